Source: an optimization exercise on an open RTL-to-GDS flow (aim: small area). Production flows keep margins and buffers that such runs may drop. The RTL was checked by simulation tests, not by an equivalence proof against the original design. The runs stand in the order in which they began. Some may have run side by side, so a run need not build on the results above it, and the first need not be the original design. Not every run is shown, and edits may drop behaviour that the tests do not exercise. The clock cells of runs 10, 11 and 13 come from the design's own scripts or RTL, not from TritonCTS. The flow treats the clock pin as an ideal source. Dropping or thinning the clock tree relies on that and would not hold on a real chip.

[flow/run.sh]
#!/bin/bash
# synth_recipe.tcl (not shown) runs the flow's synth.tcl, then flattens the netlist and writes it again
# the make line also repeats each setting of config.mk as NAME=value (left out here)
make -C /OpenROAD-flow-scripts/flow DESIGN_CONFIG=/design/flow/config.mk WORK_HOME=/design/flow/orfs CLKGATE_MAP_FILE= SYNTH_SCRIPT=/design/flow/synth_recipe.tcl finish
[flow/design.v]
`timescale 1ns / 1ps
module SPI(
input wire clk,
input wire reset,
    output reg spi_sck,
    output reg spi_mosi,
    input wire spi_miso,
    output reg spi_cs,
   input wire [7:0] tx0,tx1,tx2,tx3,tx4,tx5,tx6,  
   output reg [7:0] rx0,rx1,rx2,rx3,rx4,rx5,rx6,  
   input wire spi_go,
   input wire [2:0] spi_n,  
   output reg spi_ok,  
   output wire [3:0] ss_state  
       );
    wire reset1;
    assign reset1 = ~reset; 
    reg [3:0] ss;  
    reg [7:0] sc;  
    reg [3:0] sb;  
    reg [3:0] si;  
    reg [7:0] st;  
    assign ss_state =ss;
    always @(posedge clk or negedge reset1) begin
        if(!reset1) begin
            ss<=0; spi_cs<=1; spi_sck<=0; spi_mosi<=0; spi_ok<=0; sc<=0; sb<=0; si<=0;
            rx0<=0; rx1<=0; rx2<=0; rx3<=0; rx4<=0; rx5<=0; rx6<=0; 
        end
        else begin
            spi_ok<=0;
            case(ss)
                0: begin 
                spi_cs<=1; 
                spi_sck<=0; 
                    if(spi_go) begin 
                    si<=0; 
                    ss<=1; 
                    end 
                end
                1: begin 
                spi_cs<=0; 
                sb<=7; 
                    case(si) 
                    0:st<=tx0; 
                    1:st<=tx1; 
                    2:st<=tx2; 
                    3:st<=tx3; 
                    4:st<=tx4; 
                    5:st<=tx5; 
                    6:st<=tx6; 
                    endcase 
                sc<=0; 
                ss<=2; 
                end
                2: begin spi_mosi<=st[sb]; 
                sc<=0; 
                ss<=3; 
                end
                3: begin 
                    if(sc<12) 
                    sc<=sc+1; 
                        else begin 
                        spi_sck<=1; 
                            case(si) 
                            0:rx0<={rx0[6:0],spi_miso}; 
                            1:rx1<={rx1[6:0],spi_miso}; 
                            2:rx2<={rx2[6:0],spi_miso}; 
                            3:rx3<={rx3[6:0],spi_miso}; 
                            4:rx4<={rx4[6:0],spi_miso}; 
                            5:rx5<={rx5[6:0],spi_miso}; 
                            6:rx6<={rx6[6:0],spi_miso}; 
                            endcase 
                            sc<=0; 
                            ss<=4; 
                            end 
                        end
                4: begin 
                    if(sc<12) 
                    sc<=sc+1; 
                        else begin 
                        spi_sck<=0; 
                            if(sb==0) 
                            ss<=5; 
                            else begin 
                            sb<=sb-1; 
                            ss<=2; 
                            end 
                        end 
                end
                5: begin 
                    if(si==spi_n-1) 
                    ss<=6; 
                        else begin 
                        si<=si+1; 
                        ss<=1;
                        end 
                end
                6: begin 
                spi_cs<=1; 
                spi_sck<=0; 
                spi_ok<=1; 
                ss<=0; 
                end
            endcase
        end
    end
    endmodule
`timescale 1ns / 1ps
module Uart_tx(
    input wire clk,
    input wire reset,
    input wire uart_start,         
    input wire [7:0] uart_data,    
    output wire uart_tx,
    output wire [2:0] ust_state  
);
    wire reset1;
    assign reset1 = ~reset;
    reg uart_tx_reg;
    assign uart_tx = uart_tx_reg;
    reg [2:0] ust;       
    reg [15:0] ucnt;     
    reg [3:0] ubit;      
    reg [7:0] ubuf;      
    assign ust_state =ust;  
    always @(posedge clk or negedge reset1) begin
        if (!reset1) begin
            ust <= 0;     
            uart_tx_reg <= 1; 
            ucnt <= 0; 
            ubit <= 0;
        end 
        else case(ust)
            0: begin 
                uart_tx_reg <= 1; 
                if(uart_start) begin 
                    ubuf <= uart_data; 
                    ucnt <= 0; 
                    ust <= 1; 
                end 
            end
            1: begin 
                uart_tx_reg <= 0; 
                if(ucnt < 103) 
                    ucnt <= ucnt + 1; 
                else begin 
                    ucnt <= 0; 
                    ubit <= 0; 
                    ust <= 2; 
                end 
            end
            2: begin 
                uart_tx_reg <= ubuf[ubit]; 
                if(ucnt < 103) 
                    ucnt <= ucnt + 1; 
                else begin 
                    ucnt <= 0; 
                    if(ubit == 7) 
                        ust <= 3; 
                    else 
                        ubit <= ubit + 1; 
                end 
            end
            3: begin 
                uart_tx_reg <= 1; 
                if(ucnt < 103) 
                    ucnt <= ucnt + 1; 
                else 
                    ust <= 0; 
            end
        endcase
    end  
endmodule
`timescale 1ns / 1ps
module FSM_main(
    input wire clk,
    input wire reset,
    output reg [7:0] tx0, tx1, tx2, tx3, tx4, tx5, tx6,
    input wire [7:0] rx0, rx1, rx2, rx3, rx4, rx5, rx6,
    output reg spi_go,
    output reg [2:0] spi_n,
    input wire spi_ok,
    input wire [3:0] ss_state,   
    output reg uart_start,
    output reg [7:0] uart_data,
    input wire [2:0] ust_state,   
    output reg temp_ok
);
    wire reset1;
    assign reset1 = ~reset;
    reg [7:0] ms;
    reg [31:0] dly;
    reg [23:0] temp;
    always @(posedge clk or negedge reset1) begin
        if(!reset1) begin
            ms<=0; 
            dly<=0;
            temp<=0; 
            temp_ok<=0; 
            spi_go<=0; 
            spi_n<=0;
            tx0<=0; tx1<=0; tx2<=0; tx3<=0; tx4<=0; tx5<=0; tx6<=0;
        end else begin
            temp_ok<=0; 
            spi_go<=0;
            case(ms)
                0: begin 
                    dly<=0; 
                    ms<=1; 
                end
                1: if(dly<1200) 
                    dly<=dly+1; 
                   else begin 
                    dly<=0; 
                    ms<=2; 
                   end
                2: if(ss_state==0) begin   
                    tx0<=8'h02;
                    tx1<=8'h02; 
                    tx2<=8'h18;
                    tx3<=8'hE8; 
                    tx4<=8'h17; 
                    tx5<=8'h70; 
                    tx6<=8'h00;
                    spi_n<=7; 
                    spi_go<=1; 
                    ms<=3;
                end
                3: if(spi_ok) 
                    ms<=4;
                4: if(ss_state==0) begin
                    tx0<=8'h02; 
                    tx1<=8'h02; 
                    tx2<=8'h20;
                    tx3<=8'h79; 
                    tx4<=8'hC6; 
                    tx5<=8'h00; 
                    tx6<=8'h00;
                    spi_n<=7; 
                    spi_go<=1; 
                    ms<=5;
                end
                5: if(spi_ok) 
                    ms<=6;
                6: if(ss_state==0) begin
                    tx0<=8'h02; 
                    tx1<=8'h00; 
                    tx2<=8'h00; 
                    tx3<=8'h89;
                    spi_n<=4; 
                    spi_go<=1; 
                    dly<=0; 
                    ms<=7;
                end
                7: if(spi_ok) 
                    ms<=8;
                8: if(dly<3000) 
                    dly<=dly+1; 
                   else begin 
                    dly<=0; 
                    ms<=9; 
                   end
                9: if(ss_state==0) begin
                    tx0<=8'h03; 
                    tx1<=8'h00; 
                    tx2<=8'h00; 
                    tx3<=8'h00;
                    spi_n<=4; 
                    spi_go<=1; 
                    ms<=10;
                end
                10: if(spi_ok) begin
                    if(rx3[6]) 
                        ms<=11;
                    else begin 
                        dly<=0; 
                        ms<=8; 
                    end
                end
                11: if(ss_state==0) begin
                    tx0<=8'h03; 
                    tx1<=8'h00; 
                    tx2<=8'h30;
                    tx3<=8'h00; 
                    tx4<=8'h00; 
                    tx5<=8'h00; 
                    tx6<=8'h00;
                    spi_n<=7; 
                    spi_go<=1; 
                    ms<=12;
                end
                12: if(spi_ok) begin
                    temp <= {rx4, rx5, rx6};  
                    temp_ok <= 1;
                    dly<=0; 
                    ms<=13;
                end
                13: if(dly<12000) 
                    dly<=dly+1; 
                    else begin 
                    dly<=0; 
                    ms<=6; 
                    end
                default: ms<=0;
            endcase
        end
    end
    reg [23:0] temp_scaled;  
    reg [3:0] hundreds, tens, ones;
    reg [3:0] dec1, dec2, dec3, dec4;  
    always @(*) begin
        temp_scaled = (temp * 10000) >> 12;  
        hundreds = temp_scaled / 1000000;                    
        tens = (temp_scaled % 1000000) / 100000;             
        ones = (temp_scaled % 100000) / 10000;               
        dec1 = (temp_scaled % 10000) / 1000;                 
        dec2 = (temp_scaled % 1000) / 100;                   
        dec3 = (temp_scaled % 100) / 10;                    
        dec4 = temp_scaled % 10;                             
    end
    reg [3:0] ufmt;
    reg [4:0] uidx;
    always @(posedge clk or negedge reset1) begin
        if(!reset1) begin
            ufmt<=0; 
            uidx<=0; 
            uart_start<=0; 
            uart_data<=0;
        end else begin
            case(ufmt)
                0: begin
                    uart_start<=0;
                    if(temp_ok) begin
                        uidx<=0; 
                        ufmt<=1;
                    end
                end
                1: begin
                    if(ust_state==0) begin   
                        case(uidx)
                            0:  uart_data <= 8'h54;  
                            1:  uart_data <= 8'h3A;  
                            2:  uart_data <= 8'h20;  
                            3:  if (hundreds == 0) 
                                    uart_data <= 8'h20;
                                else 
                                    uart_data <= hundreds + 8'h30;
                            4:  if (hundreds == 0 && tens == 0) 
                                    uart_data <= 8'h20;
                                else 
                                    uart_data <= tens + 8'h30;
                            5:  uart_data <= ones + 8'h30;
                            6:  uart_data <= 8'h2E; 
                            7:  uart_data <= dec1 + 8'h30;  
                            8:  uart_data <= dec2 + 8'h30;  
                            9:  uart_data <= dec3 + 8'h30;  
                            10: uart_data <= dec4 + 8'h30;  
                            11: uart_data <= 8'h20; 
                            12: uart_data <= 8'h43; 
                            13: uart_data <= 8'h0D; 
                            14: uart_data <= 8'h0A; 
                            default: ufmt<=0;
                        endcase
                        if(uidx<15) begin 
                            uart_start<=1; 
                            uidx<=uidx+1; 
                        end
                    end
                end
                default: ufmt<=0;
            endcase
        end
    end
endmodule
`timescale 1ns / 1ps
module Top_module(
    input wire clk,
    input wire reset,
    input wire spi_miso,
    output wire spi_mosi,
    output wire spi_sck,
    output wire spi_cs,
    output wire uart_tx
);
    wire [7:0] tx0, tx1, tx2, tx3, tx4, tx5, tx6;
    wire [7:0] rx0, rx1, rx2, rx3, rx4, rx5, rx6;
    wire spi_go;
    wire [2:0] spi_n;
    wire spi_ok;
    wire [3:0] ss_state;
    wire uart_start;
    wire [7:0] uart_data;
    wire [2:0] ust_state;
    wire temp_ok;
    SPI spi_inst (
        .clk(clk),
        .reset(reset),
        .spi_sck(spi_sck),
        .spi_mosi(spi_mosi),
        .spi_miso(spi_miso),
        .spi_cs(spi_cs),
        .tx0(tx0), 
        .tx1(tx1), 
        .tx2(tx2), 
        .tx3(tx3), 
        .tx4(tx4), 
        .tx5(tx5), 
        .tx6(tx6),
        .rx0(rx0), 
        .rx1(rx1), 
        .rx2(rx2), 
        .rx3(rx3), 
        .rx4(rx4),  
        .rx5(rx5),  
        .rx6(rx6),  
        .spi_go(spi_go),
        .spi_n(spi_n),
        .spi_ok(spi_ok),
        .ss_state(ss_state)
    );
    Uart_tx uart_inst (
        .clk(clk),
        .reset(reset),
        .uart_start(uart_start),
        .uart_data(uart_data),
        .uart_tx(uart_tx),
        .ust_state(ust_state)
    );
    FSM_main fsm_inst (
        .clk(clk),
        .reset(reset),
        .tx0(tx0), 
        .tx1(tx1), 
        .tx2(tx2), 
        .tx3(tx3), 
        .tx4(tx4), 
        .tx5(tx5), 
        .tx6(tx6),
        .rx0(rx0), 
        .rx1(rx1), 
        .rx2(rx2), 
        .rx3(rx3), 
        .rx4(rx4), 
        .rx5(rx5), 
        .rx6(rx6),
        .spi_go(spi_go),
        .spi_n(spi_n),
        .spi_ok(spi_ok),
        .ss_state(ss_state),
        .uart_start(uart_start),
        .uart_data(uart_data),
        .ust_state(ust_state),
        .temp_ok(temp_ok)
    );
endmodule
[flow/config.mk]
export PLATFORM = sky130hd
export DESIGN_NAME = Top_module
export DESIGN_NICKNAME = Top_module
export VERILOG_FILES = /design/flow/design.v
export SDC_FILE = /design/flow/constraint.sdc
export NUM_CORES = 4
export LEC_CHECK = 0
export CAP_MARGIN = 20
export CORE_MARGIN = 2
export CORE_UTILIZATION = 40
export SLEW_MARGIN = 20
[flow/constraint.sdc]
create_clock -name core_clock -period 125.0 [get_ports {clk}]
set_input_delay 25.0000 -clock core_clock [delete_from_list [all_inputs] [get_ports {clk}]]
set_output_delay 25.0000 -clock core_clock [all_outputs]
set_load 0.01 [all_outputs]
==> results of run 1 <==
==> final cells by class <==
| class | instances | share of cell area, % |
|---|---|---|
| inverters | 191 | 2.598 |
| repair buffers | 53 | 1.531 |
| clock inverters | 13 | 0.5449 |
| multi-input cells | 3003 | 72.90 |
| well taps | 855 | 3.850 |
| clock buffers | 19 | 1.635 |
| flip-flops and latches | 185 | 16.94 |
==> synth_stat cells, types with 32 or more instances <==
cell type    n  area (um^2)
a211oi_1    67        503.0
a21o_1      48        360.4
a21oi_1    302         1511
a31oi_1     68        425.4
and2_1      37        231.5
and3_1      39        244.0
buf_2       32        160.2
clkbuf_1   118        442.9
dfrtp_1    168         4204
fa_1        54         1081
ha_1        90         1126
inv_1      190        713.2
mux2_2      49        551.8
mux2i_1     36        360.4
nand2_1    346         1299
nand2b_1    33        206.5
nand3_1    114        570.6
nand4_1     50        312.8
nor2_1     367         1378
nor3_1     110        550.5
nor4_1      34        212.7
o211ai_1    56        420.4
o21ai_0    238         1191
o21ai_1     32        160.2
o22ai_1     45        281.5
o31ai_1     39        292.8
or3_1       33        206.5
xnor2_1    124         1086
xor2_1      44        385.4
==> metrics by stage <==
stage                     utilization, %  hold WS, ps  setup slack [ps]
final                              42.95        453.0             98240
after floorplan                        -        417.5             95390
after detailed placement           42.00        441.7             98240
after global placement             42.00        430.0             98260
after global routing               42.95        476.4             98210
after CTS                          42.94        461.5             98190
==> logic make-up (layout without fill, tap and decap cells) <==
| family | count (synthesis) | count (layout) |
|---|---|---|
| flops | 185 | 185 |
| fa+ha+maj | 156 | 156 |
| buf+inv | 372 | 276 |
| simple gates | 1277 | 1277 |
| mux | 92 | 92 |
| xor+xnor | 173 | 173 |
| compound gates | 1305 | 1305 |
==> layout by cell type (no fill, tap or decap), types with 49 or more instances in the layout <==
cell type	n
a211oi_1	65
a21oi_1	302
a31oi_1	68
dfrtp_1	168
fa_1	54
ha_1	90
inv_1	189
mux2_2	49
nand2_1	346
nand3_1	114
nand4_1	50
nor2_1	365
nor3_1	110
o211ai_1	56
o21ai_0	238
xnor2_1	117
==> metal layers <==
| layer | wire length, um | vias to the layer above | track usage, % |
|---|---|---|---|
| li1 | - | 13160 | - |
| met4 | 1554 | 0 | 6.143 |
| met2 | 35630 | 817 | 36.31 |
| met5 | 0 | - | 0 |
| met3 | 4222 | 81 | 2.001 |
| met1 | 36670 | 12840 | 31.95 |
==> worst paths after layout <==
kind / from / depth (start not counted) / end / slack, ps
hold reg to reg: fsm_inst.uart_data[5] / 0 / uart_inst.ubuf[5] / 450
setup reg to reg: fsm_inst.temp[4] / 52 / fsm_inst.uart_data[0] / 108150
setup / recovery: uart_inst.uart_tx_reg / 1 / uart_tx / 98240
hold / removal: fsm_inst.uart_data[5] / 0 / uart_inst.ubuf[5] / 450
max in group asynchronous: reset / 3 / fsm_inst.dly[31] / 98920
min in group asynchronous: reset / 2 / spi_inst.spi_mosi / 25000
==> impl_metrics.csv, run 1 <==
group,metric,value,unit
routing,wl_per_cell,18.08,um
place,dpl_cell_area,27170,um^2
final_layout,layout-drive-gt1-share,7.910,%
yosys,synth_top_family_by_area,"compound AO/OA/AOI/OAI gates",
floorplan,io_pins,7,
global_route,track_usage,22.45,%
worst_setup_path,critPathMaxFanout,2,
timing,finalCritPeriodShare,21.41,%
worst_setup_path,arrival,1760,ps
status,status,"no timing/DRC/antenna violations",
final_layout,largestRegisters,"fsm_inst.dly (32), fsm_inst.temp (24), uart_inst.ucnt (16)",
clock_network,post_cts_buffers,0,
global_route,grt_pass1_wl,127500,um
yosys,synth.mux.area_fraction,3.935,%
timing,period_minus_slack,26760,ps
yosys,synth_flop_cell,"dfrtp_1",
routing,routed_wl,78070,um
clock_network,insertion_delay,450,ps
global_route,grt_overflow,0,
final_layout,regArea,4707,um^2
yosys,synth_xor_area_share,5.906,%
yosys,synth_nets,3707,
timing,finalMaxSlewViolations,0,
worst_setup_path,path_cells,"clkdlybuf4s50_1",
yosys,synth_compound_area_share,34.40,%
final_layout,final_nets,3598,
yosys,synth_edf_count,15,
timing,hold_viol,0,
global_route,grt_max_degree,121,
place,gp_congestion,0.9303,
final_layout,largest_register_ffs,32,
routing,ant_nets,0,
timing,setup_viol,0,
floorplan,coreArea,64700,um^2
global_route,first_global_vias,24560,
yosys,ys_warn_count,3,
timing,setup_tns,0,ps
place,io_buffers,6,
floorplan,initial_utilization,40.64,%
worst_setup_path,path_buf_inv,1,
final_layout,area_growth,5.672,%
final_layout,n_antenna_cell,0,
worst_setup_path,critPathKind,"reg -> out",
routing,first_iter_violations,2278,
routing,dr.pass1.iters,9,
yosys,postSynthCellCount,3560,
final_layout,regMostFlops,"fsm_inst.dly",
yosys,yosysSeqAreaShare,17.90,%
clock_network,ctsRootBufferMaster,"clkbuf_16",
place,dpl.hpwl,58570,um
timing,max_freq,0.03737,GHz
final_layout,final_area,27780,um^2
flow_run,max-cap-violations,0,
routing,drc_errors,0,
worst_hold_path,hold_class,"reg -> reg",
clock_network,cts.htree.levels,4,
clock_network,post_cts_resized,0,
worst_setup_path,cp_slowest_stage_delay,780,ps
final_layout,fillers,6706,
timing,tightest_slew,1136,ps
clock_network,ctsHoldBuffers,0,
final_layout,fin_cells,4319,
timing,skew,16.88,ps
worst_setup_path,path_delay_family,"buffers and inverters",
yosys,synth-seq-cells,185,
yosys,synth_cell_types,134,
clock_network,clock_path_buffers,2,
timing,grt_setup_unrepaired,"false",
floorplan,die_w,260.4,um
global_route,antenna_found_initial,0,
clock_network,cts_buffers,17,
worst_setup_path,slowest_stage,"clkdlybuf4s50_1",
yosys,netlist_area,26290,um^2
yosys,synthAdderAreaFrac,8.861,%
yosys,synth_simple_gate_area_share,23.29,%
routing,viasPerCell,6.228,
timing,relSlewSlack,23.33,%
worst_setup_path,start_kind,"flip-flop",
clock_network,cts.sinks,185,
place,placedCellCount,4287,
clock_network,clkTransAtPathRegs,80,ps
floorplan,rows,93,
yosys,syn_area_per_cell,7.386,um^2
worst_setup_path,end_kind,"output port",
worst_setup_path,cp.required,100000,ps
yosys,async_reset_ff_share,91.89,%
routing,num_vias,26900,
floorplan,die_h,260.4,um
floorplan,dieArea,67800,um^2
final_layout,multiInputGateArea,20250,um^2
clock_network,cts_tree,"yes",
Power of run 1 is not shown: the default activity estimate is doubtful for this run.
==> inputs of run 2 (changes only) <==
==> flow/design.v (replaced) <==
`timescale 1ns / 1ps
module Top_module(
    input wire clk,
    input wire reset,
    input wire spi_miso,
    output wire spi_mosi,
    output wire spi_sck,
    output wire spi_cs,
    output wire uart_tx
);
    localparam GAP = 3'd0, PRE = 3'd1, BIT = 3'd2, POST = 3'd3, FIN = 3'd4;
    localparam K_INIT = 3'd0, K_CFG1 = 3'd1, K_CFG2 = 3'd2, K_START = 3'd3,
               K_POLL = 3'd4, K_READ = 3'd5;
    reg [2:0] sp;        
    reg [2:0] kind;      
    reg [13:0] c;        
    reg mosi_r;
    reg status;
    wire in_gap = (sp == GAP);
    wire in_bit = (sp == BIT);
    wire [2:0] byte_i = c[10:8];
    wire [2:0] bit_i  = c[7:5];
    wire [4:0] k      = c[4:0];
    wire wrap = c[4] & c[3] & c[1] & (c[0] | in_bit);
    wire [13:0] c_inc = wrap ? {c[13:5] + 9'd1, 5'd0} : c + 14'd1;
    reg gap_end;
    always @(*) begin
        case (kind)
            K_INIT:  gap_end = &(c | ~14'd1371);    
            K_START: gap_end = &(c | ~14'd3431);    
            K_POLL:  gap_end = status ? c[1] : &(c | ~14'd3431);
            K_READ:  gap_end = &(c | ~14'd13715);   
            default: gap_end = c[1];                
        endcase
    end
    reg [2:0] kind_next;
    always @(*) begin
        case (kind)
            K_INIT:  kind_next = K_CFG1;
            K_CFG1:  kind_next = K_CFG2;
            K_CFG2:  kind_next = K_START;
            K_START: kind_next = K_POLL;
            K_POLL:  kind_next = status ? K_READ : K_POLL;
            default: kind_next = K_START;
        endcase
    end
    wire seven = (kind == K_CFG1) | (kind == K_CFG2) | (kind == K_READ);
    wire last_byte = c[10] & (~seven | (c[9] & c[8]));
    reg [7:0] txb;
    always @(*) begin
        txb = 8'h00;
        case (kind)
            K_CFG1: case (byte_i)
                3'd0: txb = 8'h02; 3'd1: txb = 8'h02; 3'd2: txb = 8'h18;
                3'd3: txb = 8'hE8; 3'd4: txb = 8'h17; 3'd5: txb = 8'h70;
                default: txb = 8'h00;
            endcase
            K_CFG2: case (byte_i)
                3'd0: txb = 8'h02; 3'd1: txb = 8'h02; 3'd2: txb = 8'h20;
                3'd3: txb = 8'h79; 3'd4: txb = 8'hC6;
                default: txb = 8'h00;
            endcase
            K_START: case (byte_i)
                3'd0: txb = 8'h02; 3'd3: txb = 8'h89;
                default: txb = 8'h00;
            endcase
            K_POLL: txb = (byte_i == 3'd0) ? 8'h03 : 8'h00;
            default: case (byte_i)
                3'd0: txb = 8'h03; 3'd2: txb = 8'h30;
                default: txb = 8'h00;
            endcase
        endcase
    end
    wire tx_bit = txb[~bit_i];
    wire k0  = (k == 5'd0);
    wire k13 = c[3] & c[2] & ~c[1] & c[0];
    wire sample = in_bit & k13;
    always @(posedge clk or posedge reset) begin
        if (reset) begin
            sp <= GAP;
            kind <= K_INIT;
            c <= 14'd0;
            mosi_r <= 1'b0;
        end else begin
            case (sp)
                GAP: if (gap_end) begin
                        sp <= PRE;
                        kind <= kind_next;
                        c <= 14'd0;
                     end else
                        c <= c_inc;
                PRE: sp <= BIT;
                BIT: begin
                        if (k0) mosi_r <= tx_bit;
                        if (wrap & (&bit_i)) sp <= POST;
                        c <= c_inc;
                     end
                POST: sp <= last_byte ? FIN : PRE;
                default: begin
                        sp <= GAP;
                        c <= 14'd0;
                     end
            endcase
        end
    end
    always @(posedge clk)
        if (sample & (byte_i == 3'd3) & (bit_i == 3'd1))
            status <= spi_miso;
    assign spi_sck  = in_bit & (c[4] | (c[3] & c[2] & c[1]));
    assign spi_cs   = in_gap | ((sp == PRE) & (byte_i == 3'd0));
    assign spi_mosi = mosi_r;
    reg [27:0] r;
    reg e1, e2, cy;
    reg s;               
    reg zf;              
    reg [3:0] dg;        
    reg [1:0] dst;       
    localparam D_IDLE = 2'd0, D_RUN = 2'd1, D_DONE = 2'd2;
    wire rd_gap = in_gap & (kind == K_READ);
    wire mulact = rd_gap & (c[13:7] == 7'd0);    
    wire run = (dst == D_RUN);
    reg act;
    reg [6:0] uc;
    reg [3:0] slot;
    reg [3:0] ch;
    reg [19:0] wv;
    always @(*) begin
        case (ch)
            4'd2: wv = 20'd1000000;
            4'd3: wv = 20'd100000;
            4'd4: wv = 20'd10000;
            4'd6: wv = 20'd1000;
            4'd7: wv = 20'd100;
            4'd8: wv = 20'd10;
            default: wv = 20'd1;
        endcase
    end
    wire [4:0] kw = k - 5'd8;
    wire wbit = (k >= 5'd8) & wv[kw];
    wire sub = ~s;
    wire first = k0;
    wire opx = r[0];
    wire opy = mulact ? (e2 & (k[4:1] != 4'd0)) : (wbit ^ sub);
    wire cin = first ? (sub & ~mulact) : cy;
    wire sum = opx ^ opy ^ cin;
    wire cout = (opx & opy) | (opx & cin) | (opy & cin);
    wire active = mulact | run;
    wire pend = (k == 5'd27);
    wire flip = sub ^ cout;
    wire wr3 = sample & (byte_i == 3'd3) & bit_i[2];
    wire wr4 = sample & (byte_i == 3'd4);
    wire wr5 = sample & (byte_i == 3'd5);
    wire wr6 = sample & (byte_i == 3'd6);
    always @(posedge clk) begin
        r <= {active ? sum : r[0], r[27:1]};
        if (wr3) r[21] <= 1'b0;
        if (wr4) r[19] <= spi_miso;
        if (wr5) r[17] <= spi_miso;
        if (wr6) r[15] <= spi_miso;
        e1 <= r[0];
        e2 <= e1;
        cy <= cout;
    end
    wire digch_prev = (ch == 4'd2) | (ch == 4'd3) | (ch == 4'd4) | (ch == 4'd6) |
                      (ch == 4'd7) | (ch == 4'd8) | (ch == 4'd9);
    wire window = act & digch_prev & (slot >= 4'd6);
    always @(posedge clk) begin
        if (mulact) begin
            s <= 1'b0;
            zf <= 1'b1;
        end else if (run & pend) begin
            if (flip) begin
                s <= ~s;
                zf <= zf & (dg == 4'd0);
            end else
                dg <= sub ? dg + 4'd1 : dg - 4'd1;
        end else if ((dst == D_IDLE) & window & pend)
            dg <= {s, 2'b00, s};
    end
    always @(posedge clk or posedge reset) begin
        if (reset)
            dst <= D_IDLE;
        else case (dst)
            D_IDLE: if (window & pend) dst <= D_RUN;
            D_RUN:  if (pend & flip) dst <= D_DONE;
            default: if (~window) dst <= D_IDLE;
        endcase
    end
    wire ustart = rd_gap & c[2] & ~act;
    wire slot_end = (slot == 4'd9) ? (uc[6] & uc[5] & uc[3]) :
                                     (uc[6] & uc[5] & uc[2] & uc[1] & uc[0]);
    always @(posedge clk or posedge reset) begin
        if (reset)
            act <= 1'b0;
        else if (ustart)
            act <= 1'b1;
        else if (slot_end & (slot == 4'd9) & (ch == 4'd14))
            act <= 1'b0;
    end
    always @(posedge clk) begin
        if (ustart) begin
            uc <= 7'd0;
            slot <= 4'd0;
            ch <= 4'd0;
        end else if (slot_end) begin
            uc <= 7'd0;
            if (slot == 4'd9) begin
                slot <= 4'd0;
                ch <= ch + 4'd1;
            end else
                slot <= slot + 4'd1;
        end else
            uc <= uc + 7'd1;
    end
    wire [2:0] db = slot[2:0] - 3'd1;
    wire digch = (ch == 4'd3) | (ch == 4'd4) | (ch == 4'd5) | (ch == 4'd7) |
                 (ch == 4'd8) | (ch == 4'd9) | (ch == 4'd10);
    reg [7:0] cb;
    always @(*) begin
        case (ch)
            4'd0: cb = 8'h54;
            4'd1: cb = 8'h3A;
            4'd6: cb = 8'h2E;
            4'd12: cb = 8'h43;
            4'd13: cb = 8'h0D;
            4'd14: cb = 8'h0A;
            default: cb = 8'h20;
        endcase
    end
    wire blank = zf & ((ch == 4'd3) | (ch == 4'd4));
    wire [7:0] dchar = {3'b001, ~blank, dg};
    wire [7:0] chr = digch ? dchar : cb;
    reg dbit;
    always @(*) begin
        if (slot == 4'd0) dbit = 1'b0;
        else if (slot == 4'd9) dbit = 1'b1;
        else dbit = chr[db];
    end
    assign uart_tx = ~act | dbit;
endmodule
==> run 2 against run 1 <==
Effect of this change: still clean on timing, DRC and antenna; die area down 82%; worst hold slack worse by 120 ps; register-to-register slack better by 13000 ps; via count down 86%; highest routed layer unchanged.
==> impl_metrics.csv, run 2 <==
group,metric,value,unit
final_layout,n_antenna_cell,0,
timing,finalMaxSlewViolations,0,
global_route,first_global_vias,3513,
clock_network,post_cts_buffers,0,
worst_setup_path,path_cells,"inv_1, ha_1, nor3_1, o221a_2, o31ai_1, a2111oi_0, o211ai_1, nand3_1, clkdlybuf4s50_1",
worst_setup_path,path_buf_inv,2,
yosys,synth_edf_count,5,
timing,hold_ws,332.9,ps
floorplan,dieArea,12060,um^2
clock_network,post_cts_resized,0,
floorplan,io_pins,7,
global_route,track_usage,18.67,%
routing,met1Wirelength,4792,um
yosys,synth.most_common_cell,"dfxtp_1",
timing,hold_viol,0,
final_layout,layout-drive-gt1-share,8.635,%
yosys,yosysTopAreaCell,"dfxtp_1",
worst_setup_path,path_delay_family,"compound AO/OA/AOI/OAI gates",
yosys,async_reset_ff_share,31.17,%
final_layout,regMostFlops,"r",
worst_setup_path,critPathMaxFanout,13,
clock_network,cts_tree,"yes",
timing,relSlewSlack,36.44,%
clock_network,ctsHoldBuffers,0,
timing,tightest_slew,947.5,ps
final_layout,area_growth,6.592,%
yosys,synth_nets,532,
worst_hold_path,hold_class,"reg -> reg",
final_layout,final_util,43.85,%
clock_network,cts_buffers,9,
yosys,postSynthCellCount,507,
yosys,netlist_area,4479,um^2
status,status,"no timing/DRC/antenna violations",
floorplan,initial_utilization,41.14,%
timing,setup_tns,0,ps
global_route,grt_overflow,0,
yosys,synthTopCellsByCount,"dfxtp_1 (48), nor2_1 (46), nand2_1 (33)",
timing,period_minus_slack,28050,ps
worst_setup_path,critPathKind,"reg -> out",
timing,grt_setup_unrepaired,"false",
place,dpl.hpwl,6800,um
timing,setup_viol,0,
yosys,synth_top_area_share,21.45,%
routing,viasPerCell,5.737,
worst_setup_path,slowest_stage,"clkdlybuf4s50_1",
worst_setup_path,start_kind,"flip-flop",
yosys,synth_area_leaders,"dfxtp_1 (21%), dfrtp_1 (13%), ha_1 (5.6%), nor2_1 (3.9%), edfxtp_1 (3.4%)",
place,gp_congestion,0.8821,
place,io_buffers,6,
routing,routed_wl,10100,um
routing,met3_length,473,um
yosys,ys_warn_count,1,
final_layout,fillers,1041,
floorplan,coreArea,10890,um^2
final_layout,final_common_cell,"dfxtp_1",
clock_network,cts.sinks,77,
final_layout,final_nets,518,
clock_network,clkTransAtPathRegs,90,ps
worst_setup_path,arrival,3050,ps
yosys,synth_flop_cell,"dfxtp_1",
global_route,grt_pass1_wl,17530,um
yosys,synth_cell_types,74,
worst_setup_path,cp_slowest_stage_delay,530,ps
final_layout,multiInputGateArea,2514,um^2
final_layout,largestRegisters,"r (28), c (14), uc (7)",
routing,first_iter_violations,255,
yosys,syn_area_per_cell,8.835,um^2
flow_run,max-cap-violations,0,
routing,drc_errors,0,
worst_setup_path,end_kind,"output port",
final_layout,largest_register_ffs,28,
floorplan,die_w,109.8,um
timing,skew,14.89,ps
routing,wl_per_cell,15.82,um
floorplan,die_h,109.8,um
routing,num_vias,3660,
worst_setup_path,cp.required,100000,ps
clock_network,cts.htree.levels,3,
timing,finalCritPeriodShare,22.44,%
routing,met2RoutedLength,4643,um
routing,ant_nets,0,
final_layout,regArea,1712,um^2
yosys,yosysSeqAreaShare,38.21,%
yosys,synth-seq-cells,77,
global_route,antenna_found_initial,0,
clock_network,insertion_delay,380,ps
clock_network,clock_path_buffers,2,
routing,dr.pass1.iters,5,
routing,highest_layer,"met4",
global_route,grt_max_degree,28,
timing,max_freq,0.03566,GHz
final_layout,layout_common_cells,"dfxtp_1 (48), nor2_1 (46), nand2_1 (33)",
clock_network,ctsRootBufferMaster,"clkbuf_8",
floorplan,rows,38,
[run 2: final timing paths]
check / start / to / slack, ps / depth (start not counted)
setup / recovery: ch[0] / uart_tx / 96950 / 9
hold / removal: r[12] / r[11] / 330 / 0
setup reg to reg: sp[0] / dg[2] / 121470 / 9
hold reg to reg: r[12] / r[11] / 330 / 0
max in group asynchronous: reset / c[3] / 99540 / 2
min in group asynchronous: reset / dst[0] / 25010 / 2
[run 2: kinds of logic after synthesis]
group / Yosys count / share of synthesized area, %
flip-flops: 77 / 38.21
XOR/XNOR: 20 / 3.911
multiplexers: 10 / 2.458
buffers and inverters: 58 / 5.670
AND/OR/NAND/NOR: 200 / 24.25
adder cells (fa/ha/maj): 22 / 6.480
AO/OA/AOI/OAI: 120 / 19.02
[run 2: per-stage QoR]
step | setup WS [ps] | area, um^2 | cells
floorplan | 98090 | 4479 | 507
global placement | 97470 | 4562 | 621
detailed placement | 97430 | 4562 | 621
CTS | 96970 | 4763 | 637
global route | 96770 | 4775 | 638
finish | 96950 | 4775 | 638
[run 2: cell type report]
class | instances | area share, %
well taps | 140 | 3.669
flip-flops and latches | 77 | 35.85
clock buffers | 9 | 2.594
multi-input cells | 372 | 52.65
clock inverters | 7 | 1.625
repair buffers | 8 | 1.651
inverters | 25 | 1.965
[run 2: layer usage]
| layer | track usage [%] | vias to the layer above |
|---|---|---|
| met4 | 9.042 | 0 |
| met1 | 25.35 | 1730 |
| met3 | 4.564 | 16 |
| li1 | - | 1823 |
| met5 | 0 | - |
| met2 | 27.61 | 91 |
[run 2: worst register-to-register path, delay by kind of cell (launching register included)]
kind | cells | cell delay [ps]
simple gates | 4 | 1300
compound gates | 3 | 740
flops | 1 | 600
fa+ha+maj | 1 | 440
xor+xnor | 1 | 160
Power of run 2 is not shown: the default activity estimate is doubtful for this run.
==> inputs of run 3 (changes only) <==
--- a/flow/design.v
+++ b/flow/design.v
@@ -10,12 +10,10 @@
 );
-    localparam GAP = 3'd0, PRE = 3'd1, BIT = 3'd2, POST = 3'd3, FIN = 3'd4;
     localparam K_INIT = 3'd0, K_CFG1 = 3'd1, K_CFG2 = 3'd2, K_START = 3'd3,
                K_POLL = 3'd4, K_READ = 3'd5;
-    reg [2:0] sp;        
+    reg in_bit;
     reg [2:0] kind;      
-    reg [13:0] c;        
+    reg [13:0] c;
     reg mosi_r;
     reg status;
-    wire in_gap = (sp == GAP);
-    wire in_bit = (sp == BIT);
+    wire in_gap = ~in_bit;
     wire [2:0] byte_i = c[10:8];
@@ -23,3 +21,5 @@
     wire [4:0] k      = c[4:0];
-    wire wrap = c[4] & c[3] & c[1] & (c[0] | in_bit);
+    wire b7 = &bit_i;
+    wire wrap = in_bit ? (b7 ? (c[4] & c[3] & c[2]) : (c[4] & c[3] & c[1]))
+                       : (c[4] & c[3] & c[1] & c[0]);
     wire [13:0] c_inc = wrap ? {c[13:5] + 9'd1, 5'd0} : c + 14'd1;
@@ -28,7 +28,7 @@
         case (kind)
-            K_INIT:  gap_end = &(c | ~14'd1371);    
-            K_START: gap_end = &(c | ~14'd3431);    
-            K_POLL:  gap_end = status ? c[1] : &(c | ~14'd3431);
-            K_READ:  gap_end = &(c | ~14'd13715);   
-            default: gap_end = c[1];                
+            K_INIT:  gap_end = &(c | ~14'd1376);    
+            K_START: gap_end = &(c | ~14'd3432);    
+            K_POLL:  gap_end = status ? (c[1] & c[0]) : &(c | ~14'd3432);
+            K_READ:  gap_end = &(c | ~14'd13716);   
+            default: gap_end = c[1] & c[0];         
         endcase
@@ -47,3 +47,4 @@
     wire seven = (kind == K_CFG1) | (kind == K_CFG2) | (kind == K_READ);
-    wire last_byte = c[10] & (~seven | (c[9] & c[8]));
+    wire last_byte = seven ? (byte_i == 3'd6) : (byte_i == 3'd3);
+    wire xfer_end = in_bit & wrap & b7 & last_byte;
     reg [7:0] txb;
@@ -79,3 +80,3 @@
         if (reset) begin
-            sp <= GAP;
+            in_bit <= 1'b0;
             kind <= K_INIT;
@@ -84,21 +85,12 @@
         end else begin
-            case (sp)
-                GAP: if (gap_end) begin
-                        sp <= PRE;
-                        kind <= kind_next;
-                        c <= 14'd0;
-                     end else
-                        c <= c_inc;
-                PRE: sp <= BIT;
-                BIT: begin
-                        if (k0) mosi_r <= tx_bit;
-                        if (wrap & (&bit_i)) sp <= POST;
-                        c <= c_inc;
-                     end
-                POST: sp <= last_byte ? FIN : PRE;
-                default: begin
-                        sp <= GAP;
-                        c <= 14'd0;
-                     end
-            endcase
+            if (in_bit & k0) mosi_r <= tx_bit;
+            if (in_gap & gap_end) begin
+                in_bit <= 1'b1;
+                kind <= kind_next;
+                c <= 14'd0;
+            end else if (xfer_end) begin
+                in_bit <= 1'b0;
+                c <= 14'd0;
+            end else
+                c <= c_inc;
         end
@@ -108,4 +100,4 @@
             status <= spi_miso;
-    assign spi_sck  = in_bit & (c[4] | (c[3] & c[2] & c[1]));
-    assign spi_cs   = in_gap | ((sp == PRE) & (byte_i == 3'd0));
+    assign spi_sck  = in_bit & (k >= 5'd14) & (k <= 5'd26);
+    assign spi_cs   = in_gap;
     assign spi_mosi = mosi_r;
@@ -116,7 +108,5 @@
     reg [3:0] dg;        
-    reg [1:0] dst;       
-    localparam D_IDLE = 2'd0, D_RUN = 2'd1, D_DONE = 2'd2;
+    reg run;             
     wire rd_gap = in_gap & (kind == K_READ);
     wire mulact = rd_gap & (c[13:7] == 7'd0);    
-    wire run = (dst == D_RUN);
     reg act;
@@ -165,3 +155,3 @@
                       (ch == 4'd7) | (ch == 4'd8) | (ch == 4'd9);
-    wire window = act & digch_prev & (slot >= 4'd6);
+    wire window = act & digch_prev & (slot >= 4'd6) & (slot <= 4'd8);
     always @(posedge clk) begin
@@ -170,20 +160,17 @@
             zf <= 1'b1;
-        end else if (run & pend) begin
-            if (flip) begin
-                s <= ~s;
+            dg <= 4'd0;
+        end else if (pend) begin
+            if (run) begin
+                if (flip)
+                    s <= ~s;
+                else
+                    dg <= sub ? dg + 4'd1 : dg - 4'd1;
+            end else if (window) begin
+                dg <= {s, 2'b00, s};
                 zf <= zf & (dg == 4'd0);
-            end else
-                dg <= sub ? dg + 4'd1 : dg - 4'd1;
-        end else if ((dst == D_IDLE) & window & pend)
-            dg <= {s, 2'b00, s};
-    end
-    always @(posedge clk or posedge reset) begin
-        if (reset)
-            dst <= D_IDLE;
-        else case (dst)
-            D_IDLE: if (window & pend) dst <= D_RUN;
-            D_RUN:  if (pend & flip) dst <= D_DONE;
-            default: if (~window) dst <= D_IDLE;
-        endcase
-    end
+            end
+        end
+    end
+    always @(posedge clk)
+        if (pend) run <= window;
     wire ustart = rd_gap & c[2] & ~act;
@@ -229,3 +216,3 @@
     end
-    wire blank = zf & ((ch == 4'd3) | (ch == 4'd4));
+    wire blank = zf & (dg == 4'd0) & ((ch == 4'd3) | (ch == 4'd4));
     wire [7:0] dchar = {3'b001, ~blank, dg};
==> flow/flow/run.sh (new file) <==
#!/bin/bash
# Standard synthesis, then the combinational logic is re-mapped by ABC with an
# area-oriented script (registers kept as the standard synthesis made them),
# then the standard layout from that netlist.
set -euo pipefail
R=orfs/results/${FLOW_PLATFORM}/Top_module/base
bash standard.sh synth > synth_standard.log 2>&1
cp $R/1_2_yosys.v standard_1_2_yosys.v
LIB=$(ls ${FLOW_HOME}/platforms/${FLOW_PLATFORM}/lib/sky130_fd_sc_hd__tt_025C_1v80.lib)
export RS_LIB=$LIB RS_IN=standard_1_2_yosys.v RS_OUT=resynth_1_2_yosys.v RS_ABC=flow/area.abc
yosys -c flow/resynth.tcl > resynth.log 2>&1
cp resynth_1_2_yosys.v $R/1_2_yosys.v
rm -f $R/1_synth.odb $R/1_synth.sdc
bash standard.sh synth > synth_odb.log 2>&1
bash standard.sh finish > finish.log 2>&1
==> flow/flow/area.abc (new file) <==
strash; dc2; &get -n; &dch -f; &nf -a -R 1000; &put; topo
==> flow/flow/resynth.tcl (new file) <==
# Re-map the combinational logic of the standard synthesis netlist with an
# area-oriented ABC script. Flip-flops and tie cells stay as they are.
yosys -import
set lib $::env(RS_LIB)
read_liberty -ignore_miss_func $lib
blackbox sky130_fd_sc_hd__df* sky130_fd_sc_hd__edf* sky130_fd_sc_hd__sdf* sky130_fd_sc_hd__sedf* sky130_fd_sc_hd__dl* sky130_fd_sc_hd__conb_1
read_verilog $::env(RS_IN)
hierarchy -top Top_module
flatten
opt_clean -purge
tee -o resynth_before.stat stat
# the platform's DONT_USE_CELLS
set dont_use {-dont_use sky130_fd_sc_hd__lpflow_bleeder_1 -dont_use sky130_fd_sc_hd__lpflow_clkbufkapwr_1 -dont_use sky130_fd_sc_hd__lpflow_clkbufkapwr_16 -dont_use sky130_fd_sc_hd__lpflow_clkbufkapwr_2 -dont_use sky130_fd_sc_hd__lpflow_clkbufkapwr_4 -dont_use sky130_fd_sc_hd__lpflow_clkbufkapwr_8 -dont_use sky130_fd_sc_hd__lpflow_clkinvkapwr_1 -dont_use sky130_fd_sc_hd__lpflow_clkinvkapwr_16 -dont_use sky130_fd_sc_hd__lpflow_clkinvkapwr_2 -dont_use sky130_fd_sc_hd__lpflow_clkinvkapwr_4 -dont_use sky130_fd_sc_hd__lpflow_clkinvkapwr_8 -dont_use sky130_fd_sc_hd__lpflow_decapkapwr_12 -dont_use sky130_fd_sc_hd__lpflow_decapkapwr_3 -dont_use sky130_fd_sc_hd__lpflow_decapkapwr_4 -dont_use sky130_fd_sc_hd__lpflow_decapkapwr_6 -dont_use sky130_fd_sc_hd__lpflow_decapkapwr_8 -dont_use sky130_fd_sc_hd__lpflow_inputiso0n_1 -dont_use sky130_fd_sc_hd__lpflow_inputiso0p_1 -dont_use sky130_fd_sc_hd__lpflow_inputiso1n_1 -dont_use sky130_fd_sc_hd__lpflow_inputiso1p_1 -dont_use sky130_fd_sc_hd__lpflow_inputisolatch_1 -dont_use sky130_fd_sc_hd__lpflow_isobufsrc_1 -dont_use sky130_fd_sc_hd__lpflow_isobufsrc_16 -dont_use sky130_fd_sc_hd__lpflow_isobufsrc_2 -dont_use sky130_fd_sc_hd__lpflow_isobufsrc_4 -dont_use sky130_fd_sc_hd__lpflow_isobufsrc_8 -dont_use sky130_fd_sc_hd__lpflow_isobufsrckapwr_16 -dont_use sky130_fd_sc_hd__lpflow_lsbuf_lh_hl_isowell_tap_1 -dont_use sky130_fd_sc_hd__lpflow_lsbuf_lh_hl_isowell_tap_2 -dont_use sky130_fd_sc_hd__lpflow_lsbuf_lh_hl_isowell_tap_4 -dont_use sky130_fd_sc_hd__lpflow_lsbuf_lh_isowell_4 -dont_use sky130_fd_sc_hd__lpflow_lsbuf_lh_isowell_tap_1 -dont_use sky130_fd_sc_hd__lpflow_lsbuf_lh_isowell_tap_2 -dont_use sky130_fd_sc_hd__lpflow_lsbuf_lh_isowell_tap_4 -dont_use sky130_fd_sc_hd__probe_p_8 -dont_use sky130_fd_sc_hd__probec_p_8}
abc -liberty $lib {*}$dont_use -script $::env(RS_ABC)
read_liberty -lib -overwrite $lib
hierarchy -top Top_module
splitnets
opt_clean -purge
hilomap -singleton -hicell sky130_fd_sc_hd__conb_1 HI -locell sky130_fd_sc_hd__conb_1 LO
insbuf -buf sky130_fd_sc_hd__buf_4 A X
opt_clean -purge
tee -o resynth_after.stat stat -liberty $lib
check -assert
write_verilog -noattr -nohex -nodec $::env(RS_OUT)
==> flow/standard.sh (new file) <==
#!/bin/bash
# synth_recipe.tcl (not shown) runs the flow's synth.tcl, then flattens the netlist and writes it again
# the make line also repeats each setting of config.mk as NAME=value (left out here)
make -C /OpenROAD-flow-scripts/flow DESIGN_CONFIG=/design/flow/config.mk WORK_HOME=/design/flow/orfs CLKGATE_MAP_FILE= SYNTH_SCRIPT=/design/flow/synth_recipe.tcl "${@:-finish}"
removed: flow/run.sh
==> run 3 against run 2 <==
Effect of this change: still clean; global-route usage grew 0.33 points; sequential cell count shrank 3; worst setup slack gained 410 ps; cell count shrank 16%.
==> impl_metrics.csv, run 3 <==
group,metric,value,unit
final_layout,regMostFlops,"r",
global_route,first_global_vias,2923,
worst_hold_path,hp-start,"e1",
floorplan,rows,33,
clock_network,cts_buffers,9,
place,gp_congestion,0.9297,
routing,dr.pass1.iters,4,
worst_setup_path,rr_endpoint,"dg[3]",
global_route,track_usage,19.00,%
worst_setup_path,cp_common_cell,"a21oi_1",
timing,skew,12.69,ps
yosys,syn_area_per_cell,8.393,um^2
timing,setup_viol,0,
final_layout,area_growth,11.58,%
floorplan,dieArea,9317,um^2
timing,hold_viol,0,
global_route,grt_pass1_wl,13690,um
floorplan,die_h,96.53,um
floorplan,coreArea,8258,um^2
worst_setup_path,start_kind,"flip-flop",
floorplan,io_pins,7,
worst_setup_path,critPathKind,"reg -> out",
global_route,gr-usage-met2,29.80,%
worst_setup_path,rr_worst_depth,17,
worst_setup_path,critPathMaxFanout,18,
worst_setup_path,cp.required,100000,ps
status,status,"no timing/DRC/antenna violations",
clock_network,cts.sinks,74,
timing,tightest_slew,839.0,ps
final_layout,layout-drive-gt1-share,3.721,%
routing,ant_nets,0,
yosys,netlist_area,3425,um^2
worst_setup_path,path_buf_inv,1,
routing,wl_per_cell,15.06,um
timing,period_minus_slack,27640,ps
routing,first_iter_violations,133,
timing,hold_ws,328.5,ps
clock_network,cts.htree.levels,3,
global_route,grt_max_degree,21,
floorplan,initial_utilization,41.47,%
global_route,antenna_found_initial,0,
worst_setup_path,cp-startpoint,"ch[2]",
final_layout,final_util,46.27,%
worst_setup_path,arrival,2640,ps
final_layout,n_antenna_cell,0,
worst_setup_path,slowest_stage,"dfxtp_1",
worst_setup_path,cp_slowest_stage_delay,680,ps
worst_setup_path,r2r_slack,121600,ps
clock_network,post_cts_resized,0,
clock_network,clkTransAtPathRegs,90,ps
routing,viasPerCell,5.753,
timing,relSlewSlack,43.72,%
worst_setup_path,timing.rr.start,"ch[3]",
routing,drc_errors,0,
clock_network,clock_path_buffers,2,
routing,num_vias,3078,
clock_network,insertion_delay,360,ps
worst_hold_path,hold_path_depth,0,
worst_hold_path,hold_class,"reg -> reg",
floorplan,die_w,96.53,um
timing,max_freq,0.03618,GHz
final_layout,layout_common_cells,"nor2_1 (64), dfxtp_1 (52), nand2_1 (40), a21oi_1 (40), nor3_1 (23)",
final_layout,largestRegisters,"r (28), c (14), uc (7)",
flow_run,max-cap-violations,0,
timing,finalMaxSlewViolations,0,
worst_hold_path,holdPathEnd,"e2",
routing,routed_wl,8055,um
final_layout,largest_register_ffs,28,
worst_setup_path,path_cells,"a21oi_1, nor3_1, a21o_1, a21oi_1, a311oi_1, o21ai_0, nand4_1, clkdlybuf4s50_1",
place,dpl.hpwl,5628,um
place,placedCellCount,519,
timing,setup_tns,0,ps
clock_network,post_cts_buffers,0,
final_layout,final_nets,428,
global_route,met3_usage,4.810,%
clock_network,cts_tree,"yes",
final_layout,fin_cells,535,
clock_network,ctsRootBufferMaster,"clkbuf_8",
final_layout,final_common_cell,"nor2_1",
yosys,synth_nets,411,
place,io_buffers,6,
timing,grt_setup_unrepaired,"false",
yosys,postSynthCellCount,408,
global_route,grtUsageMet1,24.42,%
clock_network,ctsHoldBuffers,0,
yosys,ys_warn_count,1,
worst_setup_path,end_kind,"output port",
worst_setup_path,path_delay_family,"compound AO/OA/AOI/OAI gates",
global_route,grt_busiest_layer,"met2",
timing,finalCritPeriodShare,22.11,%
global_route,grt_overflow,0,
==> run 3: cell count changes in the layout (fill, tap and decap cells not counted), moves of 7 or more <==
cell      delta
nand2_1      +7
nand3_1      -9
clkinv_1    +11
ha_1        -20
a21oi_1     +19
inv_1       -24
a31oi_1     -15
mux2_2       -8
nor2_1      +18
==> run 3: per-layer routing <==
layer	up-vias	wire length (um)
li1	1544	-
met4	0	219
met1	1429	3824
met2	80	3635
met5	-	0
met3	25	375
==> run 3: through the flow <==
| stage | setup slack, ps | cell area [um^2] |
|---|---|---|
| finish | 97360 | 3821 |
| floorplan | 98480 | 3425 |
| global placement | 97800 | 3616 |
| global route | 97120 | 3821 |
| detailed placement | 97770 | 3616 |
| CTS | 97370 | 3821 |
==> run 3: layout make-up <==
type / count / area (um^2)
clock buffers: 9 / 123.9
clock inverters: 7 / 81.33
fillers: 816 / 4437
inverters: 12 / 45.04
multi-input cells: 322 / 1778
flip-flops and latches: 74 / 1602
well taps: 105 / 131.4
repair buffers: 6 / 60.06
==> run 3: worst reg2reg max path, cell delays in order, from the launching register on <==
cell and delay, ps:
dfxtp_1 660, nand2b_1 310, a21oi_1 110, o31ai_1 210, o21ai_0 120, a32oi_1 180
nor2_1 70, o22ai_1 190, and3_1 190, a211o_1 140, nand2_1 70, a21oi_1 230
xnor2_1 140, nand3_1 110, nand2b_1 220, nand2_1 80, a22oi_1 200, nor2_1 60
==> run 3: worst max-delay path by stage <==
stage | end | slack [ps] | cells after the start
6_report | uart_tx | 97360 | 8
5_1_grt | uart_tx | 97120 | 8
4_1_cts | uart_tx | 97370 | 8
3_5_place_dp | uart_tx | 97770 | 8
3_3_place_gp | uart_tx | 97800 | 8
2_1_floorplan | uart_tx | 98480 | 7
Power of run 3 is not shown: the default activity estimate is doubtful for this run.
==> inputs of run 4 (changes only) <==
==> flow/run.sh (new file) <==
#!/bin/bash
# synth_recipe.tcl (not shown) runs the flow's synth.tcl, then flattens the netlist and writes it again
# the make line also repeats each setting of config.mk as NAME=value (left out here)
make -C /OpenROAD-flow-scripts/flow DESIGN_CONFIG=/design/flow/config.mk WORK_HOME=/design/flow/orfs CLKGATE_MAP_FILE= SYNTH_SCRIPT=/design/flow/synth_recipe.tcl finish
removed: flow/flow/run.sh
removed: flow/flow/area.abc
removed: flow/flow/resynth.tcl
removed: flow/standard.sh
==> run 4 against run 3 <==
Effect of this change: register-to-register slack worse by 380 ps; worst hold slack worse by 9.2 ps; critical path depth unchanged; non-clock buffer count up 2; critical endpoint unchanged.
==> impl_metrics.csv, run 4 <==
group,metric,value,unit
worst_hold_path,hold_path_depth,0,
yosys,synth_flop_cell,"dfxtp_1",
timing,tightest_slew,903.5,ps
place,io_buffers,6,
yosys,yosysTopAreaCell,"dfxtp_1",
timing,hold_ws,319.2,ps
yosys,synth-seq-cells,74,
final_layout,final_area,4542,um^2
timing,finalCritPeriodShare,22.59,%
floorplan,initial_utilization,41.00,%
clock_network,cts.sinks,74,
final_layout,regMostFlops,"r",
floorplan,coreArea,10280,um^2
clock_network,cts_buffers,9,
yosys,netlist_area,4214,um^2
timing,relSlewSlack,38.92,%
yosys,ys_warn_count,1,
timing,period_minus_slack,28240,ps
final_layout,largestRegisters,"r (28), c (14), uc (7)",
yosys,async_reset_ff_share,27.03,%
floorplan,die_h,106.6,um
yosys,syn_area_per_cell,8.707,um^2
worst_setup_path,path_delay_family,"simple AND/OR/NAND/NOR gates",
routing,wl_per_cell,15.05,um
routing,dr.pass1.iters,4,
floorplan,dieArea,11370,um^2
place,dpl.hpwl,6487,um
yosys,synth_nets,510,
final_layout,regArea,1602,um^2
worst_setup_path,critPathKind,"reg -> out",
routing,num_vias,3466,
yosys,synth_edf_count,2,
final_layout,multiInputGateArea,2387,um^2
floorplan,io_pins,7,
worst_setup_path,cp_slowest_stage_delay,550,ps
routing,ant_nets,0,
worst_setup_path,start_kind,"flip-flop",
worst_setup_path,rr_worst_depth,14,
clock_network,cts_tree,"yes",
timing,hold_viol,0,
global_route,grt_pass1_wl,16090,um
place,pre_cts_slack,97140,ps
clock_network,cts.htree.levels,3,
timing,grt_setup_unrepaired,"false",
routing,first_iter_violations,216,
yosys,synth_cell_types,70,
routing,routed_wl,9283,um
routing,viasPerCell,5.618,
final_layout,final_common_cell,"nor2_1",
clock_network,ctsHoldBuffers,0,
final_layout,area_growth,7.779,%
global_route,grt_overflow,0,
timing,finalMaxSlewViolations,0,
final_layout,layout-drive-gt1-share,6.445,%
yosys,synth.most_common_cell,"nor2_1",
routing,drc_errors,0,
final_layout,n_antenna_cell,0,
clock_network,post_cts_resized,0,
worst_setup_path,arrival,3240,ps
clock_network,post_cts_buffers,0,
timing,skew,10.07,ps
yosys,synthTopCellsByCount,"nor2_1 (54), dfxtp_1 (52), nand2_1 (40)",
worst_setup_path,path_buf_inv,2,
flow_run,max-cap-violations,0,
worst_setup_path,critPathMaxFanout,16,
yosys,synth_top_area_share,24.70,%
yosys,synth_area_leaders,"dfxtp_1 (25%), dfrtp_1 (12%), ha_1 (6.2%), nor2_1 (4.8%), nand2_1 (3.6%)",
clock_network,ctsRootBufferMaster,"clkbuf_8",
clock_network,clock_path_buffers,2,
status,status,"no timing/DRC/antenna violations",
final_layout,layout_common_cells,"nor2_1 (54), dfxtp_1 (52), nand2_1 (40)",
final_layout,final_nets,502,
clock_network,clkTransAtPathRegs,90,ps
global_route,antenna_found_initial,0,
clock_network,insertion_delay,350,ps
floorplan,die_w,106.6,um
timing,max_freq,0.03541,GHz
floorplan,rows,37,
yosys,yosysSeqAreaShare,38.00,%
final_layout,fillers,1028,
timing,setup_tns,0,ps
final_layout,largest_register_ffs,28,
worst_hold_path,hold_class,"reg -> reg",
timing,fin_ws,96760,ps
worst_setup_path,cp.required,100000,ps
global_route,grt_max_degree,23,
worst_setup_path,slowest_stage,"clkdlybuf4s50_1",
worst_setup_path,path_cells,"inv_1, ha_1, nor4b_2, nor4_4, a211oi_1, or4_1, a31oi_1, clkdlybuf4s50_1",
place,gp_congestion,0.9388,
global_route,track_usage,17.49,%
worst_setup_path,end_kind,"output port",
global_route,first_global_vias,3257,
worst_setup_path,cp.depth,8,
yosys,postSynthCellCount,484,
timing,setup_viol,0,
place,dpl_cell_area,4328,um^2
[run 4: cell count changes in the layout (fill, tap and decap cells not counted), sizes merged, moves of 4 or more]
cell,change
or4,+5
a21oi,-19
inv,+20
xor2,+6
xnor2,+8
nor2,-10
clkinv,-8
ha,+21
nand4b,-4
mux2i,+9
and3,-4
[run 4: final cells by class]
type                    instances  area share, %
clock buffers                  11          3.361
well taps                     136          3.747
inverters                      25          2.066
multi-input cells             358          52.56
clock inverters                 5          1.350
repair buffers                  8          1.653
flip-flops and latches         74          35.26
[run 4: worst register-to-register path, cell delays in order, from the launching register on]
cell and delay (ps):
dfxtp_1 360, inv_1 100, ha_1 520, a211oi_1 150, nor2_1 280, o21ai_0 160
a311oi_1 440, or4_1 170, nand3_1 110, fa_1 460, xnor2_1 220, nand2_1 100
a21oi_2 320, mux2i_1 230, nor2_1 50
[run 4: metal layers]
| layer | share of wire, % | up-vias | GRT usage [%] |
|---|---|---|---|
| met5 | 0 | - | 0 |
| met4 | 2.2 | 0 | 7.143 |
| met3 | 4.1 | 21 | 3.891 |
| met2 | 43 | 77 | 24.84 |
| met1 | 50 | 1651 | 25.51 |
| li1 | - | 1717 | - |
[run 4: cells by family after synthesis]
family,share of synthesized area (%)
simple gates,24.02
compound gates,16.12
flops,38.00
buf+inv,5.345
xor+xnor,5.404
fa+ha+maj,7.185
mux,3.919
[run 4: path summary, 6_finish.rpt]
kind                       startpoint  endpoint  slack (ps)
setup reg to reg                ch[0]     dg[2]      121220
min in group asynchronous       reset      c[9]       25130
max in group asynchronous       reset      c[6]       99350
hold / removal                   r[1]      r[0]         320
hold reg to reg                  r[1]      r[0]         320
setup / recovery                ch[0]   uart_tx       96760
[run 4: metrics by stage]
stage / util, % / cells
final: 44.19 / 617
after global routing: 44.19 / 617
after CTS: 44.19 / 617
after detailed placement: 42.11 / 601
after global placement: 42.11 / 601
after floorplan: - / 484
Power of run 4 is not shown: the default activity estimate is doubtful for this run.
==> inputs of run 5 (changes only) <==
--- a/flow/design.v
+++ b/flow/design.v
@@ -13,4 +13,8 @@
     reg in_bit;
+    reg act;
+    reg [6:0] uc;
+    reg [3:0] slot;
+    reg [3:0] ch;
     reg [2:0] kind;      
-    reg [13:0] c;
+    reg [11:0] c;
     reg mosi_r;
@@ -24,3 +28,3 @@
                        : (c[4] & c[3] & c[1] & c[0]);
-    wire [13:0] c_inc = wrap ? {c[13:5] + 9'd1, 5'd0} : c + 14'd1;
+    wire [11:0] c_inc = wrap ? {c[11:5] + 7'd1, 5'd0} : c + 12'd1;
     reg gap_end;
@@ -28,6 +32,6 @@
         case (kind)
-            K_INIT:  gap_end = &(c | ~14'd1376);    
-            K_START: gap_end = &(c | ~14'd3432);    
-            K_POLL:  gap_end = status ? (c[1] & c[0]) : &(c | ~14'd3432);
-            K_READ:  gap_end = &(c | ~14'd13716);   
+            K_INIT:  gap_end = &(c | ~12'd1376);    
+            K_START: gap_end = &(c | ~12'd3432);    
+            K_POLL:  gap_end = status ? (c[1] & c[0]) : &(c | ~12'd3432);
+            K_READ:  gap_end = (ch == 4'd11) & (slot == 4'd5) & (uc == 7'd28);  
             default: gap_end = c[1] & c[0];         
@@ -82,3 +86,3 @@
             kind <= K_INIT;
-            c <= 14'd0;
+            c <= 12'd0;
             mosi_r <= 1'b0;
@@ -89,6 +93,6 @@
                 kind <= kind_next;
-                c <= 14'd0;
+                c <= 12'd0;
             end else if (xfer_end) begin
                 in_bit <= 1'b0;
-                c <= 14'd0;
+                c <= 12'd0;
             end else
@@ -110,7 +114,3 @@
     wire rd_gap = in_gap & (kind == K_READ);
-    wire mulact = rd_gap & (c[13:7] == 7'd0);    
-    reg act;
-    reg [6:0] uc;
-    reg [3:0] slot;
-    reg [3:0] ch;
+    wire mulact = rd_gap & (c[11:7] == 5'd0) & (~act | (ch == 4'd0));    
     reg [19:0] wv;
==> flow/flow/run.sh (new file) <==
#!/bin/bash
# Standard synthesis, then the combinational logic is re-mapped by ABC with an
# area-oriented script (registers kept as the standard synthesis made them),
# then the standard layout from that netlist.
set -euo pipefail
R=orfs/results/${FLOW_PLATFORM}/Top_module/base
bash standard.sh synth > synth_standard.log 2>&1
cp $R/1_2_yosys.v standard_1_2_yosys.v
LIB=$(ls ${FLOW_HOME}/platforms/${FLOW_PLATFORM}/lib/sky130_fd_sc_hd__tt_025C_1v80.lib)
export RS_LIB=$LIB RS_IN=standard_1_2_yosys.v RS_OUT=resynth_1_2_yosys.v RS_ABC=flow/area.abc
yosys -c flow/resynth.tcl > resynth.log 2>&1
cp resynth_1_2_yosys.v $R/1_2_yosys.v
rm -f $R/1_synth.odb $R/1_synth.sdc
bash standard.sh synth > synth_odb.log 2>&1
# Port buffers of the smallest buffer; a small clock tree without dummy loads.
bash standard.sh \
  "BUFFER_PORTS_ARGS=-buffer_cell sky130_fd_sc_hd__buf_1" \
  "CTS_ARGS=-sink_clustering_enable -buf_list sky130_fd_sc_hd__clkbuf_4 -root_buf sky130_fd_sc_hd__clkbuf_4 -dont_use_dummy_load -repair_clock_nets" \
  finish > finish.log 2>&1
==> flow/flow/area.abc (new file) <==
strash; &get -n; &deepsyn -T 60; &put; dc2; &get -n; &dch -f; &nf -a -R 1000; &put; topo
==> flow/flow/resynth.tcl: back to that of run 3 <==
==> flow/standard.sh (new file) <==
#!/bin/bash
# synth_recipe.tcl (not shown) runs the flow's synth.tcl, then flattens the netlist and writes it again
# the make line also repeats each setting of config.mk as NAME=value (left out here)
make -C /OpenROAD-flow-scripts/flow DESIGN_CONFIG=/design/flow/config.mk WORK_HOME=/design/flow/orfs CLKGATE_MAP_FILE= SYNTH_SCRIPT=/design/flow/synth_recipe.tcl "${@:-finish}"
--- a/flow/config.mk
+++ b/flow/config.mk
@@ -9,3 +9,4 @@
 export CORE_MARGIN = 2
-export CORE_UTILIZATION = 40
+export CORE_UTILIZATION = 75
+export PLACE_DENSITY = 0.85
 export SLEW_MARGIN = 20
removed: flow/run.sh
==> run 5 against run 4 <==
Effect of this change: still clean; maximum frequency is 3.0% higher; critical path depth stayed put; worst hold slack better by 11 ps; wire length is 26% lower; register-to-register slack better by 360 ps; first-iteration DRC count is 31% higher; via count is 20% lower; global-route usage is 14 points higher; cell area is 27% lower; worst setup slack better by 830 ps; non-clock buffer count is 2 lower; sequential share of layout area is 11 points higher; critical path type unchanged.
==> impl_metrics.csv, run 5 <==
group,metric,value,unit
worst_hold_path,hold_path_depth,0,
final_layout,largestRegisters,"r (28), c (12), uc (7)",
worst_setup_path,rr_endpoint,"dg[3]",
final_layout,largest_register_ffs,28,
global_route,grt_max_degree,19,
worst_hold_path,hp-start,"e1",
routing,dr.pass1.iters,4,
routing,wl_per_cell,15.88,um
worst_setup_path,r2r_slack,121580,ps
yosys,postSynthCellCount,369,
yosys,ys_warn_count,1,
final_layout,fillers,260,
floorplan,coreArea,4029,um^2
status,status,"no timing/DRC/antenna violations",
routing,drc_errors,0,
floorplan,die_w,69.08,um
final_layout,final_common_cell,"nor2_1",
floorplan,io_pins,7,
global_route,grt_pass1_wl,12020,um
floorplan,rows,23,
routing,ant_nets,0,
worst_setup_path,start_kind,"flip-flop",
final_layout,final_nets,389,
timing,finalMaxSlewViolations,0,
timing,setup_tns,0,ps
global_route,first_global_vias,2606,
clock_network,cts_tree,"yes",
routing,viasPerCell,6.417,
worst_setup_path,cp.required,100000,ps
timing,setup_viol,0,
final_layout,area_growth,4.805,%
flow_run,max-cap-violations,0,
timing,finalCritPeriodShare,21.93,%
worst_setup_path,critPathMaxFanout,12,
clock_network,ctsRootBufferMaster,"clkbuf_4",
routing,first_iter_violations,283,
timing,hold_viol,0,
clock_network,ctsHoldBuffers,0,
timing,max_freq,0.03648,GHz
routing,routed_wl,6892,um
timing,relSlewSlack,51.54,%
final_layout,layout-drive-gt1-share,2.344,%
yosys,syn_area_per_cell,8.609,um^2
clock_network,post_cts_buffers,0,
clock_network,post_cts_resized,0,
clock_network,cts_buffers,9,
worst_setup_path,arrival,2410,ps
routing,num_vias,2785,
place,io_buffers,6,
clock_network,cts.htree.levels,3,
place,dpl.hpwl,4858,um
timing,skew,42.29,ps
worst_setup_path,timing.rr.start,"ch[2]",
timing,tightest_slew,719.3,ps
worst_setup_path,rr_worst_depth,17,
final_layout,layout_common_cells,"nor2_1 (54), dfxtp_1 (52), a21oi_1 (36)",
floorplan,initial_utilization,78.85,%
timing,period_minus_slack,27410,ps
worst_hold_path,hold_class,"reg -> reg",
final_layout,n_antenna_cell,0,
clock_network,cts.sinks,72,
floorplan,die_h,69.08,um
timing,grt_setup_unrepaired,"false",
global_route,grt_overflow,0,
worst_setup_path,critPathKind,"reg -> out",
global_route,antenna_found_initial,0,
clock_network,insertion_delay,420,ps
worst_hold_path,holdPathEnd,"e2",
worst_setup_path,end_kind,"output port",
clock_network,clkTransAtPathRegs,120,ps
yosys,synth_nets,372,
floorplan,dieArea,4772,um^2
final_layout,regMostFlops,"r",
clock_network,clock_path_buffers,2,
place,gp_congestion,0.9798,
yosys,netlist_area,3177,um^2
global_route,track_usage,31.52,%
[run 5: layout make-up]
type	count	area (um^2)	area share [%]
Multi-Input combinational cell	289	1595	47.91
Sequential cell	72	1551	46.60
Clock buffer	9	67.56	2.029
Tap cell	50	62.56	1.879
Inverter	8	30.03	0.9019
Timing Repair Buffer	6	22.52	0.6764
[run 5: how the worst max path moves through the flow]
stage | from | end | slack [ps] | cells past startpoint
floorplan | ch[1] | uart_tx | 98320 | 7
global placement | ch[1] | uart_tx | 98110 | 8
detailed placement | ch[1] | uart_tx | 98040 | 8
CTS | ch[3] | uart_tx | 97610 | 8
global route | ch[2] | uart_tx | 97360 | 9
finish | ch[3] | uart_tx | 97590 | 8
[run 5: worst max-delay path, cell delays in order (launching register included)]
cell and delay [ps]:
dfxtp_1 450, or3_1 470, or2_0 250, a32oi_1 250, nand2_1 80, a31oi_1 140, o21ai_0 100, nand3_1 90
buf_1 150
[run 5: per-layer routing]
metal	up-vias	share of wire [%]	track usage [%]
met2	104	48	50.43
met5	-	0	0
met1	1280	42	40.19
met4	0	3.9	17.65
li1	1371	-	-
met3	30	5.4	5.994
[run 5: through the flow]
stage	util (%)	cells	setup WS (ps)	hold WS, ps	area, um^2
3_3_place_gp	80.96	425	98110	311.0	3262
6_report	82.64	434	97590	330.5	3329
5_1_grt	82.64	434	97360	323.2	3329
2_1_floorplan	-	369	98320	309.6	3177
4_1_cts	82.64	434	97610	322.2	3329
3_5_place_dp	80.96	425	98040	312.1	3262
Power of run 5 is not shown: the default activity estimate is doubtful for this run.
==> inputs of run 6 (changes only) <==
--- a/flow/design.v
+++ b/flow/design.v
@@ -11,5 +11,5 @@
     localparam K_INIT = 3'd0, K_CFG1 = 3'd1, K_CFG2 = 3'd2, K_START = 3'd3,
-               K_POLL = 3'd4, K_READ = 3'd5;
+               K_POLL = 3'd4, K_READ = 3'd5, K_POLLOK = 3'd6;
     reg in_bit;
-    reg act;
+    wire act;
     reg [6:0] uc;
@@ -20,3 +20,2 @@
     reg mosi_r;
-    reg status;
     wire in_gap = ~in_bit;
@@ -34,4 +33,4 @@
             K_START: gap_end = &(c | ~12'd3432);    
-            K_POLL:  gap_end = status ? (c[1] & c[0]) : &(c | ~12'd3432);
-            K_READ:  gap_end = (ch == 4'd11) & (slot == 4'd5) & (uc == 7'd28);  
+            K_POLL:  gap_end = &(c | ~12'd3432);
+            K_READ:  gap_end = (ch == 4'd12) & (slot == 4'd5) & (uc == 7'd28);  
             default: gap_end = c[1] & c[0];         
@@ -46,3 +45,4 @@
             K_START: kind_next = K_POLL;
-            K_POLL:  kind_next = status ? K_READ : K_POLL;
+            K_POLL:  kind_next = K_POLL;
+            K_POLLOK: kind_next = K_READ;
             default: kind_next = K_START;
@@ -71,3 +71,3 @@
             endcase
-            K_POLL: txb = (byte_i == 3'd0) ? 8'h03 : 8'h00;
+            K_POLL, K_POLLOK: txb = (byte_i == 3'd0) ? 8'h03 : 8'h00;
             default: case (byte_i)
@@ -90,2 +90,4 @@
             if (in_bit & k0) mosi_r <= tx_bit;
+            if ((kind == K_POLL) & sample & (byte_i == 3'd3) & (bit_i == 3'd1) & spi_miso)
+                kind <= K_POLLOK;
             if (in_gap & gap_end) begin
@@ -101,5 +103,2 @@
     end
-    always @(posedge clk)
-        if (sample & (byte_i == 3'd3) & (bit_i == 3'd1))
-            status <= spi_miso;
     assign spi_sck  = in_bit & (k >= 5'd14) & (k <= 5'd26);
@@ -114,3 +113,3 @@
     wire rd_gap = in_gap & (kind == K_READ);
-    wire mulact = rd_gap & (c[11:7] == 5'd0) & (~act | (ch == 4'd0));    
+    wire mulact = rd_gap & (c[11:7] == 5'd0) & (~act | (ch == 4'd1));    
     reg [19:0] wv;
@@ -118,8 +117,8 @@
         case (ch)
-            4'd2: wv = 20'd1000000;
-            4'd3: wv = 20'd100000;
-            4'd4: wv = 20'd10000;
-            4'd6: wv = 20'd1000;
-            4'd7: wv = 20'd100;
-            4'd8: wv = 20'd10;
+            4'd3: wv = 20'd1000000;
+            4'd4: wv = 20'd100000;
+            4'd5: wv = 20'd10000;
+            4'd7: wv = 20'd1000;
+            4'd8: wv = 20'd100;
+            4'd9: wv = 20'd10;
             default: wv = 20'd1;
@@ -153,4 +152,4 @@
     end
-    wire digch_prev = (ch == 4'd2) | (ch == 4'd3) | (ch == 4'd4) | (ch == 4'd6) |
-                      (ch == 4'd7) | (ch == 4'd8) | (ch == 4'd9);
+    wire digch_prev = (ch == 4'd3) | (ch == 4'd4) | (ch == 4'd5) | (ch == 4'd7) |
+                      (ch == 4'd8) | (ch == 4'd9) | (ch == 4'd10);
     wire window = act & digch_prev & (slot >= 4'd6) & (slot <= 4'd8);
@@ -166,5 +165,5 @@
                 else
-                    dg <= sub ? dg + 4'd1 : dg - 4'd1;
+                    dg <= dg + 4'd1;
             end else if (window) begin
-                dg <= {s, 2'b00, s};
+                dg <= 4'd0;
                 zf <= zf & (dg == 4'd0);
@@ -174,3 +173,3 @@
     always @(posedge clk)
-        if (pend) run <= window;
+        if (pend) run <= window | (act & run & (s ^ flip));
     wire ustart = rd_gap & c[2] & ~act;
@@ -178,9 +177,8 @@
                                      (uc[6] & uc[5] & uc[2] & uc[1] & uc[0]);
+    assign act = (ch != 4'd0);
     always @(posedge clk or posedge reset) begin
         if (reset)
-            act <= 1'b0;
-        else if (ustart)
-            act <= 1'b1;
-        else if (slot_end & (slot == 4'd9) & (ch == 4'd14))
-            act <= 1'b0;
+            ch <= 4'd0;
+        else if (ustart | (act & slot_end & (slot == 4'd9)))
+            ch <= ch + 4'd1;
     end
@@ -190,10 +188,5 @@
             slot <= 4'd0;
-            ch <= 4'd0;
         end else if (slot_end) begin
             uc <= 7'd0;
-            if (slot == 4'd9) begin
-                slot <= 4'd0;
-                ch <= ch + 4'd1;
-            end else
-                slot <= slot + 4'd1;
+            slot <= (slot == 4'd9) ? 4'd0 : slot + 4'd1;
         end else
@@ -202,4 +195,4 @@
     wire [2:0] db = slot[2:0] - 3'd1;
-    wire digch = (ch == 4'd3) | (ch == 4'd4) | (ch == 4'd5) | (ch == 4'd7) |
-                 (ch == 4'd8) | (ch == 4'd9) | (ch == 4'd10);
+    wire digch = (ch == 4'd4) | (ch == 4'd5) | (ch == 4'd6) | (ch == 4'd8) |
+                 (ch == 4'd9) | (ch == 4'd10) | (ch == 4'd11);
     reg [7:0] cb;
@@ -207,8 +200,8 @@
         case (ch)
-            4'd0: cb = 8'h54;
-            4'd1: cb = 8'h3A;
-            4'd6: cb = 8'h2E;
-            4'd12: cb = 8'h43;
-            4'd13: cb = 8'h0D;
-            4'd14: cb = 8'h0A;
+            4'd1: cb = 8'h54;
+            4'd2: cb = 8'h3A;
+            4'd7: cb = 8'h2E;
+            4'd13: cb = 8'h43;
+            4'd14: cb = 8'h0D;
+            4'd15: cb = 8'h0A;
             default: cb = 8'h20;
@@ -216,3 +209,3 @@
     end
-    wire blank = zf & (dg == 4'd0) & ((ch == 4'd3) | (ch == 4'd4));
+    wire blank = zf & (dg == 4'd0) & ((ch == 4'd4) | (ch == 4'd5));
     wire [7:0] dchar = {3'b001, ~blank, dg};
==> flow/flow/run.sh (replaced) <==
#!/bin/bash
# Standard synthesis, then the combinational logic is re-mapped by ABC with
# area-oriented scripts (registers kept as the standard synthesis made them;
# four seeds, the smallest netlist is kept), then the standard layout from
# that netlist with the smallest port buffers and a small clock tree.
set -euo pipefail
R=orfs/results/${FLOW_PLATFORM}/Top_module/base
bash standard.sh synth > synth_standard.log 2>&1
cp $R/1_2_yosys.v standard_1_2_yosys.v
export RS_LIB=${FLOW_HOME}/platforms/${FLOW_PLATFORM}/lib/sky130_fd_sc_hd__tt_025C_1v80.lib
export RS_IN=standard_1_2_yosys.v
for i in 1 2 3 4; do
  sed "s/&deepsyn -T 60/&deepsyn -T 60 -S $i/" flow/area.abc > area_$i.abc
  RS_ABC=area_$i.abc RS_OUT=resynth_$i.v RS_TAG=resynth_$i \
    yosys -c flow/resynth.tcl > resynth_$i.log 2>&1 &
done
wait
best=""; besta=""
for i in 1 2 3 4; do
  if [[ -s resynth_$i.v ]]; then
    a=$(awk '/Chip area/ {print $NF}' resynth_${i}_after.stat)
    echo "seed $i: $a" >> resynth_pick.log
    if [[ -z "$besta" ]] || awk -v a="$a" -v b="$besta" 'BEGIN{exit !(a<b)}'; then best=$i; besta=$a; fi
  fi
done
echo "picked seed $best ($besta)" >> resynth_pick.log
cp resynth_$best.v $R/1_2_yosys.v
rm -f $R/1_synth.odb $R/1_synth.sdc
bash standard.sh synth > synth_odb.log 2>&1
bash standard.sh \
  "BUFFER_PORTS_ARGS=-buffer_cell sky130_fd_sc_hd__buf_1" \
  "CTS_ARGS=-sink_clustering_enable -buf_list sky130_fd_sc_hd__clkbuf_4 -root_buf sky130_fd_sc_hd__clkbuf_4 -dont_use_dummy_load -repair_clock_nets" \
  finish > finish.log 2>&1
--- a/flow/flow/resynth.tcl
+++ b/flow/flow/resynth.tcl
@@ -10,3 +10,3 @@
 opt_clean -purge
-tee -o resynth_before.stat stat
+tee -o $::env(RS_TAG)_before.stat stat
 # the platform's DONT_USE_CELLS
@@ -21,3 +21,3 @@
 opt_clean -purge
-tee -o resynth_after.stat stat -liberty $lib
+tee -o $::env(RS_TAG)_after.stat stat -liberty $lib
 check -assert
==> run 6 against run 5 <==
Effect of this change: critical path depth is 2 lower; first-iteration DRC count is 59% higher; global-route usage is 5.1 points higher; maximum frequency is 0.49% higher; cell count is 8.1% lower; synthesized cell count is 8.9% lower; clock-buffer cell count stayed put; register-to-register slack worse by 250 ps; wire length is 7.4% higher; sequential cell count is 2 lower; worst setup slack better by 130 ps; critical endpoint unchanged; largest cell class is now registers; highest routed layer unchanged.
==> impl_metrics.csv, run 6 <==
group,metric,value,unit
status,status,"no timing/DRC/antenna violations",
global_route,grt_max_degree,22,
routing,num_vias,2655,
clock_network,cts.sinks,70,
clock_network,post_cts_resized,0,
timing,max_freq,0.03666,GHz
timing,skew,35.03,ps
clock_network,ctsRootBufferMaster,"clkbuf_4",
final_layout,layout_common_cells,"nor2_1 (55), dfxtp_1 (48), a21oi_1 (27)",
final_layout,area_growth,5.004,%
final_layout,fillers,231,
routing,ant_nets,0,
floorplan,coreArea,3744,um^2
clock_network,cts_tree,"yes",
worst_hold_path,hold_class,"reg -> reg",
routing,viasPerCell,6.654,
clock_network,cts_buffers,9,
final_layout,largest_register_ffs,28,
worst_setup_path,path_buf_inv,1,
worst_setup_path,slowest_stage,"dfrtp_1",
place,dpl.hpwl,5213,um
worst_setup_path,cp.depth,6,
clock_network,post_cts_buffers,0,
routing,wl_per_cell,18.54,um
global_route,track_usage,36.59,%
clock_network,ctsHoldBuffers,0,
yosys,postSynthCellCount,336,
timing,grt_setup_unrepaired,"false",
worst_setup_path,path_delay_family,"simple AND/OR/NAND/NOR gates",
timing,period_minus_slack,27280,ps
clock_network,clkTransAtPathRegs,110,ps
worst_setup_path,critPathKind,"reg -> out",
worst_setup_path,path_cells,"nand2_1, nor3_1, nor4_1, o21ai_0, a31oi_1, buf_1",
floorplan,dieArea,4523,um^2
flow_run,max-cap-violations,0,
yosys,ys_warn_count,1,
final_layout,final_nets,356,
worst_setup_path,arrival,2280,ps
routing,first_iter_violations,449,
worst_setup_path,cp-startpoint,"ch[2]",
routing,dr.pass1.iters,6,
global_route,first_global_vias,2406,
routing,drc_errors,0,
yosys,netlist_area,3000,um^2
yosys,synth_nets,339,
place,io_buffers,6,
final_layout,layout-drive-gt1-share,2.564,%
global_route,grt_pass1_wl,11900,um
worst_setup_path,rr_endpoint,"dg[3]",
final_layout,largestRegisters,"r (28), c (12), uc (7)",
worst_setup_path,timing.rr.start,"ch[1]",
timing,setup_tns,0,ps
worst_setup_path,start_kind,"flip-flop",
global_route,grt_overflow,0,
timing,finalCritPeriodShare,21.82,%
clock_network,insertion_delay,410,ps
floorplan,die_w,67.25,um
floorplan,io_pins,7,
clock_network,clock_path_buffers,2,
yosys,syn_area_per_cell,8.930,um^2
final_layout,regMostFlops,"r",
timing,relSlewSlack,47.33,%
worst_setup_path,cp.required,100000,ps
global_route,antenna_found_initial,0,
final_layout,n_antenna_cell,0,
worst_setup_path,critPathMaxFanout,15,
floorplan,die_h,67.25,um
floorplan,initial_utilization,80.15,%
routing,routed_wl,7399,um
final_layout,final_common_cell,"nor2_1",
clock_network,cts.htree.levels,3,
worst_setup_path,crit_end,"uart_tx",
worst_setup_path,rr_worst_depth,18,
place,gp_congestion,1.031,
timing,setup_viol,0,
timing,hold_viol,0,
worst_setup_path,end_kind,"output port",
timing,finalMaxSlewViolations,0,
timing,tightest_slew,785.1,ps
worst_setup_path,cp_slowest_stage_delay,620,ps
worst_setup_path,r2r_slack,121330,ps
floorplan,rows,22,
## run 6: final cells by class
| type | instances | area [um^2] | area share [%] |
|---|---|---|---|
| Tap cell | 48 | 60.06 | 1.906 |
| Sequential cell | 70 | 1516 | 48.13 |
| Inverter | 3 | 11.26 | 0.3574 |
| Timing Repair Buffer | 6 | 22.52 | 0.7149 |
| Clock buffer | 9 | 67.56 | 2.145 |
| Multi-Input combinational cell | 263 | 1473 | 46.74 |
## run 6: how the worst min path moves through the flow
stage,endpoint,start,slack (ps),depth (start not counted)
floorplan,e2,e1,310,0
global route,r[16],r[17],320,0
finish,r[13],r[14],320,0
CTS,r[16],r[17],320,0
detailed placement,e2,e1,310,0
global placement,e2,e1,310,0
## run 6: routing by layer
layer  vias up  global-route usage [%]  routed length (um)  share of wire [%]
met1      1198                   46.25                2967                 40
li1       1251                       -                   -                  -
met3        38                   7.167                 624                8.4
met2       168                   60.15                3474                 47
met4         0                   17.86                 333                4.5
met5         -                       0                   0                  0
## run 6: stage by stage
| step | worst slack (ps) | instance area, um^2 | std cells | hold slack [ps] | util (%) |
|---|---|---|---|---|---|
| after floorplan | 98610 | 3000 | 336 | 309.6 | - |
| after global placement | 98440 | 3083 | 390 | 310.7 | 82.35 |
| after detailed placement | 98300 | 3083 | 390 | 312.1 | 82.35 |
| after CTS | 97840 | 3151 | 399 | 320.6 | 84.16 |
| after global routing | 97550 | 3151 | 399 | 321.4 | 84.16 |
| final | 97720 | 3151 | 399 | 323.1 | 84.16 |
Power of run 6 is not shown: the default activity estimate is doubtful for this run.
==> inputs of run 7 (changes only) <==
--- a/flow/design.v
+++ b/flow/design.v
@@ -11,3 +11,3 @@
     localparam K_INIT = 3'd0, K_CFG1 = 3'd1, K_CFG2 = 3'd2, K_START = 3'd3,
-               K_POLL = 3'd4, K_READ = 3'd5, K_POLLOK = 3'd6;
+               K_POLL = 3'd4, K_READ = 3'd5, K_POLLOK = 3'd6, K_RST = 3'd7;
     reg in_bit;
@@ -31,3 +31,4 @@
         case (kind)
-            K_INIT:  gap_end = &(c | ~12'd1376);    
+            K_INIT:  gap_end = &(c | ~12'd1371);    
+            K_RST:   gap_end = 1'b0;
             K_START: gap_end = &(c | ~12'd3432);    
@@ -85,4 +86,3 @@
             in_bit <= 1'b0;
-            kind <= K_INIT;
-            c <= 12'd0;
+            kind <= K_RST;
             mosi_r <= 1'b0;
@@ -92,2 +92,4 @@
                 kind <= K_POLLOK;
+            if (kind == K_RST)
+                kind <= K_INIT;
             if (in_gap & gap_end) begin
@@ -95,10 +97,11 @@
                 kind <= kind_next;
-                c <= 12'd0;
-            end else if (xfer_end) begin
+            end else if (xfer_end)
                 in_bit <= 1'b0;
-                c <= 12'd0;
-            end else
-                c <= c_inc;
         end
     end
+    always @(posedge clk)
+        if ((kind == K_RST) | (in_gap & gap_end) | xfer_end)
+            c <= 12'd0;
+        else
+            c <= c_inc;
     assign spi_sck  = in_bit & (k >= 5'd14) & (k <= 5'd26);
--- a/flow/flow/run.sh
+++ b/flow/flow/run.sh
@@ -3,3 +3,3 @@
 # area-oriented scripts (registers kept as the standard synthesis made them;
-# four seeds, the smallest netlist is kept), then the standard layout from
+# eight variants, the smallest netlist is kept), then the standard layout from
 # that netlist with the smallest port buffers and a small clock tree.
@@ -11,13 +11,22 @@
 export RS_IN=standard_1_2_yosys.v
-for i in 1 2 3 4; do
-  sed "s/&deepsyn -T 60/&deepsyn -T 60 -S $i/" flow/area.abc > area_$i.abc
+# eight variants: four deepsyn seeds, each mapped two ways; four at a time
+variant() {
+  local i=$1 seed=$(( ($1 - 1) % 4 + 1 ))
+  if (( i <= 4 )); then
+    echo "strash; &get -n; &deepsyn -T 60 -S $seed; &put; dc2; &get -n; &dch -f; &nf -a -R 1000; &put; topo" > area_$i.abc
+  else
+    echo "strash; &get -n; &deepsyn -T 60 -S $seed; &put; dch -f; amap; topo" > area_$i.abc
+  fi
   RS_ABC=area_$i.abc RS_OUT=resynth_$i.v RS_TAG=resynth_$i \
-    yosys -c flow/resynth.tcl > resynth_$i.log 2>&1 &
-done
+    yosys -c flow/resynth.tcl > resynth_$i.log 2>&1 || true
+}
+for i in 1 2 3 4; do variant $i & done
+wait
+for i in 5 6 7 8; do variant $i & done
 wait
 best=""; besta=""
-for i in 1 2 3 4; do
-  if [[ -s resynth_$i.v ]]; then
+for i in 1 2 3 4 5 6 7 8; do
+  if [[ -s resynth_$i.v && -s resynth_${i}_after.stat ]]; then
     a=$(awk '/Chip area/ {print $NF}' resynth_${i}_after.stat)
-    echo "seed $i: $a" >> resynth_pick.log
+    echo "variant $i: $a" >> resynth_pick.log
     if [[ -z "$besta" ]] || awk -v a="$a" -v b="$besta" 'BEGIN{exit !(a<b)}'; then best=$i; besta=$a; fi
@@ -25,3 +34,3 @@
 done
-echo "picked seed $best ($besta)" >> resynth_pick.log
+echo "picked variant $best ($besta)" >> resynth_pick.log
 cp resynth_$best.v $R/1_2_yosys.v
removed: flow/flow/area.abc
==> run 7 against run 6 <==
Effect of this change: synthesized cell count up 11%; core utilization down 0.79 points; still clean; non-clock buffer count unchanged.
==> impl_metrics.csv, run 7 <==
group,metric,value,unit
global_route,track_usage,37.44,%
final_layout,largest_register_ffs,28,
final_layout,final_area,3098,um^2
yosys,synth_nets,377,
timing,hold_viol,0,
routing,dr.pass1.iters,7,
yosys,syn_area_per_cell,7.865,um^2
status,status,"no timing/DRC/antenna violations",
routing,viasPerCell,6.622,
flow_run,max-cap-violations,0,
floorplan,die_h,66.63,um
clock_network,cts.sinks,70,
global_route,grt_max_degree,15,
worst_setup_path,end_kind,"output port",
timing,finalMaxSlewViolations,0,
clock_network,post_cts_resized,0,
global_route,grt_pass1_wl,12300,um
worst_setup_path,cp_slowest_stage_delay,420,ps
timing,finalCritPeriodShare,21.94,%
global_route,first_global_vias,2595,
clock_network,cts_tree,"yes",
timing,setup_tns,0,ps
place,gp_congestion,0.9874,
clock_network,ctsRootBufferMaster,"clkbuf_4",
floorplan,dieArea,4439,um^2
timing,max_freq,0.03646,GHz
final_layout,n_antenna_cell,0,
clock_network,clkTransAtPathRegs,130,ps
worst_hold_path,hold_class,"reg -> reg",
worst_setup_path,critPathKind,"reg -> out",
routing,first_iter_violations,430,
final_layout,area_growth,5.317,%
final_layout,final_common_cell,"nor2_1",
worst_setup_path,critPathMaxFanout,10,
timing,setup_viol,0,
timing,relSlewSlack,46.57,%
clock_network,ctsHoldBuffers,0,
routing,num_vias,2894,
clock_network,insertion_delay,420,ps
timing,grt_setup_unrepaired,"false",
routing,wl_per_cell,17.36,um
place,dpl.hpwl,5466,um
clock_network,cts_buffers,9,
routing,routed_wl,7585,um
floorplan,rows,22,
global_route,antenna_found_initial,0,
final_layout,final_nets,394,
final_layout,layout_common_cells,"nor2_1 (85), dfxtp_1 (60), clkinv_1 (40)",
routing,ant_nets,0,
worst_setup_path,arrival,2430,ps
worst_setup_path,path_cells,"clkinv_1, nor2_1, nand2_1, nand2_1, a22oi_1, o2111a_1, nor3_1, nor3_1, o21ai_0, buf_1",
clock_network,post_cts_buffers,0,
timing,hold_ws,321.6,ps
worst_setup_path,slowest_stage,"dfrtp_1",
global_route,grt_overflow,0,
final_layout,largestRegisters,"r (28), c (12), uc (7)",
timing,skew,41.53,ps
place,io_buffers,6,
floorplan,initial_utilization,79.16,%
floorplan,io_pins,7,
worst_setup_path,start_kind,"flip-flop",
yosys,postSynthCellCount,374,
final_layout,final_util,83.37,%
routing,drc_errors,0,
worst_setup_path,path_buf_inv,2,
yosys,netlist_area,2942,um^2
timing,tightest_slew,794.8,ps
final_layout,layout-drive-gt1-share,3.342,%
place,dpl_cell_area,3024,um^2
worst_setup_path,cp.required,100000,ps
floorplan,die_w,66.63,um
final_layout,regMostFlops,"r",
yosys,ys_warn_count,1,
worst_setup_path,path_delay_family,"simple AND/OR/NAND/NOR gates",
clock_network,cts.htree.levels,3,
floorplan,coreArea,3716,um^2
final_layout,fillers,231,
clock_network,clock_path_buffers,2,
timing,period_minus_slack,27430,ps
==> run 7: area by class of cell <==
cell class	count	area, um^2	share of cell area [%]
Clock buffer	9	67.56	2.181
Multi-Input combinational cell	264	1338	43.17
Tap cell	48	60.06	1.939
Inverter	40	150.1	4.847
Timing Repair Buffer	6	22.52	0.7270
Sequential cell	70	1460	47.13
==> run 7: through the flow <==
step / setup slack, ps / cells
6_report: 97570 / 437
5_1_grt: 97380 / 437
4_1_cts: 97640 / 437
3_5_place_dp: 98080 / 428
3_3_place_gp: 98110 / 428
2_1_floorplan: 98280 / 374
==> run 7: worst paths after layout <==
kind                            startpoint       to  slack, ps  cells past startpoint
worst max-delay path                 ch[1]  uart_tx      97570                     10
worst min-delay path                 r[24]    r[23]        320                      0
worst max register to register     kind[2]    dg[3]     120660                     17
worst min register to register       r[24]    r[23]        320                      0
max in group asynchronous            reset  kind[0]     100220                      2
min in group asynchronous            reset   mosi_r      24470                      2
==> run 7: worst register-to-register path, cell delays in order, from the launching register on <==
cell      delay, ps
dfstp_2         600
clkinv_1        150
nor2_1          190
clkinv_1        120
or4_1           560
nor4_2          630
a31oi_1         260
nor2_1          200
nor3_1           60
nor2_1          280
nor2_1           80
a21oi_1         120
and3_1          240
and2_0          230
nand2_1          90
nor2_1          170
nor2_1           60
a211oi_1        150
==> run 7: layer usage <==
layer	global-route usage (%)	share of wire (%)
met5	0	0
met3	8.784	9.8
met4	16.33	3.6
met2	59.62	46
met1	48.58	40
Power of run 7 is not shown: the default activity estimate is doubtful for this run.
==> inputs of run 8 (changes only) <==
--- a/flow/design.v
+++ b/flow/design.v
@@ -10,4 +10,4 @@
 );
-    localparam K_INIT = 3'd0, K_CFG1 = 3'd1, K_CFG2 = 3'd2, K_START = 3'd3,
-               K_POLL = 3'd4, K_READ = 3'd5, K_POLLOK = 3'd6, K_RST = 3'd7;
+    localparam K_RST = 3'd0, K_INIT = 3'd1, K_CFG1 = 3'd2, K_CFG2 = 3'd3,
+               K_START = 3'd4, K_POLL = 3'd5, K_READ = 3'd6, K_POLLOK = 3'd7;
     reg in_bit;
@@ -35,3 +35,3 @@
             K_POLL:  gap_end = &(c | ~12'd3432);
-            K_READ:  gap_end = (ch == 4'd12) & (slot == 4'd5) & (uc == 7'd28);  
+            K_READ:  gap_end = ch[3] & ch[2] & slot[2] & slot[0] & uc[4] & uc[3] & uc[2];
             default: gap_end = c[1] & c[0];         
@@ -52,3 +52,3 @@
     wire seven = (kind == K_CFG1) | (kind == K_CFG2) | (kind == K_READ);
-    wire last_byte = seven ? (byte_i == 3'd6) : (byte_i == 3'd3);
+    wire last_byte = seven ? (byte_i[2] & byte_i[1]) : (byte_i[1] & byte_i[0]);
     wire xfer_end = in_bit & wrap & b7 & last_byte;
@@ -90,3 +90,3 @@
             if (in_bit & k0) mosi_r <= tx_bit;
-            if ((kind == K_POLL) & sample & (byte_i == 3'd3) & (bit_i == 3'd1) & spi_miso)
+            if ((kind == K_POLL) & sample & byte_i[1] & byte_i[0] & (bit_i == 3'd1) & spi_miso)
                 kind <= K_POLLOK;
@@ -106,3 +106,3 @@
             c <= c_inc;
-    assign spi_sck  = in_bit & (k >= 5'd14) & (k <= 5'd26);
+    assign spi_sck  = in_bit & (k[4] ? ~(k[3] & (k[2] | (k[1] & k[0]))) : (k[3] & k[2] & k[1]));
     assign spi_cs   = in_gap;
@@ -116,3 +116,3 @@
     wire rd_gap = in_gap & (kind == K_READ);
-    wire mulact = rd_gap & (c[11:7] == 5'd0) & (~act | (ch == 4'd1));    
+    wire mulact = rd_gap & (c[11:7] == 5'd0) & (ch[3:1] == 3'd0);    
     reg [19:0] wv;
@@ -139,8 +139,8 @@
     wire active = mulact | run;
-    wire pend = (k == 5'd27);
+    wire pend = k[4] & k[3] & k[1] & k[0];    
     wire flip = sub ^ cout;
     wire wr3 = sample & (byte_i == 3'd3) & bit_i[2];
-    wire wr4 = sample & (byte_i == 3'd4);
-    wire wr5 = sample & (byte_i == 3'd5);
-    wire wr6 = sample & (byte_i == 3'd6);
+    wire wr4 = sample & byte_i[2] & ~byte_i[1] & ~byte_i[0];
+    wire wr5 = sample & byte_i[2] & byte_i[0];
+    wire wr6 = sample & byte_i[2] & byte_i[1];
     always @(posedge clk) begin
@@ -157,3 +157,4 @@
                       (ch == 4'd8) | (ch == 4'd9) | (ch == 4'd10);
-    wire window = act & digch_prev & (slot >= 4'd6) & (slot <= 4'd8);
+    wire slot9 = slot[3] & slot[0];
+    wire window = digch_prev & ((slot[2] & slot[1]) | (slot[3] & ~slot[0]));
     always @(posedge clk) begin
@@ -178,3 +179,3 @@
     wire ustart = rd_gap & c[2] & ~act;
-    wire slot_end = (slot == 4'd9) ? (uc[6] & uc[5] & uc[3]) :
+    wire slot_end = slot9 ? (uc[6] & uc[5] & uc[3]) :
                                      (uc[6] & uc[5] & uc[2] & uc[1] & uc[0]);
@@ -184,3 +185,3 @@
             ch <= 4'd0;
-        else if (ustart | (act & slot_end & (slot == 4'd9)))
+        else if (ustart | (act & slot_end & slot9))
             ch <= ch + 4'd1;
@@ -193,3 +194,3 @@
             uc <= 7'd0;
-            slot <= (slot == 4'd9) ? 4'd0 : slot + 4'd1;
+            slot <= slot9 ? 4'd0 : slot + 4'd1;
         end else
@@ -218,3 +219,3 @@
         if (slot == 4'd0) dbit = 1'b0;
-        else if (slot == 4'd9) dbit = 1'b1;
+        else if (slot9) dbit = 1'b1;
         else dbit = chr[db];
--- a/flow/flow/run.sh
+++ b/flow/flow/run.sh
@@ -38,5 +38,9 @@
 bash standard.sh synth > synth_odb.log 2>&1
-bash standard.sh \
-  "BUFFER_PORTS_ARGS=-buffer_cell sky130_fd_sc_hd__buf_1" \
-  "CTS_ARGS=-sink_clustering_enable -buf_list sky130_fd_sc_hd__clkbuf_4 -root_buf sky130_fd_sc_hd__clkbuf_4 -dont_use_dummy_load -repair_clock_nets" \
-  finish > finish.log 2>&1
+KNOBS=("BUFFER_PORTS_ARGS=-buffer_cell sky130_fd_sc_hd__buf_1"
+       "CTS_ARGS=-sink_clustering_enable -buf_list sky130_fd_sc_hd__clkbuf_4 -root_buf sky130_fd_sc_hd__clkbuf_4 -dont_use_dummy_load -repair_clock_nets")
+bash standard.sh "${KNOBS[@]}" cts > cts.log 2>&1
+# upsize the clock buffers whose flip-flops would see a slow clock edge
+CLKFIX_RESULTS=$R CLKFIX_LIB=$RS_LIB CLKFIX_PLATFORM=${FLOW_HOME}/platforms/${FLOW_PLATFORM} \
+  CLKFIX_CELL=sky130_fd_sc_hd__clkbuf_8 CLKFIX_LIMIT=0.112 \
+  openroad -no_init -exit flow/clkfix.tcl > clkfix.log 2>&1
+bash standard.sh "${KNOBS[@]}" finish > finish.log 2>&1
==> flow/flow/clkfix.tcl (new file) <==
# After CTS: a clock buffer whose flip-flops see a clock slew over
# CLKFIX_LIMIT (ns, estimated from placement) is swapped for CLKFIX_CELL.
set R $::env(CLKFIX_RESULTS)
read_db $R/4_cts.odb
read_liberty $::env(CLKFIX_LIB)
read_sdc $R/4_cts.sdc
source $::env(CLKFIX_PLATFORM)/setRC.tcl
set_propagated_clock [all_clocks]
estimate_parasitics -placement
set db [ord::get_db]
set block [ord::get_db_block]
set big [$db findMaster $::env(CLKFIX_CELL)]
proc worst_sink_slew {} {
  set worst [dict create]
  foreach p [get_pins -hierarchical */CLK] {
    set s [get_property $p slew_max]
    set net [get_nets -of_objects $p]
    set drv [get_pins -of_objects $net -filter "direction == output"]
    if { [llength $drv] == 0 } { continue }
    set inst [get_property [get_cells -of_objects $drv] name]
    if { ![dict exists $worst $inst] || [dict get $worst $inst] < $s } { dict set worst $inst $s }
  }
  return $worst
}
set worst [worst_sink_slew]
dict for {inst s} $worst {
  puts [format "clock driver %s: worst flip-flop clock slew %.4f" $inst $s]
  if { $s > $::env(CLKFIX_LIMIT) } {
    set i [$block findInst $inst]
    if { $i != "NULL" && [string match *clkbuf* [[$i getMaster] getName]] } {
      $i swapMaster $big
      puts "  swapped $inst to $::env(CLKFIX_CELL)"
    }
  }
}
detailed_placement
check_placement
estimate_parasitics -placement
dict for {inst s} [worst_sink_slew] { puts [format "after: %s %.4f" $inst $s] }
write_db $R/4_cts.odb
==> run 8 against run 7 <==
Effect of this change: synthesized cell count is 2.9% lower; global-route usage shrank 1.9 points; first-iteration DRC count fell by 10%; critical path type unchanged; largest cell class unchanged.
==> impl_metrics.csv, run 8 <==
group,metric,value,unit
status,status,"no timing/DRC/antenna violations",
floorplan,rows,22,
timing,setup_viol,0,
timing,period_minus_slack,27650,ps
timing,relSlewSlack,58.99,%
worst_setup_path,start_kind,"flip-flop",
worst_setup_path,cp-startpoint,"ch[2]",
final_layout,fillers,217,
yosys,postSynthCellCount,363,
clock_network,ctsRootBufferMaster,"clkbuf_4",
timing,grt_setup_unrepaired,"false",
final_layout,final_nets,383,
final_layout,regMostFlops,"r",
global_route,grt_pass1_wl,11590,um
worst_hold_path,hold_class,"reg -> reg",
clock_network,cts_tree,"yes",
global_route,track_usage,35.58,%
timing,finalCritPeriodShare,22.12,%
floorplan,coreArea,3689,um^2
routing,viasPerCell,6.359,
place,io_buffers,6,
final_layout,final_util,82.73,%
clock_network,post_cts_resized,0,
clock_network,insertion_delay,410,ps
clock_network,cts_buffers,9,
timing,tightest_slew,607.2,ps
worst_setup_path,critPathKind,"reg -> out",
final_layout,largest_register_ffs,28,
global_route,antenna_found_initial,0,
place,gp_congestion,1.003,
worst_setup_path,slowest_stage,"dfrtp_1",
worst_setup_path,critPathMaxFanout,7,
final_layout,area_growth,5.402,%
routing,ant_nets,0,
timing,max_freq,0.03616,GHz
routing,first_iter_violations,387,
worst_setup_path,cp.required,100000,ps
yosys,ys_warn_count,1,
final_layout,layout_common_cells,"nor2_1 (82), dfxtp_1 (60), clkinv_1 (47)",
clock_network,cts.htree.levels,3,
clock_network,clock_path_buffers,2,
floorplan,dieArea,4373,um^2
timing,hold_ws,312.8,ps
clock_network,post_cts_buffers,0,
global_route,first_global_vias,2494,
timing,finalMaxSlewViolations,0,
worst_setup_path,arrival,2650,ps
timing,setup_tns,0,ps
worst_hold_path,hp-start,"r[14]",
worst_setup_path,path_cells,"clkinv_1, nor2_1, nor2_1, clkinv_1, nor2_1, o21ai_0, a31oi_1, o221a_1, or4_1, buf_1",
routing,wl_per_cell,16.10,um
final_layout,final_common_cell,"nor2_1",
floorplan,die_w,66.13,um
clock_network,ctsHoldBuffers,0,
routing,num_vias,2709,
worst_setup_path,end_kind,"output port",
routing,routed_wl,6857,um
final_layout,largestRegisters,"r (28), c (12), uc (7)",
routing,dr.pass1.iters,5,
floorplan,initial_utilization,78.49,%
yosys,netlist_area,2895,um^2
clock_network,clkTransAtPathRegs,80,ps
yosys,syn_area_per_cell,7.976,um^2
place,dpl.hpwl,5024,um
floorplan,die_h,66.13,um
timing,skew,24.89,ps
final_layout,layout-drive-gt1-share,2.381,%
global_route,grt_max_degree,13,
flow_run,max-cap-violations,0,
final_layout,n_antenna_cell,0,
clock_network,cts.sinks,70,
worst_setup_path,cp_slowest_stage_delay,460,ps
yosys,synth_nets,366,
timing,hold_viol,0,
floorplan,io_pins,7,
routing,drc_errors,0,
worst_setup_path,timing.rr.start,"ch[2]",
worst_setup_path,cp_common_cell,"nor2_1",
global_route,grt_overflow,0,
-- run 8: area by class of cell --
class                           instances  area (um^2)  share of cell area, %
Multi-Input combinational cell        246         1262                  41.37
Tap cell                               48        60.06                  1.968
Clock buffer                            9        73.82                  2.419
Inverter                               47        176.4                  5.781
Sequential cell                        70         1456                  47.72
Timing Repair Buffer                    6        22.52                 0.7380
-- run 8: critical path: cells and delay by family (launching register included) --
kind | cells | cell delay [ps]
buffers and inverters | 3 | 420
flip-flops | 1 | 460
AND/OR/NAND/NOR | 4 | 870
AO/OA/AOI/OAI | 3 | 500
-- run 8: metrics by stage --
stage               setup WS, ps  instance area (um^2)  cells
floorplan                  98120                  2895    363
global placement           97920                  2978    417
detailed placement         97860                  2978    417
CTS                        97400                  3045    426
global route               97170                  3052    426
finish                     97350                  3052    426
-- run 8: final timing paths --
| kind | endpoint | slack, ps | cells past startpoint |
|---|---|---|---|
| worst max-delay path | uart_tx | 97350 | 10 |
| worst min register to register | r[13] | 310 | 0 |
| max in group asynchronous | kind[0] | 100310 | 2 |
| min in group asynchronous | ch[0] | 24470 | 2 |
| worst max register to register | dg[3] | 120690 | 20 |
| worst min-delay path | r[13] | 310 | 0 |
-- run 8: routing by layer --
layer,vias up,wire length [um],track usage [%]
met2,166,3147,55.63
met1,1219,2866,45.10
met3,30,608,11.93
met5,-,0,0
met4,0,235,14.80
li1,1294,-,-
Power of run 8 is not shown: the default activity estimate is doubtful for this run.
==> inputs of run 9 (changes only) <==
--- a/flow/design.v
+++ b/flow/design.v
@@ -182,4 +182,4 @@
     assign act = (ch != 4'd0);
-    always @(posedge clk or posedge reset) begin
-        if (reset)
+    always @(posedge clk)
+        if (kind == K_RST)
             ch <= 4'd0;
@@ -187,3 +187,2 @@
             ch <= ch + 4'd1;
-    end
     always @(posedge clk) begin
@@ -222,3 +221,3 @@
     end
-    assign uart_tx = ~act | dbit;
+    assign uart_tx = ~act | dbit | (kind == K_RST);
 endmodule
==> run 9 against run 8 <==
Effect of this change: still clean; via count is 0.59% higher; non-clock buffer count stayed put; sequential share of layout area hardly changed; clock skew is 14 ps higher; critical endpoint unchanged.
==> impl_metrics.csv, run 9 <==
group,metric,value,unit
status,status,"no timing/DRC/antenna violations",
timing,max_freq,0.03636,GHz
timing,setup_tns,0,ps
yosys,syn_area_per_cell,7.939,um^2
final_layout,layout-drive-gt1-share,2.406,%
flow_run,max-cap-violations,0,
floorplan,die_w,65.65,um
worst_setup_path,arrival,2500,ps
worst_setup_path,slowest_stage,"dfxtp_1",
final_layout,final_nets,379,
floorplan,die_h,65.65,um
routing,viasPerCell,6.457,
final_layout,n_antenna_cell,0,
yosys,synth_nets,362,
worst_setup_path,cp_common_cell,"o21ai_0",
worst_setup_path,cp.required,100000,ps
global_route,track_usage,36.10,%
timing,finalMaxSlewViolations,0,
global_route,grt_pass1_wl,11450,um
floorplan,initial_utilization,77.85,%
floorplan,coreArea,3661,um^2
clock_network,cts.htree.levels,3,
floorplan,io_pins,7,
worst_setup_path,path_buf_inv,2,
clock_network,cts_buffers,9,
clock_network,cts.sinks,70,
timing,setup_viol,0,
global_route,first_global_vias,2523,
worst_setup_path,critPathMaxFanout,10,
global_route,antenna_found_initial,0,
place,placedCellCount,413,
routing,first_iter_violations,319,
worst_setup_path,path_cells,"clkinv_1, a21oi_1, o21ai_0, o21ai_0, o21ai_0, o21a_1, nor3_1, a31oi_1, a21oi_1, nand4b_1, buf_1",
clock_network,clock_path_buffers,2,
final_layout,largestRegisters,"r (28), c (12), uc (7)",
place,dpl.hpwl,5069,um
worst_setup_path,end_kind,"output port",
clock_network,ctsRootBufferMaster,"clkbuf_4",
timing,relSlewSlack,32.75,%
final_layout,largest_register_ffs,28,
global_route,grt_max_degree,14,
timing,finalCritPeriodShare,22.00,%
clock_network,cts_tree,"yes",
worst_hold_path,hold_class,"reg -> reg",
worst_setup_path,path_delay_family,"compound AO/OA/AOI/OAI gates",
clock_network,post_cts_buffers,0,
routing,wl_per_cell,16.64,um
final_layout,layout_common_cells,"nor2_1 (78), dfxtp_1 (64), clkinv_1 (42)",
floorplan,dieArea,4309,um^2
floorplan,rows,22,
timing,skew,38.42,ps
final_layout,final_common_cell,"nor2_1",
clock_network,ctsHoldBuffers,0,
routing,routed_wl,7024,um
routing,ant_nets,0,
yosys,ys_warn_count,1,
final_layout,fin_cells,422,
timing,hold_viol,0,
timing,period_minus_slack,27500,ps
routing,dr.pass1.iters,5,
yosys,postSynthCellCount,359,
worst_setup_path,cp_slowest_stage_delay,520,ps
routing,num_vias,2725,
place,io_buffers,6,
routing,drc_errors,0,
clock_network,post_cts_resized,0,
place,gp_congestion,0.9497,
final_layout,regMostFlops,"r",
timing,hold_ws,315.5,ps
worst_setup_path,critPathKind,"reg -> out",
clock_network,clkTransAtPathRegs,110,ps
yosys,netlist_area,2850,um^2
worst_setup_path,start_kind,"flip-flop",
global_route,grt_overflow,0,
clock_network,insertion_delay,430,ps
final_layout,area_growth,5.487,%
timing,grt_setup_unrepaired,"false",
timing,tightest_slew,999.5,ps
-- run 9: layer usage --
metal  global-route usage [%]  routed length [um]
met5                        0                   0
met3                    10.79                 532
met4                    14.58                 212
met2                    60.86                3363
met1                    42.84                2915
-- run 9: cell type report --
type                    count  area [um^2]
inverters                  42        157.7
flip-flops and latches     70         1436
repair buffers              6        22.52
multi-input cells         247         1256
well taps                  48        60.06
clock buffers               9        73.82
fillers                   230        654.4
-- run 9: final timing paths --
| path | cells after the start | end | from | slack, ps |
|---|---|---|---|---|
| setup / recovery | 11 | uart_tx | ch[1] | 97500 |
| hold / removal | 0 | r[20] | r[21] | 320 |
| setup reg to reg | 18 | dg[3] | ch[1] | 120890 |
| hold reg to reg | 0 | r[20] | r[21] | 320 |
| max in group asynchronous | 2 | kind[0] | reset | 100390 |
| min in group asynchronous | 2 | kind[1] | reset | 24440 |
-- run 9: per-stage QoR --
step	utilization [%]	setup WS (ps)	instance area [um^2]
3_3_place_gp	80.11	98020	2933
4_1_cts	81.95	97530	3000
2_1_floorplan	-	98330	2850
3_5_place_dp	80.11	97990	2933
6_report	82.13	97500	3007
5_1_grt	82.13	97080	3007
Power of run 9 is not shown: the default activity estimate is doubtful for this run.
==> inputs of run 10 (changes only) <==
--- a/flow/flow/run.sh
+++ b/flow/flow/run.sh
@@ -41,6 +41,13 @@
 bash standard.sh "${KNOBS[@]}" cts > cts.log 2>&1
-# upsize the clock buffers whose flip-flops would see a slow clock edge
-CLKFIX_RESULTS=$R CLKFIX_LIB=$RS_LIB CLKFIX_PLATFORM=${FLOW_HOME}/platforms/${FLOW_PLATFORM} \
-  CLKFIX_CELL=sky130_fd_sc_hd__clkbuf_8 CLKFIX_LIMIT=0.112 \
-  openroad -no_init -exit flow/clkfix.tcl > clkfix.log 2>&1
+# Clock tree: four buffers straight from the clock port, one per balanced
+# cluster of flip-flops. If their clock slew comes out too high, keep the CTS
+# tree and upsize its slow buffers instead.
+export CLKTREE_RESULTS=$R CLKTREE_LIB=$RS_LIB CLKTREE_PLATFORM=${FLOW_HOME}/platforms/${FLOW_PLATFORM}
+if ! CLKTREE_N=4 CLKTREE_CELL=sky130_fd_sc_hd__clkbuf_8 CLKTREE_BIG=sky130_fd_sc_hd__clkbuf_16 \
+     CLKTREE_UPSIZE=0.110 CLKTREE_LIMIT=0.115 \
+     openroad -no_init -exit flow/clktree.tcl > clktree.log 2>&1; then
+  CLKFIX_RESULTS=$R CLKFIX_LIB=$RS_LIB CLKFIX_PLATFORM=${FLOW_HOME}/platforms/${FLOW_PLATFORM} \
+    CLKFIX_CELL=sky130_fd_sc_hd__clkbuf_8 CLKFIX_LIMIT=0.112 \
+    openroad -no_init -exit flow/clkfix.tcl > clkfix.log 2>&1
+fi
 bash standard.sh "${KNOBS[@]}" finish > finish.log 2>&1
==> flow/flow/clktree.tcl (new file) <==
# Replace the clock tree made by CTS with CLKTREE_N buffers of CLKTREE_CELL
# driven straight from the clock port, one per cluster of flip-flops
# (k-means on their placement). The clock port then drives CLKTREE_N pins.
set R $::env(CLKTREE_RESULTS)
read_db $R/4_cts.odb
read_liberty $::env(CLKTREE_LIB)
read_sdc $R/4_cts.sdc
source $::env(CLKTREE_PLATFORM)/setRC.tcl
set db [ord::get_db]
set block [ord::get_db_block]
set K $::env(CLKTREE_N)
set master [$db findMaster $::env(CLKTREE_CELL)]
set clkport [$block findBTerm clk]
set clknet [$clkport getNet]

# flip-flop clock pins
set sinks {}
foreach inst [$block getInsts] {
  set it [$inst findITerm CLK]
  if { $it != "NULL" && [$it getNet] != "NULL" } { lappend sinks $inst }
}
puts "clock sinks: [llength $sinks]"

# remove the tree: every buffer/inverter on the clock network
set removed 0
set again 1
while { $again } {
  set again 0
  foreach it [$clknet getITerms] {
    set inst [$it getInst]
    set m [[$inst getMaster] getName]
    if { [string match *clkbuf* $m] || [string match *clkinv* $m] || [string match *buf* $m] } {
      set onet [[$inst findITerm X] getNet]
      if { $onet == "NULL" } { continue }
      foreach oit [$onet getITerms] {
        if { [$oit getInst] != $inst } { $oit disconnect; $oit connect $clknet }
      }
      $it disconnect
      odb::dbInst_destroy $inst
      odb::dbNet_destroy $onet
      incr removed
      set again 1
      break
    }
  }
}
puts "removed $removed clock tree cells"

# k-means on sink locations
proc center { inst } {
  set b [$inst getBBox]
  return [list [expr { ([$b xMin] + [$b xMax]) / 2.0 }] [expr { ([$b yMin] + [$b yMax]) / 2.0 }]]
}
set pts {}
foreach s $sinks { lappend pts [center $s] }
set xs [lsort -real [lmap p $pts {lindex $p 0}]]
# initial centers spread along a sorted order of x+y
set order [lsort -real -index 0 [lmap p $pts {list [expr {[lindex $p 0] + [lindex $p 1]}] $p}]]
set cents {}
for { set i 0 } { $i < $K } { incr i } {
  set idx [expr { int(($i + 0.5) * [llength $order] / $K) }]
  lappend cents [lindex [lindex $order $idx] 1]
}
# balanced clusters: pairs (sink, center) by distance, each center takes at
# most ceil(sinks / K) sinks; then the centers move to their clusters' means
set cap [expr { ([llength $pts] + $K - 1) / $K }]
for { set iter 0 } { $iter < 30 } { incr iter } {
  set pairs {}
  set j 0
  foreach p $pts {
    for { set i 0 } { $i < $K } { incr i } {
      set c [lindex $cents $i]
      lappend pairs [list [expr { abs([lindex $p 0] - [lindex $c 0]) + abs([lindex $p 1] - [lindex $c 1]) }] $j $i]
    }
    incr j
  }
  set assign [lrepeat [llength $pts] -1]
  set load [lrepeat $K 0]
  foreach pr [lsort -real -index 0 $pairs] {
    lassign $pr d j i
    if { [lindex $assign $j] < 0 && [lindex $load $i] < $cap } {
      lset assign $j $i
      lset load $i [expr { [lindex $load $i] + 1 }]
    }
  }
  set new {}
  for { set i 0 } { $i < $K } { incr i } {
    set sx 0; set sy 0; set n 0
    foreach p $pts a $assign { if { $a == $i } { set sx [expr {$sx + [lindex $p 0]}]; set sy [expr {$sy + [lindex $p 1]}]; incr n } }
    if { $n > 0 } { lappend new [list [expr {$sx / $n}] [expr {$sy / $n}]] } else { lappend new [lindex $cents $i] }
  }
  set cents $new
}

# one buffer per cluster, at the cluster's center
for { set i 0 } { $i < $K } { incr i } {
  set c [lindex $cents $i]
  set buf [odb::dbInst_create $block $master clktree_$i]
  $buf setLocation [expr { int([lindex $c 0]) }] [expr { int([lindex $c 1]) }]
  $buf setPlacementStatus PLACED
  [$buf findITerm A] connect $clknet
  set net [odb::dbNet_create $block clknet_tree_$i]
  $net setSigType CLOCK
  [$buf findITerm X] connect $net
  set n 0
  foreach s $sinks a $assign {
    if { $a == $i } {
      set it [$s findITerm CLK]
      $it disconnect
      $it connect $net
      incr n
    }
  }
  puts "buffer clktree_$i: $n flip-flops"
}
global_connect
detailed_placement
check_placement
set_propagated_clock [all_clocks]
estimate_parasitics -placement
proc worst_slew {} {
  set mx 0
  foreach p [get_pins -hierarchical */CLK] { set s [get_property $p slew_max]; if { $s > $mx } { set mx $s } }
  return $mx
}
# a cluster whose flip-flops see too slow a clock edge gets the bigger buffer
set big [$db findMaster $::env(CLKTREE_BIG)]
for { set i 0 } { $i < $K } { incr i } {
  set mx 0
  foreach p [get_pins -of_objects [get_nets clknet_tree_$i] -filter "direction == input"] {
    set s [get_property $p slew_max]; if { $s > $mx } { set mx $s }
  }
  puts [format "cluster %d: worst flip-flop clock slew %.4f" $i $mx]
  if { $mx > $::env(CLKTREE_UPSIZE) } {
    [$block findInst clktree_$i] swapMaster $big
    puts "  clktree_$i is now $::env(CLKTREE_BIG)"
  }
}
detailed_placement
check_placement
estimate_parasitics -placement
set mx [worst_slew]
puts [format "worst flip-flop clock slew %.4f" $mx]
if { $mx > $::env(CLKTREE_LIMIT) } { error "clock slew over the limit" }
write_db $R/4_cts.odb
==> run 10 against run 9 <==
Effect of this change: sequential share of layout area is the same; global-route usage fell by 2.3 points; still clean on timing, DRC and antenna; wire length fell by 3.0%.
==> impl_metrics.csv, run 10 <==
group,metric,value,unit
status,status,"no timing/DRC/antenna violations",
place,io_buffers,6,
final_layout,area_growth,5.210,%
place,gp_congestion,0.8932,
timing,period_minus_slack,27130,ps
timing,skew,18.46,ps
worst_hold_path,hold_path_depth,0,
global_route,first_global_vias,2491,
routing,first_iter_violations,399,
routing,dr.pass1.iters,7,
clock_network,post_cts_buffers,0,
global_route,grt_pass1_wl,11120,um
timing,hold_viol,0,
floorplan,die_h,65.73,um
final_layout,largestRegisters,"r (28), c (12), uc (7)",
final_layout,fillers,244,
final_layout,n_antenna_cell,0,
routing,met2RoutedLength,3156,um
routing,met1Wirelength,2747,um
clock_network,post_cts_resized,0,
routing,drc_errors,0,
routing,highest_layer,"met4",
global_route,antenna_found_initial,0,
final_layout,final_nets,374,
timing,tightest_slew,841.3,ps
routing,num_vias,2691,
worst_setup_path,end_kind,"output port",
flow_run,max-cap-violations,0,
yosys,syn_area_per_cell,7.960,um^2
routing,wl_per_cell,16.34,um
routing,routed_wl,6812,um
worst_setup_path,cp.depth,7,
worst_setup_path,critPathKind,"reg -> out",
routing,viasPerCell,6.453,
final_layout,layout_common_cells,"nor2_1 (77), dfxtp_1 (64), clkinv_1 (50)",
timing,setup_tns,0,ps
timing,finalCritPeriodShare,21.71,%
final_layout,final_common_cell,"nor2_1",
timing,setup_viol,0,
routing,met3_length,632,um
yosys,ys_warn_count,1,
global_route,track_usage,33.78,%
final_layout,final_util,82.13,%
place,placedCellCount,413,
timing,grt_setup_unrepaired,"false",
worst_setup_path,rr_worst_depth,15,
final_layout,largest_register_ffs,28,
worst_setup_path,start_kind,"flip-flop",
floorplan,dieArea,4320,um^2
yosys,synth_nets,362,
clock_network,ctsHoldBuffers,0,
final_layout,fin_cells,417,
timing,hold_ws,327.9,ps
worst_setup_path,cp.required,100000,ps
floorplan,die_w,65.73,um
yosys,netlist_area,2858,um^2
timing,max_freq,0.03686,GHz
timing,finalMaxSlewViolations,0,
worst_setup_path,path_cells,"clkinv_1, nor2_1, o221ai_1, a32oi_1, nor4_1, or3_1, buf_1",
worst_setup_path,cp_slowest_stage_delay,450,ps
clock_network,clkTransAtPathRegs,100,ps
timing,relSlewSlack,43.39,%
final_layout,regMostFlops,"r",
worst_setup_path,arrival,2130,ps
routing,ant_nets,0,
floorplan,initial_utilization,78.06,%
final_layout,regArea,1436,um^2
worst_setup_path,slowest_stage,"dfxtp_1",
worst_setup_path,path_delay_family,"simple AND/OR/NAND/NOR gates",
floorplan,io_pins,7,
worst_hold_path,hold_class,"reg -> reg",
yosys,postSynthCellCount,359,
place,dpl.hpwl,4946,um
final_layout,multiInputGateArea,1234,um^2
worst_setup_path,critPathMaxFanout,6,
clock_network,insertion_delay,160,ps
floorplan,coreArea,3661,um^2
final_layout,layout-drive-gt1-share,1.084,%
floorplan,rows,22,
global_route,grt_overflow,0,
clock_network,cts.sinks,70,
worst_setup_path,path_buf_inv,2,
global_route,grt_max_degree,19,
run 10: cell types whose count changed in the layout (fill, tap and decap cells not counted), moves of 3 or more:
cell / before / now
a31oi_1: 10 / 4
o21a_1: 4 / 0
a211oi_1: 17 / 13
clkbuf_4: 8 / 0
a221oi_1: 1 / 4
a41oi_1: 0 / 3
nand2_1: 24 / 35
o211ai_1: 0 / 3
a21oi_1: 18 / 14
clkinv_1: 42 / 50
nor3_1: 27 / 13
run 10: worst register-to-register path, cell delays in order (launching register included):
cell	delay (ps)
dfrtp_1	440
clkinv_1	200
nor2_1	220
nand3_1	170
or3_1	390
nor4_1	660
clkinv_1	290
a31oi_1	290
a21oi_1	80
o21ai_0	350
clkinv_1	200
a221oi_1	440
and2_0	270
and3_1	230
nor2_1	50
a211oi_1	190
run 10: per-stage QoR:
stage	instance area, um^2	setup slack, ps
detailed placement	2940	98160
global placement	2940	98190
CTS	3008	97730
floorplan	2858	98460
global route	3007	97740
finish	3007	97870
run 10: routing by layer:
metal,track usage [%],vias up
met4,14.58,0
met2,55.18,181
li1,-,1269
met5,0,-
met1,43.41,1204
met3,6.678,37
run 10: worst paths after layout:
path / startpoint / to / slack (ps)
max reg2reg: kind[2] / dg[3] / 120450
max in group asynchronous: reset / mosi_r / 100180
max: ch[2] / uart_tx / 97870
min reg2reg: r[9] / r[8] / 330
min: r[9] / r[8] / 330
min in group asynchronous: reset / in_bit / 24670
run 10: cell type report:
type / instances / share of cell area, %
plain buffers: 4 / 2.206
inverters: 50 / 6.242
multi-input cells: 239 / 41.03
flip-flops and latches: 70 / 47.77
well taps: 48 / 1.998
repair buffers: 6 / 0.7491
Power of run 10 is not shown: the default activity estimate is doubtful for this run.
==> inputs of run 11 (changes only) <==
--- a/flow/flow/run.sh
+++ b/flow/flow/run.sh
@@ -1,6 +1,7 @@
 #!/bin/bash
-# Standard synthesis, then the combinational logic is re-mapped by ABC with
-# area-oriented scripts (registers kept as the standard synthesis made them;
-# eight variants, the smallest netlist is kept), then the standard layout from
-# that netlist with the smallest port buffers and a small clock tree.
+# Layout flow: the standard synthesis; its combinational logic re-mapped by
+# ABC with area-oriented scripts (registers kept exactly as the standard
+# synthesis made them; sixteen variants, the smallest netlist is kept); then
+# the standard layout from that netlist with the smallest port buffers and a
+# small clock tree. Each tool writes its full output to a log file here.
 set -euo pipefail
@@ -11,6 +12,7 @@
 export RS_IN=standard_1_2_yosys.v
-# eight variants: four deepsyn seeds, each mapped two ways; four at a time
+
+# sixteen variants: eight deepsyn seeds, each mapped two ways; four at a time
 variant() {
-  local i=$1 seed=$(( ($1 - 1) % 4 + 1 ))
-  if (( i <= 4 )); then
+  local i=$1 seed=$(( ($1 - 1) % 8 + 1 ))
+  if (( i <= 8 )); then
     echo "strash; &get -n; &deepsyn -T 60 -S $seed; &put; dc2; &get -n; &dch -f; &nf -a -R 1000; &put; topo" > area_$i.abc
@@ -22,8 +24,8 @@
 }
-for i in 1 2 3 4; do variant $i & done
-wait
-for i in 5 6 7 8; do variant $i & done
-wait
+for batch in "1 2 3 4" "5 6 7 8" "9 10 11 12" "13 14 15 16"; do
+  for i in $batch; do variant $i & done
+  wait
+done
 best=""; besta=""
-for i in 1 2 3 4 5 6 7 8; do
+for i in $(seq 1 16); do
   if [[ -s resynth_$i.v && -s resynth_${i}_after.stat ]]; then
@@ -34,2 +36,7 @@
 done
+if [[ -z "$best" ]]; then
+  echo "no variant; keeping the standard netlist" >> resynth_pick.log
+  cp standard_1_2_yosys.v resynth_0.v
+  best=0
+fi
 echo "picked variant $best ($besta)" >> resynth_pick.log
@@ -38,2 +45,3 @@
 bash standard.sh synth > synth_odb.log 2>&1
+
 KNOBS=("BUFFER_PORTS_ARGS=-buffer_cell sky130_fd_sc_hd__buf_1"
@@ -46,3 +54,3 @@
 if ! CLKTREE_N=4 CLKTREE_CELL=sky130_fd_sc_hd__clkbuf_8 CLKTREE_BIG=sky130_fd_sc_hd__clkbuf_16 \
-     CLKTREE_UPSIZE=0.110 CLKTREE_LIMIT=0.115 \
+     CLKTREE_UPSIZE=0.112 CLKTREE_LIMIT=0.118 \
      openroad -no_init -exit flow/clktree.tcl > clktree.log 2>&1; then
@@ -50,3 +58,3 @@
     CLKFIX_CELL=sky130_fd_sc_hd__clkbuf_8 CLKFIX_LIMIT=0.112 \
-    openroad -no_init -exit flow/clkfix.tcl > clkfix.log 2>&1
+    openroad -no_init -exit flow/clkfix.tcl > clkfix.log 2>&1 || true
 fi
==> run 11 against run 10 <==
Effect of this change: synthesized cell count unchanged; register-to-register slack gained 350 ps; global-route usage is 1.1 points higher; sequential cell count unchanged; still clean on timing, DRC and antenna; highest routed layer unchanged; first-iteration DRC count fell by 3.0%; core utilization is 0.21 points lower; worst hold slack better by 7.8 ps; critical endpoint unchanged.
==> impl_metrics.csv, run 11 <==
group,metric,value,unit
status,status,"no timing/DRC/antenna violations",
worst_setup_path,slowest_stage,"dfxtp_1",
place,dpl.hpwl,5069,um
global_route,grt_pass1_wl,11430,um
final_layout,fillers,224,
floorplan,io_pins,7,
timing,hold_viol,0,
place,io_buffers,6,
floorplan,coreArea,3661,um^2
global_route,grt_overflow,0,
routing,viasPerCell,6.381,
global_route,track_usage,34.85,%
routing,first_iter_violations,387,
yosys,synth_nets,362,
worst_hold_path,hold_class,"reg -> reg",
clock_network,insertion_delay,160,ps
final_layout,layout_common_cells,"nor2_1 (78), dfxtp_1 (64), clkinv_1 (42)",
final_layout,layout-drive-gt1-share,1.084,%
clock_network,post_cts_resized,0,
yosys,netlist_area,2850,um^2
worst_setup_path,critPathKind,"reg -> out",
clock_network,cts.sinks,70,
final_layout,n_antenna_cell,0,
yosys,postSynthCellCount,359,
timing,tightest_slew,1036,ps
timing,max_freq,0.03661,GHz
timing,setup_viol,0,
final_layout,regArea,1436,um^2
final_layout,largest_register_ffs,28,
routing,ant_nets,0,
final_layout,final_common_cell,"nor2_1",
final_layout,final_util,81.92,%
worst_setup_path,path_cells,"clkinv_1, a21oi_1, o21ai_0, o21ai_0, o21ai_0, o21a_1, nor3_1, a31oi_1, a21oi_1, nand4b_1, buf_1",
routing,wl_per_cell,16.77,um
final_layout,regMostFlops,"r",
timing,skew,22.61,ps
global_route,grt_max_degree,19,
worst_setup_path,cp_slowest_stage_delay,550,ps
clock_network,clkTransAtPathRegs,110,ps
global_route,first_global_vias,2493,
final_layout,area_growth,5.224,%
worst_setup_path,cp_common_cell,"o21ai_0",
floorplan,die_w,65.65,um
routing,drc_errors,0,
routing,num_vias,2661,
worst_setup_path,cp.required,100000,ps
final_layout,largestRegisters,"r (28), c (12), uc (7)",
routing,dr.pass1.iters,5,
floorplan,rows,22,
worst_setup_path,critPathMaxFanout,10,
place,gp_congestion,0.9497,
routing,routed_wl,6992,um
timing,period_minus_slack,27320,ps
timing,finalCritPeriodShare,21.85,%
global_route,antenna_found_initial,0,
worst_setup_path,start_kind,"flip-flop",
yosys,syn_area_per_cell,7.939,um^2
final_layout,multiInputGateArea,1256,um^2
floorplan,dieArea,4309,um^2
yosys,ys_warn_count,1,
floorplan,initial_utilization,77.85,%
clock_network,ctsHoldBuffers,0,
timing,setup_tns,0,ps
timing,relSlewSlack,30.29,%
worst_setup_path,arrival,2320,ps
flow_run,max-cap-violations,0,
global_route,gr-usage-met2,61.62,%
final_layout,final_nets,374,
timing,grt_setup_unrepaired,"false",
global_route,grt_busiest_layer,"met2",
floorplan,die_h,65.65,um
timing,finalMaxSlewViolations,0,
global_route,met3_usage,6.336,%
worst_setup_path,end_kind,"output port",
global_route,grtUsageMet1,43.85,%
clock_network,post_cts_buffers,0,
==> run 11: layout make-up <==
class                           count  area share, %
Tap cell                           48          2.003
Inverter                           42          5.257
Sequential cell                    70          47.89
Buffer                              4          2.211
Multi-Input combinational cell    247          41.89
Timing Repair Buffer                6         0.7509
==> run 11: worst paths after layout <==
| check | start | endpoint | slack (ps) | depth (start not counted) |
|---|---|---|---|---|
| max | ch[1] | uart_tx | 97680 | 11 |
| min | r[17] | r[16] | 340 | 0 |
| max reg2reg | ch[1] | dg[3] | 120800 | 18 |
| min reg2reg | r[17] | r[16] | 340 | 0 |
| max in group asynchronous | reset | mosi_r | 100140 | 2 |
| min in group asynchronous | reset | kind[0] | 24680 | 2 |
==> run 11: metal layers <==
metal  share of wire [%]  routed length, um
met5                   0                  0
met4                 1.8                124
met3                 6.2                433
met2                  50               3507
met1                  42               2926
==> run 11: worst max-delay path, delay by kind of cell, from the launching register on <==
kind | cells | cell delay (ps)
buffers and inverters | 2 | 430
AO/OA/AOI/OAI | 7 | 910
flip-flops | 1 | 550
AND/OR/NAND/NOR | 2 | 270
==> run 11: metrics by stage <==
stage	setup slack (ps)	cell area, um^2	cells	hold slack [ps]
finish	97680	2999	417	335.7
detailed placement	97990	2933	413	312.1
global route	97350	2999	417	337.4
global placement	98020	2933	413	311.0
CTS	97530	3000	422	317.1
floorplan	98330	2850	359	309.6
Power of run 11 is not shown: the default activity estimate is doubtful for this run.
==> inputs of run 12 (changes only) <==
==> flow/flow/run.sh (replaced) <==
#!/bin/bash
# Layout flow: the standard synthesis; its combinational logic re-mapped by
# ABC with area-oriented scripts (registers kept exactly as the standard
# synthesis made them), keeping the smallest of several randomized runs and
# then re-running from the best netlist for a few rounds; then the standard
# layout from that netlist with the smallest port buffers and a small clock
# tree. Each tool writes its full output to a log file here.
set -euo pipefail
R=orfs/results/${FLOW_PLATFORM}/Top_module/base
bash standard.sh synth > synth_standard.log 2>&1
cp $R/1_2_yosys.v standard_1_2_yosys.v
export RS_LIB=${FLOW_HOME}/platforms/${FLOW_PLATFORM}/lib/sky130_fd_sc_hd__tt_025C_1v80.lib

# variant N: deepsyn with seed N from netlist $2, then mapped by &nf or amap
variant() {
  local i=$1 in=$2 map
  if (( i % 2 )); then map="dc2; &get -n; &dch -f; &nf -a -R 1000; &put"; else map="dch -f; amap"; fi
  echo "strash; &get -n; &deepsyn -T 60 -S $i; &put; $map; topo" > area_$i.abc
  RS_IN=$in RS_ABC=area_$i.abc RS_OUT=resynth_$i.v RS_TAG=resynth_$i \
    yosys -c flow/resynth.tcl > resynth_$i.log 2>&1 || true
}
best=""; besta=""
pick() {
  local i a
  for i in "$@"; do
    if [[ -s resynth_$i.v && -s resynth_${i}_after.stat ]]; then
      a=$(awk '/Chip area/ {print $NF}' resynth_${i}_after.stat)
      echo "variant $i: $a" >> resynth_pick.log
      if [[ -z "$besta" ]] || awk -v a="$a" -v b="$besta" 'BEGIN{exit !(a<b)}'; then best=$i; besta=$a; fi
    fi
  done
}
# round 1: eight runs from the standard netlist, four at a time
for batch in "1 2 3 4" "5 6 7 8"; do
  for i in $batch; do variant $i standard_1_2_yosys.v & done
  wait
done
pick 1 2 3 4 5 6 7 8
# rounds 2-4: four runs from the best netlist so far
for round in 2 3 4; do
  if [[ -z "$best" ]]; then break; fi
  from=resynth_$best.v
  ids=""
  for j in 1 2 3 4; do
    i=$(( round * 10 + j ))
    ids="$ids $i"
    variant $i $from &
  done
  wait
  pick $ids
done
if [[ -z "$best" ]]; then
  echo "no variant; keeping the standard netlist" >> resynth_pick.log
  cp standard_1_2_yosys.v resynth_0.v
  best=0
fi
echo "picked variant $best ($besta)" >> resynth_pick.log
cp resynth_$best.v $R/1_2_yosys.v
rm -f $R/1_synth.odb $R/1_synth.sdc
bash standard.sh synth > synth_odb.log 2>&1

KNOBS=("BUFFER_PORTS_ARGS=-buffer_cell sky130_fd_sc_hd__buf_1"
       "CTS_ARGS=-sink_clustering_enable -buf_list sky130_fd_sc_hd__clkbuf_4 -root_buf sky130_fd_sc_hd__clkbuf_4 -dont_use_dummy_load -repair_clock_nets")
bash standard.sh "${KNOBS[@]}" cts > cts.log 2>&1
# upsize the clock buffers whose flip-flops would see a slow clock edge
CLKFIX_RESULTS=$R CLKFIX_LIB=$RS_LIB CLKFIX_PLATFORM=${FLOW_HOME}/platforms/${FLOW_PLATFORM} \
  CLKFIX_CELL=sky130_fd_sc_hd__clkbuf_8 CLKFIX_LIMIT=0.112 \
  openroad -no_init -exit flow/clkfix.tcl > clkfix.log 2>&1 || true
bash standard.sh "${KNOBS[@]}" finish > finish.log 2>&1
removed: flow/flow/clktree.tcl
==> run 12 against run 11 <==
Effect of this change: sequential share of layout area decreased by 0.26 points; area after synthesis increased by 0.31%; worst setup slack improved by 95 ps; sequential cell count unchanged; worst hold slack got worse by 31 ps; cell area increased by 0.54%; synthesized cell count increased by 1.1%; first-iteration DRC count increased by 26%; maximum frequency increased by 0.35%; via count increased by 2.1%; global-route usage increased by 2.5 points; die area increased by 0.29%; critical endpoint unchanged; highest routed layer unchanged.
==> impl_metrics.csv, run 12 <==
group,metric,value,unit
status,status,"no timing/DRC/antenna violations",
yosys,synth_nets,366,
final_layout,area_growth,5.470,%
routing,ant_nets,0,
worst_setup_path,critPathMaxFanout,5,
floorplan,rows,22,
timing,max_freq,0.03673,GHz
floorplan,die_h,65.74,um
timing,fin_ws,97780,ps
global_route,grt_overflow,0,
place,dpl.hpwl,5340,um
timing,relSlewSlack,32.59,%
timing,finalMaxSlewViolations,0,
routing,met1Wirelength,2966,um
timing,setup_viol,0,
global_route,track_usage,37.31,%
final_layout,fillers,236,
final_layout,final_common_cell,"nor2_1",
routing,highest_layer,"met4",
place,io_buffers,6,
worst_setup_path,cp.required,100000,ps
clock_network,cts_tree,"yes",
timing,tightest_slew,1002,ps
yosys,ys_warn_count,1,
clock_network,cts.htree.levels,3,
floorplan,io_pins,7,
routing,met3_length,524,um
floorplan,initial_utilization,78.09,%
yosys,postSynthCellCount,363,
worst_setup_path,start_kind,"flip-flop",
final_layout,largest_register_ffs,28,
timing,skew,29.57,ps
place,pre_cts_slack,98250,ps
flow_run,max-cap-violations,0,
global_route,grt_max_degree,14,
clock_network,ctsHoldBuffers,0,
worst_hold_path,hold_class,"reg -> reg",
routing,routed_wl,7311,um
global_route,first_global_vias,2597,
worst_setup_path,critPathKind,"reg -> out",
clock_network,ctsRootBufferMaster,"clkbuf_4",
routing,drc_errors,0,
final_layout,fin_cells,426,
worst_setup_path,timing.rr.start,"kind[2]",
global_route,grt_pass1_wl,11940,um
final_layout,final_area,3015,um^2
place,placedCellCount,417,
timing,grt_setup_unrepaired,"false",
clock_network,cts.sinks,70,
routing,met2RoutedLength,3579,um
worst_setup_path,crit_end,"uart_tx",
final_layout,n_antenna_cell,0,
floorplan,dieArea,4322,um^2
worst_setup_path,rr_worst_depth,16,
yosys,syn_area_per_cell,7.876,um^2
routing,num_vias,2716,
routing,dr.pass1.iters,9,
final_layout,largestRegisters,"r (28), c (12), uc (7)",
routing,wl_per_cell,17.16,um
floorplan,coreArea,3661,um^2
clock_network,post_cts_buffers,0,
clock_network,clock_path_buffers,2,
place,gp_congestion,0.9711,
worst_setup_path,r2r_slack,120970,ps
routing,viasPerCell,6.376,
routing,first_iter_violations,489,
final_layout,final_nets,383,
place,dpl_cell_area,2942,um^2
clock_network,cts_buffers,9,
clock_network,clkTransAtPathRegs,100,ps
clock_network,post_cts_resized,0,
final_layout,multiInputGateArea,1239,um^2
final_layout,regArea,1436,um^2
timing,setup_tns,0,ps
final_layout,layout-drive-gt1-share,2.381,%
timing,finalCritPeriodShare,21.78,%
floorplan,die_w,65.74,um
timing,period_minus_slack,27220,ps
worst_setup_path,cp-startpoint,"ch[2]",
global_route,antenna_found_initial,0,
timing,hold_viol,0,
yosys,netlist_area,2859,um^2
worst_setup_path,arrival,2220,ps
clock_network,insertion_delay,400,ps
worst_setup_path,end_kind,"output port",
worst_setup_path,rr_endpoint,"dg[2]",
final_layout,regMostFlops,"r",
final_layout,layout_common_cells,"nor2_1 (80), dfxtp_1 (64), clkinv_1 (49)",
## run 12: how the worst min path moves through the flow
| stage | start | endpoint | slack [ps] | cells after the start |
|---|---|---|---|---|
| 6_report | r[21] | r[20] | 300 | 0 |
| 5_1_grt | r[21] | r[20] | 300 | 0 |
| 4_1_cts | r[3] | r[2] | 310 | 0 |
| 3_5_place_dp | r[21] | r[20] | 310 | 0 |
| 3_3_place_gp | r[23] | r[22] | 310 | 0 |
| 2_1_floorplan | e1 | e2 | 310 | 0 |
## run 12: worst max-delay path, stage by stage (launching register included)
cell and delay, ps:
dfxtp_1 450, clkinv_1 190, nor2_1 230, clkinv_1 160, nor2_1 160, o21a_1 160
a31oi_1 40, nor2_1 100, nor4_1 50, o21ai_0 130, buf_1 160
## run 12: layout make-up
type	count	area share [%]
multi-input cells	244	41.08
well taps	48	1.992
flip-flops and latches	70	47.63
repair buffers	6	0.7469
clock buffers	9	2.448
inverters	49	6.100
## run 12: metrics by stage
step	hold slack [ps]	utilization, %
after detailed placement	312.1	80.35
after floorplan	309.6	-
after global placement	310.3	80.35
final	304.3	82.37
after CTS	314.8	82.19
after global routing	303.8	82.37
## run 12: layer usage
layer	up-vias	global-route usage (%)
met5	-	0
met2	173	62.88
met3	32	7.877
met1	1214	43.35
li1	1297	-
met4	0	22.14
Power of run 12 is not shown: the default activity estimate is doubtful for this run.
==> inputs of run 13 (changes only) <==
--- a/flow/flow/run.sh
+++ b/flow/flow/run.sh
@@ -64,6 +64,13 @@
 bash standard.sh "${KNOBS[@]}" cts > cts.log 2>&1
-# upsize the clock buffers whose flip-flops would see a slow clock edge
-CLKFIX_RESULTS=$R CLKFIX_LIB=$RS_LIB CLKFIX_PLATFORM=${FLOW_HOME}/platforms/${FLOW_PLATFORM} \
-  CLKFIX_CELL=sky130_fd_sc_hd__clkbuf_8 CLKFIX_LIMIT=0.112 \
-  openroad -no_init -exit flow/clkfix.tcl > clkfix.log 2>&1 || true
+# Clock tree: four buffers straight from the clock port, one per balanced
+# cluster of flip-flops. If their clock slew comes out too high, keep the CTS
+# tree and upsize its slow buffers instead.
+export CLKTREE_RESULTS=$R CLKTREE_LIB=$RS_LIB CLKTREE_PLATFORM=${FLOW_HOME}/platforms/${FLOW_PLATFORM}
+if ! CLKTREE_N=4 CLKTREE_CELL=sky130_fd_sc_hd__clkbuf_8 CLKTREE_BIG=sky130_fd_sc_hd__clkbuf_16 \
+     CLKTREE_UPSIZE=0.105 CLKTREE_LIMIT=0.108 \
+     openroad -no_init -exit flow/clktree.tcl > clktree.log 2>&1; then
+  CLKFIX_RESULTS=$R CLKFIX_LIB=$RS_LIB CLKFIX_PLATFORM=${FLOW_HOME}/platforms/${FLOW_PLATFORM} \
+    CLKFIX_CELL=sky130_fd_sc_hd__clkbuf_8 CLKFIX_LIMIT=0.112 \
+    openroad -no_init -exit flow/clkfix.tcl > clkfix.log 2>&1 || true
+fi
 bash standard.sh "${KNOBS[@]}" finish > finish.log 2>&1
==> flow/flow/clktree.tcl: back to that of run 10 <==
==> run 13 against run 12 <==
Effect of this change: via count grew 1.8%; cell count fell by 1.2%; critical endpoint unchanged; clock skew is 17 ps lower; synthesized cell count is the same; area after synthesis did not move; maximum frequency increased by 0.90%; die area did not move; core utilization shrank 0.51 points; global-route usage down 1.0 points; sequential share of layout area increased by 0.30 points.
==> impl_metrics.csv, run 13 <==
group,metric,value,unit
worst_setup_path,cp_slowest_stage_delay,440,ps
timing,period_minus_slack,26980,ps
worst_setup_path,path_delay_family,"simple AND/OR/NAND/NOR gates",
worst_hold_path,hold_class,"reg -> reg",
worst_setup_path,path_buf_inv,3,
worst_hold_path,holdPathEnd,"r[20]",
worst_setup_path,end_kind,"output port",
routing,routed_wl,7314,um
timing,finalCritPeriodShare,21.58,%
routing,num_vias,2764,
global_route,first_global_vias,2564,
global_route,track_usage,36.28,%
routing,first_iter_violations,444,
final_layout,largestRegisters,"r (28), c (12), uc (7)",
yosys,postSynthCellCount,363,
timing,setup_tns,0,ps
timing,grt_setup_unrepaired,"false",
final_layout,final_common_cell,"nor2_1",
clock_network,cts.sinks,70,
yosys,ys_warn_count,1,
clock_network,insertion_delay,160,ps
floorplan,die_w,65.74,um
yosys,synth_nets,366,
timing,setup_viol,0,
floorplan,coreArea,3661,um^2
timing,tightest_slew,983.5,ps
routing,ant_nets,0,
timing,skew,12.25,ps
worst_setup_path,start_kind,"flip-flop",
worst_setup_path,slowest_stage,"dfxtp_1",
routing,drc_errors,0,
timing,hold_viol,0,
routing,dr.pass1.iters,5,
timing,relSlewSlack,33.83,%
status,status,"no timing/DRC/antenna violations",
worst_setup_path,cp.required,100000,ps
final_layout,largest_register_ffs,28,
floorplan,io_pins,7,
routing,viasPerCell,6.565,
worst_hold_path,hp-start,"r[21]",
routing,wl_per_cell,17.37,um
final_layout,final_nets,378,
place,io_buffers,6,
final_layout,layout-drive-gt1-share,1.072,%
global_route,grt_pass1_wl,11900,um
clock_network,clkTransAtPathRegs,110,ps
final_layout,regMostFlops,"r",
clock_network,post_cts_buffers,0,
worst_setup_path,cp_common_cell,"nor2_1",
worst_setup_path,rr_worst_depth,16,
worst_setup_path,path_cells,"clkinv_1, nor2_1, clkinv_1, nor2_1, o21a_1, a31oi_1, nor2_1, nor4_1, o21ai_0, buf_1",
worst_setup_path,rr_endpoint,"dg[2]",
worst_hold_path,hold_path_depth,0,
clock_network,ctsHoldBuffers,0,
place,gp_congestion,0.9711,
place,dpl.hpwl,5340,um
floorplan,rows,22,
yosys,netlist_area,2859,um^2
floorplan,initial_utilization,78.09,%
worst_setup_path,r2r_slack,120890,ps
final_layout,layout_common_cells,"nor2_1 (80), dfxtp_1 (64), clkinv_1 (49)",
worst_setup_path,critPathMaxFanout,5,
clock_network,post_cts_resized,0,
global_route,grt_max_degree,19,
timing,max_freq,0.03706,GHz
floorplan,die_h,65.74,um
global_route,antenna_found_initial,0,
final_layout,n_antenna_cell,0,
yosys,syn_area_per_cell,7.876,um^2
timing,finalMaxSlewViolations,0,
worst_setup_path,critPathKind,"reg -> out",
global_route,grt_overflow,0,
final_layout,area_growth,4.814,%
flow_run,max-cap-violations,0,
worst_setup_path,timing.rr.start,"kind[2]",
floorplan,dieArea,4322,um^2
worst_setup_path,arrival,1980,ps
==> run 13: worst max-delay path by stage <==
stage	cells after the start	from	end	slack, ps
floorplan	9	ch[2]	uart_tx	98500
global placement	10	ch[2]	uart_tx	98280
detailed placement	10	ch[2]	uart_tx	98250
CTS	10	ch[2]	uart_tx	97830
global route	10	ch[2]	uart_tx	97830
finish	10	ch[2]	uart_tx	98020
==> run 13: layer usage <==
metal	GRT usage (%)	wire length [um]
met2	62.88	3650
met3	7.021	495
met1	43.68	2897
met4	15.36	270
met5	0	0
==> run 13: cell type report <==
class | instances | area [um^2]
well taps | 48 | 60.06
fillers | 244 | 664.4
flip-flops and latches | 70 | 1436
inverters | 49 | 183.9
multi-input cells | 244 | 1239
repair buffers | 6 | 22.52
plain buffers | 4 | 55.05
==> run 13: stage by stage <==
stage | instances | instance area, um^2 | util (%) | setup slack (ps) | hold slack, ps
CTS | 426 | 3009 | 82.19 | 97830 | 314.8
finish | 421 | 2997 | 81.85 | 98020 | 321.6
floorplan | 363 | 2859 | - | 98500 | 309.6
global placement | 417 | 2942 | 80.35 | 98280 | 310.3
detailed placement | 417 | 2942 | 80.35 | 98250 | 312.1
global route | 421 | 2997 | 81.85 | 97830 | 332.9
Power of run 13 is not shown: the default activity estimate is doubtful for this run.

-- what the ideal ports hide --
The results above use ideal ports. As a check the final layouts listed here were re-extracted and re-timed, cells and wires unchanged.
Step 1 (the two cells are an assumption about what drives the block):
set clk [get_ports {clk}]
set_driving_cell -lib_cell sky130_fd_sc_hd__clkbuf_16 $clk
set_driving_cell -lib_cell sky130_fd_sc_hd__buf_2 [delete_from_list [all_inputs] $clk]
Step 2 also shifts input and output timing later by t, the mid clock arrival at the registers, as if the neighbouring blocks saw the same clock.
Three values: ideal ports, drivers, drivers and shift; two values: the first two.
run | shift t [ns] | slack for setup (ns) | hold WS [ns] | worst register clock-pin slew, ns
run 1 | 0.502 | 98.239 / 98.181 / 98.290 | 0.453 / 0.453 / 0.453 | 0.08 / 0.08
run 2 | 0.405 | 96.954 / 96.921 / 97.327 | 0.333 / 0.333 / 0.333 | 0.10 / 0.10
run 3 | 0.382 | 97.364 / 97.334 / 97.716 | 0.328 / 0.328 / 0.328 | 0.09 / 0.09
run 4 | 0.380 | 96.758 / 96.722 / 97.102 | 0.319 / 0.319 / 0.319 | 0.09 / 0.09
run 5 | 0.422 | 97.591 / 97.567 / 97.989 | 0.330 / 0.330 / 0.330 | 0.12 / 0.12
run 6 | 0.423 | 97.724 / 97.698 / 98.121 | 0.323 / 0.323 / 0.323 | 0.11 / 0.11
run 7 | 0.427 | 97.573 / 97.544 / 97.971 | 0.322 / 0.322 / 0.322 | 0.13 / 0.13
run 8 | 0.427 | 97.346 / 97.319 / 97.747 | 0.313 / 0.313 / 0.313 | 0.09 / 0.09
run 9 | 0.431 | 97.498 / 97.473 / 97.904 | 0.316 / 0.316 / 0.316 | 0.11 / 0.11
run 10 | 0.213 | 97.868 / 97.804 / 98.017 | 0.328 / 0.328 / 0.328 | 0.10 / 0.10
run 11 | 0.214 | 97.682 / 97.623 / 97.836 | 0.336 / 0.336 / 0.336 | 0.11 / 0.11
run 12 | 0.416 | 97.777 / 97.751 / 98.167 | 0.304 / 0.304 / 0.304 | 0.11 / 0.11
run 13 | 0.213 | 98.020 / 97.962 / 98.176 | 0.322 / 0.322 / 0.322 | 0.11 / 0.11
After both steps setup and hold are still met in every run listed.
